Source: an optimization exercise on an open RTL-to-GDS flow (aim: small area). Production flows keep margins and buffers that such runs may drop. Function was checked by simulation only, so behaviour that the tests miss may differ from the original. Runs are listed by start time; runs that overlapped did not see each other's results, and the first one shown may already differ from the original design. Some runs may be left out. An edit can pass the tests and still lose a function that they never use. No activity file was given, so power comes from the tool's default toggle rates.

$ cat design/flow/config.mk
export PLATFORM = sky130hd
export DESIGN_NAME = axi_gpio
export DESIGN_NICKNAME = axi_gpio
export VERILOG_FILES = /design/flow/design.v
export SDC_FILE = /design/flow/constraint.sdc
export NUM_CORES = 4
export LEC_CHECK = 0
export CAP_MARGIN = 20
export CORE_MARGIN = 2
export CORE_UTILIZATION = 40
export SLEW_MARGIN = 20
$ cat design/flow/constraint.sdc
create_clock -name core_clock -period 5.0 [get_ports {aclk}]
set_input_delay 1.0000 -clock core_clock [delete_from_list [all_inputs] [get_ports {aclk}]]
set_output_delay 1.0000 -clock core_clock [all_outputs]
set_load 0.01 [all_outputs]
$ cat design/flow/design.v
module axi_gpio #(
    parameter int N_GPIOS = 32,
    parameter int AXI_ADDR_WIDTH = 12,
    parameter int AXI_DATA_WIDTH = 32
)(
   input aclk,
   input aresetn, 
   input  logic [N_GPIOS-1:0] gpio_in_raw ,
   output logic [N_GPIOS-1:0] gpio_out,
   output logic irq,  
   output logic arready,
   input logic [AXI_ADDR_WIDTH-1:0] araddr,
   input logic arvalid,
   output logic [AXI_DATA_WIDTH-1:0] rdata,
   output logic [1:0] rresp,
   output logic rvalid,
   input logic rready,
   input logic wvalid,
   output logic wready,
   input logic [AXI_DATA_WIDTH-1:0] wdata,
   input logic [AXI_DATA_WIDTH/8-1:0] wstrb,
   input logic bready,
   output logic bvalid,
   output logic [1:0] bresp,
   output logic awready,
   input logic [AXI_ADDR_WIDTH-1:0] awaddr,
   input logic awvalid
);
  localparam logic [31:0] VERSION = 32'h0001_0000;
  localparam int WORD_IDX_W = (AXI_ADDR_WIDTH >= 2) ? (AXI_ADDR_WIDTH-2) : 1;
  localparam logic [WORD_IDX_W-1:0] VERSION_WORD = 'h0B;  
  localparam logic [WORD_IDX_W-1:0] SCRATCH_WORD = 'h0C;  
  localparam logic [WORD_IDX_W-1:0] DIR_WORD       = 'h000;  
  localparam logic [WORD_IDX_W-1:0] OUT_WORD       = 'h001;  
  localparam logic [WORD_IDX_W-1:0] OUT_SET_WORD   = 'h002;  
  localparam logic [WORD_IDX_W-1:0] OUT_CLR_WORD   = 'h003;  
  localparam logic [WORD_IDX_W-1:0] IN_WORD        = 'h004;  
  localparam logic [WORD_IDX_W-1:0] IRQ_MASK_WORD  = 'h005;  
  localparam logic [WORD_IDX_W-1:0] IRQ_STATUS_WORD= 'h006;  
  localparam logic [WORD_IDX_W-1:0] IRQ_CLEAR_WORD = 'h007;  
  localparam logic [WORD_IDX_W-1:0] EDGE_EN_WORD   = 'h008;  
  localparam logic [WORD_IDX_W-1:0] EDGE_POL_WORD  = 'h009;  
  localparam logic [WORD_IDX_W-1:0] LVL_POL_WORD   = 'h00A;  
  localparam logic [WORD_IDX_W-1:0] DEBOUNCE_WORD  = 'h00D;  
  logic [AXI_DATA_WIDTH-1:0] scratch_q;  
  logic [N_GPIOS-1:0] dir_q, out_q;
  logic [N_GPIOS-1:0] in_meta, in_sync;  
  logic [N_GPIOS-1:0] clr_mask, clr_mask_next;
  logic [N_GPIOS-1:0] irq_mask_q, irq_status_q, edge_en_q, edge_pol_q, lvl_pol_q;
  logic [7:0]         debounce_cfg_q;             
  logic [N_GPIOS-1:0] in_db_q, in_db_d;          
  logic [AXI_ADDR_WIDTH-1:0] araddr_q;
  logic [AXI_ADDR_WIDTH-1:0] awaddr_q;
  logic [AXI_DATA_WIDTH-1:0] wdata_q;
  logic [AXI_DATA_WIDTH/8-1:0] wstrb_q;
  logic                  ar_hs;  
  assign ar_hs         = arvalid & arready;
  function automatic logic [AXI_DATA_WIDTH-1:0] apply_wstrb(
    input logic [AXI_DATA_WIDTH-1:0] cur,
    input logic [AXI_DATA_WIDTH-1:0] wdata_i,
    input logic [AXI_DATA_WIDTH/8-1:0] wstrb_i
);
logic [AXI_DATA_WIDTH-1:0] mask;
mask = { {8{wstrb_i[3]}}, {8{wstrb_i[2]}}, {8{wstrb_i[1]}}, {8{wstrb_i[0]}} };
apply_wstrb = (cur & ~mask) | (wdata_i & mask);
  endfunction
function automatic [N_GPIOS-1:0] apply_wstrb_to_gpio(
  input [N_GPIOS-1:0]            prev,
  input [AXI_DATA_WIDTH-1:0]     wdata_i,
  input [AXI_DATA_WIDTH/8-1:0]   wstrb_i
);
  logic [AXI_DATA_WIDTH-1:0] prev_ext, nxt_ext;
  prev_ext                 = '0;
  prev_ext[N_GPIOS-1:0]    = prev;
  nxt_ext                  = apply_wstrb(prev_ext, wdata_i, wstrb_i);
  apply_wstrb_to_gpio = nxt_ext[N_GPIOS-1:0];
endfunction
function automatic [N_GPIOS-1:0] w1_mask_gpio(
  input [AXI_DATA_WIDTH-1:0]     wdata_i,
  input [AXI_DATA_WIDTH/8-1:0]   wstrb_i
);
  logic [AXI_DATA_WIDTH-1:0] strobe_mask;
  logic [AXI_DATA_WIDTH-1:0] masked;
  strobe_mask = '0;
  for (int b = 0; b < AXI_DATA_WIDTH/8; b++)
    strobe_mask[8*b +: 8] = {8{wstrb_i[b]}};
    masked = wdata_i & strobe_mask;
  w1_mask_gpio = masked[N_GPIOS-1:0];
endfunction
always_ff @(posedge aclk or negedge aresetn) begin
  if (!aresetn) begin
    in_meta <= '0;
    in_sync <= '0;
  end else begin
    in_meta <= gpio_in_raw;  
    in_sync <= in_meta;      
  end
end
logic [7:0] db_cnt   [0:N_GPIOS-1];  
always_ff @(posedge aclk or negedge aresetn) begin
  if (!aresetn) begin
    for (int i=0;i<N_GPIOS;i++) begin
      db_cnt[i] <= '0;
    end
    in_db_q <= '0;
  end else begin
    if (debounce_cfg_q == 8'd0) begin
      in_db_q <= in_sync;
      for (int i=0;i<N_GPIOS;i++) db_cnt[i] <= '0;
    end else begin
      for (int i=0;i<N_GPIOS;i++) begin
        if (in_sync[i] == in_db_q[i]) begin
          db_cnt[i] <= '0;  
        end else begin
          db_cnt[i] <= db_cnt[i] + 8'd1;
          if (db_cnt[i] >= debounce_cfg_q) begin
            in_db_q[i] <= in_sync[i];  
            db_cnt[i]  <= '0;
          end
        end
      end
    end
  end
end
always_ff @(posedge aclk or negedge aresetn) begin
  if (!aresetn) in_db_d <= '0;
  else          in_db_d <= in_db_q;
end
wire [N_GPIOS-1:0] rise =  in_db_q & ~in_db_d;
wire [N_GPIOS-1:0] fall = ~in_db_q &  in_db_d;
wire [N_GPIOS-1:0] edge_evt  = ((edge_pol_q & rise) | (~edge_pol_q & fall)) & edge_en_q;
wire [N_GPIOS-1:0] level_evt = (in_db_q    ^ ~lvl_pol_q) & ~edge_en_q;
wire [N_GPIOS-1:0] new_events = edge_evt | level_evt;
always_ff @(posedge aclk or negedge aresetn) begin
  if (!aresetn) begin
    irq_status_q <= '0;
  end else begin
    irq_status_q <= (irq_status_q | new_events) & ~clr_mask;
  end
end
assign irq = |(irq_status_q & irq_mask_q);
    logic aw_hs, w_hs;
    assign aw_hs = awvalid && awready;
    assign w_hs = wvalid && wready;
    always_ff @(posedge aclk or negedge aresetn)begin
        if(!aresetn)begin
            awready <= 1'b1;
            bvalid <= 1'b0;
            bresp <= 2'b00;
            wready <= 1'b1;
            awaddr_q <= '0;
            wdata_q <= '0;
            wstrb_q <= '0;
            scratch_q <= '0;
            irq_mask_q     <= '0;
            edge_en_q      <= '0;             
            edge_pol_q     <= {N_GPIOS{1'b1}};   
            lvl_pol_q      <= {N_GPIOS{1'b1}};   
            debounce_cfg_q <= 8'd0;           
            clr_mask_next <= '0;
            dir_q <= '0;
            out_q <= '0;
        end else begin
            if(awready && awvalid)begin 
                awready <= 1'b0;     
                awaddr_q <= awaddr;  
            end
            if(wready && wvalid) begin
                wready <= 1'b0;
                wdata_q <= wdata;
                wstrb_q <= wstrb;
            end
            clr_mask_next <= '0;
            if (!bvalid && !awready && !wready)begin  
                unique case (awaddr_q[AXI_ADDR_WIDTH-1:2])
                    DIR_WORD: dir_q <= apply_wstrb_to_gpio(dir_q,wdata_q,wstrb_q);
                    OUT_WORD: out_q <= apply_wstrb_to_gpio(out_q,wdata_q,wstrb_q);
                    OUT_SET_WORD: begin  
                        out_q <= out_q | w1_mask_gpio(wdata_q, wstrb_q);
                    end
                    OUT_CLR_WORD: begin  
                        out_q <= out_q & ~w1_mask_gpio(wdata_q, wstrb_q);
                    end
                    SCRATCH_WORD: scratch_q <= apply_wstrb(scratch_q, wdata_q, wstrb_q);
                    IRQ_MASK_WORD:  irq_mask_q  <= apply_wstrb_to_gpio(irq_mask_q,  wdata_q, wstrb_q);
                    EDGE_EN_WORD:   edge_en_q   <= apply_wstrb_to_gpio(edge_en_q,   wdata_q, wstrb_q);
                    EDGE_POL_WORD:  edge_pol_q  <= apply_wstrb_to_gpio(edge_pol_q,  wdata_q, wstrb_q);
                    LVL_POL_WORD:   lvl_pol_q   <= apply_wstrb_to_gpio(lvl_pol_q,   wdata_q, wstrb_q);
                    IRQ_CLEAR_WORD: begin
                      clr_mask_next <= w1_mask_gpio(wdata_q, wstrb_q);
                    end
                     DEBOUNCE_WORD: begin
                        if (wstrb_q[0]) debounce_cfg_q <= wdata_q[7:0];
                      end
                    default: ;
                endcase       
                bvalid <= 1'b1;
                bresp <= 2'b00;  
        end
            if(bvalid && bready)begin
                bvalid <= 1'b0;
                awready <= 1'b1;
                wready <= 1'b1;
        end
        end
    end
always_ff @(posedge aclk or negedge aresetn) begin
  if (!aresetn) clr_mask <= '0;
  else          clr_mask <= clr_mask_next;
end
  always_ff @(posedge aclk or negedge aresetn)begin
    if(!aresetn) begin
        arready <= 1'b1;
        rvalid <= 1'b0;
        rdata <= '0;
        rresp <= 2'b00;  
    end
    else begin
        if(arready && arvalid) begin
            araddr_q <= araddr;
            arready <= 1'b0;
            rvalid <= 1'b1;
            unique case (araddr[AXI_ADDR_WIDTH-1:2])
                DIR_WORD:      rdata <= {{(AXI_DATA_WIDTH-N_GPIOS){1'b0}}, dir_q};  
                OUT_WORD:      rdata <= {{(AXI_DATA_WIDTH-N_GPIOS){1'b0}}, out_q};
                OUT_SET_WORD:  rdata <= {{(AXI_DATA_WIDTH-N_GPIOS){1'b0}}, out_q};  
                OUT_CLR_WORD:  rdata <= {{(AXI_DATA_WIDTH-N_GPIOS){1'b0}}, out_q};  
                IN_WORD:         rdata <= {{(AXI_DATA_WIDTH-N_GPIOS){1'b0}}, in_db_q};  
                IRQ_MASK_WORD:   rdata <= {{(AXI_DATA_WIDTH-N_GPIOS){1'b0}}, irq_mask_q};
                IRQ_STATUS_WORD: rdata <= {{(AXI_DATA_WIDTH-N_GPIOS){1'b0}}, irq_status_q};
                EDGE_EN_WORD:    rdata <= {{(AXI_DATA_WIDTH-N_GPIOS){1'b0}}, edge_en_q};
                EDGE_POL_WORD:   rdata <= {{(AXI_DATA_WIDTH-N_GPIOS){1'b0}}, edge_pol_q};
                LVL_POL_WORD:    rdata <= {{(AXI_DATA_WIDTH-N_GPIOS){1'b0}}, lvl_pol_q};
                DEBOUNCE_WORD:   rdata <= {{(AXI_DATA_WIDTH-8){1'b0}}, debounce_cfg_q};
                VERSION_WORD: rdata <= VERSION;  
                SCRATCH_WORD: rdata <= scratch_q;
                default: rdata <='0;
            endcase
            rresp <= 2'b00;
        end
        if(rvalid && rready)begin
            rvalid <= 1'b0;
            arready <= 1'b1;
        end
        end
    end
    assign gpio_out = out_q & dir_q;
endmodule
$ cat design/flow/run.sh
#!/bin/bash
# synth_recipe.tcl (not shown) runs the flow's synth.tcl, then flattens the netlist and writes it again
# the make line also repeats each setting of config.mk as NAME=value (left out here)
make -C /OpenROAD-flow-scripts/flow DESIGN_CONFIG=/design/flow/config.mk WORK_HOME=/design/flow/orfs CLKGATE_MAP_FILE= SYNTH_SCRIPT=/design/flow/synth_recipe.tcl finish
==> flow_summary.ini, run 1 <==
[detailed_routing]
routed_wirelength_um = 111100
vias = 27921
detail_route.iter0.violations = 2066
detail_route.wl_per_cell_um = 21.85
drcViolationCount = 0
routed_antenna_nets = 0
first_pass_iters = 5
post_drt_via_cell_ratio = 5.493

[global_route]
grt.total_usage_pct = 22.02
grt_first_pass_wirelength_um = 171000
via_count_of_the_first_global_routing_pass = 27409
gr-total-overflow = 0
maximum_number_of_pins_on_one_net_before_global_route_repair = 113
grt_antenna_before_repair = 4

[cells_and_area]
layout-drive-gt1-share_pct = 15.42
n_fill_cell = 8983
finalNetCount = 4106
post_synthesis_to_final_layout_area_growth_pct = 16.03
post-route-util_pct = 46.60
final_cells = 5083

[logic_synthesis]
most_used_flip_flop_cell_after_synthesis = dfrtp_1
synth_seq_area_share_pct = 50.76
yosysWarnings = 2
synth.avg_cell_area_um2 = 11.13
post_synth_num_cell_types = 62
post_synth_main_area_contributors = dfrtp_1 (46%), ha_1 (9.2%), mux2_2 (7.9%), dfstp_2 (4.5%), xor2_1 (4.3%)
mappedNetlistArea_mm2 = 0.03936
synth-seq-cells = 795
synth-async-reset-ratio_pct = 100.0
synth_area_leader_cell = dfrtp_1
postSynthCellCount = 3537
synth_edf_count = 0
synth_top_cell_area_share_pct = 46.29

[clock_tree]
ctsHoldBuffers = 0
worst_skew_pair.late_latency_ns = 0.67
cts_tree = built
number_of_gates_resized_after_cts = 0
number_of_buffers_on_the_longest_clock_path = 3
clock_buffers_created_by_tritoncts = 89
worst_path_clk_slew_ns = 0.06
cts_htree_levels = 3
clk_root_buffer_cell = clkbuf_16
post_cts.repair.setup_buffers = 0
clock_sink_count = 795

[sta]
finalSetupViolCount = 0
slew_viol_final = 0
slew_headroom_pct = 22.66
finalSetupTns_ns = 0
hold_violations = 0
unrepaired_setup_endpoints_after_global_routing = false
maxClockFrequency_ghz = 0.2614
worst_hold_slack_ns = 0.3440
fin_crit_ns = 3.826
max_slew.worst_pin.slew_ns = 1.158
period_share_pct = 76.52
skew_ns = 0.03787

[run]
timing.max_cap.violations = 0

[power_and_ir_drop]
share_comb_of_total_power_pct = 9.9
share_seq_of_total_power_pct = 47.5
power_frac_clock_pct = 42.5
switching_share_pct = 27.83
power.static_leakage_nw = 20.64
ir_worst_vdd_v = 0.0002851
internal_power_mw = 11.60
p_per_area_mw_per_mm2 = 351.9
total_switching_power_mw = 4.473
design_power_total_mw = 16.07

[hold_path]
min_path_type = flip-flop to flip-flop

[setup_path]
cp_data_required_time_ns = 4.00
critPathLaunchType = flip-flop
path_class = flip-flop to output port
worst_setup_path_endpoint = irq
timing.critical_path.buf_inv = 1
crit_path_start = irq_status_q[9]
worst-r2r-cell-count = 6
worstPathArrival_ns = 2.83
worstSetupPathDepth = 4
cp_slowest_stage_delay_ns = 0.63
timing.critical_path.slowest_stage_cell = or4_1
cpLargestDelayFamily = simple AND/OR/NAND/NOR gates
reg2reg_setup_slack_ns = 1.92
crit_path_max_fanout = 3
r2r-end = out_q[2]
critical_path.endpoint_type = output port
critical_path.cell_chain = a22oi_1, nand4_1, or4_1, clkdlybuf4s50_1
regToRegStartpoint = awaddr_q[11]

[placement]
port_buffers = 164
dp_hpwl_um = 76130
placed_cells_incl_taps = 4915
globalplace.congestion = 0.8684

[die]
core_area_mm2 = 0.09799
initial_utilization_pct = 40.17
die_x_um = 317.7
placement_rows = 115
dieHeight_um = 317.7
ios = 173
total_die_area_mm2 = 0.1009

[status]
result_of_the_run = finished clean
[per-stage QoR]
stage | instance area (µm²) | setup slack, ns
final | 45670 | 1.174
after global routing | 45660 | 1.093
after CTS | 45660 | 1.177
after detailed placement | 42560 | 1.234
after global placement | 42560 | 1.269
after floorplan | 39370 | 2.411
[cell type report]
cell class	count	area (µm²)	share of cell area, %
Multi-Input combinational cell	2529	18580	40.68
Antenna cell	2	5.005	0.01096
Sequential cell	795	19980	43.75
Inverter	101	379.1	0.8302
Timing Repair Buffer	203	2019	4.422
Clock inverter	38	421.7	0.9234
Clock buffer	128	2675	5.858
Tap cell	1287	1610	3.526
[synth_stat cells (all sizes together) (3+ instances only)]
cell type	number
nand4	74
o22ai	17
a211oi	35
dfrtp	728
mux2	287
o21a	31
and3	131
dfstp	67
a31oi	8
or4	4
nor4	4
clkbuf	56
xor2	191
nand2	138
or3	3
nand2b	34
mux2i	63
nor3	75
nand3	160
o221ai	17
and2	45
nor2b	42
a221oi	8
o21ai	148
buf	59
nor2	396
o31ai	5
nand3b	32
a22oi	42
a22o	31
ha	288
a2111oi	33
inv	101
xnor2	59
a21oi	102
[worst min path at each step]
stage               slack, ns              start            to  cells past startpoint
floorplan                0.33   clr_mask_next[0]   clr_mask[0]                      0
global placement         0.33  clr_mask_next[30]  clr_mask[30]                      0
detailed placement       0.33  clr_mask_next[30]  clr_mask[30]                      0
CTS                      0.35        in_meta[15]   in_sync[15]                      0
global route             0.35  clr_mask_next[18]  clr_mask[18]                      0
finish                   0.34        in_meta[15]   in_sync[15]                      0
[metal layers]
layer	wire, µm	global-route usage, %
met5	13	0
met2	50250	34.69
met1	51460	31.37
met3	5936	2.809
met4	3414	7.545
[cells by family (layout without fill, tap and decap cells)]
kind of cell             count (synthesis)  count (layout)  synth area share, %
AND/OR/NAND/NOR                       1145            1145                14.42
flip-flops                             795             795                50.76
AO/OA/AOI/OAI                          492             492                8.053
multiplexers                           350             350                9.814
adder cells (fa/ha/maj)                288             288                9.156
XOR/XNOR                               250             250                5.563
buffers and inverters                  216             470                2.228
other                                    1               6             0.009528
[power by group through the flow]
stage	registers (mW)	logic, mW	clock network [mW]
after floorplan	7.13	1.29	0
after global placement	7.72	1.58	0
after detailed placement	7.72	1.60	0
after CTS	7.61	1.61	6.99
after global routing	7.70	1.77	7.25
final	7.63	1.60	6.84
[cell usage in the layout (no fill, tap or decap), drive strengths merged, types with 74 or more instances in the layout]
cell type / instances
clkbuf: 128
o21ai: 148
inv: 103
mux2: 287
clkdlybuf4s50: 159
nand2: 138
nand3: 160
dfrtp: 728
and3: 131
nor3: 75
nand4: 74
a21oi: 102
ha: 288
nor2: 396
xor2: 191
==> run 2: changes to the inputs <==
==> design/flow/design.v (replaced) <==
module axi_gpio #(
    parameter int N_GPIOS = 32,
    parameter int AXI_ADDR_WIDTH = 12,
    parameter int AXI_DATA_WIDTH = 32
)(
   input aclk,
   input aresetn,
   input  logic [N_GPIOS-1:0] gpio_in_raw ,
   output logic [N_GPIOS-1:0] gpio_out,
   output logic irq,  
   output logic arready,
   input logic [AXI_ADDR_WIDTH-1:0] araddr,
   input logic arvalid,
   output logic [AXI_DATA_WIDTH-1:0] rdata,
   output logic [1:0] rresp,
   output logic rvalid,
   input logic rready,
   input logic wvalid,
   output logic wready,
   input logic [AXI_DATA_WIDTH-1:0] wdata,
   input logic [AXI_DATA_WIDTH/8-1:0] wstrb,
   input logic bready,
   output logic bvalid,
   output logic [1:0] bresp,
   output logic awready,
   input logic [AXI_ADDR_WIDTH-1:0] awaddr,
   input logic awvalid
);
  localparam logic [3:0] DIR_W      = 4'h0;
  localparam logic [3:0] OUT_W      = 4'h1;
  localparam logic [3:0] OUT_SET_W  = 4'h2;
  localparam logic [3:0] OUT_CLR_W  = 4'h3;
  localparam logic [3:0] IN_W       = 4'h4;
  localparam logic [3:0] IRQ_MASK_W = 4'h5;
  localparam logic [3:0] IRQ_STAT_W = 4'h6;
  localparam logic [3:0] IRQ_CLR_W  = 4'h7;
  localparam logic [3:0] EDGE_EN_W  = 4'h8;
  localparam logic [3:0] EDGE_POL_W = 4'h9;
  localparam logic [3:0] LVL_POL_W  = 4'hA;
  localparam logic [3:0] VERSION_W  = 4'hB;
  localparam logic [3:0] SCRATCH_W  = 4'hC;
  localparam logic [3:0] DEBOUNCE_W = 4'hD;
  logic [31:0] dir_q, out_q, irq_mask_q, irq_status_q;
  logic [31:0] edge_en_q, edge_pol_q, lvl_pol_q, scratch_q;
  logic [7:0]  debounce_cfg_q;
  logic [31:0] in_meta, in_sync, in_db_q, in_db_d;
  logic [7:0]  db_cnt [0:31];
  logic [3:0]  awcode_q;
  logic [31:0] wdata_q;
  logic [3:0]  wstrb_q;
  logic        clr_p1, clr_p2;    
  wire wr_apply = ~bvalid & ~awready & ~wready;
  always_ff @(posedge aclk) begin
    if (awready) awcode_q <= awaddr[5:2] | {4{|awaddr[11:6]}};
    if (wready) begin
      wdata_q <= wdata;
      wstrb_q <= wstrb;
    end
  end
  always_ff @(posedge aclk or negedge aresetn) begin
    if (!aresetn) begin
      awready <= 1'b1;
      wready  <= 1'b1;
      bvalid  <= 1'b0;
    end else begin
      if (awvalid & awready) awready <= 1'b0;
      if (wvalid & wready)   wready  <= 1'b0;
      if (wr_apply)          bvalid  <= 1'b1;
      if (bvalid & bready) begin
        bvalid  <= 1'b0;
        awready <= 1'b1;
        wready  <= 1'b1;
      end
    end
  end
  assign bresp = 2'b00;
  wire [31:0] bmask = {{8{wstrb_q[3]}}, {8{wstrb_q[2]}}, {8{wstrb_q[1]}}, {8{wstrb_q[0]}}};
  wire [31:0] w1    = wdata_q & bmask;
  wire wr_dir   = wr_apply & (awcode_q == DIR_W);
  wire wr_out   = wr_apply & (awcode_q == OUT_W);
  wire wr_set   = wr_apply & (awcode_q == OUT_SET_W);
  wire wr_clr   = wr_apply & (awcode_q == OUT_CLR_W);
  wire wr_mask  = wr_apply & (awcode_q == IRQ_MASK_W);
  wire wr_iclr  = wr_apply & (awcode_q == IRQ_CLR_W);
  wire wr_een   = wr_apply & (awcode_q == EDGE_EN_W);
  wire wr_epol  = wr_apply & (awcode_q == EDGE_POL_W);
  wire wr_lpol  = wr_apply & (awcode_q == LVL_POL_W);
  wire wr_scr   = wr_apply & (awcode_q == SCRATCH_W);
  wire wr_db    = wr_apply & (awcode_q == DEBOUNCE_W);
  always_ff @(posedge aclk or negedge aresetn) begin
    if (!aresetn) begin
      dir_q          <= '0;
      out_q          <= '0;
      irq_mask_q     <= '0;
      edge_en_q      <= '0;
      edge_pol_q     <= '1;
      lvl_pol_q      <= '1;
      scratch_q      <= '0;
      debounce_cfg_q <= '0;
      clr_p1         <= 1'b0;
      clr_p2         <= 1'b0;
    end else begin
      for (int i = 0; i < 32; i++) begin
        if (bmask[i]) begin
          if (wr_dir)  dir_q[i]      <= wdata_q[i];
          if (wr_out)  out_q[i]      <= wdata_q[i];
          if (wr_set & wdata_q[i]) out_q[i] <= 1'b1;
          if (wr_clr & wdata_q[i]) out_q[i] <= 1'b0;
          if (wr_mask) irq_mask_q[i] <= wdata_q[i];
          if (wr_een)  edge_en_q[i]  <= wdata_q[i];
          if (wr_epol) edge_pol_q[i] <= wdata_q[i];
          if (wr_lpol) lvl_pol_q[i]  <= wdata_q[i];
          if (wr_scr)  scratch_q[i]  <= wdata_q[i];
        end
      end
      if (wr_db & wstrb_q[0]) debounce_cfg_q <= wdata_q[7:0];
      clr_p1 <= wr_iclr;
      clr_p2 <= clr_p1;
    end
  end
  always_ff @(posedge aclk or negedge aresetn) begin
    if (!aresetn) begin
      in_meta <= '0;
      in_sync <= '0;
      in_db_q <= '0;
      in_db_d <= '0;
    end else begin
      in_meta <= gpio_in_raw;
      in_sync <= in_meta;
      in_db_d <= in_db_q;
      for (int i = 0; i < 32; i++)
        if ((in_sync[i] != in_db_q[i]) && ((debounce_cfg_q == 8'd0) || (db_cnt[i] >= debounce_cfg_q)))
          in_db_q[i] <= in_sync[i];
    end
  end
  always_ff @(posedge aclk) begin
    for (int i = 0; i < 32; i++) begin
      if ((in_sync[i] == in_db_q[i]) || (debounce_cfg_q == 8'd0) || (db_cnt[i] >= debounce_cfg_q))
        db_cnt[i] <= 8'd0;
      else
        db_cnt[i] <= db_cnt[i] + 8'd1;
    end
  end
  wire [31:0] rise = in_db_q & ~in_db_d;
  wire [31:0] fall = ~in_db_q & in_db_d;
  wire [31:0] edge_evt  = ((edge_pol_q & rise) | (~edge_pol_q & fall)) & edge_en_q;
  wire [31:0] level_evt = (in_db_q ~^ lvl_pol_q) & ~edge_en_q;
  wire [31:0] clr_mask  = clr_p2 ? w1 : 32'd0;
  always_ff @(posedge aclk or negedge aresetn) begin
    if (!aresetn) irq_status_q <= '0;
    else          irq_status_q <= (irq_status_q | edge_evt | level_evt) & ~clr_mask;
  end
  assign irq = |(irq_status_q & irq_mask_q);
  assign gpio_out = out_q & dir_q;
  always_ff @(posedge aclk or negedge aresetn) begin
    if (!aresetn) rvalid <= 1'b0;
    else if (arvalid & ~rvalid) rvalid <= 1'b1;
    else if (rready) rvalid <= 1'b0;
  end
  assign arready = ~rvalid;
  assign rresp   = 2'b00;
  logic [31:0] rd_mux;
  always_comb begin
    rd_mux = '0;
    if (araddr[11:6] == 6'd0) begin
      case (araddr[5:2])
        DIR_W:      rd_mux = dir_q;
        OUT_W,
        OUT_SET_W,
        OUT_CLR_W:  rd_mux = out_q;
        IN_W:       rd_mux = in_db_q;
        IRQ_MASK_W: rd_mux = irq_mask_q;
        IRQ_STAT_W: rd_mux = irq_status_q;
        EDGE_EN_W:  rd_mux = edge_en_q;
        EDGE_POL_W: rd_mux = edge_pol_q;
        LVL_POL_W:  rd_mux = lvl_pol_q;
        VERSION_W:  rd_mux = 32'h0001_0000;
        SCRATCH_W:  rd_mux = scratch_q;
        DEBOUNCE_W: rd_mux = {24'd0, debounce_cfg_q};
        default:    rd_mux = '0;
      endcase
    end
  end
  always_ff @(posedge aclk) begin
    if (~rvalid) rdata <= rd_mux;
  end
endmodule
==> run 2 against run 1 <==
Flip-flop and latch count shrank 69. Non-clock buffer count grew 7. Sequential power shrank 3.0%. Critical path type unchanged.
==> flow_summary.ini, run 2 <==
[setup_path]
worstPathArrival_ns = 2.74
critical_path.endpoint_type = output port
path_class = flip-flop to output port
reg2reg_setup_slack_ns = 2.10
critPathLaunchType = flip-flop
timing.critical_path.slowest_stage_cell = or4_1
crit_path_max_fanout = 3
cp_data_required_time_ns = 4.00
cp_slowest_stage_delay_ns = 0.61
critical_path.cell_chain = a22oi_1, nand4_1, or4_1, clkdlybuf4s50_1

[clock_tree]
clk_root_buffer_cell = clkbuf_16
worst_skew_pair.late_latency_ns = 0.63
clock_sink_count = 726
number_of_gates_resized_after_cts = 0
worst_path_clk_slew_ns = 0.05
cts_htree_levels = 3
post_cts.repair.setup_buffers = 0
cts_tree = built
number_of_buffers_on_the_longest_clock_path = 3
clock_buffers_created_by_tritoncts = 82
ctsHoldBuffers = 0

[placement]
placed_cells_incl_taps = 4623
placedInstanceArea_mm2 = 0.03929
globalplace.congestion = 0.9014
dp_slack_ns = 1.449
port_buffers = 164
dp_hpwl_um = 69670

[cells_and_area]
commonest_cells_after_routing_fill_and_taps_aside = nor2_1 (368), dfrtp_1 (331), ha_1 (288), dfxtp_1 (256), mux2_2 (209)
post-route-util_pct = 46.64
largest_register_ffs = 256
final_cells = 4777
layout-drive-gt1-share_pct = 16.08
n_fill_cell = 8335
antenna-diode-count = 0
post_synthesis_to_final_layout_area_growth_pct = 15.69
final-seq-area_mm2 = 0.01733
multiInputGateArea_mm2 = 0.01817
final_common_cell = nor2_1
finalNetCount = 3919
final_design_area_no_fill_mm2 = 0.04198
regMostFlops = db_cnt

[detailed_routing]
drcViolationCount = 0
routed_antenna_nets = 0
routed_wirelength_um = 101600
detail_route.iter0.violations = 1972
vias = 26070
detail_route.wl_per_cell_um = 21.27
first_pass_iters = 5
post_drt_via_cell_ratio = 5.457

[logic_synthesis]
synth_top_cell_area_share_pct = 22.90
synth_seq_area_share_pct = 47.76
synth.avg_cell_area_um2 = 10.86
synth_edf_count = 72
post_synth_main_area_contributors = dfrtp_1 (23%), dfxtp_1 (14%), ha_1 (9.9%), mux2_2 (6.5%), edfxtp_1 (6.0%)
postSynthCellCount = 3342
most_used_flip_flop_cell_after_synthesis = dfrtp_1
synth-async-reset-ratio_pct = 54.82
synth-seq-cells = 726
mappedNetlistArea_mm2 = 0.03629
synth_area_leader_cell = dfrtp_1
synthMostInstantiatedCell = nor2_1
post_synth_num_cell_types = 79
yosysWarnings = 2
post_synth_most_frequent_cells = nor2_1 (368), dfrtp_1 (332), ha_1 (288)

[global_route]
via_count_of_the_first_global_routing_pass = 25245
grt_first_pass_wirelength_um = 154900
gr-total-overflow = 0
grt.total_usage_pct = 21.65
grt_antenna_before_repair = 4
maximum_number_of_pins_on_one_net_before_global_route_repair = 98

[sta]
worst_hold_slack_ns = 0.3456
max_slew.worst_pin.slew_ns = 1.045
maxClockFrequency_ghz = 0.2675
finalSetupViolCount = 0
hold_violations = 0
slew_headroom_pct = 30.09
finalSetupTns_ns = 0
period_share_pct = 74.76
fin_crit_ns = 3.738
finalWorstSetupSlack_ns = 1.262
slew_viol_final = 0
unrepaired_setup_endpoints_after_global_routing = false
skew_ns = 0.02320

[die]
dieHeight_um = 305.2
placement_rows = 110
die_x_um = 305.2
core_area_mm2 = 0.09001
total_die_area_mm2 = 0.09314
ios = 173
initial_utilization_pct = 40.31

[hold_path]
min_path_type = flip-flop to flip-flop

[power_and_ir_drop]
design_power_total_mw = 17.59
p_per_area_mw_per_mm2 = 419.1
power.static_leakage_nw = 17.55
ir_worst_vdd_v = 0.0002407

[run]
timing.max_cap.violations = 0

[status]
result_of_the_run = finished clean
[run 2: power breakdown]
group / leakage, nW / internal (mW) / switching [mW]
Sequential: 7.61 / 6.48 / 0.920
Clock: 1.30 / 3.58 / 2.43
Combinational: 8.64 / 1.88 / 2.30
Total: 17.5 / 11.9 / 5.65
[run 2: kinds of logic after synthesis]
family | Yosys count | share of synthesized area, %
compound gates | 495 | 8.931
xor+xnor | 288 | 6.951
fa+ha+maj | 288 | 9.931
buf+inv | 188 | 2.217
flops | 726 | 47.76
mux | 274 | 8.734
other cells | 1 | 0.01033
simple gates | 1082 | 15.47
[run 2: area by class of cell]
type	instances	area share (%)
repair buffers	210	4.825
well taps	1176	3.505
clock inverters	21	0.4948
flip-flops and latches	726	41.28
multi-input cells	2431	43.29
inverters	81	0.7243
clock buffers	132	5.878
[run 2: worst max-delay path, delay by kind of cell (launching register included)]
| family | cells | cell delay [ns] |
|---|---|---|
| AND/OR/NAND/NOR | 2 | 0.76 |
| buffers and inverters | 1 | 0.55 |
| flip-flops | 1 | 0.43 |
| AO/OA/AOI/OAI | 1 | 0.38 |
[run 2: worst paths after layout]
kind / start / to / cells past startpoint
min in group asynchronous: aresetn / in_meta[6] / 1
max: irq_status_q[27] / irq / 4
min: in_meta[3] / in_sync[3] / 0
max in group asynchronous: aresetn / lvl_pol_q[28] / 2
min reg2reg: in_meta[3] / in_sync[3] / 0
max reg2reg: debounce_cfg_q[6] / in_db_q[13] / 8
[run 2: layer usage]
metal	track usage (%)	vias up	wire (µm)
met5	0	-	30
met1	30.47	12688	46670
met2	33.37	819	44720
met3	4.361	187	7188
met4	7.034	6	2985
li1	-	12370	-
==> run 3: changes to the inputs <==
--- a/design/flow/config.mk
+++ b/design/flow/config.mk
@@ -8,4 +8,5 @@
 export CAP_MARGIN = 20
 export CORE_MARGIN = 2
 export CORE_UTILIZATION = 40
+export CTS_BUF_LIST = sky130_fd_sc_hd__clkbuf_4
 export SLEW_MARGIN = 20
==> run 3 against run 2 <==
Flip-flop and latch count stayed put. Clock power is 6.2% lower. Fmax is 11% lower. Worst hold slack worse by 0.011 ns. Register-to-register slack worse by 0.07 ns. Combinational power hardly changed. Cell count is 4.7% higher. Power is 2.1% lower. First-iteration DRC count is 0.76% higher. Count of clock-buffer cells in the layout is 190 higher. Worst setup slack worse by 0.45 ns. Critical path type unchanged. Largest power group unchanged.
==> flow_summary.ini, run 3 <==
[die]
core_area_mm2 = 0.09001
die_x_um = 305.2
ios = 173
dieHeight_um = 305.2
placement_rows = 110
total_die_area_mm2 = 0.09314
initial_utilization_pct = 40.31

[sta]
period_share_pct = 83.83
max_slew.worst_pin.slew_ns = 1.092
finalSetupTns_ns = 0
maxClockFrequency_ghz = 0.2386
skew_ns = 0.1005
finalSetupViolCount = 0
hold_violations = 0
slew_viol_final = 0
fin_crit_ns = 4.192
unrepaired_setup_endpoints_after_global_routing = false
slew_headroom_pct = 26.91

[setup_path]
timing.critical_path.slowest_stage_cell = or4_1
cpLargestDelayFamily = simple AND/OR/NAND/NOR gates
crit_path_start = irq_mask_q[0]
cp_slowest_stage_delay_ns = 0.61
cp_data_required_time_ns = 4.00
critical_path.endpoint_type = output port
regToRegStartpoint = debounce_cfg_q[6]
timing.critical_path.buf_inv = 1
worstPathArrival_ns = 3.19
critical_path.cell_chain = a22oi_1, nand4_1, or4_1, clkdlybuf4s50_1
critPathLaunchType = flip-flop
crit_path_max_fanout = 3
reg2reg_setup_slack_ns = 2.03
path_class = flip-flop to output port

[global_route]
maximum_number_of_pins_on_one_net_before_global_route_repair = 98
grt_first_pass_wirelength_um = 156000
grt.total_usage_pct = 21.97
via_count_of_the_first_global_routing_pass = 26187
gr-total-overflow = 0
grt_antenna_before_repair = 7

[placement]
globalplace.congestion = 0.9014
dp_hpwl_um = 69670
placed_cells_incl_taps = 4623
port_buffers = 164
placedInstanceArea_mm2 = 0.03929

[logic_synthesis]
mappedNetlistArea_mm2 = 0.03629
synth_top_cell_area_share_pct = 22.90
synth.avg_cell_area_um2 = 10.86
post_synth_main_area_contributors = dfrtp_1 (23%), dfxtp_1 (14%), ha_1 (9.9%), mux2_2 (6.5%), edfxtp_1 (6.0%)
largest_family_of_logic_cells_by_synthesized_area = simple AND/OR/NAND/NOR gates
synth-xor-area-share_pct = 6.951
synth_area_leader_cell = dfrtp_1
postSynthCellCount = 3342
synth-seq-cells = 726
synth-compound-area-share_pct = 8.931
yosysWarnings = 2
synthMostInstantiatedCell = nor2_1
synth_edf_count = 72
synth_seq_area_share_pct = 47.76
muxShareOfSynthArea_pct = 8.734
synth-simple-area-share_pct = 15.47
synth-adder-area-share_pct = 9.931
synth-async-reset-ratio_pct = 54.82
most_used_flip_flop_cell_after_synthesis = dfrtp_1
post_synth_most_frequent_cells = nor2_1 (368), dfrtp_1 (332), ha_1 (288)
post_synth_num_cell_types = 79

[cells_and_area]
n_fill_cell = 8520
commonest_cells_after_routing_fill_and_taps_aside = nor2_1 (368), dfrtp_1 (331), clkbuf_4 (322), ha_1 (288), dfxtp_1 (256)
regMostFlops = db_cnt
finalNetCount = 4034
post_synthesis_to_final_layout_area_growth_pct = 15.89
final_design_area_no_fill_mm2 = 0.04205
largest_register_ffs = 256
final_cells = 5002
layout-drive-gt1-share_pct = 21.04
post-route-util_pct = 46.72
final_common_cell = nor2_1

[run]
timing.max_cap.violations = 0

[clock_tree]
clk_root_buffer_cell = clkbuf_4
worst_skew_pair.late_latency_ns = 1.14
clock_buffers_created_by_tritoncts = 196
cts_htree_levels = 4
worst_path_clk_slew_ns = 0.07
post_cts.repair.setup_buffers = 0
cts_tree = built
number_of_buffers_on_the_longest_clock_path = 3
clock_sink_count = 726

[power_and_ir_drop]
share_comb_of_total_power_pct = 24.3
power_frac_clock_pct = 32.8
share_seq_of_total_power_pct = 43.0
power.static_leakage_nw = 17.85
ir_worst_vdd_v = 0.0002204
internal_power_mw = 11.42
p_per_area_mw_per_mm2 = 409.6
total_switching_power_mw = 5.803
switching_share_pct = 33.69

[hold_path]
launch_point_of_the_worst_hold_path = gpio_in_raw[2]
min_path_type = primary input to flip-flop

[detailed_routing]
routed_antenna_nets = 0
first_pass_iters = 9
vias = 26780
routed_wirelength_um = 102300
drcViolationCount = 0
detail_route.iter0.violations = 1987
detail_route.wl_per_cell_um = 20.46
post_drt_via_cell_ratio = 5.354

[status]
result_of_the_run = finished clean
==> run 3: cell counts after synthesis <==
Identical to the previous run, type by type.
==> run 3: layout make-up <==
cell class                      instances  area (µm²)  area share [%]
Timing Repair Buffer                  211        2036           4.841
Multi-Input combinational cell       2431       18170           43.22
Inverter                               81       304.0          0.7230
Tap cell                             1176        1471           3.499
Clock buffer                          322        2417           5.749
Sequential cell                       726       17330           41.21
Antenna cell                           10       25.02         0.05951
Clock inverter                         45       294.0          0.6992
==> run 3: repair_timing <==
action,CTS,global route
endpoints found under the hold margin,63,0
resized for setup,0,0
hold buffers,1,0
==> run 3: logic make-up after synthesis <==
family / count (synthesis)
AND/OR/NAND/NOR: 1082
flip-flops: 726
AO/OA/AOI/OAI: 495
adder cells (fa/ha/maj): 288
XOR/XNOR: 288
multiplexers: 274
buffers and inverters: 188
other: 1
==> run 3: final timing paths <==
path | to | cells past startpoint
max reg2reg | in_db_q[19] | 8
min reg2reg | in_sync[15] | 0
min in group asynchronous | in_meta[5] | 2
max | irq | 4
max in group asynchronous | lvl_pol_q[20] | 3
min | in_meta[2] | 1
==> run 3: per-stage QoR <==
| step | hold WS [ns] | total power [mW] | setup slack [ns] |
|---|---|---|---|
| after global routing | 0.2662 | 18.31 | 0.7404 |
| after detailed placement | 0.3347 | 11.73 | 1.449 |
| after global placement | 0.3331 | 11.66 | 1.490 |
| after floorplan | 0.3312 | 10.23 | 2.542 |
| after CTS | 0.2235 | 17.47 | 0.7261 |
| final | 0.3345 | 17.22 | 0.8084 |
==> run 3: power groups by stage <==
stage | logic [mW] | clock network, mW | registers, mW
after floorplan | 3.20 | 0 | 7.04
after global placement | 4.15 | 0 | 7.51
after detailed placement | 4.21 | 0 | 7.52
after CTS | 4.23 | 5.84 | 7.40
after global routing | 4.68 | 6.15 | 7.49
final | 4.18 | 5.64 | 7.40
==> run 3: layer usage <==
metal	global-route usage, %	routed length [µm]	vias up
li1	-	-	12752
met1	30.04	46920	12922
met2	33.14	44570	882
met3	5.761	7581	218
met4	8.798	3235	6
met5	0	30	-
==> run 3: worst reg2reg max path, delay by kind of cell, from the launching register on <==
kind	cells	cell delay (ns)
AOI/OAI and AO/OA	2	0.23
adders and majority gates	1	0.30
buffers and inverters	2	1.07
DFF	1	0.45
muxes	1	0.30
and+or+nand+nor	2	0.43
==> run 4: changes to the inputs <==
--- a/design/flow/config.mk
+++ b/design/flow/config.mk
@@ -8,5 +8,5 @@
 export CAP_MARGIN = 20
 export CORE_MARGIN = 2
 export CORE_UTILIZATION = 40
-export CTS_BUF_LIST = sky130_fd_sc_hd__clkbuf_4
+export CTS_BUF_LIST = sky130_fd_sc_hd__clkbuf_8
 export SLEW_MARGIN = 20
==> run 4 against run 3 <==
Still clean. Fmax rose by 6.5%. Flip-flop and latch count did not move. Non-clock buffer count down 1. Sequential power is essentially flat. Clock power is 3.9% higher. Clock skew is 0.061 ns lower. Critical path depth stayed put. Combinational power is essentially flat. Count of clock-buffer cells in the layout down 159. Largest cell class unchanged.
==> flow_summary.ini, run 4 <==
[clock_tree]
cts_htree_levels = 4
worst_path_clk_slew_ns = 0.06
cts_tree = built
ctsHoldBuffers = 0
clock_sink_count = 726
worst_skew_pair.late_latency_ns = 0.82
number_of_buffers_on_the_longest_clock_path = 3
clk_root_buffer_cell = clkbuf_8
post_cts.repair.setup_buffers = 0
number_of_gates_resized_after_cts = 0
clock_buffers_created_by_tritoncts = 133

[logic_synthesis]
postSynthCellCount = 3342
post_synth_main_area_contributors = dfrtp_1 (23%), dfxtp_1 (14%), ha_1 (9.9%), mux2_2 (6.5%), edfxtp_1 (6.0%)
synth_seq_area_share_pct = 47.76
synth-seq-cells = 726
post_synth_most_frequent_cells = nor2_1 (368), dfrtp_1 (332), ha_1 (288)
yosysWarnings = 2
synthMostInstantiatedCell = nor2_1
mappedNetlistArea_mm2 = 0.03629
synth_area_leader_cell = dfrtp_1
post_synth_num_cell_types = 79
synth_top_cell_area_share_pct = 22.90
synth_edf_count = 72
most_used_flip_flop_cell_after_synthesis = dfrtp_1
synth.avg_cell_area_um2 = 10.86
synth-async-reset-ratio_pct = 54.82

[placement]
port_buffers = 164
dp_slack_ns = 1.449
globalplace.congestion = 0.9014
dp_hpwl_um = 69670

[cells_and_area]
n_fill_cell = 8401
commonest_cells_after_routing_fill_and_taps_aside = nor2_1 (368), dfrtp_1 (331), ha_1 (288), dfxtp_1 (256), mux2_2 (209)
largest_register_ffs = 256
post_synthesis_to_final_layout_area_growth_pct = 16.00
regMostFlops = db_cnt
finalNetCount = 3970
post-route-util_pct = 46.76
layout-drive-gt1-share_pct = 17.81
final_common_cell = nor2_1

[setup_path]
crit_path_max_fanout = 3
worst-r2r-cell-count = 8
r2r-end = in_db_q[20]
timing.critical_path.slowest_stage_cell = or4_1
cp_data_required_time_ns = 4.00
cp_slowest_stage_delay_ns = 0.61
reg2reg_setup_slack_ns = 2.07
critical_path.cell_chain = a22oi_1, nand4_1, or4_1, clkdlybuf4s50_1
critical_path.endpoint_type = output port
path_class = flip-flop to output port
timing.critical_path.buf_inv = 1
crit_path_start = irq_status_q[27]
regToRegStartpoint = debounce_cfg_q[6]
worstPathArrival_ns = 2.94
critPathLaunchType = flip-flop
cpLargestDelayFamily = simple AND/OR/NAND/NOR gates

[die]
placement_rows = 110
ios = 173
initial_utilization_pct = 40.31
die_x_um = 305.2
total_die_area_mm2 = 0.09314
core_area_mm2 = 0.09001
dieHeight_um = 305.2

[hold_path]
min_path_type = primary input to asynchronous set/reset pin

[sta]
period_share_pct = 78.72
skew_ns = 0.03903
slew_viol_final = 0
hold_violations = 0
maxClockFrequency_ghz = 0.2541
slew_headroom_pct = 29.50
finalSetupTns_ns = 0
finalSetupViolCount = 0
finalWorstSetupSlack_ns = 1.064
max_slew.worst_pin.slew_ns = 1.054
fin_crit_ns = 3.936
unrepaired_setup_endpoints_after_global_routing = false

[power_and_ir_drop]
share_seq_of_total_power_pct = 42.5
ir_worst_vdd_v = 0.0002569
power_frac_clock_pct = 33.6
internal_power_mw = 11.63
p_per_area_mw_per_mm2 = 414.5
design_power_total_mw = 17.45
total_switching_power_mw = 5.814
switching_share_pct = 33.32
share_comb_of_total_power_pct = 23.9
power.static_leakage_nw = 17.81

[detailed_routing]
first_pass_iters = 6
vias = 26289
post_drt_via_cell_ratio = 5.394
routed_antenna_nets = 0
drcViolationCount = 0
routed_wirelength_um = 102300
detail_route.iter0.violations = 2020
detail_route.wl_per_cell_um = 20.99

[global_route]
maximum_number_of_pins_on_one_net_before_global_route_repair = 98
grt_first_pass_wirelength_um = 156200
gr-total-overflow = 0
grt.total_usage_pct = 21.94
grt_antenna_before_repair = 5
via_count_of_the_first_global_routing_pass = 25782

[status]
result_of_the_run = finished clean

[run]
timing.max_cap.violations = 0
## run 4: cell types whose count changed in the layout (fill, tap and decap cells not counted)
cell,previous run,this run
clkbuf_4,322,0
clkbuf_8,0,163
inv_1,72,113
clkinv_1,31,15
clkinv_2,2,11
diode_2,10,3
bufinv_16,3,6
clkinvlp_4,5,7
dlygate4sd3_1,1,0
## run 4: area by class of cell
type / count / area [µm²] / area share (%)
repair buffers: 210 / 2026 / 4.812
diodes: 3 / 7.507 / 0.01783
multi-input cells: 2431 / 18170 / 43.17
clock inverters: 84 / 538.0 / 1.278
inverters: 81 / 304.0 / 0.7223
well taps: 1176 / 1471 / 3.496
flip-flops and latches: 726 / 17330 / 41.17
clock buffers: 163 / 2243 / 5.330
## run 4: how the worst max path moves through the flow
stage | end | slack, ns | cells past startpoint
global placement | rdata[21] | 1.49 | 9
CTS | irq | 1.05 | 4
floorplan | db_cnt[0][2] | 2.54 | 7
detailed placement | rdata[21] | 1.45 | 9
global route | irq | 1.02 | 4
finish | irq | 1.06 | 4
## run 4: metal layers
| layer | vias to the layer above | GRT usage [%] | wire length (µm) |
|---|---|---|---|
| met1 | 12758 | 30.49 | 47000 |
| met5 | - | 0 | 31 |
| met4 | 6 | 7.813 | 2997 |
| li1 | 12489 | - | - |
| met2 | 836 | 33.33 | 44840 |
| met3 | 200 | 5.269 | 7431 |
## run 4: logic make-up (layout without fill, tap and decap cells)
kind of cell / count (synthesis) / count (layout) / synth area share [%]
AOI/OAI and AO/OA: 495 / 495 / 8.931
buffers and inverters: 188 / 538 / 2.217
DFF: 726 / 726 / 47.76
xor gates and xnor gates: 288 / 288 / 6.951
and+or+nand+nor: 1082 / 1082 / 15.47
other: 1 / 7 / 0.01033
muxes: 274 / 274 / 8.734
adders and majority gates: 288 / 288 / 9.931
## run 4: power groups by stage
stage,Combinational [mW],Clock [mW],Sequential (mW)
after global placement,4.15,0,7.51
after global routing,4.68,6.30,7.50
final,4.18,5.86,7.41
after CTS,4.24,6.03,7.41
after floorplan,3.20,0,7.04
after detailed placement,4.21,0,7.52
## run 4: through the flow
stage | std cells | hold slack [ns] | instance area [µm²]
4_1_cts | 4870 | 0.1928 | 42070
2_1_floorplan | 3345 | 0.3312 | 36300
3_5_place_dp | 4623 | 0.3347 | 39290
6_report | 4874 | 0.1670 | 42090
3_3_place_gp | 4623 | 0.3331 | 39290
5_1_grt | 4872 | 0.1986 | 42090
==> run 5: changes to the inputs <==
==> design/flow/flow/run.sh (new file) <==
#!/bin/bash
# Own layout flow:
#  1. the standard synthesis (standard.sh synth), unchanged;
#  2. the combinational cells of its netlist are re-mapped by ABC with an
#     area-oriented script; every flip-flop instance (name, cell type) is kept;
#  3. the standard layout from that netlist, with input/output ports
#     buffered by buf_1 cells and no CTS dummy loads.
set -euo pipefail
here=$(pwd)
R=$here/orfs/results/$FLOW_PLATFORM/axi_gpio/base
LIB=$FLOW_HOME/platforms/$FLOW_PLATFORM/lib/sky130_fd_sc_hd__tt_025C_1v80.lib

bash standard.sh synth > synth.log 2>&1

python3 flow/splitlib.py $LIB seq.lib comb.lib > splitlib.log 2>&1
DU=""
for c in $(sed -n '/DONT_USE_CELLS/,/^#/p' $FLOW_HOME/platforms/$FLOW_PLATFORM/config.mk | grep -o 'sky130_fd_sc_hd__[a-z0-9_]*'); do
  DU="$DU -dont_use $c"
done
cp $R/1_2_yosys.v 1_2_yosys_std.v
cat > remap.ys <<EOF
read_liberty -lib seq.lib
read_liberty -ignore_miss_func comb.lib
read_verilog 1_2_yosys_std.v
hierarchy -top $FLOW_TOP
flatten
opt_clean -purge
abc -liberty $LIB $DU -script $here/flow/remap.abc
opt_clean -purge
splitnets
opt_clean -purge
hilomap -singleton -hicell sky130_fd_sc_hd__conb_1 HI -locell sky130_fd_sc_hd__conb_1 LO
insbuf -buf sky130_fd_sc_hd__buf_4 A X
rename -enumerate -pattern remap_%_ w:\$*
rename -enumerate -pattern remapc_%_ c:\$*
stat -liberty $LIB
write_verilog -noattr -noexpr -nohex -nodec 1_2_yosys_remap.v
EOF
yosys -l remap.log -q remap.ys > /dev/null 2>&1
cp 1_2_yosys_remap.v $R/1_2_yosys.v
rm -f $R/1_synth.odb

bash standard.sh \
  BUFFER_PORTS_ARGS="-buffer_cell sky130_fd_sc_hd__buf_1" \
  CTS_ARGS="-sink_clustering_enable -repair_clock_nets -dont_use_dummy_load" \
  finish > finish.log 2>&1
==> design/flow/flow/remap.abc (new file) <==
strash
dc2
dc2
dch -f
amap
topo
==> design/flow/flow/splitlib.py (new file) <==
# Split the platform liberty into sequential cells (kept as black boxes)
# and combinational cells (read as logic so ABC can re-map them).
import re, sys
src, seq_out, comb_out = sys.argv[1:4]
t = open(src).read()
starts = [m.start() for m in re.finditer(r'\n\s*cell\s*\(', t)]
hdr = t[:starts[0]]
seq, comb = [], []
for s in starts:
    p = t.index('{', s); depth = 0
    while True:
        c = t[p]
        if c == '{': depth += 1
        elif c == '}':
            depth -= 1
            if depth == 0: break
        p += 1
    body = t[s:p + 1]
    (seq if re.search(r'\b(ff|latch|statetable)\s*\(', body) else comb).append(body)
open(seq_out, 'w').write(hdr + ''.join(seq) + '\n}\n')
open(comb_out, 'w').write(hdr + ''.join(comb) + '\n}\n')
==> design/flow/standard.sh (new file) <==
#!/bin/bash
# synth_recipe.tcl (not shown) runs the flow's synth.tcl, then flattens the netlist and writes it again
# the make line also repeats each setting of config.mk as NAME=value (left out here)
make -C /OpenROAD-flow-scripts/flow DESIGN_CONFIG=/design/flow/config.mk WORK_HOME=/design/flow/orfs CLKGATE_MAP_FILE= SYNTH_SCRIPT=/design/flow/synth_recipe.tcl "${@:-finish}"
--- a/design/flow/config.mk
+++ b/design/flow/config.mk
@@ -8,5 +8,4 @@
 export CAP_MARGIN = 20
 export CORE_MARGIN = 2
 export CORE_UTILIZATION = 40
-export CTS_BUF_LIST = sky130_fd_sc_hd__clkbuf_8
 export SLEW_MARGIN = 20
removed: design/flow/run.sh
==> run 5 against run 4 <==
Still clean on timing, DRC and antenna. Cell count down 3.5%. Worst hold slack better by 0.18 ns. Count of clock-buffer cells in the layout down 82. Critical path depth up 1. Non-clock buffer count up 37. Sequential power down 2.8%. Core utilization down 0.27 points. Final area down 16%. Fmax down 8.0%. Die area down 15%. Flip-flop and latch count unchanged. Synthesized area down 15%. Largest cell class is now sequential cells.
==> flow_summary.ini, run 5 <==
[status]
result_of_the_run = finished clean

[global_route]
gr-usage-met3_pct = 5.861
grt.total_usage_pct = 26.04
m2_gr_usage_pct = 38.59
maximum_number_of_pins_on_one_net_before_global_route_repair = 108
grt_antenna_before_repair = 3
grt_first_pass_wirelength_um = 155000
gr-total-overflow = 0
via_count_of_the_first_global_routing_pass = 24992
globalRoute.busiestLayer = met2
grtUsageMet1_pct = 36.55

[sta]
slew_headroom_pct = 22.55
maxClockFrequency_ghz = 0.2338
finalSetupViolCount = 0
slew_viol_final = 0
skew_ns = 0.06743
finalWorstSetupSlack_ns = 0.7233
unrepaired_setup_endpoints_after_global_routing = false
finalSetupTns_ns = 0
worst_hold_slack_ns = 0.3441
fin_crit_ns = 4.277
period_share_pct = 85.53
max_slew.worst_pin.slew_ns = 1.157
hold_violations = 0

[die]
initial_utilization_pct = 40.43
total_die_area_mm2 = 0.07901
placement_rows = 101
die_x_um = 281.1
core_area_mm2 = 0.07595
ios = 173
dieHeight_um = 281.1

[clock_tree]
ctsHoldBuffers = 0
cts_tree = built
worst_skew_pair.late_latency_ns = 0.65
clk_root_buffer_cell = clkbuf_16
number_of_buffers_on_the_longest_clock_path = 3
clock_sink_count = 726
clock_buffers_created_by_tritoncts = 81
post_cts.repair.setup_buffers = 0
cts_htree_levels = 3
number_of_gates_resized_after_cts = 0
worst_path_clk_slew_ns = 0.05

[power_and_ir_drop]
ir_worst_vdd_v = 0.0002704
power.static_leakage_nw = 12.66
design_power_total_mw = 15.97
internal_power_mw = 10.64
share_seq_of_total_power_pct = 45.1
power_frac_clock_pct = 31.5
total_switching_power_mw = 5.324
share_comb_of_total_power_pct = 23.4
p_per_area_mw_per_mm2 = 452.2
switching_share_pct = 33.34

[cells_and_area]
post-route-util_pct = 46.49
largest_register_ffs = 256
post_synthesis_to_final_layout_area_growth_pct = 14.98
final_common_cell = nor2_1
commonest_cells_after_routing_fill_and_taps_aside = nor2_1 (620), clkinv_1 (511), dfrtp_1 (332), o22ai_1 (322), nand2_1 (258)
n_fill_cell = 7318
finalNetCount = 3775
regMostFlops = db_cnt
final_design_area_no_fill_mm2 = 0.03531
layout-drive-gt1-share_pct = 6.532
final_cells = 4705

[placement]
dp_hpwl_um = 70970
dp_slack_ns = 1.071
port_buffers = 164
placedInstanceArea_mm2 = 0.03328
placed_cells_incl_taps = 4623
globalplace.congestion = 0.9518

[run]
timing.max_cap.violations = 0

[setup_path]
path_class = flip-flop to output port
cp_slowest_stage_delay_ns = 0.71
cpLargestDelayFamily = simple AND/OR/NAND/NOR gates
timing.critical_path.slowest_stage_cell = a222oi_1
crit_path_max_fanout = 2
critical_path.cell_chain = a222oi_1, o221ai_1, or3_1, or4b_1, buf_1
critical_path.endpoint_type = output port
worstPathArrival_ns = 3.28
cp_data_required_time_ns = 4.00
critPathLaunchType = flip-flop
timing.critical_path.buf_inv = 1

[hold_path]
min_path_type = flip-flop to flip-flop

[detailed_routing]
vias = 27105
drcViolationCount = 0
detail_route.wl_per_cell_um = 21.95
first_pass_iters = 6
routed_antenna_nets = 0
post_drt_via_cell_ratio = 5.761
detail_route.iter0.violations = 2746
routed_wirelength_um = 103300

[logic_synthesis]
yosysWarnings = 2
mappedNetlistArea_mm2 = 0.03071
postSynthCellCount = 3347
synth.avg_cell_area_um2 = 9.175
[run 5: power by group through the flow]
stage / Sequential [mW] / Combinational, mW / Clock, mW
finish: 7.20 / 3.73 / 5.03
global route: 7.29 / 4.15 / 5.39
CTS: 7.21 / 3.70 / 5.14
detailed placement: 7.31 / 3.68 / 0
global placement: 7.30 / 3.64 / 0
floorplan: 7.13 / 2.44 / 0
[run 5: layout make-up]
class	instances	area [µm²]	share of cell area [%]
flip-flops and latches	726	17330	49.08
multi-input cells	2103	11430	32.37
clock buffers	81	2027	5.740
inverters	517	1941	5.496
repair buffers	247	1294	3.664
well taps	1030	1289	3.650
diodes	1	2.502	0.007087
[run 5: final timing paths]
| path | from | endpoint | slack [ns] | cells after the start |
|---|---|---|---|---|
| setup / recovery | irq_mask_q[22] | irq | 0.72 | 5 |
| hold / removal | in_meta[15] | in_sync[15] | 0.34 | 0 |
| setup reg to reg | awready | lvl_pol_q[3] | 1.03 | 7 |
| hold reg to reg | in_meta[15] | in_sync[15] | 0.34 | 0 |
| max in group asynchronous | aresetn | out_q[6] | 3.50 | 2 |
| min in group asynchronous | aresetn | dir_q[25] | 0.42 | 1 |
[run 5: metal layers]
layer  share of wire, %  wire, µm  up-vias
li1                   -         -    12764
met2                 42     43740     1211
met4                4.4      4580        0
met3                9.6      9946      247
met1                 44     44990    12883
met5                  0         0        -
==> run 6: changes to the inputs <==
--- a/design/flow/flow/run.sh
+++ b/design/flow/flow/run.sh
@@ -42,5 +42,5 @@
 
 bash standard.sh \
   BUFFER_PORTS_ARGS="-buffer_cell sky130_fd_sc_hd__buf_1" \
-  CTS_ARGS="-sink_clustering_enable -repair_clock_nets -dont_use_dummy_load" \
+  CTS_ARGS="-sink_clustering_enable -repair_clock_nets -dont_use_dummy_load -buf_list sky130_fd_sc_hd__clkbuf_4 -sink_clustering_size 20" \
   finish > finish.log 2>&1
==> run 6 against run 5 <==
Still clean on timing, DRC and antenna. Flip-flop and latch count unchanged. Critical endpoint unchanged. Die area unchanged. Final area down 0.56%. Routed wire length up 1.4%. Non-clock buffer count up 33.
==> flow_summary.ini, run 6 <==
[die]
core_area_mm2 = 0.07595
total_die_area_mm2 = 0.07901
placement_rows = 101
dieHeight_um = 281.1
die_x_um = 281.1
initial_utilization_pct = 40.43
ios = 173

[clock_tree]
worst_path_clk_slew_ns = 0.06
cts_tree = built
cts_htree_levels = 4
clock_buffers_created_by_tritoncts = 197
clk_root_buffer_cell = clkbuf_4
number_of_buffers_on_the_longest_clock_path = 3
worst_skew_pair.late_latency_ns = 1.07
clock_sink_count = 726
number_of_gates_resized_after_cts = 0

[detailed_routing]
detail_route.wl_per_cell_um = 21.54
detail_route.iter0.violations = 2843
drcViolationCount = 0
routed_wirelength_um = 104700
first_pass_iters = 6
post_drt_via_cell_ratio = 5.771
routed_antenna_nets = 0
vias = 28059

[setup_path]
cp_data_required_time_ns = 4.00
critPathLaunchType = flip-flop
worstPathArrival_ns = 3.73
timing.critical_path.buf_inv = 1
cp_slowest_stage_delay_ns = 0.73
critical_path.cell_chain = a222oi_1, o221ai_1, or3_1, or4b_1, buf_1
crit_path_max_fanout = 2
timing.critical_path.slowest_stage_cell = a222oi_1
cpLargestDelayFamily = simple AND/OR/NAND/NOR gates
critical_path.endpoint_type = output port
path_class = flip-flop to output port

[placement]
placed_cells_incl_taps = 4623
dp_slack_ns = 1.071
port_buffers = 164
globalplace.congestion = 0.9518
dp_hpwl_um = 70970
placedInstanceArea_mm2 = 0.03328

[cells_and_area]
final_cells = 4862
n_fill_cell = 7445
regMostFlops = db_cnt
final-seq-area_mm2 = 0.01733
post-route-util_pct = 46.23
finalNetCount = 3924
post_synthesis_to_final_layout_area_growth_pct = 14.34
commonest_cells_after_routing_fill_and_taps_aside = nor2_1 (620), clkinv_1 (511), dfrtp_1 (332), o22ai_1 (322), nand2_1 (258)
layout-drive-gt1-share_pct = 9.312
largest_register_ffs = 256
final_design_area_no_fill_mm2 = 0.03511
final_common_cell = nor2_1
multiInputGateArea_mm2 = 0.01143

[global_route]
grt.total_usage_pct = 26.58
grt_antenna_before_repair = 7
gr-total-overflow = 0
maximum_number_of_pins_on_one_net_before_global_route_repair = 108
grt_first_pass_wirelength_um = 157800
via_count_of_the_first_global_routing_pass = 26019

[sta]
finalWorstSetupSlack_ns = 0.2682
unrepaired_setup_endpoints_after_global_routing = false
slew_viol_final = 0
hold_violations = 0
finalSetupViolCount = 0
period_share_pct = 94.64
skew_ns = 0.1212
maxClockFrequency_ghz = 0.2113
fin_crit_ns = 4.732
finalSetupTns_ns = 0
max_slew.worst_pin.slew_ns = 1.139
slew_headroom_pct = 23.81

[power_and_ir_drop]
power.static_leakage_nw = 12.71
ir_worst_vdd_v = 0.0001831
p_per_area_mw_per_mm2 = 425.3

[logic_synthesis]
yosysWarnings = 2
mappedNetlistArea_mm2 = 0.03071
postSynthCellCount = 3347
synth.avg_cell_area_um2 = 9.175

[run]
timing.max_cap.violations = 0

[status]
result_of_the_run = finished clean

[hold_path]
min_path_type = primary input to flip-flop
[run 6: worst register-to-register path, stage by stage, from the launching register on]
cell and delay, ns:
dfstp_2 0.41, clkinv_1 0.07, nand3_1 0.20, or3_1 0.59, or3_1 0.60, nor2_1 0.93, clkinv_1 0.73, o22ai_1 0.36
[run 6: final cells by class]
cell class              instances  area share, %
flip-flops and latches        726          49.35
multi-input cells            2103          32.55
inverters                     517          5.527
repair buffers                280          4.625
clock buffers                 197          4.212
well taps                    1030          3.670
diodes                          9        0.06414
[run 6: where the power goes]
group	leakage, nW	internal [mW]	total, mW	switching, mW
registers	7.64	6.58	7.21	0.625
logic	4.16	1.25	3.75	2.51
clock network	0.906	1.77	3.97	2.20
[run 6: worst paths after layout]
kind                                     start                 to  slack [ns]  cells past startpoint
worst max-delay path            irq_mask_q[22]                irq        0.27                      5
worst min-delay path                  wdata[0]         wdata_q[0]        0.11                      1
worst max register to register         awready       lvl_pol_q[6]        0.98                      7
worst min register to register     in_meta[25]        in_sync[25]        0.34                      0
max in group asynchronous              aresetn  debounce_cfg_q[6]        3.34                      3
min in group asynchronous              aresetn   irq_status_q[31]        0.55                      2
[run 6: metal layers]
metal / GRT usage [%] / vias to the layer above / wire length [µm]
met5: 0 / - / 27
met4: 12.49 / 4 / 4554
met3: 7.199 / 302 / 10730
met2: 39.08 / 1413 / 44270
met1: 36.28 / 13224 / 45150
li1: - / 13116 / -
[run 6: what timing repair did]
item                                    in CTS  in global routing
setup buffers                                0                  0
hold buffers                                33                  0
hold endpoints to repair                    57                  0
endpoints found under the setup margin       0                  0
[run 6: metrics by stage]
step,hold WS (ns),power (mW)
global placement,0.3324,10.94
global route,0.03093,15.87
detailed placement,0.3347,10.99
floorplan,0.3312,9.568
finish,0.1128,14.93
CTS,0.0005512,15.04
==> run 7: changes to the inputs <==
--- a/design/flow/flow/run.sh
+++ b/design/flow/flow/run.sh
@@ -42,5 +42,6 @@
 
 bash standard.sh \
   BUFFER_PORTS_ARGS="-buffer_cell sky130_fd_sc_hd__buf_1" \
-  CTS_ARGS="-sink_clustering_enable -repair_clock_nets -dont_use_dummy_load -buf_list sky130_fd_sc_hd__clkbuf_4 -sink_clustering_size 20" \
+  CTS_ARGS="-sink_clustering_enable -repair_clock_nets -dont_use_dummy_load -buf_list sky130_fd_sc_hd__clkbuf_8 -sink_clustering_size 30" \
+  GPL_TIMING_DRIVEN=0 \
   finish > finish.log 2>&1
==> run 7 against run 6 <==
Routed wire length decreased by 0.83%. Final area increased by 0.18%. First-iteration DRC count increased by 14%. Via count decreased by 3.0%. Largest power group unchanged.
==> flow_summary.ini, run 7 <==
[status]
result_of_the_run = finished clean

[power_and_ir_drop]
power_frac_clock_pct = 29.2
ir_worst_vdd_v = 0.0002006
share_seq_of_total_power_pct = 47.3
power.static_leakage_nw = 12.55
share_comb_of_total_power_pct = 23.4
total_switching_power_mw = 5.354
internal_power_mw = 10.12
switching_share_pct = 34.60
p_per_area_mw_per_mm2 = 440.0

[logic_synthesis]
synth.avg_cell_area_um2 = 9.175
yosysWarnings = 2
postSynthCellCount = 3347
mappedNetlistArea_mm2 = 0.03071

[clock_tree]
number_of_buffers_on_the_longest_clock_path = 3
post_cts.repair.setup_buffers = 0
worst_skew_pair.late_latency_ns = 0.78
clk_root_buffer_cell = clkbuf_8
ctsHoldBuffers = 0
cts_htree_levels = 4
clock_buffers_created_by_tritoncts = 131
cts_tree = built
worst_path_clk_slew_ns = 0.05
clock_sink_count = 726

[sta]
period_share_pct = 94.79
finalSetupViolCount = 0
worst_hold_slack_ns = 0.1807
unrepaired_setup_endpoints_after_global_routing = false
hold_violations = 0
fin_crit_ns = 4.740
skew_ns = 0.06925
slew_headroom_pct = 17.22
maxClockFrequency_ghz = 0.2110
max_slew.worst_pin.slew_ns = 1.234
slew_viol_final = 0

[detailed_routing]
routed_wirelength_um = 103900
drcViolationCount = 0
post_drt_via_cell_ratio = 5.778
detail_route.iter0.violations = 3250
first_pass_iters = 6
detail_route.wl_per_cell_um = 22.05
vias = 27220
routed_antenna_nets = 0

[setup_path]
r2r-end = db_cnt[25][4]
path_class = primary input to flip-flop
worst_setup_path_endpoint = rdata[17]
critical_path.endpoint_type = flip-flop
critPathLaunchType = primary input
crit_path_max_fanout = 18
crit_path_start = araddr[3]
cp_data_required_time_ns = 5.59
worst-r2r-cell-count = 11
worstPathArrival_ns = 5.33
regToRegStartpoint = debounce_cfg_q[1]
reg2reg_setup_slack_ns = 0.28

[global_route]
gr-total-overflow = 0
grt.total_usage_pct = 26.38
grt_antenna_before_repair = 3
via_count_of_the_first_global_routing_pass = 25305
grt_first_pass_wirelength_um = 156200
maximum_number_of_pins_on_one_net_before_global_route_repair = 63

[placement]
port_buffers = 164
dp_hpwl_um = 69820
placed_cells_incl_taps = 4577
placedInstanceArea_mm2 = 0.03335
globalplace.congestion = 0.9171

[cells_and_area]
largest_register_ffs = 256
layout-drive-gt1-share_pct = 7.176
commonest_cells_after_routing_fill_and_taps_aside = nor2_1 (616), clkinv_1 (506), dfrtp_1 (329), o22ai_1 (322), nand2_1 (257)
regMostFlops = db_cnt
finalNetCount = 3780
post_synthesis_to_final_layout_area_growth_pct = 14.54
post-route-util_pct = 46.31
final_common_cell = nor2_1
final_design_area_no_fill_mm2 = 0.03518
final_cells = 4711

[die]
total_die_area_mm2 = 0.07901
initial_utilization_pct = 40.43
die_x_um = 281.1
ios = 173
dieHeight_um = 281.1
placement_rows = 101
core_area_mm2 = 0.07595

[run]
timing.max_cap.violations = 0

[hold_path]
min_path_type = primary input to asynchronous set/reset pin
## run 7: area by class of cell
cell class,count,area [µm²]
tap,1030,1289
buffer,4,30.03
antenna,2,5.005
timing repair buffer,198,1287
multi-input combinational,2103,11460
clock buffer,131,1803
fill,7318,40770
inverter,517,1962
sequential,726,17340
## run 7: metrics by stage
stage	setup WS, ns	total power, mW	TNS [ns]
6_report	0.2605	15.48	0
5_1_grt	0.08059	16.34	0
4_1_cts	0.4411	15.56	0
3_5_place_dp	-0.3422	10.99	-2.981
3_3_place_gp	-18.94	10.86	-7341.12
2_1_floorplan	1.441	9.568	0
## run 7: how the worst min path moves through the flow
stage | cells after the start | start | endpoint | slack, ns
floorplan | 0 | clr_p1 | clr_p2 | 0.33
global placement | 0 | clr_p1 | clr_p2 | 0.33
detailed placement | 0 | in_meta[11] | in_sync[11] | 0.34
CTS | 1 | aresetn | out_q[16] | 0.12
global route | 1 | aresetn | out_q[16] | 0.16
finish | 1 | aresetn | out_q[16] | 0.18
## run 7: what timing repair did
action / in CTS / in global routing
setup endpoints to repair: 0 / 1
endpoints found under the hold margin: 0 / 0
gates resized for setup: 0 / 1
## run 7: layer usage
metal	routed length [µm]	GRT usage, %	up-vias
met2	43620	38.56	1322
met3	10680	7.108	276
met5	26	0	-
met4	4477	11.20	4
li1	-	-	12743
met1	45050	36.70	12875
## run 7: power groups by stage
| stage | clock network [mW] | registers [mW] | logic, mW |
|---|---|---|---|
| final | 4.53 | 7.33 | 3.62 |
| after global routing | 4.90 | 7.41 | 4.03 |
| after CTS | 4.65 | 7.33 | 3.57 |
| after detailed placement | 0 | 7.43 | 3.56 |
| after global placement | 0 | 7.43 | 3.43 |
| after floorplan | 0 | 7.13 | 2.44 |
## run 7: critical path, cell delays in order
cell	delay (ns)
buf_2	0.40
clkinv_1	0.99
nor2_1	1.21
nand2_1	0.93
o22ai_1	0.35
a21oi_1	0.07
nor2_1	0.11
nor4_1	0.08
nor2_1	0.18
==> run 8: changes to the inputs <==
--- a/design/flow/flow/run.sh
+++ b/design/flow/flow/run.sh
@@ -42,6 +42,5 @@
 
 bash standard.sh \
   BUFFER_PORTS_ARGS="-buffer_cell sky130_fd_sc_hd__buf_1" \
-  CTS_ARGS="-sink_clustering_enable -repair_clock_nets -dont_use_dummy_load -buf_list sky130_fd_sc_hd__clkbuf_8 -sink_clustering_size 30" \
-  GPL_TIMING_DRIVEN=0 \
+  CTS_ARGS="-sink_clustering_enable -repair_clock_nets -dont_use_dummy_load -buf_list sky130_fd_sc_hd__clkbuf_8 -sink_clustering_size 17 -sink_clustering_max_diameter 50 -sink_buffer_max_cap_derate 1.0" \
   finish > finish.log 2>&1
==> run 8 against run 7 <==
Routed wire length fell by 0.55%. Still clean. Largest cell class unchanged. Critical path type is now flip-flop to output port. Global-route usage fell by 0.37 points. Combinational power rose by 3%.
==> flow_summary.ini, run 8 <==
[status]
result_of_the_run = finished clean

[setup_path]
crit_path_start = irq_mask_q[22]
worst_setup_path_endpoint = irq
regToRegStartpoint = awready
critical_path.endpoint_type = output port
cp_data_required_time_ns = 4.00
crit_path_max_fanout = 2
worst-r2r-cell-count = 7
path_class = flip-flop to output port
worstPathArrival_ns = 3.49
reg2reg_setup_slack_ns = 1.00
r2r-end = lvl_pol_q[3]
critPathLaunchType = flip-flop

[clock_tree]
cts_tree = built
clock_buffers_created_by_tritoncts = 89
worst_path_clk_slew_ns = 0.09
number_of_gates_resized_after_cts = 0
number_of_buffers_on_the_longest_clock_path = 3
post_cts.repair.setup_buffers = 0
cts_htree_levels = 3
worst_skew_pair.late_latency_ns = 0.76
ctsHoldBuffers = 0
clk_root_buffer_cell = clkbuf_8
clock_sink_count = 726

[die]
dieHeight_um = 281.1
initial_utilization_pct = 40.43
die_x_um = 281.1
ios = 173
total_die_area_mm2 = 0.07901
placement_rows = 101
core_area_mm2 = 0.07595

[global_route]
grt_first_pass_wirelength_um = 154800
via_count_of_the_first_global_routing_pass = 24910
grt.total_usage_pct = 26.01
globalRoute.busiestLayer = met2
maximum_number_of_pins_on_one_net_before_global_route_repair = 108
gr-usage-met3_pct = 5.603
grtUsageMet1_pct = 36.40
m2_gr_usage_pct = 39.06
gr-total-overflow = 0
grt_antenna_before_repair = 7

[sta]
skew_ns = 0.1138
slew_viol_final = 0
unrepaired_setup_endpoints_after_global_routing = false
hold_violations = 0
slew_headroom_pct = 22.49
period_share_pct = 89.81
finalSetupTns_ns = 0
finalSetupViolCount = 0
max_slew.worst_pin.slew_ns = 1.158
fin_crit_ns = 4.491
maxClockFrequency_ghz = 0.2227

[detailed_routing]
detail_route.wl_per_cell_um = 21.91
post_drt_via_cell_ratio = 5.781
drcViolationCount = 0
detail_route.iter0.violations = 3055
routed_antenna_nets = 0
vias = 27250
first_pass_iters = 7
routed_wirelength_um = 103300

[cells_and_area]
commonest_cells_after_routing_fill_and_taps_aside = nor2_1 (620), clkinv_1 (511), dfrtp_1 (332), o22ai_1 (322), nand2_1 (258)
n_fill_cell = 7440
final_common_cell = nor2_1
post_synthesis_to_final_layout_area_growth_pct = 12.38
layout-drive-gt1-share_pct = 6.735
finalNetCount = 3783
largest_register_ffs = 256
regMostFlops = db_cnt
post-route-util_pct = 45.44
final-seq-area_mm2 = 0.01733
final_design_area_no_fill_mm2 = 0.03451
multiInputGateArea_mm2 = 0.01143

[hold_path]
min_path_type = primary input to asynchronous set/reset pin

[logic_synthesis]
synth.avg_cell_area_um2 = 9.175
yosysWarnings = 2
mappedNetlistArea_mm2 = 0.03071
postSynthCellCount = 3347

[placement]
placedInstanceArea_mm2 = 0.03328
dp_hpwl_um = 70970
port_buffers = 164
globalplace.congestion = 0.9518

[run]
timing.max_cap.violations = 0

[power_and_ir_drop]
p_per_area_mw_per_mm2 = 421.5
design_power_total_mw = 14.55
power.static_leakage_nw = 12.30
ir_worst_vdd_v = 0.0001922
## run 8: worst min path at each step
stage	slack, ns	endpoint	start
5_1_grt	0.32	in_meta[17]	gpio_in_raw[17]
3_3_place_gp	0.33	clr_p2	clr_p1
2_1_floorplan	0.33	clr_p2	clr_p1
4_1_cts	0.30	in_meta[3]	gpio_in_raw[3]
6_report	0.32	dir_q[27]	aresetn
3_5_place_dp	0.33	in_sync[15]	in_meta[15]
## run 8: metal layers
layer	wire, µm	share of wire, %
met1	44750	43
met2	44370	43
met3	10130	9.8
met4	4012	3.9
met5	25	0.024
## run 8: cell type report
class	count	area share [%]
tap	1030	3.734
clock buffer	89	3.549
inverter	517	5.623
antenna	2	0.01450
timing repair buffer	247	3.749
multi-input combinational	2103	33.12
sequential	726	50.21
## run 8: through the flow
| stage | hold WS (ns) | setup WS (ns) | cells |
|---|---|---|---|
| after global placement | 0.3324 | 1.161 | 4623 |
| after CTS | 0.2980 | 0.7346 | 4712 |
| final | 0.3231 | 0.5094 | 4714 |
| after global routing | 0.3200 | 0.5272 | 4713 |
| after detailed placement | 0.3347 | 1.071 | 4623 |
| after floorplan | 0.3312 | 1.441 | 3350 |
## run 8: where the power goes
group	total, mW	internal, mW	switching (mW)
sequential	7.20	6.57	0.621
clock	3.62	1.57	2.04
combinational	3.73	1.23	2.50
total	14.5	9.38	5.17
## run 8: worst max-delay path: stages, from the launching register on
cell and delay, ns:
dfrtp_1 0.45, a222oi_1 0.76, o221ai_1 0.30, or3_1 0.40, or4b_1 0.65, buf_1 0.18
==> run 9: changes to the inputs <==
--- a/design/flow/flow/run.sh
+++ b/design/flow/flow/run.sh
@@ -42,5 +42,5 @@
 
 bash standard.sh \
   BUFFER_PORTS_ARGS="-buffer_cell sky130_fd_sc_hd__buf_1" \
-  CTS_ARGS="-sink_clustering_enable -repair_clock_nets -dont_use_dummy_load -buf_list sky130_fd_sc_hd__clkbuf_8 -sink_clustering_size 17 -sink_clustering_max_diameter 50 -sink_buffer_max_cap_derate 1.0" \
+  CTS_ARGS="-sink_clustering_enable -repair_clock_nets -dont_use_dummy_load -buf_list sky130_fd_sc_hd__clkbuf_8 -sink_clustering_size 15 -sink_clustering_max_diameter 80 -sink_buffer_max_cap_derate 1.0" \
   finish > finish.log 2>&1
==> run 9 against run 8 <==
Power fell by 4.9%. First-iteration DRC count decreased by 3.0%. Via count decreased by 0.25%. Non-clock buffer count unchanged. Die area did not move. Core utilization is 0.61 points lower. Cell count down 0.70%. Combinational power about the same. Worst setup slack improved by 0.019 ns. Synthesized cell count did not move. Critical path depth stayed put.
==> flow_summary.ini, run 9 <==
[status]
result_of_the_run = finished clean

[setup_path]
cp_data_required_time_ns = 4.00
timing.critical_path.buf_inv = 1
path_class = flip-flop to output port
critPathLaunchType = flip-flop
worstPathArrival_ns = 3.47
crit_path_max_fanout = 2
critical_path.endpoint_type = output port
cpLargestDelayFamily = compound AO/OA/AOI/OAI gates
timing.critical_path.slowest_stage_cell = a222oi_1
critical_path.cell_chain = a222oi_1, o221ai_1, or3_1, or4b_1, buf_1
cp_slowest_stage_delay_ns = 0.78

[power_and_ir_drop]
power.static_leakage_nw = 12.06
p_per_area_mw_per_mm2 = 406.2
ir_worst_vdd_v = 0.0002305

[global_route]
m2_gr_usage_pct = 39.35
via_count_of_the_first_global_routing_pass = 24637
maximum_number_of_pins_on_one_net_before_global_route_repair = 108
grt_antenna_before_repair = 7
grt_first_pass_wirelength_um = 154300
grtUsageMet1_pct = 36.71
globalRoute.busiestLayer = met2
gr-total-overflow = 0
grt.total_usage_pct = 25.87
gr-usage-met3_pct = 5.221

[clock_tree]
cts_htree_levels = 2
cts_tree = built
clk_root_buffer_cell = clkbuf_8
worst_path_clk_slew_ns = 0.10
clock_buffers_created_by_tritoncts = 55
post_cts.repair.setup_buffers = 0
number_of_gates_resized_after_cts = 0
clock_sink_count = 726
worst_skew_pair.late_latency_ns = 0.71
ctsHoldBuffers = 0
number_of_buffers_on_the_longest_clock_path = 3

[placement]
dp_hpwl_um = 70970
port_buffers = 164
globalplace.congestion = 0.9518
placed_cells_incl_taps = 4623

[sta]
finalSetupViolCount = 0
skew_ns = 0.05582
maxClockFrequency_ghz = 0.2236
slew_viol_final = 0
max_slew.worst_pin.slew_ns = 1.103
fin_crit_ns = 4.472
finalSetupTns_ns = 0
unrepaired_setup_endpoints_after_global_routing = false
slew_headroom_pct = 26.22
worst_hold_slack_ns = 0.3248
hold_violations = 0
period_share_pct = 89.44

[cells_and_area]
post-route-util_pct = 44.83
n_fill_cell = 7449
largest_register_ffs = 256
final_common_cell = nor2_1
post_synthesis_to_final_layout_area_growth_pct = 10.86
finalNetCount = 3749
commonest_cells_after_routing_fill_and_taps_aside = nor2_1 (620), clkinv_1 (511), dfrtp_1 (332), o22ai_1 (322), nand2_1 (258)
layout-drive-gt1-share_pct = 5.866
final_cells = 4681
regMostFlops = db_cnt

[run]
timing.max_cap.violations = 0

[detailed_routing]
first_pass_iters = 6
drcViolationCount = 0
detail_route.wl_per_cell_um = 22.03
routed_antenna_nets = 0
detail_route.iter0.violations = 2963
vias = 27183
routed_wirelength_um = 103100
post_drt_via_cell_ratio = 5.807

[die]
ios = 173
initial_utilization_pct = 40.43
dieHeight_um = 281.1
total_die_area_mm2 = 0.07901
placement_rows = 101
core_area_mm2 = 0.07595
die_x_um = 281.1

[logic_synthesis]
postSynthCellCount = 3347
mappedNetlistArea_mm2 = 0.03071
yosysWarnings = 2
synth.avg_cell_area_um2 = 9.175

[hold_path]
min_path_type = primary input to asynchronous set/reset pin
## run 9: cell types whose count changed in the layout (fill, tap and decap cells not counted)
cell / change
diode_2: +1
clkbuf_8: -34
## run 9: worst paths after layout
check / from / to / slack, ns / cells after the start
max in group asynchronous: aresetn / in_meta[10] / 3.63 / 2
worst min-delay path: aresetn / dir_q[25] / 0.32 / 1
min in group core_clock: in_meta[11] / in_sync[11] / 0.35 / 0
worst max register to register: awready / lvl_pol_q[3] / 1.03 / 7
worst max-delay path: irq_mask_q[22] / irq / 0.53 / 5
worst min register to register: in_meta[11] / in_sync[11] / 0.35 / 0
## run 9: where the power goes
part	switching (mW)	internal (mW)
sequential	0.622	6.57
combinational	2.51	1.23
clock	1.92	0.982
total	5.05	8.78
## run 9: worst register-to-register path, stage by stage (launching register included)
cell      delay, ns
dfstp_2        0.42
clkinv_1       0.07
nand3_1        0.20
or3_1          0.59
or3_1          0.60
nor2_1         0.90
clkinv_1       0.72
o22ai_1        0.40
## run 9: per-stage QoR
stage | worst slack, ns | power, mW | cell area (µm²)
finish | 0.5282 | 13.83 | 34050
global route | 0.5368 | 14.62 | 34040
CTS | 0.7456 | 13.87 | 34040
detailed placement | 1.071 | 10.99 | 33280
global placement | 1.161 | 10.94 | 33280
floorplan | 1.441 | 9.568 | 30720
## run 9: layer usage
metal	up-vias	wire length, µm
met2	1306	44180
met5	-	29
met3	238	10190
met4	4	3755
met1	12940	44980
li1	12695	-
## run 9: cell type report
type	instances	area [µm²]	share of cell area, %
clock buffer	55	757.0	2.223
tap	1030	1289	3.785
antenna	3	7.507	0.02205
sequential	726	17330	50.90
timing repair buffer	247	1294	3.800
multi-input combinational	2103	11430	33.57
inverter	517	1941	5.700
==> run 10: changes to the inputs <==
--- a/design/flow/design.v
+++ b/design/flow/design.v
@@ -41,7 +41,9 @@
   localparam logic [3:0] SCRATCH_W  = 4'hC;
   localparam logic [3:0] DEBOUNCE_W = 4'hD;
   logic [31:0] dir_q, out_q, irq_mask_q, irq_status_q;
-  logic [31:0] edge_en_q, edge_pol_q, lvl_pol_q, scratch_q;
+  logic [31:0] edge_en_q, edge_npol_q, lvl_npol_q, scratch_q;
+  wire [31:0] edge_pol_q = ~edge_npol_q;
+  wire [31:0] lvl_pol_q = ~lvl_npol_q;
   logic [7:0]  debounce_cfg_q;
   logic [31:0] in_meta, in_sync, in_db_q, in_db_d;
   logic [7:0]  db_cnt [0:31];
@@ -93,8 +95,8 @@
       out_q          <= '0;
       irq_mask_q     <= '0;
       edge_en_q      <= '0;
-      edge_pol_q     <= '1;
-      lvl_pol_q      <= '1;
+      edge_npol_q    <= '0;
+      lvl_npol_q     <= '0;
       scratch_q      <= '0;
       debounce_cfg_q <= '0;
       clr_p1         <= 1'b0;
@@ -108,8 +110,8 @@
           if (wr_clr & wdata_q[i]) out_q[i] <= 1'b0;
           if (wr_mask) irq_mask_q[i] <= wdata_q[i];
           if (wr_een)  edge_en_q[i]  <= wdata_q[i];
-          if (wr_epol) edge_pol_q[i] <= wdata_q[i];
-          if (wr_lpol) lvl_pol_q[i]  <= wdata_q[i];
+          if (wr_epol) edge_npol_q[i] <= ~wdata_q[i];
+          if (wr_lpol) lvl_npol_q[i]  <= ~wdata_q[i];
           if (wr_scr)  scratch_q[i]  <= wdata_q[i];
         end
       end
==> design/flow/flow/run.sh (replaced) <==
#!/bin/bash
# Own layout flow:
#  1. the standard synthesis (standard.sh synth), unchanged;
#  2. the combinational cells of its netlist are re-mapped by ABC with
#     area-oriented scripts (several seeds, smallest kept); every flip-flop
#     instance (name, cell type) is kept, and each result is proven
#     equivalent to the standard netlist before it may be used;
#  3. the standard layout from that netlist, with input/output ports
#     buffered by buf_1 cells and a clock tree of clkbuf_8 leaf clusters
#     without dummy loads.
set -uo pipefail
here=$(pwd)
R=$here/orfs/results/$FLOW_PLATFORM/axi_gpio/base
export LIB=$FLOW_HOME/platforms/$FLOW_PLATFORM/lib/sky130_fd_sc_hd__tt_025C_1v80.lib

bash standard.sh synth > synth.log 2>&1 || exit 1

python3 flow/splitlib.py $LIB seq.lib comb.lib > splitlib.log 2>&1
DU=""
for c in $(sed -n '/DONT_USE_CELLS/,/^#/p' $FLOW_HOME/platforms/$FLOW_PLATFORM/config.mk | grep -o 'sky130_fd_sc_hd__[a-z0-9_]*'); do
  DU="$DU -dont_use $c"
done
export DU
cp $R/1_2_yosys.v 1_2_yosys_std.v

for t in s0 s7 s13 fast; do
  bash flow/remap.sh 1_2_yosys_std.v 1_2_yosys_$t.v flow/remap_$t.abc $t > remap_sh_$t.log 2>&1 &
done
wait
best=""; barea=""
for t in s0 s7 s13 fast; do
  [[ -s area_$t.txt ]] || continue
  a=$(cat area_$t.txt)
  if [[ -z "$best" ]] || awk "BEGIN{exit !($a < $barea)}"; then best=$t; barea=$a; fi
done
echo "remap choice: ${best:-none} area ${barea:-n/a}" > remap_choice.log
if [[ -n "$best" ]]; then
  cp 1_2_yosys_$best.v $R/1_2_yosys.v
  rm -f $R/1_synth.odb
fi

bash standard.sh \
  BUFFER_PORTS_ARGS="-buffer_cell sky130_fd_sc_hd__buf_1" \
  CTS_ARGS="-sink_clustering_enable -repair_clock_nets -dont_use_dummy_load -buf_list sky130_fd_sc_hd__clkbuf_8 -sink_clustering_size 14 -sink_clustering_max_diameter 80 -sink_buffer_max_cap_derate 1.0" \
  finish > finish.log 2>&1
==> design/flow/flow/remap.sh (new file) <==
#!/bin/bash
# usage: remap.sh in.v out.v script.abc tag
# Re-maps the combinational cells of in.v with ABC; flip-flops are kept as
# they are (black boxes). Writes out.v and the log remap_<tag>.log.
in=$1; out=$2; scr=$3; tag=$4
cat > remap_$tag.ys <<EOF
read_liberty -lib seq.lib
read_liberty -ignore_miss_func comb.lib
read_verilog $in
hierarchy -top $FLOW_TOP
flatten
opt_clean -purge
abc -liberty $LIB $DU -script $scr
opt_clean -purge
splitnets
opt_clean -purge
hilomap -singleton -hicell sky130_fd_sc_hd__conb_1 HI -locell sky130_fd_sc_hd__conb_1 LO
insbuf -buf sky130_fd_sc_hd__buf_4 A X
rename -enumerate -pattern remap_%_ w:\\\$*
rename -enumerate -pattern remapc_%_ c:\\\$*
stat -liberty $LIB
write_verilog -noattr -noexpr -nohex -nodec $out
EOF
yosys -l remap_$tag.log -q remap_$tag.ys > /dev/null 2>&1 || exit 1
cat > equiv_$tag.ys <<EOF
read_liberty -ignore_miss_func seq.lib
read_liberty -ignore_miss_func comb.lib
read_verilog $in
rename $FLOW_TOP gold
read_verilog $out
rename $FLOW_TOP gate
flatten
opt_clean
async2sync
equiv_make gold gate equiv
hierarchy -top equiv
equiv_simple -seq 2
equiv_induct
equiv_status -assert
EOF
yosys -l equiv_$tag.log -q equiv_$tag.ys > /dev/null 2>&1 || exit 1
grep -q "Equivalence successfully proven" equiv_$tag.log || exit 1
grep "Chip area" remap_$tag.log | awk '{print $NF}' > area_$tag.txt
==> design/flow/flow/remap_fast.abc (new file) <==
strash
dc2
dc2
dch -f
amap
topo
==> design/flow/flow/remap_s0.abc (new file) <==
strash
&get -n
&deepsyn -J 50 -T 240 -S 0
&put
dch -f
amap -m -F 4 -A 10 -C 2000
topo
==> design/flow/flow/remap_s13.abc (new file) <==
strash
&get -n
&deepsyn -J 50 -T 240 -S 13
&put
dch -f
amap -m -F 4 -A 10 -C 2000
topo
==> design/flow/flow/remap_s21.abc (new file) <==
strash
&get -n
&deepsyn -J 50 -T 240 -S 21
&put
dch -f
amap -m -F 4 -A 10 -C 2000
topo
==> design/flow/flow/remap_s7.abc (new file) <==
strash
&get -n
&deepsyn -J 50 -T 240 -S 7
&put
dch -f
amap -m -F 4 -A 10 -C 2000
topo
removed: design/flow/flow/remap.abc
==> run 10 against run 9 <==
Power is 3.4% lower. Register-to-register slack improved by 0.36 ns. Synthesized cell count fell by 7.3%. Flip-flop and latch count unchanged. Non-clock buffer count is 28 lower. Critical endpoint unchanged. Via count decreased by 7.0%. Sequential power barely moved. Clock skew increased by 0.00052 ns. Final area is 3.8% lower.
==> flow_summary.ini, run 10 <==
[status]
result_of_the_run = finished clean

[global_route]
grt.total_usage_pct = 24.61
maximum_number_of_pins_on_one_net_before_global_route_repair = 129
gr-total-overflow = 0
grt_first_pass_wirelength_um = 143600
grt_antenna_before_repair = 2
via_count_of_the_first_global_routing_pass = 23444

[placement]
dp_slack_ns = 1.425
port_buffers = 164
placedInstanceArea_mm2 = 0.03191
placed_cells_incl_taps = 4280
globalplace.congestion = 0.8858
dp_hpwl_um = 63750

[detailed_routing]
first_pass_iters = 6
post_drt_via_cell_ratio = 5.825
drcViolationCount = 0
routed_wirelength_um = 95630
detail_route.wl_per_cell_um = 22.04
detail_route.iter0.violations = 2789
routed_antenna_nets = 0
vias = 25276

[setup_path]
timing.critical_path.slowest_stage_cell = a222oi_1
regToRegStartpoint = awready
cp_slowest_stage_delay_ns = 0.67
worstPathArrival_ns = 2.76
timing.critical_path.buf_inv = 1
crit_path_max_fanout = 3
critical_path.endpoint_type = output port
cpLargestDelayFamily = simple AND/OR/NAND/NOR gates
critical_path.cell_chain = a222oi_1, nand3_1, or4_1, buf_1
cp_data_required_time_ns = 4.00
critPathLaunchType = flip-flop
path_class = flip-flop to output port
crit_path_start = irq_status_q[19]

[cells_and_area]
final_design_area_no_fill_mm2 = 0.03274
largest_register_ffs = 256
regMostFlops = db_cnt
layout-drive-gt1-share_pct = 3.817
n_fill_cell = 7130
antenna-diode-count = 0
commonest_cells_after_routing_fill_and_taps_aside = clkinv_1 (473), nor2_1 (426), dfrtp_1 (395), o21ai_0 (343), dfxtp_1 (256)
post_synthesis_to_final_layout_area_growth_pct = 10.51
finalNetCount = 3481
final_common_cell = clkinv_1
post-route-util_pct = 44.80
final_cells = 4339

[logic_synthesis]
mappedNetlistArea_mm2 = 0.02963
synth.avg_cell_area_um2 = 9.544
postSynthCellCount = 3104
yosysWarnings = 2

[die]
placement_rows = 99
ios = 173
core_area_mm2 = 0.07308
total_die_area_mm2 = 0.07626
dieHeight_um = 276.2
die_x_um = 276.2
initial_utilization_pct = 40.54

[sta]
max_slew.worst_pin.slew_ns = 1.145
skew_ns = 0.05634
slew_viol_final = 0
finalWorstSetupSlack_ns = 1.244
hold_violations = 0
maxClockFrequency_ghz = 0.2662
unrepaired_setup_endpoints_after_global_routing = false
finalSetupTns_ns = 0
slew_headroom_pct = 23.70
finalSetupViolCount = 0
period_share_pct = 75.12
fin_crit_ns = 3.756

[power_and_ir_drop]
p_per_area_mw_per_mm2 = 408.2
switching_share_pct = 35.42
power_frac_clock_pct = 21.9
share_comb_of_total_power_pct = 24.4
ir_worst_vdd_v = 0.0002058
share_seq_of_total_power_pct = 53.7
power.static_leakage_nw = 11.57
total_switching_power_mw = 4.733
internal_power_mw = 8.630

[clock_tree]
cts_htree_levels = 2
clock_sink_count = 726
worst_skew_pair.late_latency_ns = 0.72
number_of_gates_resized_after_cts = 0
number_of_buffers_on_the_longest_clock_path = 3
worst_path_clk_slew_ns = 0.10
clock_buffers_created_by_tritoncts = 58
cts_tree = built
ctsHoldBuffers = 0
post_cts.repair.setup_buffers = 0
clk_root_buffer_cell = clkbuf_8

[hold_path]
min_path_type = primary input to asynchronous set/reset pin

[run]
timing.max_cap.violations = 0
-- run 10: final timing paths --
path / cells after the start / end / slack (ns)
max in group asynchronous: 2 / debounce_cfg_q[7] / 3.57
setup reg to reg: 7 / edge_npol_q[10] / 1.39
hold reg to reg: 0 / in_sync[10] / 0.35
setup / recovery: 4 / irq / 1.24
hold / removal: 1 / dir_q[21] / 0.27
min in group core_clock: 0 / in_sync[10] / 0.35
-- run 10: power by group through the flow --
stage          combinational (mW)  clock, mW  sequential [mW]
5_1_grt                      3.62       3.23             7.26
4_1_cts                      3.25       3.03             7.17
3_5_place_dp                 3.24          0             7.30
6_report                     3.26       2.92             7.17
3_3_place_gp                 3.21          0             7.29
2_1_floorplan                2.06          0             7.14
-- run 10: worst reg2reg max path, stage by stage (launching register included) --
cell	delay, ns
dfstp_2	0.47
clkinv_1	0.09
nand3_1	0.21
or3_1	0.43
or3_1	0.46
nor2_1	0.78
clkinv_1	0.75
o21ai_0	0.34
-- run 10: per-stage QoR --
stage          hold slack [ns]  power, mW
2_1_floorplan           0.3312      9.205
5_1_grt                 0.2627      14.11
3_5_place_dp            0.3347      10.53
6_report                0.2706      13.36
3_3_place_gp            0.3333      10.50
4_1_cts                 0.2392      13.44
-- run 10: final cells by class --
type	instances	area, µm²	share of cell area, %
Clock buffer	58	798.3	2.438
Multi-Input combinational cell	1902	10620	32.43
Inverter	475	1783	5.446
Timing Repair Buffer	219	1090	3.329
Tap cell	959	1200	3.665
Sequential cell	726	17250	52.69
-- run 10: layer usage --
| layer | track usage (%) | wire length, µm | up-vias |
|---|---|---|---|
| li1 | - | - | 11868 |
| met1 | 33.80 | 41080 | 12106 |
| met2 | 38.57 | 42590 | 1061 |
| met3 | 4.343 | 7813 | 237 |
| met4 | 10.09 | 4119 | 4 |
| met5 | 0 | 20 | - |
==> run 11: changes to the inputs <==
--- a/design/flow/config.mk
+++ b/design/flow/config.mk
@@ -5,7 +5,8 @@
 export SDC_FILE = /design/flow/constraint.sdc
 export NUM_CORES = 4
 export LEC_CHECK = 0
-export CAP_MARGIN = 20
+export CAP_MARGIN = 5
 export CORE_MARGIN = 2
 export CORE_UTILIZATION = 40
-export SLEW_MARGIN = 20
+export GPL_TIMING_DRIVEN = 0
+export SLEW_MARGIN = 5
==> run 11 against run 10 <==
Final area is 1.1% higher. Count of clock-buffer cells in the layout grew 1. Sequential share of layout area down 0.55 points. Largest power group unchanged. Clock skew rose by 0.024 ns. Global-route usage fell by 0.13 points.
==> flow_summary.ini, run 11 <==
[setup_path]
reg2reg_setup_slack_ns = 0.85
path_class = flip-flop to flip-flop
r2r-end = db_cnt[4][2]
critPathLaunchType = flip-flop
crit_path_max_fanout = 39
crit_path_start = debounce_cfg_q[2]
worst_setup_path_endpoint = db_cnt[4][2]
regToRegStartpoint = debounce_cfg_q[2]
cp_data_required_time_ns = 5.59
critical_path.endpoint_type = flip-flop
worstPathArrival_ns = 4.73
worst-r2r-cell-count = 12

[detailed_routing]
detail_route.wl_per_cell_um = 21.87
first_pass_iters = 9
routed_wirelength_um = 94760
detail_route.iter0.violations = 2777
drcViolationCount = 0
routed_antenna_nets = 0
post_drt_via_cell_ratio = 5.796
vias = 25115

[sta]
fin_crit_ns = 4.147
unrepaired_setup_endpoints_after_global_routing = false
finalWorstSetupSlack_ns = 0.8532
slew_viol_final = 0
slew_headroom_pct = 10.15
worst_hold_slack_ns = 0.1688
period_share_pct = 82.94
max_slew.worst_pin.slew_ns = 1.348
maxClockFrequency_ghz = 0.2411
skew_ns = 0.08061
hold_violations = 0
finalSetupViolCount = 0

[die]
core_area_mm2 = 0.07308
dieHeight_um = 276.2
total_die_area_mm2 = 0.07626
placement_rows = 99
die_x_um = 276.2
ios = 173
initial_utilization_pct = 40.54

[power_and_ir_drop]
ir_worst_vdd_v = 0.0002172
p_per_area_mw_per_mm2 = 403.7
power.static_leakage_nw = 11.66

[clock_tree]
ctsHoldBuffers = 0
post_cts.repair.setup_buffers = 0
clk_root_buffer_cell = clkbuf_8
number_of_gates_resized_after_cts = 0
cts_htree_levels = 2
clock_sink_count = 726
worst_path_clk_slew_ns = 0.09
cts_tree = built
worst_skew_pair.late_latency_ns = 0.72
clock_buffers_created_by_tritoncts = 59
number_of_buffers_on_the_longest_clock_path = 3

[placement]
port_buffers = 164
placedInstanceArea_mm2 = 0.03228
globalplace.congestion = 0.8321
dp_hpwl_um = 64120
dp_slack_ns = 0.3277
placed_cells_incl_taps = 4273

[global_route]
grt_first_pass_wirelength_um = 143300
grt.total_usage_pct = 24.47
maximum_number_of_pins_on_one_net_before_global_route_repair = 42
grt_antenna_before_repair = 1
gr-total-overflow = 0
via_count_of_the_first_global_routing_pass = 23434

[cells_and_area]
final_design_area_no_fill_mm2 = 0.03310
layout-drive-gt1-share_pct = 4.002
commonest_cells_after_routing_fill_and_taps_aside = clkinv_1 (465), nor2_1 (426), dfrtp_1 (390), o21ai_0 (343), dfxtp_1 (256)
final_common_cell = clkinv_1
regMostFlops = db_cnt
finalNetCount = 3474
final_cells = 4333
largest_register_ffs = 256
post_synthesis_to_final_layout_area_growth_pct = 11.72

[run]
timing.max_cap.violations = 0

[logic_synthesis]
yosysWarnings = 2
postSynthCellCount = 3104
synth.avg_cell_area_um2 = 9.544
mappedNetlistArea_mm2 = 0.02963

[status]
result_of_the_run = finished clean

[hold_path]
min_path_type = primary input to asynchronous set/reset pin
## run 11: final cells by class
type | instances | area [µm²]
fill | 7058 | 39980
sequential | 726 | 17260
multi-input combinational | 1902 | 10640
inverter | 475 | 1795
timing repair buffer | 207 | 1360
tap | 959 | 1200
clock buffer | 59 | 812.0
buffer | 4 | 30.03
antenna | 1 | 2.502
## run 11: where the power goes
group	switching, mW	leakage (nW)	total [mW]	internal (mW)
Sequential	0.727	7.84	7.29	6.56
Clock	1.89	0.424	2.94	1.05
Combinational	2.07	3.40	3.13	1.06
Total	4.69	11.7	13.4	8.68
## run 11: layer usage
layer	global-route usage (%)	vias to the layer above	wire length, µm
li1	-	11877	-
met4	8.925	0	3349
met2	39.06	1008	42890
met5	0	-	0
met3	3.752	184	7507
met1	33.81	12046	41010
## run 11: worst min path at each step
stage                     start     endpoint
floorplan                clr_p1       clr_p2
global placement    in_meta[16]  in_sync[16]
detailed placement  in_meta[12]  in_sync[12]
CTS                     aresetn  in_sync[21]
global route            aresetn  in_sync[21]
finish                  aresetn  in_sync[21]
## run 11: through the flow
stage / util (%) / total power [mW] / setup TNS [ns]
after global routing: 45.29 / 14.12 / 0
after CTS: 45.29 / 13.42 / 0
final: 45.29 / 13.36 / 0
after floorplan: - / 9.205 / 0
after detailed placement: 44.18 / 10.52 / 0
after global placement: 43.04 / 10.38 / -8021.77
## run 11: critical path: stages (launching register included)
cell and delay, ns:
dfrtp_2 0.61, buf_12 0.25, clkinv_2 0.73, o221ai_1 0.54
o221ai_1 0.18, o221ai_1 0.10, o221ai_1 0.17, o21ai_0 0.10
o21a_1 0.17, o22ai_1 0.10, a211oi_1 0.73, o21ai_0 0.19
nor2_1 0.13
==> run 12: changes to the inputs <==
--- a/design/flow/flow/run.sh
+++ b/design/flow/flow/run.sh
@@ -41,5 +41,5 @@
 
 bash standard.sh \
   BUFFER_PORTS_ARGS="-buffer_cell sky130_fd_sc_hd__buf_1" \
-  CTS_ARGS="-sink_clustering_enable -repair_clock_nets -dont_use_dummy_load -buf_list sky130_fd_sc_hd__clkbuf_8 -sink_clustering_size 14 -sink_clustering_max_diameter 80 -sink_buffer_max_cap_derate 1.0" \
+  CTS_ARGS="-sink_clustering_enable -repair_clock_nets -dont_use_dummy_load -buf_list sky130_fd_sc_hd__clkbuf_16 -sink_clustering_size 28 -sink_clustering_max_diameter 100 -sink_buffer_max_cap_derate 1.0" \
   finish > finish.log 2>&1
==> design/flow/config.mk (replaced) <==
export PLATFORM = sky130hd
export DESIGN_NAME = axi_gpio
export DESIGN_NICKNAME = axi_gpio
export VERILOG_FILES = /design/flow/design.v
export SDC_FILE = /design/flow/constraint.sdc
export NUM_CORES = 4
export LEC_CHECK = 0
export CAP_MARGIN = 20
export CORE_MARGIN = 2
export CORE_UTILIZATION = 40
export SLEW_MARGIN = 20
==> run 12 against run 11 <==
Still clean. Global-route usage shrank 0.20 points. Core utilization shrank 0.52 points. Non-clock buffer count grew 8. Flip-flop and latch count is the same. Count of clock-buffer cells in the layout shrank 28. Synthesized area is the same. Clock skew shrank 0.043 ns. Routed wire length grew 0.18%. Synthesized cell count is the same. Critical path type unchanged. Largest cell class unchanged. Highest routed layer is now met5.
==> flow_summary.ini, run 12 <==
[setup_path]
worst-r2r-cell-count = 7
critical_path.endpoint_type = flip-flop
worstPathArrival_ns = 4.29
path_class = flip-flop to flip-flop
crit_path_max_fanout = 10
critPathLaunchType = flip-flop
reg2reg_setup_slack_ns = 1.24
regToRegStartpoint = awready
cp_data_required_time_ns = 5.53
r2r-end = edge_npol_q[12]

[clock_tree]
ctsHoldBuffers = 0
worst_skew_pair.late_latency_ns = 0.64
clock_buffers_created_by_tritoncts = 31
post_cts.repair.setup_buffers = 0
clk_root_buffer_cell = clkbuf_16
clock_sink_count = 726
number_of_gates_resized_after_cts = 0
worst_path_clk_slew_ns = 0.11
cts_tree = built
cts_htree_levels = 1
number_of_buffers_on_the_longest_clock_path = 3

[cells_and_area]
largest_register_ffs = 256
final_common_cell = clkinv_1
post_synthesis_to_final_layout_area_growth_pct = 10.44
final_design_area_no_fill_mm2 = 0.03272
n_fill_cell = 7099
layout-drive-gt1-share_pct = 3.042
commonest_cells_after_routing_fill_and_taps_aside = clkinv_1 (473), nor2_1 (426), dfrtp_1 (395), o21ai_0 (343), dfxtp_1 (256)
final_cells = 4313
post-route-util_pct = 44.77
finalNetCount = 3454
regMostFlops = db_cnt

[sta]
fin_crit_ns = 3.759
hold_violations = 0
period_share_pct = 75.17
max_slew.worst_pin.slew_ns = 1.099
unrepaired_setup_endpoints_after_global_routing = false
worst_hold_slack_ns = 0.3337
slew_headroom_pct = 26.73
finalSetupViolCount = 0
slew_viol_final = 0
maxClockFrequency_ghz = 0.2661
finalSetupTns_ns = 0
skew_ns = 0.03772

[detailed_routing]
detail_route.iter0.violations = 2790
first_pass_iters = 7
post_drt_via_cell_ratio = 5.842
vias = 25198
drcViolationCount = 0
detail_route.wl_per_cell_um = 22.01
routed_antenna_nets = 0
routed_wirelength_um = 94930

[logic_synthesis]
synth.avg_cell_area_um2 = 9.544
yosysWarnings = 2
postSynthCellCount = 3104
mappedNetlistArea_mm2 = 0.02963

[run]
timing.max_cap.violations = 0

[placement]
globalplace.congestion = 0.8858
port_buffers = 164
placed_cells_incl_taps = 4280
dp_hpwl_um = 63750
placedInstanceArea_mm2 = 0.03191

[global_route]
gr-total-overflow = 0
via_count_of_the_first_global_routing_pass = 23178
grt_antenna_before_repair = 2
grt.total_usage_pct = 24.27
maximum_number_of_pins_on_one_net_before_global_route_repair = 129
grt_first_pass_wirelength_um = 142500

[power_and_ir_drop]
power.static_leakage_nw = 11.53
total_switching_power_mw = 4.652
internal_power_mw = 8.708
ir_worst_vdd_v = 0.0002873
share_seq_of_total_power_pct = 53.7
power_frac_clock_pct = 21.9
share_comb_of_total_power_pct = 24.4
switching_share_pct = 34.82
p_per_area_mw_per_mm2 = 408.3

[die]
placement_rows = 99
die_x_um = 276.2
initial_utilization_pct = 40.54
ios = 173
core_area_mm2 = 0.07308
total_die_area_mm2 = 0.07626
dieHeight_um = 276.2

[status]
result_of_the_run = finished clean

[hold_path]
min_path_type = primary input to asynchronous set/reset pin
==> run 12: changes by cell type in the layout (fill, tap and decap cells not counted), moves of 2 or more <==
cell,previous run,this run
buf_4,11,51
clkinv_2,10,0
dfrtp_1,390,395
buf_12,21,3
inv_2,0,2
nor2_2,0,5
clkinv_1,465,473
dfrtp_2,6,1
clkbuf_8,59,0
nor2_4,6,1
clkbuf_16,0,31
buf_6,8,0
buf_16,6,1
==> run 12: final cells by class <==
class                      count  area [µm²]  area share [%]
antenna                        1       2.502        0.007648
clock buffer                  31       775.7           2.371
inverter                     475        1783           5.449
multi-input combinational   1902       10620           32.45
sequential                   726       17250           52.72
tap                          959        1200           3.667
timing repair buffer         219        1090           3.331
==> run 12: how the worst max path moves through the flow <==
stage / from / to / cells after the start
after floorplan: araddr[4] / rdata[16] / 3
after global placement: araddr[4] / rdata[9] / 7
after detailed placement: araddr[4] / rdata[9] / 7
after CTS: irq_status_q[19] / irq / 4
after global routing: irq_status_q[11] / irq / 4
final: awready / edge_npol_q[12] / 7
==> run 12: per-stage QoR <==
stage | worst slack, ns | power (mW)
4_1_cts | 1.332 | 13.42
6_report | 1.241 | 13.36
5_1_grt | 1.218 | 14.08
3_5_place_dp | 1.425 | 10.53
2_1_floorplan | 0.5751 | 9.205
3_3_place_gp | 1.450 | 10.50
==> run 12: per-layer routing <==
| metal | global-route usage, % | part of all wire, % |
|---|---|---|
| met1 | 33.85 | 43 |
| met3 | 3.448 | 7.8 |
| met4 | 8.281 | 4.1 |
| met2 | 38.85 | 45 |
| met5 | 0 | 0.023 |
==> run 12: critical path, cell delays in order (launching register included) <==
cell and delay, ns:
dfstp_2 0.48, clkinv_1 0.09, nand3_1 0.22, or3_1 0.43, or3_1 0.46, nor2_1 0.84
clkinv_1 0.78, o21ai_0 0.35
==> run 12: power by group through the flow <==
| stage | sequential (mW) | combinational [mW] | clock (mW) |
|---|---|---|---|
| 6_report | 7.18 | 3.26 | 2.92 |
| 4_1_cts | 7.17 | 3.25 | 3.00 |
| 5_1_grt | 7.26 | 3.62 | 3.20 |
| 3_5_place_dp | 7.30 | 3.24 | 0 |
| 3_3_place_gp | 7.29 | 3.21 | 0 |
| 2_1_floorplan | 7.14 | 2.06 | 0 |
==> run 13: changes to the inputs <==
--- a/design/flow/flow/run.sh
+++ b/design/flow/flow/run.sh
@@ -41,5 +41,5 @@
 
 bash standard.sh \
   BUFFER_PORTS_ARGS="-buffer_cell sky130_fd_sc_hd__buf_1" \
-  CTS_ARGS="-sink_clustering_enable -repair_clock_nets -dont_use_dummy_load -buf_list sky130_fd_sc_hd__clkbuf_16 -sink_clustering_size 28 -sink_clustering_max_diameter 100 -sink_buffer_max_cap_derate 1.0" \
+  CTS_ARGS="-sink_clustering_enable -repair_clock_nets -dont_use_dummy_load -buf_list sky130_fd_sc_hd__clkbuf_8 -sink_clustering_size 14 -sink_clustering_max_diameter 80 -sink_buffer_max_cap_derate 1.0" \
   finish > finish.log 2>&1
--- a/design/flow/config.mk
+++ b/design/flow/config.mk
@@ -7,5 +7,5 @@
 export LEC_CHECK = 0
 export CAP_MARGIN = 20
 export CORE_MARGIN = 2
-export CORE_UTILIZATION = 40
+export CORE_UTILIZATION = 60
 export SLEW_MARGIN = 20
==> run 13 against run 12 <==
Still clean on timing, DRC and antenna. Register-to-register slack improved by 0.07 ns. Clock power fell by 1%. Final area fell by 1.1%. Count of clock-buffer cells in the layout rose by 26. First-iteration DRC count rose by 18%. Cell count fell by 6.3%. Core utilization rose by 21 points. Routed wire length fell by 0.45%. Critical endpoint is now irq.
==> flow_summary.ini, run 13 <==
[clock_tree]
number_of_buffers_on_the_longest_clock_path = 3
cts_htree_levels = 2
number_of_gates_resized_after_cts = 0
cts_tree = built
post_cts.repair.setup_buffers = 0
worst_skew_pair.late_latency_ns = 0.70
clk_root_buffer_cell = clkbuf_8
clock_sink_count = 726
worst_path_clk_slew_ns = 0.10
ctsHoldBuffers = 0
clock_buffers_created_by_tritoncts = 57

[die]
core_area_mm2 = 0.04885
placement_rows = 81
die_x_um = 226.2
ios = 173
initial_utilization_pct = 60.65
total_die_area_mm2 = 0.05117
dieHeight_um = 226.2

[detailed_routing]
routed_wirelength_um = 94500
vias = 26143
post_drt_via_cell_ratio = 6.466
routed_antenna_nets = 0
drcViolationCount = 0
detail_route.iter0.violations = 3279
detail_route.wl_per_cell_um = 23.37
first_pass_iters = 8

[global_route]
grt_first_pass_wirelength_um = 142300
gr-total-overflow = 0
maximum_number_of_pins_on_one_net_before_global_route_repair = 98
grt_antenna_before_repair = 2
via_count_of_the_first_global_routing_pass = 24745
grt.total_usage_pct = 37.17

[cells_and_area]
commonest_cells_after_routing_fill_and_taps_aside = clkinv_1 (474), nor2_1 (426), dfrtp_1 (396), o21ai_0 (343), dfxtp_1 (256)
final_common_cell = clkinv_1
largest_register_ffs = 256
post_synthesis_to_final_layout_area_growth_pct = 9.194
regMostFlops = db_cnt
layout-drive-gt1-share_pct = 3.672
finalNetCount = 3478
final_design_area_no_fill_mm2 = 0.03235

[setup_path]
worstPathArrival_ns = 3.01
crit_path_max_fanout = 3
cp_slowest_stage_delay_ns = 0.93
cpLargestDelayFamily = compound AO/OA/AOI/OAI gates
worstSetupPathDepth = 4
path_class = flip-flop to output port
crit_path_start = irq_status_q[12]
worst_setup_path_endpoint = irq
reg2reg_setup_slack_ns = 1.31
critical_path.cell_chain = a222oi_1, nand3_1, or4_1, buf_1
cp_data_required_time_ns = 4.00
timing.critical_path.buf_inv = 1
critPathLaunchType = flip-flop
r2r-end = edge_npol_q[10]
critical_path.endpoint_type = output port
regToRegStartpoint = bvalid
worst-r2r-cell-count = 7
timing.critical_path.slowest_stage_cell = a222oi_1

[logic_synthesis]
synth.avg_cell_area_um2 = 9.544
mappedNetlistArea_mm2 = 0.02963
postSynthCellCount = 3104
yosysWarnings = 2

[status]
result_of_the_run = finished clean

[sta]
period_share_pct = 80.29
max_slew.worst_pin.slew_ns = 1.146
hold_violations = 0
fin_crit_ns = 4.014
unrepaired_setup_endpoints_after_global_routing = false
skew_ns = 0.01980
finalSetupTns_ns = 0
finalSetupViolCount = 0
slew_headroom_pct = 23.32
maxClockFrequency_ghz = 0.2491
slew_viol_final = 0

[placement]
port_buffers = 164
dp_hpwl_um = 61690
globalplace.congestion = 0.9330
placedInstanceArea_mm2 = 0.03156

[power_and_ir_drop]
switching_share_pct = 35.34
total_switching_power_mw = 4.712
power_frac_clock_pct = 21.6
p_per_area_mw_per_mm2 = 412.1
power.static_leakage_nw = 11.55
ir_worst_vdd_v = 0.0003253
internal_power_mw = 8.620
share_seq_of_total_power_pct = 53.4
share_comb_of_total_power_pct = 25.0

[run]
timing.max_cap.violations = 0

[hold_path]
min_path_type = flip-flop to flip-flop
[run 13: worst min path at each step]
stage | start | end | slack [ns] | cells after the start
after floorplan | clr_p1 | clr_p2 | 0.33 | 0
after global placement | in_meta[23] | in_sync[23] | 0.33 | 0
after detailed placement | in_meta[23] | in_sync[23] | 0.34 | 0
after CTS | gpio_in_raw[17] | in_meta[17] | 0.35 | 1
after global routing | gpio_in_raw[9] | in_meta[9] | 0.36 | 1
final | in_meta[5] | in_sync[5] | 0.35 | 0
[run 13: power groups by stage]
stage	clock (mW)	combinational [mW]	sequential, mW
after CTS	2.92	3.27	7.11
after global routing	3.15	3.67	7.19
final	2.88	3.34	7.12
after detailed placement	0	3.25	7.23
after global placement	0	3.16	7.19
after floorplan	0	2.06	7.14
[run 13: worst register-to-register path, stage by stage (launching register included)]
cell	delay (ns)
dfrtp_1	0.39
clkinv_1	0.09
nand3_1	0.20
or3_1	0.42
or3_1	0.47
nor2_1	0.86
clkinv_1	0.80
o21ai_0	0.37
[run 13: routing by layer]
| metal | global-route usage, % | vias up | routed length [µm] |
|---|---|---|---|
| li1 | - | 11871 | - |
| met1 | 49.15 | 12526 | 36790 |
| met2 | 57.97 | 1440 | 42900 |
| met3 | 7.234 | 306 | 9606 |
| met4 | 20.37 | 0 | 5206 |
| met5 | 0 | - | 0 |
[run 13: stage by stage]
step	util [%]	hold slack, ns	total power, mW	worst slack, ns	instances
5_1_grt	66.22	0.3576	14.01	1.027	4043
6_report	66.22	0.3502	13.33	0.9855	4043
3_3_place_gp	64.61	0.3324	10.36	1.540	3984
4_1_cts	66.21	0.3525	13.29	0.9859	4041
3_5_place_dp	64.61	0.3363	10.49	1.439	3984
2_1_floorplan	-	0.3312	9.205	0.5751	3107
[run 13: layout make-up]
type | count | area [µm²]
antenna | 2 | 5.005
clock buffer | 57 | 784.5
fill | 3991 | 16500
inverter | 475 | 1783
multi-input combinational | 1902 | 10620
sequential | 726 | 17250
tap | 664 | 830.8
timing repair buffer | 217 | 1080
==> run 14: changes to the inputs <==
--- a/design/flow/flow/run.sh
+++ b/design/flow/flow/run.sh
@@ -2,7 +2,7 @@
 # Own layout flow:
 #  1. the standard synthesis (standard.sh synth), unchanged;
 #  2. the combinational cells of its netlist are re-mapped by ABC with
-#     area-oriented scripts (several seeds, smallest kept); every flip-flop
+#     area-oriented scripts (eight seeds of ABC's &deepsyn plus one quick script, smallest kept); every flip-flop
 #     instance (name, cell type) is kept, and each result is proven
 #     equivalent to the standard netlist before it may be used;
 #  3. the standard layout from that netlist, with input/output ports
@@ -23,12 +23,15 @@
 export DU
 cp $R/1_2_yosys.v 1_2_yosys_std.v
 
-for t in s0 s7 s13 fast; do
-  bash flow/remap.sh 1_2_yosys_std.v 1_2_yosys_$t.v flow/remap_$t.abc $t > remap_sh_$t.log 2>&1 &
+# two waves of four ABC runs (the flow has four CPUs)
+for wave in "s0 s1 s2 s5" "s7 s13 s17 s29 fast"; do
+  for t in $wave; do
+    bash flow/remap.sh 1_2_yosys_std.v 1_2_yosys_$t.v flow/remap_$t.abc $t > remap_sh_$t.log 2>&1 &
+  done
+  wait
 done
-wait
 best=""; barea=""
-for t in s0 s7 s13 fast; do
+for t in s0 s1 s2 s5 s7 s13 s17 s29 fast; do
   [[ -s area_$t.txt ]] || continue
   a=$(cat area_$t.txt)
   if [[ -z "$best" ]] || awk "BEGIN{exit !($a < $barea)}"; then best=$t; barea=$a; fi
==> design/flow/flow/remap_s0.abc (replaced) <==
strash
&get -n
&deepsyn -J 50 -T 240 -S 0
&put
dch -f
amap -m -F 8 -A 20 -C 5000
topo
==> design/flow/flow/remap_s1.abc (new file) <==
strash
&get -n
&deepsyn -J 50 -T 240 -S 1
&put
dch -f
amap -m -F 8 -A 20 -C 5000
topo
==> design/flow/flow/remap_s13.abc (replaced) <==
strash
&get -n
&deepsyn -J 50 -T 240 -S 13
&put
dch -f
amap -m -F 8 -A 20 -C 5000
topo
==> design/flow/flow/remap_s17.abc (new file) <==
strash
&get -n
&deepsyn -J 50 -T 240 -S 17
&put
dch -f
amap -m -F 8 -A 20 -C 5000
topo
==> design/flow/flow/remap_s2.abc (new file) <==
strash
&get -n
&deepsyn -J 50 -T 240 -S 2
&put
dch -f
amap -m -F 8 -A 20 -C 5000
topo
==> design/flow/flow/remap_s29.abc (new file) <==
strash
&get -n
&deepsyn -J 50 -T 240 -S 29
&put
dch -f
amap -m -F 8 -A 20 -C 5000
topo
==> design/flow/flow/remap_s5.abc (new file) <==
strash
&get -n
&deepsyn -J 50 -T 240 -S 5
&put
dch -f
amap -m -F 8 -A 20 -C 5000
topo
==> design/flow/flow/remap_s7.abc (replaced) <==
strash
&get -n
&deepsyn -J 50 -T 240 -S 7
&put
dch -f
amap -m -F 8 -A 20 -C 5000
topo
--- a/design/flow/config.mk
+++ b/design/flow/config.mk
@@ -7,5 +7,5 @@
 export LEC_CHECK = 0
 export CAP_MARGIN = 20
 export CORE_MARGIN = 2
-export CORE_UTILIZATION = 60
+export CORE_UTILIZATION = 40
 export SLEW_MARGIN = 20
removed: design/flow/flow/remap_s21.abc
==> run 14 against run 13 <==
Still clean. Clock power up 3%. Count of clock-buffer cells in the layout up 2. Cell count up 5.9%. Power up 1.4%. Highest routed layer is now met5.
==> flow_summary.ini, run 14 <==
[global_route]
grt.total_usage_pct = 24.99
gr-total-overflow = 0
via_count_of_the_first_global_routing_pass = 23265
grt_antenna_before_repair = 4
grt_first_pass_wirelength_um = 145200
maximum_number_of_pins_on_one_net_before_global_route_repair = 111

[clock_tree]
cts_tree = built
cts_htree_levels = 2
clock_buffers_created_by_tritoncts = 59
worst_path_clk_slew_ns = 0.10
post_cts.repair.setup_buffers = 0
number_of_gates_resized_after_cts = 0
worst_skew_pair.late_latency_ns = 0.75
clk_root_buffer_cell = clkbuf_8
clock_sink_count = 726
ctsHoldBuffers = 0
number_of_buffers_on_the_longest_clock_path = 3

[setup_path]
cp_data_required_time_ns = 4.00
path_class = flip-flop to output port
crit_path_max_fanout = 2
critPathLaunchType = flip-flop
critical_path.endpoint_type = output port
worstPathArrival_ns = 2.76

[placement]
placedInstanceArea_mm2 = 0.03198
dp_hpwl_um = 63420
dp_slack_ns = 1.499
globalplace.congestion = 0.8739
placed_cells_incl_taps = 4223
port_buffers = 164

[sta]
finalSetupTns_ns = 0
period_share_pct = 75.22
maxClockFrequency_ghz = 0.2659
unrepaired_setup_endpoints_after_global_routing = false
finalWorstSetupSlack_ns = 1.239
hold_violations = 0
slew_viol_final = 0
skew_ns = 0.06952
fin_crit_ns = 3.761
slew_headroom_pct = 23.12
finalSetupViolCount = 0
max_slew.worst_pin.slew_ns = 1.146

[power_and_ir_drop]
design_power_total_mw = 13.52
p_per_area_mw_per_mm2 = 412.1
power.static_leakage_nw = 11.51
ir_worst_vdd_v = 0.0002487

[die]
core_area_mm2 = 0.07308
total_die_area_mm2 = 0.07624
die_x_um = 276.1
initial_utilization_pct = 40.53
ios = 173
dieHeight_um = 276.1
placement_rows = 99

[detailed_routing]
routed_wirelength_um = 96540
routed_antenna_nets = 0
vias = 25117
first_pass_iters = 18
post_drt_via_cell_ratio = 5.864
detail_route.wl_per_cell_um = 22.54
drcViolationCount = 0
detail_route.iter0.violations = 2989

[logic_synthesis]
synth.avg_cell_area_um2 = 9.739
postSynthCellCount = 3041
yosysWarnings = 2
mappedNetlistArea_mm2 = 0.02962

[cells_and_area]
final_cells = 4283
n_fill_cell = 7146
layout-drive-gt1-share_pct = 4.123
final_design_area_no_fill_mm2 = 0.03280
post_synthesis_to_final_layout_area_growth_pct = 10.74
largest_register_ffs = 256
final_common_cell = clkinv_1
regMostFlops = db_cnt
finalNetCount = 3424
commonest_cells_after_routing_fill_and_taps_aside = clkinv_1 (525), dfrtp_1 (394), nor2_1 (361), o21ai_0 (313), o22ai_1 (273)

[status]
result_of_the_run = finished clean

[run]
timing.max_cap.violations = 0

[hold_path]
min_path_type = flip-flop to flip-flop
[run 14: changes by cell type in the layout (fill, tap and decap cells not counted), sizes merged, moves of 12 or more]
cell    delta
o22a      +31
o21a      -33
nor2      -63
o22ai     +40
o221ai    +42
clkinv    +51
nand2     -35
a31oi     -27
a21oi     -71
o21ai     -30
nand3     +29
a222oi    +12
[run 14: routing by layer]
metal / routed length (µm) / GRT usage [%] / vias up
met1: 41930 / 35.29 / 11948
met4: 4158 / 10.26 / 6
met2: 41850 / 37.91 / 1127
met5: 35 / 0 / -
li1: - / - / 11801
met3: 8568 / 4.538 / 235
[run 14: final timing paths]
check / depth (start not counted) / to / slack, ns / from
min in group asynchronous: 1 / rvalid / 0.37 / aresetn
max in group asynchronous: 2 / in_db_q[20] / 3.55 / aresetn
max reg2reg: 9 / lvl_npol_q[10] / 1.32 / awready
max: 4 / irq / 1.24 / irq_mask_q[0]
min reg2reg: 0 / in_sync[4] / 0.30 / in_meta[4]
min: 0 / in_sync[4] / 0.30 / in_meta[4]
[run 14: area by class of cell]
class                      count  area, µm²  area share, %
antenna                        1      2.502       0.007630
clock buffer                  59      812.0          2.476
inverter                     527       1978          6.031
multi-input combinational   1787      10420          31.77
sequential                   726      17250          52.60
tap                          959       1200          3.658
timing repair buffer         224       1132          3.452
[run 14: power by group]
| group | switching, mW | internal [mW] | total (mW) |
|---|---|---|---|
| registers | 0.593 | 6.56 | 7.15 |
| logic | 2.29 | 1.11 | 3.40 |
| clock network | 1.92 | 1.05 | 2.97 |
[run 14: critical path, stage by stage (launching register included)]
cell	delay (ns)
dfrtp_1	0.40
a222oi_1	0.65
nand3_1	0.12
or4_1	0.66
buf_1	0.18
[run 14: metrics by stage]
| step | utilization, % | hold slack (ns) |
|---|---|---|
| after global routing | 44.88 | 0.3057 |
| after global placement | 43.76 | 0.3319 |
| final | 44.88 | 0.2981 |
| after CTS | 44.87 | 0.2995 |
| after floorplan | - | 0.3312 |
| after detailed placement | 43.76 | 0.3347 |
==> run 15: changes to the inputs <==
--- a/design/flow/flow/run.sh
+++ b/design/flow/flow/run.sh
@@ -2,7 +2,7 @@
 # Own layout flow:
 #  1. the standard synthesis (standard.sh synth), unchanged;
 #  2. the combinational cells of its netlist are re-mapped by ABC with
-#     area-oriented scripts (eight seeds of ABC's &deepsyn plus one quick script, smallest kept); every flip-flop
+#     area-oriented scripts (several seeds, smallest kept); every flip-flop
 #     instance (name, cell type) is kept, and each result is proven
 #     equivalent to the standard netlist before it may be used;
 #  3. the standard layout from that netlist, with input/output ports
@@ -23,15 +23,12 @@
 export DU
 cp $R/1_2_yosys.v 1_2_yosys_std.v
 
-# two waves of four ABC runs (the flow has four CPUs)
-for wave in "s0 s1 s2 s5" "s7 s13 s17 s29 fast"; do
-  for t in $wave; do
-    bash flow/remap.sh 1_2_yosys_std.v 1_2_yosys_$t.v flow/remap_$t.abc $t > remap_sh_$t.log 2>&1 &
-  done
-  wait
+for t in s0 s7 s13 fast; do
+  bash flow/remap.sh 1_2_yosys_std.v 1_2_yosys_$t.v flow/remap_$t.abc $t > remap_sh_$t.log 2>&1 &
 done
+wait
 best=""; barea=""
-for t in s0 s1 s2 s5 s7 s13 s17 s29 fast; do
+for t in s0 s7 s13 fast; do
   [[ -s area_$t.txt ]] || continue
   a=$(cat area_$t.txt)
   if [[ -z "$best" ]] || awk "BEGIN{exit !($a < $barea)}"; then best=$t; barea=$a; fi
==> design/flow/flow/remap_s0.abc (replaced) <==
strash
&get -n
&deepsyn -J 50 -T 240 -S 0
&put
dch -f
amap -m -F 4 -A 10 -C 2000
topo
==> design/flow/flow/remap_s13.abc (replaced) <==
strash
&get -n
&deepsyn -J 50 -T 240 -S 13
&put
dch -f
amap -m -F 4 -A 10 -C 2000
topo
==> design/flow/flow/remap_s21.abc (new file) <==
strash
&get -n
&deepsyn -J 50 -T 240 -S 21
&put
dch -f
amap -m -F 4 -A 10 -C 2000
topo
==> design/flow/flow/remap_s7.abc (replaced) <==
strash
&get -n
&deepsyn -J 50 -T 240 -S 7
&put
dch -f
amap -m -F 4 -A 10 -C 2000
topo
--- a/design/flow/config.mk
+++ b/design/flow/config.mk
@@ -5,7 +5,7 @@
 export SDC_FILE = /design/flow/constraint.sdc
 export NUM_CORES = 4
 export LEC_CHECK = 0
-export CAP_MARGIN = 20
+export CAP_MARGIN = 5
 export CORE_MARGIN = 2
 export CORE_UTILIZATION = 40
-export SLEW_MARGIN = 20
+export SLEW_MARGIN = 5
removed: design/flow/flow/remap_s1.abc
removed: design/flow/flow/remap_s17.abc
removed: design/flow/flow/remap_s2.abc
removed: design/flow/flow/remap_s29.abc
removed: design/flow/flow/remap_s5.abc
==> run 15 against run 14 <==
Still clean. Critical path depth unchanged. Clock skew shrank 0.015 ns. Sequential power hardly changed. Sequential share of layout area increased by 0.13 points. Synthesized area barely moved. Power down 1.2%. Clock power fell by 1%. Largest cell class unchanged. Largest power group unchanged.
==> flow_summary.ini, run 15 <==
[status]
result_of_the_run = finished clean

[clock_tree]
ctsHoldBuffers = 0
cts_htree_levels = 2
clock_buffers_created_by_tritoncts = 58
number_of_buffers_on_the_longest_clock_path = 3
worst_path_clk_slew_ns = 0.09
clock_sink_count = 726
worst_skew_pair.late_latency_ns = 0.72
clk_root_buffer_cell = clkbuf_8
number_of_gates_resized_after_cts = 0
cts_tree = built
post_cts.repair.setup_buffers = 0

[setup_path]
cp_data_required_time_ns = 4.00
worst_setup_path_endpoint = irq
r2r-end = edge_npol_q[10]
crit_path_start = irq_status_q[23]
worst-r2r-cell-count = 7
critical_path.endpoint_type = output port
worstPathArrival_ns = 2.76
crit_path_max_fanout = 3
reg2reg_setup_slack_ns = 1.34
regToRegStartpoint = awready
critPathLaunchType = flip-flop
path_class = flip-flop to output port

[global_route]
via_count_of_the_first_global_routing_pass = 23444
maximum_number_of_pins_on_one_net_before_global_route_repair = 129
grt.total_usage_pct = 24.61
grt_antenna_before_repair = 2
gr-total-overflow = 0
grt_first_pass_wirelength_um = 143600

[logic_synthesis]
synth.avg_cell_area_um2 = 9.544
mappedNetlistArea_mm2 = 0.02963
yosysWarnings = 2
postSynthCellCount = 3104

[die]
placement_rows = 99
die_x_um = 276.2
core_area_mm2 = 0.07308
dieHeight_um = 276.2
initial_utilization_pct = 40.54
ios = 173
total_die_area_mm2 = 0.07626

[detailed_routing]
post_drt_via_cell_ratio = 5.820
vias = 25251
drcViolationCount = 0
routed_antenna_nets = 0
first_pass_iters = 8
routed_wirelength_um = 95590
detail_route.wl_per_cell_um = 22.03
detail_route.iter0.violations = 2718

[power_and_ir_drop]
share_comb_of_total_power_pct = 24.4
switching_share_pct = 35.44
internal_power_mw = 8.625
total_switching_power_mw = 4.734
power_frac_clock_pct = 21.9
power.static_leakage_nw = 11.56
ir_worst_vdd_v = 0.0002063
p_per_area_mw_per_mm2 = 408.4
share_seq_of_total_power_pct = 53.7
design_power_total_mw = 13.36

[cells_and_area]
layout-drive-gt1-share_pct = 3.788
final_design_area_no_fill_mm2 = 0.03271
regMostFlops = db_cnt
post_synthesis_to_final_layout_area_growth_pct = 10.42
finalNetCount = 3480
largest_register_ffs = 256
n_fill_cell = 7132
commonest_cells_after_routing_fill_and_taps_aside = clkinv_1 (473), nor2_1 (426), dfrtp_1 (395), o21ai_0 (343), dfxtp_1 (256)
final_common_cell = clkinv_1

[sta]
finalWorstSetupSlack_ns = 1.241
finalSetupTns_ns = 0
skew_ns = 0.05491
fin_crit_ns = 3.759
hold_violations = 0
slew_headroom_pct = 18.95
slew_viol_final = 0
period_share_pct = 75.18
max_slew.worst_pin.slew_ns = 1.216
finalSetupViolCount = 0
unrepaired_setup_endpoints_after_global_routing = false
maxClockFrequency_ghz = 0.2660

[run]
timing.max_cap.violations = 0

[placement]
globalplace.congestion = 0.8858
port_buffers = 164
dp_slack_ns = 1.425
dp_hpwl_um = 63750
placedInstanceArea_mm2 = 0.03191

[hold_path]
min_path_type = primary input to asynchronous set/reset pin
[run 15: per-layer routing]
metal	share of wire [%]	track usage (%)	routed length (µm)
met1	43	33.80	41090
met5	0.021	0	20
met2	45	38.57	42780
met3	8.1	4.343	7789
met4	4.1	10.09	3901
[run 15: layout make-up]
cell class / instances / area [µm²] / area share [%]
antenna: 1 / 2.502 / 0.007649
clock buffer: 58 / 798.3 / 2.440
inverter: 475 / 1783 / 5.450
multi-input combinational: 1902 / 10620 / 32.46
sequential: 726 / 17250 / 52.73
tap: 959 / 1200 / 3.668
timing repair buffer: 218 / 1062 / 3.247
[run 15: how the worst min path moves through the flow]
stage	start	end	cells after the start
6_report	aresetn	scratch_q[16]	1
5_1_grt	aresetn	out_q[21]	1
4_1_cts	aresetn	dir_q[21]	1
3_5_place_dp	clr_p1	clr_p2	0
3_3_place_gp	in_meta[29]	in_sync[29]	0
2_1_floorplan	clr_p1	clr_p2	0
[run 15: critical path, cell delays in order (launching register included)]
cell and delay, ns:
dfrtp_1 0.45, a22oi_1 0.53, nand4_1 0.28, or4_1 0.62
buf_1 0.17
[run 15: power by group through the flow]
stage,sequential [mW],combinational [mW],clock [mW]
after floorplan,7.14,2.06,0
after global placement,7.29,3.21,0
after detailed placement,7.30,3.24,0
after CTS,7.17,3.25,3.03
after global routing,7.26,3.61,3.23
final,7.18,3.25,2.93
[run 15: through the flow]
step,hold slack (ns),instances,util [%]
floorplan,0.3312,3107,-
global placement,0.3333,4280,43.67
detailed placement,0.3347,4280,43.67
CTS,0.2392,4338,44.76
global route,0.2627,4338,44.76
finish,0.2724,4339,44.76
==> run 16: changes to the inputs <==
==> design/flow/flow/run.sh (replaced) <==
#!/bin/bash
# Own layout flow:
#  1. the standard synthesis (standard.sh synth), unchanged;
#  2. the combinational cells of its netlist are re-mapped by ABC with
#     area-oriented scripts (twelve seeds of ABC's &deepsyn plus one quick script, smallest kept); every flip-flop
#     instance (name, cell type) is kept, and each result is proven
#     equivalent to the standard netlist before it may be used;
#  3. the standard layout from that netlist, with input/output ports
#     buffered by buf_1 cells and a clock tree of clkbuf_16 leaf clusters
#     without dummy loads.
set -uo pipefail
here=$(pwd)
R=$here/orfs/results/$FLOW_PLATFORM/axi_gpio/base
export LIB=$FLOW_HOME/platforms/$FLOW_PLATFORM/lib/sky130_fd_sc_hd__tt_025C_1v80.lib

bash standard.sh synth > synth.log 2>&1 || exit 1

python3 flow/splitlib.py $LIB seq.lib comb.lib > splitlib.log 2>&1
DU=""
for c in $(sed -n '/DONT_USE_CELLS/,/^#/p' $FLOW_HOME/platforms/$FLOW_PLATFORM/config.mk | grep -o 'sky130_fd_sc_hd__[a-z0-9_]*'); do
  DU="$DU -dont_use $c"
done
export DU
cp $R/1_2_yosys.v 1_2_yosys_std.v

# three waves of four ABC runs (the flow has four CPUs)
for wave in "s0 s1 s2 s5" "s7 s13 s17 s29" "s3 s11 s42 s77 fast"; do
  for t in $wave; do
    bash flow/remap.sh 1_2_yosys_std.v 1_2_yosys_$t.v flow/remap_$t.abc $t > remap_sh_$t.log 2>&1 &
  done
  wait
done
best=""; barea=""
for t in s0 s1 s2 s5 s7 s13 s17 s29 s3 s11 s42 s77 fast; do
  [[ -s area_$t.txt ]] || continue
  a=$(cat area_$t.txt)
  if [[ -z "$best" ]] || awk "BEGIN{exit !($a < $barea)}"; then best=$t; barea=$a; fi
done
echo "remap choice: ${best:-none} area ${barea:-n/a}" > remap_choice.log
if [[ -n "$best" ]]; then
  cp 1_2_yosys_$best.v $R/1_2_yosys.v
  rm -f $R/1_synth.odb
fi

bash standard.sh \
  BUFFER_PORTS_ARGS="-buffer_cell sky130_fd_sc_hd__buf_1" \
  CTS_ARGS="-sink_clustering_enable -repair_clock_nets -dont_use_dummy_load -buf_list sky130_fd_sc_hd__clkbuf_16 -sink_clustering_size 28 -sink_clustering_max_diameter 100 -sink_buffer_max_cap_derate 1.0" \
  finish > finish.log 2>&1
==> design/flow/flow/remap_s0.abc (replaced) <==
strash
&get -n
&deepsyn -J 50 -T 240 -S 0
&put
dch -f
amap -m -F 8 -A 20 -C 5000
topo
==> design/flow/flow/remap_s1.abc (new file) <==
strash
&get -n
&deepsyn -J 50 -T 240 -S 1
&put
dch -f
amap -m -F 8 -A 20 -C 5000
topo
==> design/flow/flow/remap_s11.abc (new file) <==
strash
&get -n
&deepsyn -J 50 -T 240 -S 11
&put
dch -f
amap -m -F 8 -A 20 -C 5000
topo
==> design/flow/flow/remap_s13.abc (replaced) <==
strash
&get -n
&deepsyn -J 50 -T 240 -S 13
&put
dch -f
amap -m -F 8 -A 20 -C 5000
topo
==> design/flow/flow/remap_s17.abc (new file) <==
strash
&get -n
&deepsyn -J 50 -T 240 -S 17
&put
dch -f
amap -m -F 8 -A 20 -C 5000
topo
==> design/flow/flow/remap_s2.abc (new file) <==
strash
&get -n
&deepsyn -J 50 -T 240 -S 2
&put
dch -f
amap -m -F 8 -A 20 -C 5000
topo
==> design/flow/flow/remap_s29.abc (new file) <==
strash
&get -n
&deepsyn -J 50 -T 240 -S 29
&put
dch -f
amap -m -F 8 -A 20 -C 5000
topo
==> design/flow/flow/remap_s3.abc (new file) <==
strash
&get -n
&deepsyn -J 50 -T 240 -S 3
&put
dch -f
amap -m -F 8 -A 20 -C 5000
topo
==> design/flow/flow/remap_s42.abc (new file) <==
strash
&get -n
&deepsyn -J 50 -T 240 -S 42
&put
dch -f
amap -m -F 8 -A 20 -C 5000
topo
==> design/flow/flow/remap_s5.abc (new file) <==
strash
&get -n
&deepsyn -J 50 -T 240 -S 5
&put
dch -f
amap -m -F 8 -A 20 -C 5000
topo
==> design/flow/flow/remap_s7.abc (replaced) <==
strash
&get -n
&deepsyn -J 50 -T 240 -S 7
&put
dch -f
amap -m -F 8 -A 20 -C 5000
topo
==> design/flow/flow/remap_s77.abc (new file) <==
strash
&get -n
&deepsyn -J 50 -T 240 -S 77
&put
dch -f
amap -m -F 8 -A 20 -C 5000
topo
removed: design/flow/flow/remap_s21.abc
==> run 16 against run 15 <==
Still clean on timing, DRC and antenna. Via count down 1.3%. Final area up 0.14%. Critical path depth unchanged. Clock skew up 0.0039 ns. Flip-flop and latch count unchanged. Core utilization up 0.062 points. First-iteration DRC count up 13%. Global-route usage about the same. Highest routed layer unchanged.
==> flow_summary.ini, run 16 <==
[global_route]
gr-total-overflow = 0
maximum_number_of_pins_on_one_net_before_global_route_repair = 111
via_count_of_the_first_global_routing_pass = 23075
grt_first_pass_wirelength_um = 143800
grt.total_usage_pct = 24.62
grt_antenna_before_repair = 4

[power_and_ir_drop]
p_per_area_mw_per_mm2 = 411.7
ir_worst_vdd_v = 0.0002637
power.static_leakage_nw = 11.47
design_power_total_mw = 13.49

[die]
placement_rows = 99
core_area_mm2 = 0.07308
total_die_area_mm2 = 0.07624
die_x_um = 276.1
dieHeight_um = 276.1
ios = 173
initial_utilization_pct = 40.53

[setup_path]
timing.critical_path.buf_inv = 1
critPathLaunchType = flip-flop
worstSetupPathDepth = 4
crit_path_start = irq_status_q[0]
timing.critical_path.slowest_stage_cell = a222oi_1
critical_path.cell_chain = a222oi_1, nand3_1, or4_1, buf_1
cp_data_required_time_ns = 4.00
worst_setup_path_endpoint = irq
cpLargestDelayFamily = simple AND/OR/NAND/NOR gates
cp_slowest_stage_delay_ns = 0.67
r2r-end = lvl_npol_q[10]
regToRegStartpoint = awready
reg2reg_setup_slack_ns = 1.40
crit_path_max_fanout = 3
worstPathArrival_ns = 2.74
path_class = flip-flop to output port
worst-r2r-cell-count = 8
critical_path.endpoint_type = output port

[sta]
finalSetupViolCount = 0
maxClockFrequency_ghz = 0.2674
slew_viol_final = 0
max_slew.worst_pin.slew_ns = 1.155
fin_crit_ns = 3.740
finalWorstSetupSlack_ns = 1.260
hold_violations = 0
unrepaired_setup_endpoints_after_global_routing = false
worst_hold_slack_ns = 0.3494
slew_headroom_pct = 22.54
skew_ns = 0.05882
period_share_pct = 74.80
finalSetupTns_ns = 0

[cells_and_area]
largest_register_ffs = 256
post-route-util_pct = 44.82
commonest_cells_after_routing_fill_and_taps_aside = clkinv_1 (526), dfrtp_1 (394), nor2_1 (361), o21ai_0 (313), o22ai_1 (273)
regMostFlops = db_cnt
layout-drive-gt1-share_pct = 3.278
final_design_area_no_fill_mm2 = 0.03276
finalNetCount = 3396
final_common_cell = clkinv_1
post_synthesis_to_final_layout_area_growth_pct = 10.61
antenna-diode-count = 0
n_fill_cell = 7114
multiInputGateArea_mm2 = 0.01042
final_cells = 4254
final-seq-area_mm2 = 0.01725

[detailed_routing]
routed_wirelength_um = 95550
drcViolationCount = 0
routed_antenna_nets = 0
detail_route.wl_per_cell_um = 22.46
first_pass_iters = 19
vias = 24919
post_drt_via_cell_ratio = 5.858
detail_route.iter0.violations = 3060

[clock_tree]
cts_tree = built
worst_path_clk_slew_ns = 0.12
clock_buffers_created_by_tritoncts = 31
number_of_buffers_on_the_longest_clock_path = 3
ctsHoldBuffers = 0
clk_root_buffer_cell = clkbuf_16
worst_skew_pair.late_latency_ns = 0.67
number_of_gates_resized_after_cts = 0
clock_sink_count = 726
cts_htree_levels = 1
post_cts.repair.setup_buffers = 0

[placement]
placed_cells_incl_taps = 4223
globalplace.congestion = 0.8739
placedInstanceArea_mm2 = 0.03198
dp_slack_ns = 1.499
dp_hpwl_um = 63420
port_buffers = 164

[logic_synthesis]
mappedNetlistArea_mm2 = 0.02962
postSynthCellCount = 3041
synth.avg_cell_area_um2 = 9.739
yosysWarnings = 2

[hold_path]
min_path_type = flip-flop to flip-flop

[run]
timing.max_cap.violations = 0

[status]
result_of_the_run = finished clean
==> run 16: layout make-up <==
| class | count | area share (%) |
|---|---|---|
| clock buffers | 31 | 2.368 |
| inverters | 527 | 6.039 |
| multi-input cells | 1787 | 31.81 |
| flip-flops and latches | 726 | 52.66 |
| well taps | 959 | 3.663 |
| repair buffers | 224 | 3.457 |
==> run 16: power breakdown <==
group	total, mW	internal (mW)	switching (mW)
clock	2.94	1.11	1.83
combinational	3.40	1.11	2.29
sequential	7.15	6.56	0.589
==> run 16: how the worst min path moves through the flow <==
stage | from | end | slack, ns | cells past startpoint
after floorplan | clr_p1 | clr_p2 | 0.33 | 0
after global placement | in_meta[0] | in_sync[0] | 0.33 | 0
after detailed placement | in_meta[0] | in_sync[0] | 0.33 | 0
after CTS | in_meta[4] | in_sync[4] | 0.35 | 0
after global routing | in_meta[6] | in_sync[6] | 0.36 | 0
final | in_meta[4] | in_sync[4] | 0.35 | 0
==> run 16: per-layer routing <==
metal	track usage [%]	vias up	wire length, µm
met1	34.80	11870	41760
li1	-	11780	-
met5	0	-	49
met2	38.00	1063	41910
met4	8.953	8	3821
met3	4.267	198	8009
==> run 17: changes to the inputs <==
==> design/flow/flow/run.sh (replaced) <==
#!/bin/bash
# Own layout flow:
#  1. the standard synthesis (standard.sh synth), unchanged;
#  2. the combinational cells of its netlist are re-mapped by ABC with
#     area-oriented scripts (several seeds, smallest kept); every flip-flop
#     instance (name, cell type) is kept, and each result is proven
#     equivalent to the standard netlist before it may be used;
#  3. the standard layout from that netlist, with input/output ports
#     buffered by buf_1 cells and a clock tree of clkbuf_8 leaf clusters
#     without dummy loads.
set -uo pipefail
here=$(pwd)
R=$here/orfs/results/$FLOW_PLATFORM/axi_gpio/base
export LIB=$FLOW_HOME/platforms/$FLOW_PLATFORM/lib/sky130_fd_sc_hd__tt_025C_1v80.lib

bash standard.sh synth > synth.log 2>&1 || exit 1

python3 flow/splitlib.py $LIB seq.lib comb.lib > splitlib.log 2>&1
DU=""
for c in $(sed -n '/DONT_USE_CELLS/,/^#/p' $FLOW_HOME/platforms/$FLOW_PLATFORM/config.mk | grep -o 'sky130_fd_sc_hd__[a-z0-9_]*'); do
  DU="$DU -dont_use $c"
done
export DU
cp $R/1_2_yosys.v 1_2_yosys_std.v

for t in s0 s7 s13 fast; do
  bash flow/remap.sh 1_2_yosys_std.v 1_2_yosys_$t.v flow/remap_$t.abc $t > remap_sh_$t.log 2>&1 &
done
wait
best=""; barea=""
for t in s0 s7 s13 fast; do
  [[ -s area_$t.txt ]] || continue
  a=$(cat area_$t.txt)
  if [[ -z "$best" ]] || awk "BEGIN{exit !($a < $barea)}"; then best=$t; barea=$a; fi
done
echo "remap choice: ${best:-none} area ${barea:-n/a}" > remap_choice.log
if [[ -n "$best" ]]; then
  cp 1_2_yosys_$best.v $R/1_2_yosys.v
  rm -f $R/1_synth.odb
fi

bash standard.sh \
  BUFFER_PORTS_ARGS="-buffer_cell sky130_fd_sc_hd__buf_1" \
  CTS_ARGS="-sink_clustering_enable -repair_clock_nets -dont_use_dummy_load -buf_list sky130_fd_sc_hd__clkbuf_8 -sink_clustering_size 14 -sink_clustering_max_diameter 80 -sink_buffer_max_cap_derate 1.0" \
  finish > finish.log 2>&1
==> design/flow/flow/remap_s0.abc (replaced) <==
strash
&get -n
&deepsyn -J 50 -T 240 -S 0
&put
dch -f
amap -m -F 4 -A 10 -C 2000
topo
==> design/flow/flow/remap_s13.abc (replaced) <==
strash
&get -n
&deepsyn -J 50 -T 240 -S 13
&put
dch -f
amap -m -F 4 -A 10 -C 2000
topo
==> design/flow/flow/remap_s21.abc (new file) <==
strash
&get -n
&deepsyn -J 50 -T 240 -S 21
&put
dch -f
amap -m -F 4 -A 10 -C 2000
topo
==> design/flow/flow/remap_s7.abc (replaced) <==
strash
&get -n
&deepsyn -J 50 -T 240 -S 7
&put
dch -f
amap -m -F 4 -A 10 -C 2000
topo
--- a/design/flow/config.mk
+++ b/design/flow/config.mk
@@ -7,5 +7,6 @@
 export LEC_CHECK = 0
 export CAP_MARGIN = 5
 export CORE_MARGIN = 2
-export CORE_UTILIZATION = 40
+export CORE_UTILIZATION = 70
+export PLACE_DENSITY = 0.8
 export SLEW_MARGIN = 5
removed: design/flow/flow/remap_s1.abc
removed: design/flow/flow/remap_s11.abc
removed: design/flow/flow/remap_s17.abc
removed: design/flow/flow/remap_s2.abc
removed: design/flow/flow/remap_s29.abc
removed: design/flow/flow/remap_s3.abc
removed: design/flow/flow/remap_s42.abc
removed: design/flow/flow/remap_s5.abc
removed: design/flow/flow/remap_s77.abc
==> run 17 against run 16 <==
Still clean on timing, DRC and antenna. Combinational power shrank 3%. Flip-flop and latch count is the same. Critical path depth up 10. Core utilization grew 32 points. Fmax down 2.5%. Synthesized area hardly changed. First-iteration DRC count rose by 35%. Via count is 6.8% higher. Routed wire length is 4.3% lower. Sequential share of layout area increased by 1.0 points. Synthesized cell count grew 2.1%. Critical endpoint is now db_cnt[27][4]. Largest cell class unchanged. Highest routed layer unchanged.
==> flow_summary.ini, run 17 <==
[placement]
dp_slack_ns = 1.371
placedInstanceArea_mm2 = 0.03134
placed_cells_incl_taps = 3855
globalplace.congestion = 0.9512
port_buffers = 164
dp_hpwl_um = 59830

[hold_path]
min_path_type = flip-flop to flip-flop
min_delay_path_depth = 0
hold_end = in_sync[2]
launch_point_of_the_worst_hold_path = in_meta[2]

[global_route]
via_count_of_the_first_global_routing_pass = 25369
grt.total_usage_pct = 41.32
grt_antenna_before_repair = 4
grt_first_pass_wirelength_um = 138500
gr-total-overflow = 0
maximum_number_of_pins_on_one_net_before_global_route_repair = 104

[clock_tree]
clock_sink_count = 726
number_of_gates_resized_after_cts = 0
post_cts.repair.setup_buffers = 0
worst_skew_pair.late_latency_ns = 0.71
ctsHoldBuffers = 0
clock_buffers_created_by_tritoncts = 57
cts_htree_levels = 2
cts_tree = built
number_of_buffers_on_the_longest_clock_path = 3
clk_root_buffer_cell = clkbuf_8
worst_path_clk_slew_ns = 0.10

[logic_synthesis]
synth.avg_cell_area_um2 = 9.544
postSynthCellCount = 3104
mappedNetlistArea_mm2 = 0.02963
yosysWarnings = 2

[die]
die_x_um = 209.7
core_area_mm2 = 0.04185
placement_rows = 75
dieHeight_um = 209.7
total_die_area_mm2 = 0.04398
ios = 173
initial_utilization_pct = 70.79

[setup_path]
timing.critical_path.buf_inv = 2
regToRegStartpoint = debounce_cfg_q[1]
worstPathArrival_ns = 4.42
critPathLaunchType = flip-flop
critical_path.cell_chain = clkinv_1, buf_4, o22ai_1, o221ai_1, o21ai_0, a21oi_1, o22ai_1, o21ai_0, o21ai_0, a21oi_1, a221oi_1, o21bai_1, o221ai_1, a211oi_1
r2r-end = db_cnt[27][4]
cp_slowest_stage_delay_ns = 1.03
timing.critical_path.slowest_stage_cell = dfrtp_2
worstSetupPathDepth = 14
crit_path_max_fanout = 27
path_class = flip-flop to flip-flop
reg2reg_setup_slack_ns = 1.16
worst-r2r-cell-count = 14
critical_path.endpoint_type = flip-flop
cp_data_required_time_ns = 5.58
cpLargestDelayFamily = compound AO/OA/AOI/OAI gates
crit_path_frequent_cell = o21ai_0

[detailed_routing]
top_routing_layer_in_use = met5
wl_met3_um = 12660
detail_route.iter0.violations = 4145
routed_antenna_nets = 0
detail_route.wl_per_cell_um = 23.37
wl_met2_um = 39630
first_pass_iters = 8
routed_wirelength_um = 91490
drcViolationCount = 0
met1Wirelength_um = 33620
post_drt_via_cell_ratio = 6.797
vias = 26609

[sta]
worst_hold_slack_ns = 0.3445
slew_viol_final = 0
fin_crit_ns = 3.838
finalWorstSetupSlack_ns = 1.162
unrepaired_setup_endpoints_after_global_routing = false
max_slew.worst_pin.slew_ns = 1.076
hold_violations = 0
period_share_pct = 76.75
slew_headroom_pct = 28.29
finalSetupTns_ns = 0
finalSetupViolCount = 0
maxClockFrequency_ghz = 0.2606
skew_ns = 0.04060

[cells_and_area]
largest_register_ffs = 256
post_synthesis_to_final_layout_area_growth_pct = 8.451
final_cells = 3915
n_fill_cell = 2973
finalNetCount = 3474
layout-drive-gt1-share_pct = 3.587
regMostFlops = db_cnt
commonest_cells_after_routing_fill_and_taps_aside = clkinv_1 (474), nor2_1 (426), dfrtp_1 (395), o21ai_0 (343), dfxtp_1 (256)
post-route-util_pct = 76.77
final_design_area_no_fill_mm2 = 0.03213
final_common_cell = clkinv_1

[power_and_ir_drop]
ir_worst_vdd_v = 0.0004308
power.static_leakage_nw = 11.52
p_per_area_mw_per_mm2 = 412.8
design_power_total_mw = 13.26

[status]
result_of_the_run = finished clean

[run]
timing.max_cap.violations = 0
## run 17: routing by layer
metal / up-vias / track usage (%)
li1: 11826 / -
met1: 12560 / 55.62
met2: 1841 / 61.75
met3: 378 / 10.56
met4: 4 / 23.33
met5: - / 0
## run 17: worst reg2reg max path: cells and delay by family, from the launching register on
family          cells  cell delay, ns
compound gates     12            2.14
buf+inv             2            0.56
flops               1            1.03
## run 17: power breakdown
part | internal, mW | switching [mW]
combinational | 1.04 | 2.26
sequential | 6.56 | 0.590
clock | 1.01 | 1.80
## run 17: worst max path at each step
stage | start | endpoint | slack (ns)
floorplan | araddr[4] | rdata[16] | 0.58
detailed placement | debounce_cfg_q[1] | db_cnt[27][4] | 1.37
CTS | irq_status_q[19] | irq | 1.26
global placement | debounce_cfg_q[1] | db_cnt[27][5] | 1.53
global route | debounce_cfg_q[1] | db_cnt[27][4] | 0.95
finish | debounce_cfg_q[1] | db_cnt[27][4] | 1.16
## run 17: layout make-up
cell class | count | area, µm² | area share [%]
clock buffers | 57 | 784.5 | 2.442
flip-flops and latches | 726 | 17250 | 53.69
repair buffers | 213 | 1012 | 3.150
multi-input cells | 1902 | 10620 | 33.05
well taps | 539 | 674.4 | 2.099
diodes | 3 | 7.507 | 0.02337
inverters | 475 | 1783 | 5.549
==> run 18: changes to the inputs <==
--- a/design/flow/config.mk
+++ b/design/flow/config.mk
@@ -7,6 +7,6 @@
 export LEC_CHECK = 0
 export CAP_MARGIN = 5
 export CORE_MARGIN = 2
-export CORE_UTILIZATION = 70
-export PLACE_DENSITY = 0.8
+export CORE_UTILIZATION = 40
+export PLACE_DENSITY = 0.85
 export SLEW_MARGIN = 5
==> run 18 against run 17 <==
Non-clock buffer count is the same. Power up 0.20%. Critical path depth decreased by 10. Cell count up 11%. Sequential share of layout area is 0.89 points lower. Via count down 0.98%. Synthesized cell count unchanged. Clock skew is 0.045 ns higher. Core utilization decreased by 32 points. Combinational power about the same. Fmax about the same. Routed wire length is 0.30% higher. Critical endpoint is now irq. Highest routed layer unchanged.
==> flow_summary.ini, run 18 <==
[placement]
globalplace.congestion = 0.9754
placed_cells_incl_taps = 4275
placedInstanceArea_mm2 = 0.03187
dp_slack_ns = 1.423
port_buffers = 164
dp_hpwl_um = 62720

[logic_synthesis]
mappedNetlistArea_mm2 = 0.02963
synth.avg_cell_area_um2 = 9.544
postSynthCellCount = 3104
yosysWarnings = 2

[clock_tree]
worst_skew_pair.late_latency_ns = 0.72
number_of_buffers_on_the_longest_clock_path = 3
clock_sink_count = 726
clk_root_buffer_cell = clkbuf_8
cts_tree = built
number_of_gates_resized_after_cts = 0
cts_htree_levels = 2
worst_path_clk_slew_ns = 0.09
clock_buffers_created_by_tritoncts = 57
post_cts.repair.setup_buffers = 0
ctsHoldBuffers = 0

[power_and_ir_drop]
ir_worst_vdd_v = 0.0003693
p_per_area_mw_per_mm2 = 406.8
power.static_leakage_nw = 11.53
design_power_total_mw = 13.29

[cells_and_area]
largest_register_ffs = 256
post_synthesis_to_final_layout_area_growth_pct = 10.27
layout-drive-gt1-share_pct = 3.558
regMostFlops = db_cnt
final_cells = 4336
final_common_cell = clkinv_1
commonest_cells_after_routing_fill_and_taps_aside = clkinv_1 (474), nor2_1 (426), dfrtp_1 (396), o21ai_0 (343), dfxtp_1 (256)
finalNetCount = 3474
final_design_area_no_fill_mm2 = 0.03267
post-route-util_pct = 44.70

[setup_path]
regToRegStartpoint = bvalid
worst-r2r-cell-count = 7
r2r-end = lvl_npol_q[7]
path_class = flip-flop to output port
reg2reg_setup_slack_ns = 1.19
cp_data_required_time_ns = 4.00
critical_path.endpoint_type = output port
worstPathArrival_ns = 2.83
critPathLaunchType = flip-flop
crit_path_max_fanout = 3

[global_route]
grt_antenna_before_repair = 3
grt_first_pass_wirelength_um = 139600
gr-total-overflow = 0
via_count_of_the_first_global_routing_pass = 24689
maximum_number_of_pins_on_one_net_before_global_route_repair = 106
grt.total_usage_pct = 23.33

[hold_path]
hold_end = in_sync[8]
launch_point_of_the_worst_hold_path = in_meta[8]
min_path_type = flip-flop to flip-flop
min_delay_path_depth = 0

[sta]
worst_hold_slack_ns = 0.3519
maxClockFrequency_ghz = 0.2608
finalSetupViolCount = 0
max_slew.worst_pin.slew_ns = 1.188
period_share_pct = 76.69
unrepaired_setup_endpoints_after_global_routing = false
finalSetupTns_ns = 0
slew_viol_final = 0
slew_headroom_pct = 20.50
hold_violations = 0
skew_ns = 0.08576
finalWorstSetupSlack_ns = 1.166
fin_crit_ns = 3.834

[detailed_routing]
routed_antenna_nets = 0
first_pass_iters = 10
drcViolationCount = 0
vias = 26349
detail_route.iter0.violations = 4311
post_drt_via_cell_ratio = 6.077
detail_route.wl_per_cell_um = 21.16
routed_wirelength_um = 91760

[die]
die_x_um = 276.2
ios = 173
initial_utilization_pct = 40.54
dieHeight_um = 276.2
total_die_area_mm2 = 0.07626
placement_rows = 99
core_area_mm2 = 0.07308

[run]
timing.max_cap.violations = 0

[status]
result_of_the_run = finished clean
==> run 18: worst max path at each step <==
stage | from | end | slack [ns] | cells after the start
5_1_grt | irq_status_q[30] | irq | 1.14 | 4
3_3_place_gp | araddr[4] | rdata[25] | 1.46 | 7
3_5_place_dp | araddr[4] | rdata[25] | 1.42 | 7
2_1_floorplan | araddr[4] | rdata[16] | 0.58 | 3
4_1_cts | irq_status_q[30] | irq | 1.25 | 4
6_report | irq_status_q[30] | irq | 1.17 | 4
==> run 18: worst max-delay path: stages, from the launching register on <==
cell and delay [ns]:
dfrtp_1 0.48, a22oi_1 0.39, nand4_1 0.34, or4_1 0.73, buf_1 0.19
==> run 18: cell type report <==
cell class | count | area [µm²]
Multi-Input combinational cell | 1902 | 10620
Timing Repair Buffer | 213 | 1025
Inverter | 475 | 1783
Tap cell | 959 | 1200
Antenna cell | 4 | 10.01
Sequential cell | 726 | 17250
Clock buffer | 57 | 784.5
Fill cell | 6764 | 40410
==> run 18: power breakdown <==
part           switching, mW  internal, mW
combinational           2.23          1.03
clock                   1.84          1.02
sequential             0.612          6.56
total                   4.68          8.61
==> run 18: metal layers <==
layer / vias up / GRT usage [%] / routed length [µm] / share of wire [%]
met4: 4 / 11.46 / 4885 / 5.3
met2: 1750 / 35.35 / 39460 / 43
met1: 12323 / 30.07 / 34230 / 37
met3: 378 / 7.538 / 13150 / 14
met5: - / 0.2502 / 36 / 0.039
li1: 11894 / - / - / -
==> run 19: changes to the inputs <==
--- a/design/flow/config.mk
+++ b/design/flow/config.mk
@@ -7,6 +7,6 @@
 export LEC_CHECK = 0
 export CAP_MARGIN = 5
 export CORE_MARGIN = 2
-export CORE_UTILIZATION = 40
-export PLACE_DENSITY = 0.85
+export CORE_UTILIZATION = 75
+export PLACE_DENSITY = 0.92
 export SLEW_MARGIN = 5
==> run 19 against run 18 <==
Still clean on timing, DRC and antenna. Synthesized cell count is the same. Routed wire length increased by 4.2%. Combinational power is 5% higher. Final area down 1.5%. Global-route usage grew 24 points. First-iteration DRC count rose by 17%. Sequential power is essentially flat. Via count increased by 4.7%. Count of clock-buffer cells in the layout did not move. Register-to-register slack got worse by 0.03 ns. Largest power group unchanged.
==> flow_summary.ini, run 19 <==
[sta]
fin_crit_ns = 3.840
finalWorstSetupSlack_ns = 1.160
slew_headroom_pct = 11.75
slew_viol_final = 0
finalSetupViolCount = 0
hold_violations = 0
maxClockFrequency_ghz = 0.2604
skew_ns = 0.03131
period_share_pct = 76.80
unrepaired_setup_endpoints_after_global_routing = false
max_slew.worst_pin.slew_ns = 1.319
finalSetupTns_ns = 0

[detailed_routing]
detail_route.wl_per_cell_um = 24.51
routed_antenna_nets = 0
post_drt_via_cell_ratio = 7.074
vias = 27594
detail_route.iter0.violations = 5044
drcViolationCount = 0
first_pass_iters = 11
routed_wirelength_um = 95630

[setup_path]
cp_data_required_time_ns = 5.58
critical_path.endpoint_type = flip-flop
worstPathArrival_ns = 4.42
crit_path_max_fanout = 9
critPathLaunchType = flip-flop
path_class = flip-flop to flip-flop

[clock_tree]
clock_sink_count = 726
post_cts.repair.setup_buffers = 0
clk_root_buffer_cell = clkbuf_8
number_of_gates_resized_after_cts = 0
worst_skew_pair.late_latency_ns = 0.70
clock_buffers_created_by_tritoncts = 57
worst_path_clk_slew_ns = 0.09
number_of_buffers_on_the_longest_clock_path = 3
cts_tree = built
cts_htree_levels = 2
ctsHoldBuffers = 0

[cells_and_area]
final_common_cell = clkinv_1
regMostFlops = db_cnt
commonest_cells_after_routing_fill_and_taps_aside = clkinv_1 (474), nor2_1 (426), dfrtp_1 (396), o21ai_0 (343), dfxtp_1 (256)
post_synthesis_to_final_layout_area_growth_pct = 8.599
layout-drive-gt1-share_pct = 3.700
largest_register_ffs = 256
finalNetCount = 3479

[power_and_ir_drop]
design_power_total_mw = 13.42
power.static_leakage_nw = 11.56
p_per_area_mw_per_mm2 = 417.1
ir_worst_vdd_v = 0.0003087

[global_route]
via_count_of_the_first_global_routing_pass = 27512
grt_antenna_before_repair = 6
maximum_number_of_pins_on_one_net_before_global_route_repair = 109
grt.total_usage_pct = 47.02
grt_first_pass_wirelength_um = 147700
gr-total-overflow = 0

[die]
ios = 173
total_die_area_mm2 = 0.04111
core_area_mm2 = 0.03883
die_x_um = 202.8
placement_rows = 72
dieHeight_um = 202.8
initial_utilization_pct = 76.30

[run]
timing.max_cap.violations = 0

[placement]
globalplace.congestion = 0.9589
port_buffers = 164
dp_slack_ns = 1.610
dp_hpwl_um = 62650

[logic_synthesis]
mappedNetlistArea_mm2 = 0.02963
synth.avg_cell_area_um2 = 9.544
yosysWarnings = 2
postSynthCellCount = 3104

[hold_path]
min_path_type = primary input to asynchronous set/reset pin

[status]
result_of_the_run = finished clean
==> run 19: cell type report <==
type                            count  area, µm²
Tap cell                          518      648.1
Antenna cell                        5      12.51
Sequential cell                   726      17250
Multi-Input combinational cell   1902      10620
Timing Repair Buffer              218       1079
Inverter                          475       1783
Clock buffer                       57      784.5
Fill cell                        2321       6654
==> run 19: stage by stage <==
stage / cells / instance area, µm² / hold slack, ns / utilization (%)
finish: 3901 / 32170 / 0.2923 / 82.86
global route: 3897 / 32160 / 0.3097 / 82.84
CTS: 3895 / 32150 / 0.2804 / 82.80
detailed placement: 3838 / 31370 / 0.3347 / 80.78
global placement: 3838 / 31370 / 0.3334 / 80.78
floorplan: 3107 / 29640 / 0.3312 / -
==> run 19: final timing paths <==
check | start | to | slack (ns) | depth (start not counted)
max | awready | lvl_npol_q[12] | 1.16 | 7
min | aresetn | in_db_q[21] | 0.29 | 1
max reg2reg | awready | lvl_npol_q[12] | 1.16 | 7
min reg2reg | in_meta[7] | in_sync[7] | 0.35 | 0
max in group asynchronous | aresetn | out_q[31] | 3.75 | 2
min in group core_clock | in_meta[7] | in_sync[7] | 0.35 | 0
==> run 19: report_power, final <==
group          internal, mW  leakage (nW)  switching [mW]
clock network          1.02         0.410            1.83
registers              6.56          7.85           0.606
logic                  1.03          3.30            2.37
total                  8.61          11.6            4.81
==> run 19: worst max-delay path, cell delays in order (launching register included) <==
cell	delay, ns
dfstp_2	0.42
clkinv_1	0.08
nand3_1	0.14
or3_1	0.42
or3_1	0.45
nor2_1	1.03
clkinv_1	0.85
o22ai_1	0.33
==> run 19: layer usage <==
layer	share of wire [%]	global-route usage [%]
met5	0.022	0.2381
met4	7.9	33.76
met3	14	13.66
met2	44	70.99
met1	34	58.49
==> run 20: changes to the inputs <==
--- a/design/flow/flow/run.sh
+++ b/design/flow/flow/run.sh
@@ -41,5 +41,5 @@
 
 bash standard.sh \
   BUFFER_PORTS_ARGS="-buffer_cell sky130_fd_sc_hd__buf_1" \
-  CTS_ARGS="-sink_clustering_enable -repair_clock_nets -dont_use_dummy_load -buf_list sky130_fd_sc_hd__clkbuf_8 -sink_clustering_size 14 -sink_clustering_max_diameter 80 -sink_buffer_max_cap_derate 1.0" \
+  CTS_ARGS="-sink_clustering_enable -repair_clock_nets -dont_use_dummy_load -buf_list sky130_fd_sc_hd__clkbuf_16 -sink_clustering_size 28 -sink_clustering_max_diameter 60 -sink_buffer_max_cap_derate 1.0" \
   finish > finish.log 2>&1
--- a/design/flow/config.mk
+++ b/design/flow/config.mk
@@ -7,6 +7,6 @@
 export LEC_CHECK = 0
 export CAP_MARGIN = 5
 export CORE_MARGIN = 2
-export CORE_UTILIZATION = 75
-export PLACE_DENSITY = 0.92
+export CORE_UTILIZATION = 70
+export PLACE_DENSITY = 0.8
 export SLEW_MARGIN = 5
==> run 20 against run 19 <==
Fmax fell by 0.80%. Via count fell by 2.8%. Sequential power barely moved. Flip-flop and latch count did not move. Routed wire length fell by 3.4%. Worst hold slack improved by 0.047 ns. Critical path type unchanged. Critical endpoint is now db_cnt[27][4]. Largest cell class unchanged.
==> flow_summary.ini, run 20 <==
[clock_tree]
number_of_buffers_on_the_longest_clock_path = 3
number_of_gates_resized_after_cts = 0
clock_buffers_created_by_tritoncts = 43
worst_skew_pair.late_latency_ns = 0.61
cts_htree_levels = 2
cts_tree = built
clk_root_buffer_cell = clkbuf_16
worst_path_clk_slew_ns = 0.10
ctsHoldBuffers = 0
clock_sink_count = 726
post_cts.repair.setup_buffers = 0

[placement]
placed_cells_incl_taps = 3855
port_buffers = 164
globalplace.congestion = 0.9512
dp_hpwl_um = 59830
placedInstanceArea_mm2 = 0.03134

[sta]
unrepaired_setup_endpoints_after_global_routing = false
max_slew.worst_pin.slew_ns = 1.119
period_share_pct = 77.42
hold_violations = 0
maxClockFrequency_ghz = 0.2583
skew_ns = 0.05049
slew_viol_final = 0
slew_headroom_pct = 25.40
finalSetupViolCount = 0
fin_crit_ns = 3.871
finalSetupTns_ns = 0

[setup_path]
worst_setup_path_endpoint = db_cnt[27][4]
timing.critical_path.slowest_stage_cell = dfrtp_2
worst-r2r-cell-count = 14
worstPathArrival_ns = 4.36
critical_path.cell_chain = clkinv_1, buf_4, o22ai_1, o221ai_1, o21ai_0, a21oi_1, o22ai_1, o21ai_0, o21ai_0, a21oi_1, a221oi_1, o21bai_1, o221ai_1, a211oi_1
crit_path_start = debounce_cfg_q[1]
worstSetupPathDepth = 14
regToRegStartpoint = debounce_cfg_q[1]
crit_path_frequent_cell = o21ai_0
reg2reg_setup_slack_ns = 1.13
r2r-end = db_cnt[27][4]
critical_path.endpoint_type = flip-flop
cpLargestDelayFamily = compound AO/OA/AOI/OAI gates
timing.critical_path.buf_inv = 2
cp_data_required_time_ns = 5.49
path_class = flip-flop to flip-flop
cp_slowest_stage_delay_ns = 1.01
crit_path_max_fanout = 27
critPathLaunchType = flip-flop

[cells_and_area]
commonest_cells_after_routing_fill_and_taps_aside = clkinv_1 (474), nor2_1 (426), dfrtp_1 (395), o21ai_0 (343), dfxtp_1 (256)
post_synthesis_to_final_layout_area_growth_pct = 9.418
largest_register_ffs = 256
layout-drive-gt1-share_pct = 3.185
final_common_cell = clkinv_1
final_design_area_no_fill_mm2 = 0.03242
final_cells = 3899
regMostFlops = db_cnt
finalNetCount = 3460

[detailed_routing]
routed_wirelength_um = 92400
detail_route.wl_per_cell_um = 23.70
top_routing_layer_in_use = met5
wl_met3_um = 13080
met1Wirelength_um = 33370
wl_met2_um = 40060
post_drt_via_cell_ratio = 6.877
first_pass_iters = 10
drcViolationCount = 0
vias = 26813
detail_route.iter0.violations = 4336
routed_antenna_nets = 0

[hold_path]
min_path_type = flip-flop to flip-flop
min_delay_path_depth = 0

[die]
ios = 173
initial_utilization_pct = 70.79
die_x_um = 209.7
total_die_area_mm2 = 0.04398
placement_rows = 75
dieHeight_um = 209.7
core_area_mm2 = 0.04185

[global_route]
grt_first_pass_wirelength_um = 139500
grt.total_usage_pct = 41.72
grt_antenna_before_repair = 4
via_count_of_the_first_global_routing_pass = 25514
gr-total-overflow = 0
maximum_number_of_pins_on_one_net_before_global_route_repair = 104

[power_and_ir_drop]
power.static_leakage_nw = 11.64
p_per_area_mw_per_mm2 = 427.2
ir_worst_vdd_v = 0.0004477
design_power_total_mw = 13.85

[logic_synthesis]
synth.avg_cell_area_um2 = 9.544
mappedNetlistArea_mm2 = 0.02963
yosysWarnings = 2
postSynthCellCount = 3104

[run]
timing.max_cap.violations = 0

[status]
result_of_the_run = finished clean
-- run 20: metal layers --
| layer | up-vias | track usage [%] |
|---|---|---|
| met3 | 415 | 10.43 |
| met4 | 6 | 24.11 |
| li1 | 11819 | - |
| met1 | 12638 | 55.98 |
| met5 | - | 0 |
| met2 | 1935 | 62.47 |
-- run 20: how the worst min path moves through the flow --
stage,endpoint,from,slack [ns]
after floorplan,clr_p2,clr_p1,0.33
after global placement,in_sync[16],in_meta[16],0.33
after detailed placement,in_sync[5],in_meta[5],0.33
after CTS,in_sync[26],in_meta[26],0.34
after global routing,in_sync[26],in_meta[26],0.35
final,in_sync[26],in_meta[26],0.34
-- run 20: stage by stage --
stage / setup WS, ns / hold WS, ns / utilization (%)
CTS: 1.270 / 0.3449 / 77.45
detailed placement: 1.371 / 0.3347 / 74.88
finish: 1.129 / 0.3392 / 77.45
floorplan: 0.5751 / 0.3312 / -
global placement: 1.527 / 0.3326 / 74.88
global route: 0.8811 / 0.3548 / 77.45
-- run 20: power breakdown --
part,internal [mW],switching [mW]
registers,6.56,0.595
logic,1.04,2.27
clock network,1.53,1.85
total,9.13,4.72
-- run 20: worst reg2reg max path, stage by stage (launching register included) --
cell,delay (ns)
dfrtp_2,1.01
clkinv_1,0.22
buf_4,0.34
o22ai_1,0.23
o221ai_1,0.13
o21ai_0,0.14
a21oi_1,0.06
o22ai_1,0.16
o21ai_0,0.10
o21ai_0,0.10
a21oi_1,0.08
a221oi_1,0.27
o21bai_1,0.21
o221ai_1,0.39
a211oi_1,0.32
-- run 20: area by class of cell --
cell class / count / area (µm²)
Tap cell: 539 / 674.4
Fill cell: 2911 / 9437
Clock buffer: 43 / 1076
Antenna cell: 1 / 2.502
Timing Repair Buffer: 213 / 1012
Inverter: 475 / 1783
Multi-Input combinational cell: 1902 / 10620
Sequential cell: 726 / 17250
==> run 21: changes to the inputs <==
--- a/design/flow/flow/run.sh
+++ b/design/flow/flow/run.sh
@@ -41,5 +41,5 @@
 
 bash standard.sh \
   BUFFER_PORTS_ARGS="-buffer_cell sky130_fd_sc_hd__buf_1" \
-  CTS_ARGS="-sink_clustering_enable -repair_clock_nets -dont_use_dummy_load -buf_list sky130_fd_sc_hd__clkbuf_16 -sink_clustering_size 28 -sink_clustering_max_diameter 60 -sink_buffer_max_cap_derate 1.0" \
+  CTS_ARGS="-sink_clustering_enable -repair_clock_nets -dont_use_dummy_load -buf_list sky130_fd_sc_hd__clkbuf_8 -sink_clustering_size 18 -sink_clustering_max_diameter 80 -sink_buffer_max_cap_derate 1.0" \
   finish > finish.log 2>&1
==> run 21 against run 20 <==
Final area fell by 1.4%. Via count fell by 1.0%. Synthesized area did not move. Register-to-register slack worse by 0.04 ns. Clock power decreased by 23%. First-iteration DRC count decreased by 5.1%. Sequential share of layout area is 0.73 points higher. Worst setup slack got worse by 0.045 ns. Fmax decreased by 1.1%. Routed wire length shrank 1.0%. Clock skew increased by 0.039 ns.
==> flow_summary.ini, run 21 <==
[global_route]
grt_antenna_before_repair = 4
gr-total-overflow = 0
maximum_number_of_pins_on_one_net_before_global_route_repair = 104
via_count_of_the_first_global_routing_pass = 25254
grt_first_pass_wirelength_um = 137900
grt.total_usage_pct = 41.22

[setup_path]
crit_path_frequent_cell = o21ai_0
crit_path_start = debounce_cfg_q[1]
critical_path.cell_chain = clkinv_1, buf_4, o22ai_1, o221ai_1, o21ai_0, a21oi_1, o22ai_1, o21ai_0, o21ai_0, a21oi_1, a221oi_1, o21bai_1, o221ai_1, a211oi_1
crit_path_max_fanout = 27
regToRegStartpoint = debounce_cfg_q[1]
timing.critical_path.slowest_stage_cell = dfrtp_2
critical_path.endpoint_type = flip-flop
reg2reg_setup_slack_ns = 1.08
path_class = flip-flop to flip-flop
cp_data_required_time_ns = 5.58
worst-r2r-cell-count = 14
worstPathArrival_ns = 4.50
worst_setup_path_endpoint = db_cnt[27][4]
r2r-end = db_cnt[27][4]
critPathLaunchType = flip-flop
cp_slowest_stage_delay_ns = 1.01

[placement]
placed_cells_incl_taps = 3855
globalplace.congestion = 0.9512
dp_slack_ns = 1.371
port_buffers = 164
placedInstanceArea_mm2 = 0.03134
dp_hpwl_um = 59830

[clock_tree]
worst_skew_pair.late_latency_ns = 0.70
clk_root_buffer_cell = clkbuf_8
cts_htree_levels = 2
number_of_gates_resized_after_cts = 0
worst_path_clk_slew_ns = 0.11
number_of_buffers_on_the_longest_clock_path = 3
ctsHoldBuffers = 0
post_cts.repair.setup_buffers = 0
clock_buffers_created_by_tritoncts = 46
cts_tree = built
clock_sink_count = 726

[die]
placement_rows = 75
ios = 173
die_x_um = 209.7
initial_utilization_pct = 70.79
core_area_mm2 = 0.04185
dieHeight_um = 209.7
total_die_area_mm2 = 0.04398

[detailed_routing]
vias = 26537
routed_antenna_nets = 0
first_pass_iters = 10
detail_route.wl_per_cell_um = 23.43
post_drt_via_cell_ratio = 6.799
detail_route.iter0.violations = 4115
routed_wirelength_um = 91460
drcViolationCount = 0

[cells_and_area]
n_fill_cell = 2983
final_design_area_no_fill_mm2 = 0.03198
final_cells = 3903
post-route-util_pct = 76.40
commonest_cells_after_routing_fill_and_taps_aside = clkinv_1 (474), nor2_1 (426), dfrtp_1 (395), o21ai_0 (343), dfxtp_1 (256)
largest_register_ffs = 256
regMostFlops = db_cnt
finalNetCount = 3463
final_common_cell = clkinv_1
post_synthesis_to_final_layout_area_growth_pct = 7.932
layout-drive-gt1-share_pct = 3.272

[sta]
worst_hold_slack_ns = 0.3570
finalWorstSetupSlack_ns = 1.084
unrepaired_setup_endpoints_after_global_routing = false
slew_viol_final = 0
slew_headroom_pct = 26.77
skew_ns = 0.08928
fin_crit_ns = 3.916
hold_violations = 0
maxClockFrequency_ghz = 0.2554
finalSetupTns_ns = 0
finalSetupViolCount = 0
max_slew.worst_pin.slew_ns = 1.093
period_share_pct = 78.32

[status]
result_of_the_run = finished clean

[logic_synthesis]
yosysWarnings = 2
synth.avg_cell_area_um2 = 9.544
postSynthCellCount = 3104
mappedNetlistArea_mm2 = 0.02963

[power_and_ir_drop]
ir_worst_vdd_v = 0.0003835
p_per_area_mw_per_mm2 = 408.0
design_power_total_mw = 13.05
power.static_leakage_nw = 11.44

[hold_path]
min_path_type = flip-flop to flip-flop

[run]
timing.max_cap.violations = 0
run 21: routing by layer:
| layer | part of all wire, % | track usage [%] |
|---|---|---|
| met5 | 0.028 | 0 |
| met4 | 6.1 | 22.08 |
| met3 | 14 | 11.52 |
| met2 | 43 | 61.54 |
| met1 | 36 | 55.36 |
run 21: area by class of cell:
class	instances	area [µm²]	share of cell area, %
Antenna cell	2	5.005	0.01565
Clock buffer	46	633.1	1.980
Inverter	475	1783	5.576
Multi-Input combinational cell	1902	10620	33.21
Sequential cell	726	17250	53.95
Tap cell	539	674.4	2.109
Timing Repair Buffer	213	1012	3.166
run 21: report_power, final:
part	switching, mW	internal [mW]	total, mW
registers	0.589	6.56	7.15
clock network	1.77	0.830	2.60
logic	2.26	1.04	3.30
total	4.62	8.43	13.0
run 21: worst max-delay path: cells and delay by family (launching register included):
kind	cells	cell delay, ns
compound gates	12	2.21
buf+inv	2	0.55
flops	1	1.01
run 21: worst min-delay path by stage:
stage	startpoint	cells past startpoint	endpoint
2_1_floorplan	clr_p1	0	clr_p2
3_3_place_gp	in_meta[16]	0	in_sync[16]
3_5_place_dp	in_meta[5]	0	in_sync[5]
4_1_cts	in_meta[2]	0	in_sync[2]
5_1_grt	in_meta[5]	0	in_sync[5]
6_report	in_meta[25]	0	in_sync[25]
==> run 22: changes to the inputs <==
--- a/design/flow/flow/run.sh
+++ b/design/flow/flow/run.sh
@@ -41,5 +41,5 @@
 
 bash standard.sh \
   BUFFER_PORTS_ARGS="-buffer_cell sky130_fd_sc_hd__buf_1" \
-  CTS_ARGS="-sink_clustering_enable -repair_clock_nets -dont_use_dummy_load -buf_list sky130_fd_sc_hd__clkbuf_8 -sink_clustering_size 18 -sink_clustering_max_diameter 80 -sink_buffer_max_cap_derate 1.0" \
+  CTS_ARGS="-sink_clustering_enable -repair_clock_nets -dont_use_dummy_load -buf_list sky130_fd_sc_hd__clkbuf_8 -sink_clustering_size 16 -sink_clustering_max_diameter 80 -sink_buffer_max_cap_derate 1.0" \
   finish > finish.log 2>&1
==> run 22 against run 21 <==
Highest routed layer unchanged. Critical path depth unchanged. Largest cell class unchanged. Count of clock-buffer cells in the layout is 5 higher. Clock power up 4%. Routed wire length down 0.16%. Global-route usage rose by 0.12 points. Synthesized cell count unchanged. Critical path type unchanged. Power is 0.83% higher. Flip-flop and latch count is the same. Combinational power barely moved. Cell count rose by 0.10%. Synthesized area stayed put.
==> flow_summary.ini, run 22 <==
[cells_and_area]
post_synthesis_to_final_layout_area_growth_pct = 8.155
n_fill_cell = 2980
largest_register_ffs = 256
final_common_cell = clkinv_1
commonest_cells_after_routing_fill_and_taps_aside = clkinv_1 (474), nor2_1 (426), dfrtp_1 (395), o21ai_0 (343), dfxtp_1 (256)
regMostFlops = db_cnt
layout-drive-gt1-share_pct = 3.416
post-route-util_pct = 76.56
finalNetCount = 3468

[die]
core_area_mm2 = 0.04185
die_x_um = 209.7
total_die_area_mm2 = 0.04398
ios = 173
dieHeight_um = 209.7
initial_utilization_pct = 70.79
placement_rows = 75

[run]
timing.max_cap.violations = 0

[setup_path]
reg2reg_setup_slack_ns = 1.12
r2r-end = db_cnt[27][4]
regToRegStartpoint = debounce_cfg_q[1]
crit_path_max_fanout = 27
path_class = flip-flop to flip-flop
cp_data_required_time_ns = 5.58
worstPathArrival_ns = 4.46
critical_path.endpoint_type = flip-flop
critPathLaunchType = flip-flop
worst-r2r-cell-count = 14

[clock_tree]
number_of_buffers_on_the_longest_clock_path = 3
post_cts.repair.setup_buffers = 0
worst_skew_pair.late_latency_ns = 0.71
cts_htree_levels = 2
cts_tree = built
number_of_gates_resized_after_cts = 0
worst_path_clk_slew_ns = 0.11
clk_root_buffer_cell = clkbuf_8
clock_sink_count = 726
clock_buffers_created_by_tritoncts = 51
ctsHoldBuffers = 0

[global_route]
via_count_of_the_first_global_routing_pass = 25349
grt_antenna_before_repair = 4
gr-total-overflow = 0
maximum_number_of_pins_on_one_net_before_global_route_repair = 104
grt.total_usage_pct = 41.34
grt_first_pass_wirelength_um = 138600

[status]
result_of_the_run = finished clean

[sta]
slew_headroom_pct = 26.97
skew_ns = 0.05139
finalSetupTns_ns = 0
unrepaired_setup_endpoints_after_global_routing = false
period_share_pct = 77.67
maxClockFrequency_ghz = 0.2575
finalSetupViolCount = 0
max_slew.worst_pin.slew_ns = 1.089
slew_viol_final = 0
hold_violations = 0
fin_crit_ns = 3.884

[logic_synthesis]
yosysWarnings = 2
synth.avg_cell_area_um2 = 9.544
mappedNetlistArea_mm2 = 0.02963
postSynthCellCount = 3104

[power_and_ir_drop]
power.static_leakage_nw = 11.48
design_power_total_mw = 13.16
p_per_area_mw_per_mm2 = 410.6
ir_worst_vdd_v = 0.0003337

[detailed_routing]
routed_antenna_nets = 0
post_drt_via_cell_ratio = 6.784
routed_wirelength_um = 91320
drcViolationCount = 0
first_pass_iters = 13
detail_route.wl_per_cell_um = 23.37
vias = 26504
detail_route.iter0.violations = 4091

[placement]
dp_hpwl_um = 59830
globalplace.congestion = 0.9512
port_buffers = 164

[hold_path]
min_path_type = primary input to asynchronous set/reset pin
-- run 22: worst max-delay path by stage --
stage / slack (ns) / endpoint / start / depth (start not counted)
global placement: 1.53 / db_cnt[27][5] / debounce_cfg_q[1] / 14
global route: 0.94 / db_cnt[27][4] / debounce_cfg_q[1] / 14
finish: 1.12 / db_cnt[27][4] / debounce_cfg_q[1] / 14
floorplan: 0.58 / rdata[16] / araddr[4] / 3
detailed placement: 1.37 / db_cnt[27][4] / debounce_cfg_q[1] / 14
CTS: 1.26 / irq / irq_status_q[19] / 4
-- run 22: through the flow --
stage	cells	instance area (µm²)	hold WS [ns]	setup slack (ns)
finish	3907	32040	0.3478	1.116
global route	3907	32040	0.3578	0.9428
CTS	3906	32040	0.3509	1.262
detailed placement	3855	31340	0.3347	1.371
global placement	3855	31340	0.3326	1.527
floorplan	3107	29640	0.3312	0.5751
-- run 22: area by class of cell --
class	instances	area (µm²)	area share (%)
Antenna cell	1	2.502	0.007810
Clock buffer	51	701.9	2.191
Inverter	475	1783	5.564
Multi-Input combinational cell	1902	10620	33.14
Sequential cell	726	17250	53.84
Tap cell	539	674.4	2.105
Timing Repair Buffer	213	1012	3.159
-- run 22: critical path, cell delays in order (launching register included) --
cell and delay (ns):
dfrtp_2 1.02, clkinv_1 0.21, buf_4 0.34, o22ai_1 0.21, o221ai_1 0.13, o21ai_0 0.14, a21oi_1 0.06, o22ai_1 0.16
o21ai_0 0.10, o21ai_0 0.11, a21oi_1 0.08, a221oi_1 0.24, o21bai_1 0.21, o221ai_1 0.40, a211oi_1 0.33
-- run 22: where the power goes --
group,total (mW),switching [mW],internal (mW),leakage [nW]
Clock,2.70,1.79,0.914,0.367
Combinational,3.30,2.27,1.04,3.26
Sequential,7.15,0.590,6.56,7.85
Total,13.2,4.64,8.51,11.5
-- run 22: layer usage --
| metal | track usage [%] | vias up | wire (µm) |
|---|---|---|---|
| met1 | 55.69 | 12424 | 33390 |
| met3 | 11.07 | 400 | 12840 |
| met5 | 0 | - | 29 |
| met4 | 23.40 | 6 | 5723 |
| met2 | 61.31 | 1842 | 39340 |
| li1 | - | 11832 | - |
==> run 23: changes to the inputs <==
--- a/design/flow/flow/run.sh
+++ b/design/flow/flow/run.sh
@@ -6,7 +6,7 @@
 #     instance (name, cell type) is kept, and each result is proven
 #     equivalent to the standard netlist before it may be used;
 #  3. the standard layout from that netlist, with input/output ports
-#     buffered by buf_1 cells and a clock tree of clkbuf_8 leaf clusters
+#     buffered by buf_1 cells and a clock tree of clkbuf_8 leaf clusters (at most 16 sinks each)
 #     without dummy loads.
 set -uo pipefail
 here=$(pwd)
==> run 23 against run 22 <==
Critical path type unchanged. Combinational power hardly changed. Via count stayed put. Largest power group unchanged. Synthesized area stayed put. First-iteration DRC count stayed put. Global-route usage stayed put. Final area stayed put. Die area stayed put. Count of clock-buffer cells in the layout stayed put. Routed wire length stayed put.
==> flow_summary.ini, run 23 <==
[die]
core_area_mm2 = 0.04185
initial_utilization_pct = 70.79
die_x_um = 209.7
ios = 173
dieHeight_um = 209.7
total_die_area_mm2 = 0.04398
placement_rows = 75

[clock_tree]
worst_path_clk_slew_ns = 0.11
clock_buffers_created_by_tritoncts = 51
post_cts.repair.setup_buffers = 0
cts_htree_levels = 2
clock_sink_count = 726
worst_skew_pair.late_latency_ns = 0.71
clk_root_buffer_cell = clkbuf_8
cts_tree = built
number_of_gates_resized_after_cts = 0
ctsHoldBuffers = 0
number_of_buffers_on_the_longest_clock_path = 3

[global_route]
grt_antenna_before_repair = 4
maximum_number_of_pins_on_one_net_before_global_route_repair = 104
grt_first_pass_wirelength_um = 138600
grt.total_usage_pct = 41.34
gr-total-overflow = 0
via_count_of_the_first_global_routing_pass = 25349

[setup_path]
worstPathArrival_ns = 4.46
critical_path.cell_chain = clkinv_1, buf_4, o22ai_1, o221ai_1, o21ai_0, a21oi_1, o22ai_1, o21ai_0, o21ai_0, a21oi_1, a221oi_1, o21bai_1, o221ai_1, a211oi_1
cp_data_required_time_ns = 5.58
critical_path.endpoint_type = flip-flop
critPathLaunchType = flip-flop
path_class = flip-flop to flip-flop
crit_path_frequent_cell = o21ai_0
crit_path_max_fanout = 27
cp_slowest_stage_delay_ns = 1.02
timing.critical_path.slowest_stage_cell = dfrtp_2

[sta]
maxClockFrequency_ghz = 0.2575
max_slew.worst_pin.slew_ns = 1.089
slew_viol_final = 0
hold_violations = 0
worst_hold_slack_ns = 0.3478
fin_crit_ns = 3.884
skew_ns = 0.05139
unrepaired_setup_endpoints_after_global_routing = false
finalSetupViolCount = 0
finalSetupTns_ns = 0
finalWorstSetupSlack_ns = 1.116
period_share_pct = 77.67
slew_headroom_pct = 26.97

[detailed_routing]
first_pass_iters = 13
detail_route.wl_per_cell_um = 23.37
met1Wirelength_um = 33390
routed_antenna_nets = 0
vias = 26504
detail_route.iter0.violations = 4091
top_routing_layer_in_use = met5
wl_met2_um = 39340
wl_met3_um = 12840
post_drt_via_cell_ratio = 6.784
routed_wirelength_um = 91320
drcViolationCount = 0

[placement]
globalplace.congestion = 0.9512
port_buffers = 164
dp_hpwl_um = 59830
placed_cells_incl_taps = 3855
dp_slack_ns = 1.371

[cells_and_area]
largest_register_ffs = 256
layout-drive-gt1-share_pct = 3.416
final_common_cell = clkinv_1
post-route-util_pct = 76.56
commonest_cells_after_routing_fill_and_taps_aside = clkinv_1 (474), nor2_1 (426), dfrtp_1 (395), o21ai_0 (343), dfxtp_1 (256)
post_synthesis_to_final_layout_area_growth_pct = 8.155
finalNetCount = 3468
regMostFlops = db_cnt
final_cells = 3907

[logic_synthesis]
mappedNetlistArea_mm2 = 0.02963
yosysWarnings = 2
postSynthCellCount = 3104
synth.avg_cell_area_um2 = 9.544

[power_and_ir_drop]
p_per_area_mw_per_mm2 = 410.6
power.static_leakage_nw = 11.48
ir_worst_vdd_v = 0.0003337

[run]
timing.max_cap.violations = 0

[status]
result_of_the_run = finished clean

[hold_path]
min_path_type = primary input to asynchronous set/reset pin
## run 23: power breakdown
| part | internal, mW | switching (mW) | leakage [nW] | total, mW |
|---|---|---|---|---|
| combinational | 1.04 | 2.27 | 3.26 | 3.30 |
| sequential | 6.56 | 0.590 | 7.85 | 7.15 |
| clock | 0.914 | 1.79 | 0.367 | 2.70 |
| total | 8.51 | 4.64 | 11.5 | 13.2 |
## run 23: final timing paths
path | slack [ns] | startpoint | depth (start not counted) | endpoint
setup / recovery | 1.12 | debounce_cfg_q[1] | 14 | db_cnt[27][4]
hold / removal | 0.35 | aresetn | 1 | in_meta[23]
setup reg to reg | 1.12 | debounce_cfg_q[1] | 14 | db_cnt[27][4]
hold reg to reg | 0.35 | in_meta[5] | 0 | in_sync[5]
max in group asynchronous | 3.57 | aresetn | 2 | in_meta[2]
min in group core_clock | 0.35 | in_meta[5] | 0 | in_sync[5]
## run 23: area by class of cell
| cell class | instances | area [µm²] |
|---|---|---|
| diodes | 1 | 2.502 |
| clock buffers | 51 | 701.9 |
| fillers | 2980 | 9811 |
| inverters | 475 | 1783 |
| multi-input cells | 1902 | 10620 |
| flip-flops and latches | 726 | 17250 |
| well taps | 539 | 674.4 |
| repair buffers | 213 | 1012 |
## run 23: layer usage
layer	global-route usage, %	vias up
met3	11.07	400
met2	61.31	1842
met1	55.69	12424
met5	0	-
met4	23.40	6
li1	-	11832
## run 23: critical path, delay by kind of cell, from the launching register on
kind	cells	cell delay, ns
DFF	1	1.02
buffers and inverters	2	0.55
AOI/OAI and AO/OA	12	2.17
## run 23: through the flow
stage	cell area (µm²)	total power [mW]
floorplan	29640	9.205
global placement	31340	10.27
detailed placement	31340	10.43
CTS	32040	13.06
global route	32040	13.73
finish	32040	13.16
==> run 24: changes to the inputs <==
--- a/design/flow/config.mk
+++ b/design/flow/config.mk
@@ -8,5 +8,6 @@
 export CAP_MARGIN = 5
 export CORE_MARGIN = 2
 export CORE_UTILIZATION = 70
+export GPL_TIMING_DRIVEN = 0
 export PLACE_DENSITY = 0.8
 export SLEW_MARGIN = 5
==> run 24 against run 23 <==
Routed wire length grew 0.44%. Die area is the same. Synthesized area is the same. Count of clock-buffer cells in the layout is the same. Via count grew 0.39%. Cell count shrank 0.13%. Global-route usage grew 0.55 points. Final area grew 1.3%. Fmax shrank 14%.
==> flow_summary.ini, run 24 <==
[logic_synthesis]
mappedNetlistArea_mm2 = 0.02963
yosysWarnings = 2
synth.avg_cell_area_um2 = 9.544
postSynthCellCount = 3104

[hold_path]
min_path_type = primary input to asynchronous set/reset pin

[die]
initial_utilization_pct = 70.79
dieHeight_um = 209.7
core_area_mm2 = 0.04185
die_x_um = 209.7
placement_rows = 75
ios = 173
total_die_area_mm2 = 0.04398

[cells_and_area]
regMostFlops = db_cnt
largest_register_ffs = 256
antenna-diode-count = 0
final_design_area_no_fill_mm2 = 0.03247
final_common_cell = clkinv_1
layout-drive-gt1-share_pct = 3.717
final_cells = 3902
commonest_cells_after_routing_fill_and_taps_aside = clkinv_1 (466), nor2_1 (426), dfrtp_1 (389), o21ai_0 (343), dfxtp_1 (256)
finalNetCount = 3464
post_synthesis_to_final_layout_area_growth_pct = 9.587

[detailed_routing]
detail_route.iter0.violations = 4110
first_pass_iters = 10
post_drt_via_cell_ratio = 6.819
routed_wirelength_um = 91720
routed_antenna_nets = 0
detail_route.wl_per_cell_um = 23.50
vias = 26608
drcViolationCount = 0

[placement]
dp_slack_ns = 0.2659
dp_hpwl_um = 61000
placedInstanceArea_mm2 = 0.03174
placed_cells_incl_taps = 3850
port_buffers = 164
globalplace.congestion = 0.9224

[global_route]
grt_first_pass_wirelength_um = 140100
grt.total_usage_pct = 41.89
gr-total-overflow = 0
grt_antenna_before_repair = 3
via_count_of_the_first_global_routing_pass = 25643
maximum_number_of_pins_on_one_net_before_global_route_repair = 41

[power_and_ir_drop]
internal_power_mw = 8.550
ir_worst_vdd_v = 0.0003138
share_comb_of_total_power_pct = 24.3
total_switching_power_mw = 4.662
share_seq_of_total_power_pct = 55.2
power_frac_clock_pct = 20.5
switching_share_pct = 35.29
p_per_area_mw_per_mm2 = 406.9
power.static_leakage_nw = 11.60

[run]
timing.max_cap.violations = 0

[sta]
skew_ns = 0.05225
maxClockFrequency_ghz = 0.2221
fin_crit_ns = 4.502
hold_violations = 0
period_share_pct = 90.05
slew_headroom_pct = 14.56
finalSetupViolCount = 0
slew_viol_final = 0
unrepaired_setup_endpoints_after_global_routing = false
finalWorstSetupSlack_ns = 0.4977
max_slew.worst_pin.slew_ns = 1.282

[clock_tree]
number_of_gates_resized_after_cts = 0
worst_path_clk_slew_ns = 0.10
ctsHoldBuffers = 0
clk_root_buffer_cell = clkbuf_8
worst_skew_pair.late_latency_ns = 0.71
post_cts.repair.setup_buffers = 0
clock_sink_count = 726
clock_buffers_created_by_tritoncts = 51
cts_tree = built
number_of_buffers_on_the_longest_clock_path = 3
cts_htree_levels = 2

[status]
result_of_the_run = finished clean

[setup_path]
critPathLaunchType = flip-flop
path_class = flip-flop to flip-flop
cp_data_required_time_ns = 5.61
worstPathArrival_ns = 5.12
worst-r2r-cell-count = 12
crit_path_max_fanout = 27
critical_path.endpoint_type = flip-flop
## run 24: metrics by stage
step                setup TNS, ns  util [%]  hold WS [ns]  total power, mW
finish                          0     77.57        0.2124            13.21
global route                    0     77.57        0.2194            13.78
CTS                             0     77.51        0.1976            13.09
detailed placement              0     75.83        0.3347            10.47
global placement         -7412.67     73.90        0.3336            10.19
floorplan                       0         -        0.3312            9.205
## run 24: power groups by stage
stage | registers [mW] | logic (mW) | clock network [mW]
finish | 7.29 | 3.21 | 2.71
global route | 7.36 | 3.50 | 2.91
CTS | 7.26 | 3.10 | 2.72
detailed placement | 7.38 | 3.09 | 0
global placement | 7.43 | 2.76 | 0
floorplan | 7.14 | 2.06 | 0
## run 24: critical path, cell delays in order (launching register included)
cell and delay (ns):
dfrtp_1 0.91, clkinv_2 1.00, o22ai_1 0.50, o21ai_0 0.13, o21ai_0 0.13, o221ai_1 0.14, o221ai_1 0.13, o221ai_1 0.19
o221ai_1 0.12, o221ai_1 0.17, o21ai_0 0.19, o221ai_1 0.44, a211oi_1 0.32
## run 24: final timing paths
check,slack [ns],to,start
worst max-delay path,0.50,db_cnt[30][1],debounce_cfg_q[0]
worst min-delay path,0.21,in_sync[5],aresetn
worst max register to register,0.50,db_cnt[30][1],debounce_cfg_q[0]
worst min register to register,0.30,in_sync[22],in_meta[22]
max in group asynchronous,3.48,in_sync[28],aresetn
min in group core_clock,0.30,in_sync[22],in_meta[22]
## run 24: per-layer routing
| metal | wire length (µm) | track usage [%] | vias up |
|---|---|---|---|
| met5 | 40 | 0 | - |
| met4 | 6007 | 25.63 | 6 |
| met3 | 12220 | 10.95 | 465 |
| met2 | 39960 | 62.79 | 1844 |
| met1 | 33480 | 55.21 | 12468 |
| li1 | - | - | 11825 |
## run 24: final cells by class
class / count / area, µm²
Tap cell: 539 / 674.4
Fill cell: 2924 / 9387
Clock buffer: 51 / 701.9
Multi-Input combinational cell: 1902 / 10640
Timing Repair Buffer: 205 / 1365
Inverter: 475 / 1794
Sequential cell: 726 / 17260
Buffer: 4 / 30.03
==> run 25: changes to the inputs <==
==> design/flow/config.mk (replaced) <==
export PLATFORM = sky130hd
export DESIGN_NAME = axi_gpio
export DESIGN_NICKNAME = axi_gpio
export VERILOG_FILES = /design/flow/design.v
export SDC_FILE = /design/flow/constraint.sdc
export NUM_CORES = 4
export LEC_CHECK = 0
export CAP_MARGIN = 0
export CORE_MARGIN = 2
export CORE_UTILIZATION = 70
export PLACE_DENSITY = 0.8
export SLEW_MARGIN = 0
==> run 25 against run 24 <==
First-iteration DRC count shrank 0.46%. Synthesized area is the same. Core utilization fell by 1.0 points. Critical endpoint is now db_cnt[27][4].
==> flow_summary.ini, run 25 <==
[hold_path]
min_path_type = primary input to asynchronous set/reset pin

[die]
total_die_area_mm2 = 0.04398
die_x_um = 209.7
dieHeight_um = 209.7
placement_rows = 75
ios = 173
initial_utilization_pct = 70.79
core_area_mm2 = 0.04185

[clock_tree]
worst_path_clk_slew_ns = 0.11
number_of_buffers_on_the_longest_clock_path = 3
cts_tree = built
clock_buffers_created_by_tritoncts = 51
worst_skew_pair.late_latency_ns = 0.71
ctsHoldBuffers = 0
post_cts.repair.setup_buffers = 0
clk_root_buffer_cell = clkbuf_8
cts_htree_levels = 2
number_of_gates_resized_after_cts = 0
clock_sink_count = 726

[placement]
dp_hpwl_um = 59830
globalplace.congestion = 0.9512
placed_cells_incl_taps = 3855
port_buffers = 164

[setup_path]
crit_path_max_fanout = 27
critical_path.endpoint_type = flip-flop
cp_data_required_time_ns = 5.58
worstPathArrival_ns = 4.46
critPathLaunchType = flip-flop
path_class = flip-flop to flip-flop
worst-r2r-cell-count = 14

[logic_synthesis]
mappedNetlistArea_mm2 = 0.02963
synth.avg_cell_area_um2 = 9.544
yosysWarnings = 2
postSynthCellCount = 3104

[power_and_ir_drop]
switching_share_pct = 35.28
power.static_leakage_nw = 11.48
share_comb_of_total_power_pct = 25.1
total_switching_power_mw = 4.641
p_per_area_mw_per_mm2 = 410.6
share_seq_of_total_power_pct = 54.4
power_frac_clock_pct = 20.5
design_power_total_mw = 13.16
ir_worst_vdd_v = 0.0003337
internal_power_mw = 8.514

[sta]
finalSetupViolCount = 0
slew_headroom_pct = 26.97
period_share_pct = 77.67
hold_violations = 0
worst_hold_slack_ns = 0.3478
slew_viol_final = 0
skew_ns = 0.05139
fin_crit_ns = 3.884
maxClockFrequency_ghz = 0.2575
finalSetupTns_ns = 0
unrepaired_setup_endpoints_after_global_routing = false
max_slew.worst_pin.slew_ns = 1.089

[cells_and_area]
post-route-util_pct = 76.56
largest_register_ffs = 256
final_common_cell = clkinv_1
n_fill_cell = 2980
layout-drive-gt1-share_pct = 3.416
final-seq-area_mm2 = 0.01725
finalNetCount = 3468
multiInputGateArea_mm2 = 0.01062
regMostFlops = db_cnt
final_cells = 3907
post_synthesis_to_final_layout_area_growth_pct = 8.155
commonest_cells_after_routing_fill_and_taps_aside = clkinv_1 (474), nor2_1 (426), dfrtp_1 (395), o21ai_0 (343), dfxtp_1 (256)

[global_route]
grt.total_usage_pct = 41.34
gr-total-overflow = 0
via_count_of_the_first_global_routing_pass = 25349
maximum_number_of_pins_on_one_net_before_global_route_repair = 104
grt_antenna_before_repair = 4
grt_first_pass_wirelength_um = 138600

[detailed_routing]
post_drt_via_cell_ratio = 6.784
drcViolationCount = 0
routed_antenna_nets = 0
vias = 26504
detail_route.wl_per_cell_um = 23.37
detail_route.iter0.violations = 4091
routed_wirelength_um = 91320
first_pass_iters = 13

[run]
timing.max_cap.violations = 0

[status]
result_of_the_run = finished clean
-- run 25: cell types whose count changed in the layout (fill, tap and decap cells not counted), moves of 5 or more --
cell,delta
buf_12,-19
buf_16,-7
buf_4,+39
buf_6,-8
clkinv_1,+8
clkinv_2,-9
dfrtp_1,+6
dfrtp_2,-6
nor2_2,+5
nor2_4,-5
-- run 25: final timing paths --
path | to | slack [ns] | startpoint
worst min-delay path | in_meta[23] | 0.35 | aresetn
max in group asynchronous | in_meta[2] | 3.57 | aresetn
worst min register to register | in_sync[5] | 0.35 | in_meta[5]
worst max register to register | db_cnt[27][4] | 1.12 | debounce_cfg_q[1]
min in group core_clock | in_sync[5] | 0.35 | in_meta[5]
worst max-delay path | db_cnt[27][4] | 1.12 | debounce_cfg_q[1]
-- run 25: through the flow --
step	area [µm²]	worst slack [ns]
5_1_grt	32040	0.9428
3_5_place_dp	31340	1.371
3_3_place_gp	31340	1.527
4_1_cts	32040	1.262
6_report	32040	1.116
2_1_floorplan	29640	0.5751
-- run 25: power groups by stage --
stage / Sequential (mW) / Combinational [mW] / Clock [mW]
2_1_floorplan: 7.14 / 2.06 / 0
3_3_place_gp: 7.22 / 3.05 / 0
3_5_place_dp: 7.25 / 3.18 / 0
4_1_cts: 7.13 / 3.20 / 2.72
5_1_grt: 7.23 / 3.60 / 2.91
6_report: 7.15 / 3.30 / 2.70
-- run 25: metal layers --
| metal | track usage [%] | vias up | wire (µm) |
|---|---|---|---|
| met4 | 23.40 | 6 | 5723 |
| met3 | 11.07 | 400 | 12840 |
| met1 | 55.69 | 12424 | 33390 |
| met5 | 0 | - | 29 |
| li1 | - | 11832 | - |
| met2 | 61.31 | 1842 | 39340 |
-- run 25: worst max-delay path: stages (launching register included) --
cell,delay (ns)
dfrtp_2,1.02
clkinv_1,0.21
buf_4,0.34
o22ai_1,0.21
o221ai_1,0.13
o21ai_0,0.14
a21oi_1,0.06
o22ai_1,0.16
o21ai_0,0.10
o21ai_0,0.11
a21oi_1,0.08
a221oi_1,0.24
o21bai_1,0.21
o221ai_1,0.40
a211oi_1,0.33
-- run 25: cell type report --
type	instances	area share [%]
flip-flops and latches	726	53.84
multi-input cells	1902	33.14
inverters	475	5.564
repair buffers	213	3.159
clock buffers	51	2.191
well taps	539	2.105
diodes	1	0.007810

## static timing again, ports no longer ideal
The results above use ideal ports. As a check the final layouts listed here were re-extracted and re-timed, cells and wires unchanged.
Step 1: set_driving_cell puts a clkbuf_16 on aclk and a buf_2 on each other input, an assumption about the parent block.
Step 2 moves the port delays by t, midway between the first and last clock arrival at a register: inputs arrive t later, outputs are due t later. That takes back most of the time a late clock gives input paths.
Slacks: no drivers / after step 1 / after step 2; pairs: no drivers / after step 1.
run | t (ns) | slack for setup (ns) | worst setup path after step 2 | latest minus earliest clock arrival (ns) | pins driven straight from the clock port
run 1 | 0.719 | 1.174 / 1.108 / 1.138 | input to register | 0.040 / 0.040 | 1
run 2 | 0.689 | 1.262 / 1.194 / 1.321 | input to register | 0.024 / 0.025 | 1
run 3 | 1.149 | 0.808 / 0.749 / 1.236 | input to register | 0.104 / 0.104 | 1
run 4 | 0.864 | 1.064 / 0.997 / 1.304 | input to register | 0.040 / 0.040 | 1
run 5 | 0.683 | 0.723 / 0.658 / 0.769 | input to register | 0.069 / 0.069 | 1
run 6 | 1.079 | 0.268 / 0.206 / 0.825 | input to register | 0.143 / 0.143 | 1
run 7 | 0.806 | 0.260 / 0.255 / -0.551 | input to register | 0.078 / 0.077 | 1
run 8 | 0.756 | 0.509 / 0.452 / 0.890 | input to register | 0.114 / 0.114 | 1
run 9 | 0.754 | 0.528 / 0.470 / 0.859 | input to register | 0.077 / 0.077 | 1
run 10 | 0.757 | 1.244 / 1.184 / 1.234 | input to register | 0.062 / 0.062 | 1
run 11 | 0.748 | 0.853 / 0.853 / 0.148 | input to register | 0.086 / 0.086 | 1
run 12 | 0.690 | 1.241 / 1.241 / 1.193 | input to register | 0.040 / 0.040 | 1
run 13 | 0.758 | 0.986 / 0.925 / 1.313 | register to register | 0.024 / 0.023 | 1
run 14 | 0.776 | 1.239 / 1.180 / 1.317 | register to register | 0.069 / 0.069 | 1
run 15 | 0.759 | 1.241 / 1.181 / 1.231 | input to register | 0.060 / 0.060 | 1
run 16 | 0.700 | 1.260 / 1.197 / 1.396 | register to register | 0.059 / 0.059 | 1
run 17 | 0.748 | 1.162 / 1.162 / 1.162 | register to register | 0.041 / 0.042 | 1
run 18 | 0.730 | 1.166 / 1.110 / 1.078 | input to register | 0.086 / 0.085 | 1
run 19 | 0.748 | 1.160 / 1.160 / 1.160 | register to register | 0.031 / 0.031 | 1
run 20 | 0.643 | 1.129 / 1.129 / 1.129 | register to register | 0.059 / 0.060 | 1
run 21 | 0.712 | 1.084 / 1.084 / 1.084 | register to register | 0.091 / 0.091 | 1
run 22 | 0.738 | 1.116 / 1.116 / 1.116 | register to register | 0.052 / 0.051 | 1
run 23 | 0.738 | 1.116 / 1.116 / 1.116 | register to register | 0.052 / 0.051 | 1
run 24 | 0.740 | 0.498 / 0.498 / 0.284 | input to register | 0.053 / 0.053 | 1
run 25 | 0.738 | 1.116 / 1.116 / 1.116 | register to register | 0.052 / 0.051 | 1
With both steps, setup timing fails in run 7, where it was met with ideal ports. For run 7, which loses most, drivers alone change the setup slack by -0.005 ns; drivers and shift together by -0.811 ns.
